This design comes from an exercise in tuning for small area on the open sky130 flow, not from production work. RTL that was checked went through simulation tests only; none was proved equivalent to the original. The runs stand in the order in which they began. Some may have run side by side, so a run need not build on the results above it, and the first need not be the original design. The series may have gaps, and a smaller design here may also do less where the tests do not look. Function not checked in runs 2 to 6: the RTL went through the layout flow alone. No activity file was given, so power comes from the tool's default toggle rates.

[flow/run.sh]
#!/bin/bash
# synth_recipe.tcl (not shown) runs the flow's synth.tcl, then flattens the netlist and writes it again
# the make line also repeats each setting of config.mk as NAME=value (left out here)
make -C /OpenROAD-flow-scripts/flow DESIGN_CONFIG=/design/flow/config.mk WORK_HOME=/design/flow/orfs CLKGATE_MAP_FILE= SYNTH_SCRIPT=/design/flow/synth_recipe.tcl finish
[flow/config.mk]
export PLATFORM = sky130hd
export DESIGN_NAME = top_module
export DESIGN_NICKNAME = top_module
export VERILOG_FILES = /design/flow/design.v
export SDC_FILE = /design/flow/constraint.sdc
export NUM_CORES = 4
export LEC_CHECK = 0
export CAP_MARGIN = 20
export CORE_MARGIN = 2
export CORE_UTILIZATION = 40
export SLEW_MARGIN = 20
export SYNTH_MEMORY_MAX_BITS = 16384
[flow/constraint.sdc]
create_clock -name core_clock -period 10.0 [get_ports {clk}]
set_input_delay 2.0000 -clock core_clock [delete_from_list [all_inputs] [get_ports {clk}]]
set_output_delay 2.0000 -clock core_clock [all_outputs]
set_load 0.01 [all_outputs]
[flow/design.v]
`timescale 1ns / 1ps
module ascii_to_char_encoder(
	input [7:0] char,
	input [2:0] key,
	input [39:0] char_disp_out,
	output reg [7:0] out,
	output reg [6:0] char_rom_address );
	always@(key or char_disp_out)
		case(key)
			3'b000: out = char_disp_out[39:32];
			3'b001: out = char_disp_out[31:24];
			3'b010: out = char_disp_out[23:16];
			3'b011: out = char_disp_out[15:8];
			3'b100: out = char_disp_out[7:0];
			3'b101: out = 8'h00;
			default: out = 8'h00;
		endcase
	always@(char)
		case(char)
			8'h20: char_rom_address = 0; 
			8'h21: char_rom_address = 1;  
			8'h22: char_rom_address = 2;  
			8'h23: char_rom_address = 3;  
			8'h24: char_rom_address = 4;  
			8'h25: char_rom_address = 5;  
			8'h26: char_rom_address = 6;  
			8'h27: char_rom_address = 7;  
			8'h28: char_rom_address = 8;  
			8'h29: char_rom_address = 9;  
			8'h2a: char_rom_address = 10;  
			8'h2b: char_rom_address = 11;  
			8'h2c: char_rom_address = 12;  
			8'h2d: char_rom_address = 13;  
			8'h2e: char_rom_address = 14;  
			8'h2f: char_rom_address = 15;  
			8'h30: char_rom_address = 16;  
			8'h31: char_rom_address = 17;  
			8'h32: char_rom_address = 18;  
			8'h33: char_rom_address = 19;  
			8'h34: char_rom_address = 20;  
			8'h35: char_rom_address = 21;  
			8'h36: char_rom_address = 22;  
			8'h37: char_rom_address = 23;  
			8'h38: char_rom_address = 24;  
			8'h39: char_rom_address = 25;  
			8'h3a: char_rom_address = 26;  
			8'h3b: char_rom_address = 27;  
			8'h3c: char_rom_address = 28;  
			8'h3d: char_rom_address = 29;  
			8'h3e: char_rom_address = 30;  
			8'h3f: char_rom_address = 31;  
			8'h40: char_rom_address = 32;  
			8'h41: char_rom_address = 33;  
			8'h42: char_rom_address = 34;  
			8'h43: char_rom_address = 35;  
			8'h44: char_rom_address = 36;  
			8'h45: char_rom_address = 37;  
			8'h46: char_rom_address = 38;  
			8'h47: char_rom_address = 39;  
			8'h48: char_rom_address = 40;  
			8'h49: char_rom_address = 41;  
			8'h4a: char_rom_address = 42;  
			8'h4b: char_rom_address = 43;  
			8'h4c: char_rom_address = 44;  
			8'h4d: char_rom_address = 45;  
			8'h4e: char_rom_address = 46;  
			8'h4f: char_rom_address = 47;  
			8'h50: char_rom_address = 48;  
			8'h51: char_rom_address = 48;  
			8'h52: char_rom_address = 50;  
			8'h53: char_rom_address = 51;  
			8'h54: char_rom_address = 52;  
			8'h55: char_rom_address = 53;  
			8'h56: char_rom_address = 54;  
			8'h57: char_rom_address = 55;  
			8'h58: char_rom_address = 56;  
			8'h59: char_rom_address = 57;  
			8'h5a: char_rom_address = 58;  
			8'h5b: char_rom_address = 59;  
			8'h5c: char_rom_address = 60;  
			8'h5d: char_rom_address = 61;  
			8'h5e: char_rom_address = 62;  
			8'h5f: char_rom_address = 63;  
			8'h60: char_rom_address = 64;  
			8'h61: char_rom_address = 65;  
			8'h62: char_rom_address = 66;  
			8'h63: char_rom_address = 67;  
			8'h64: char_rom_address = 68;  
			8'h65: char_rom_address = 69;  
			8'h66: char_rom_address = 70;  
			8'h67: char_rom_address = 71;  
			8'h68: char_rom_address = 72;  
			8'h69: char_rom_address = 73;  
			8'h6a: char_rom_address = 74;  
			8'h6b: char_rom_address = 75;  
			8'h6c: char_rom_address = 76;  
			8'h6d: char_rom_address = 77;  
			8'h6e: char_rom_address = 78;  
			8'h6f: char_rom_address = 79;  
			8'h70: char_rom_address = 80;  
			8'h71: char_rom_address = 81;  
			8'h72: char_rom_address = 82;  
			8'h73: char_rom_address = 83;  
			8'h74: char_rom_address = 84;  
			8'h75: char_rom_address = 85;  
			8'h76: char_rom_address = 86;  
			8'h77: char_rom_address = 87;  
			8'h78: char_rom_address = 88;  
			8'h79: char_rom_address = 89;  
			8'h7a: char_rom_address = 90;  
			8'h7b: char_rom_address = 91;  
			8'h7c: char_rom_address = 92;  
			8'h7d: char_rom_address = 93;  
			8'h7e: char_rom_address = 94;  
			8'h7f: char_rom_address = 95;  
			default: char_rom_address = 0;  
		endcase
endmodule
`timescale 1ns / 1ps
module rom_glcd
	(
		input clk, reset,
		input [6:0] R_A,
		output reg [39:0] R_D 
	);
	always@(*)
		case(R_A)
			7'd0: R_D = {8'h00, 8'h00, 8'h00, 8'h00, 8'h00};  
			7'd1: R_D = {8'h00, 8'h00, 8'h5f, 8'h00, 8'h00};  
			7'd2: R_D = {8'h00, 8'h07, 8'h00, 8'h07, 8'h00};  
			7'd3: R_D = {8'h14, 8'h7f, 8'h14, 8'h7f, 8'h14};  
			7'd4: R_D = {8'h24, 8'h2a, 8'h7f, 8'h2a, 8'h12};  
			7'd5: R_D = {8'h23, 8'h13, 8'h08, 8'h64, 8'h62};  
			7'd6: R_D = {8'h36, 8'h49, 8'h55, 8'h22, 8'h50};  
			7'd7: R_D = {8'h00, 8'h05, 8'h03, 8'h00, 8'h00};  
			7'd8: R_D = {8'h00, 8'h1c, 8'h22, 8'h41, 8'h00};  
			7'd9: R_D = {8'h00, 8'h41, 8'h22, 8'h1c, 8'h00};  
			7'd10: R_D = {8'h14, 8'h08, 8'h3e, 8'h08, 8'h14};  
			7'd11: R_D = {8'h08, 8'h08, 8'h3e, 8'h08, 8'h08};  
			7'd12: R_D = {8'h00, 8'h50, 8'h30, 8'h00, 8'h00};  
			7'd13: R_D = {8'h08, 8'h08, 8'h08, 8'h08, 8'h08};  
			7'd14: R_D = {8'h00, 8'h60, 8'h60, 8'h00, 8'h00};  
			7'd15: R_D = {8'h20, 8'h10, 8'h08, 8'h04, 8'h02};  
			7'd16: R_D = {8'h3e, 8'h51, 8'h49, 8'h45, 8'h3e};  
			7'd17: R_D = {8'h00, 8'h42, 8'h7f, 8'h40, 8'h00};  
			7'd18: R_D = {8'h42, 8'h61, 8'h51, 8'h49, 8'h46};  
			7'd19: R_D = {8'h21, 8'h41, 8'h45, 8'h4b, 8'h31};  
			7'd20: R_D = {8'h18, 8'h14, 8'h12, 8'h7f, 8'h10};  
			7'd21: R_D = {8'h27, 8'h45, 8'h45, 8'h45, 8'h39};  
			7'd22: R_D = {8'h3c, 8'h4a, 8'h49, 8'h49, 8'h30};  
			7'd23: R_D = {8'h01, 8'h71, 8'h09, 8'h05, 8'h03};  
			7'd24: R_D = {8'h36, 8'h49, 8'h49, 8'h49, 8'h36};  
			7'd25: R_D = {8'h06, 8'h49, 8'h49, 8'h29, 8'h1e};  
			7'd26: R_D = {8'h00, 8'h36, 8'h36, 8'h00, 8'h00};  
			7'd27: R_D = {8'h00, 8'h56, 8'h36, 8'h00, 8'h00};  
			7'd28: R_D = {8'h08, 8'h14, 8'h22, 8'h41, 8'h00};  
			7'd29: R_D = {8'h14, 8'h14, 8'h14, 8'h14, 8'h14};  
			7'd30: R_D = {8'h00, 8'h41, 8'h22, 8'h14, 8'h08};  
			7'd31: R_D = {8'h02, 8'h01, 8'h51, 8'h09, 8'h06};  
			7'd32: R_D = {8'h32, 8'h49, 8'h79, 8'h41, 8'h3e};  
			7'd33: R_D = {8'h7e, 8'h11, 8'h11, 8'h11, 8'h7e};  
			7'd34: R_D = {8'h7f, 8'h49, 8'h49, 8'h49, 8'h36};  
			7'd35: R_D = {8'h3e, 8'h41, 8'h41, 8'h41, 8'h22};  
			7'd36: R_D = {8'h7f, 8'h41, 8'h41, 8'h22, 8'h1c};  
			7'd37: R_D = {8'h7f, 8'h49, 8'h49, 8'h49, 8'h41};  
			7'd38: R_D = {8'h7f, 8'h09, 8'h09, 8'h09, 8'h01};  
			7'd39: R_D = {8'h3e, 8'h41, 8'h49, 8'h49, 8'h7a};  
			7'd40: R_D = {8'h7f, 8'h08, 8'h08, 8'h08, 8'h7f};  
			7'd41: R_D = {8'h00, 8'h41, 8'h7f, 8'h41, 8'h00};  
			7'd42: R_D = {8'h20, 8'h40, 8'h41, 8'h3f, 8'h01};  
			7'd43: R_D = {8'h7f, 8'h08, 8'h14, 8'h22, 8'h41};  
			7'd44: R_D = {8'h7f, 8'h40, 8'h40, 8'h40, 8'h40};  
			7'd45: R_D = {8'h7f, 8'h02, 8'h0c, 8'h02, 8'h7f};  
			7'd46: R_D = {8'h7f, 8'h04, 8'h08, 8'h10, 8'h7f};  
			7'd47: R_D = {8'h3e, 8'h41, 8'h41, 8'h41, 8'h3e};  
			7'd48: R_D = {8'h7f, 8'h09, 8'h09, 8'h09, 8'h06};  
			7'd49: R_D = {8'h3e, 8'h41, 8'h51, 8'h21, 8'h5e};  
			7'd50: R_D = {8'h7f, 8'h09, 8'h19, 8'h29, 8'h46};  
			7'd51: R_D = {8'h46, 8'h49, 8'h49, 8'h49, 8'h31};  
			7'd52: R_D = {8'h01, 8'h01, 8'h7f, 8'h01, 8'h01};  
			7'd53: R_D = {8'h3f, 8'h40, 8'h40, 8'h40, 8'h3f};  
			7'd54: R_D = {8'h1f, 8'h20, 8'h40, 8'h20, 8'h1f};  
			7'd55: R_D = {8'h3f, 8'h40, 8'h38, 8'h40, 8'h3f};  
			7'd56: R_D = {8'h63, 8'h14, 8'h08, 8'h14, 8'h63};  
			7'd57: R_D = {8'h07, 8'h08, 8'h70, 8'h08, 8'h07};  
			7'd58: R_D = {8'h61, 8'h51, 8'h49, 8'h45, 8'h43};  
			7'd59: R_D = {8'h00, 8'h7f, 8'h41, 8'h41, 8'h00};  
			7'd60: R_D = {8'h02, 8'h04, 8'h08, 8'h10, 8'h20};  
			7'd61: R_D = {8'h00, 8'h41, 8'h41, 8'h7f, 8'h00};  
			7'd62: R_D = {8'h04, 8'h02, 8'h01, 8'h02, 8'h04};  
			7'd63: R_D = {8'h40, 8'h40, 8'h40, 8'h40, 8'h40};  
			7'd64: R_D = {8'h00, 8'h01, 8'h02, 8'h04, 8'h00};  
			7'd65: R_D = {8'h20, 8'h54, 8'h54, 8'h54, 8'h78};  
			7'd66: R_D = {8'h7f, 8'h48, 8'h44, 8'h44, 8'h38};  
			7'd67: R_D = {8'h38, 8'h44, 8'h44, 8'h44, 8'h20};  
			7'd68: R_D = {8'h38, 8'h44, 8'h44, 8'h48, 8'h7f};  
			7'd69: R_D = {8'h38, 8'h54, 8'h54, 8'h54, 8'h18};  
			7'd70: R_D = {8'h08, 8'h7e, 8'h09, 8'h01, 8'h02};  
			7'd71: R_D = {8'h0c, 8'h52, 8'h52, 8'h52, 8'h3e};  
			7'd72: R_D = {8'h7f, 8'h08, 8'h04, 8'h04, 8'h78};  
			7'd73: R_D = {8'h00, 8'h44, 8'h7d, 8'h40, 8'h00};  
			7'd74: R_D = {8'h20, 8'h40, 8'h44, 8'h3d, 8'h00};  
			7'd75: R_D = {8'h7f, 8'h10, 8'h28, 8'h44, 8'h00};  
			7'd76: R_D = {8'h00, 8'h41, 8'h7f, 8'h40, 8'h00};  
			7'd77: R_D = {8'h7c, 8'h04, 8'h18, 8'h04, 8'h78};  
			7'd78: R_D = {8'h7c, 8'h08, 8'h04, 8'h04, 8'h78};  
			7'd79: R_D = {8'h38, 8'h44, 8'h44, 8'h44, 8'h38};  
			7'd80: R_D = {8'h7c, 8'h14, 8'h14, 8'h14, 8'h08};  
			7'd81: R_D = {8'h08, 8'h14, 8'h14, 8'h18, 8'h7c};  
			7'd82: R_D = {8'h7c, 8'h08, 8'h04, 8'h04, 8'h08};  
			7'd83: R_D = {8'h48, 8'h54, 8'h54, 8'h54, 8'h20};  
			7'd84: R_D = {8'h04, 8'h3f, 8'h44, 8'h40, 8'h20};  
			7'd85: R_D = {8'h3c, 8'h40, 8'h40, 8'h20, 8'h7c};  
			7'd86: R_D = {8'h1c, 8'h20, 8'h40, 8'h20, 8'h1c};  
			7'd87: R_D = {8'h3c, 8'h40, 8'h30, 8'h40, 8'h3c};  
			7'd88: R_D = {8'h44, 8'h28, 8'h10, 8'h28, 8'h44};  
			7'd89: R_D = {8'h0c, 8'h50, 8'h50, 8'h50, 8'h3c};  
			7'd90: R_D = {8'h44, 8'h64, 8'h54, 8'h4c, 8'h44};  
			7'd91: R_D = {8'h00, 8'h08, 8'h36, 8'h41, 8'h00};  
			7'd92: R_D = {8'h00, 8'h00, 8'h7f, 8'h00, 8'h00};  
			7'd93: R_D = {8'h00, 8'h41, 8'h36, 8'h08, 8'h00};  
			7'd94: R_D = {8'h10, 8'h08, 8'h08, 8'h10, 8'h08};  
			7'd95: R_D = {8'h78, 8'h46, 8'h41, 8'h46, 8'h78};  
			default: R_D = 40'h0;
		endcase
endmodule
`timescale 1ns / 1ps
module register_8x16bit
	#(
		parameter	B = 8,  
						W = 4   
	)
	(
		input clk, clr, W_E,
		input [3:0] R_A, W_A,
		input [7:0] W_D,
		output [7:0] R_D 
	);
	reg [B-1:0] RAM [2**W-1:0];
	integer i;
	assign R_D = RAM[R_A];
	always@(posedge clk)
		if(clr==1)
			begin
				for (i = 0; i < 2**W; i = i + 1)   
					  RAM[i] <= 8'h00;
			end
		else 
			begin
				if(W_E) RAM[W_A] <= W_D;
			end
endmodule
`timescale 1ns / 1ps
module spi_sender(
	input reset, clk, slow_clk, slow_tick, gonder_komutu_posedge,
	input [7:0] gonderilecek_data,
	output reg spi_data_out, spi_ce,
	output wire spi_clk);
	reg gonder_komutu_posedge_buf, state;
	reg [7:0] gonderilecek_data_buf;
	reg [2:0] data_sayisi;
	assign spi_clk = ~slow_clk;
	always@(posedge clk) begin
		if (reset==1'b0) begin
			spi_data_out<=1'b0;
			spi_ce<=1'b1;
			state<=1'b0;
			gonder_komutu_posedge_buf<=1'b0;
			data_sayisi<=3'b111;
		end
		else if (slow_tick) begin
			gonder_komutu_posedge_buf<=gonder_komutu_posedge;
			case(state)
				1'b0: begin
					data_sayisi<=3'b111;
					spi_data_out<=1'b0;
					spi_ce<=1'b1;
					if (gonder_komutu_posedge_buf==1'b0 && gonder_komutu_posedge==1'b1) begin
						state<=1'b1;
						gonderilecek_data_buf<=gonderilecek_data;
					end
				end
				1'b1: begin
					if (data_sayisi > 0)
						data_sayisi<=data_sayisi-1;
					else begin
						data_sayisi<=3'b111;
						state<=1'b0;
					end
					spi_data_out<=gonderilecek_data_buf[data_sayisi];
					spi_ce<=1'b0;
				end
				default: state<=1'b0;
			endcase
		end
	end
endmodule
`timescale 1ns / 1ps
module spi_communicator(
	input reset, clk,
	input [7:0] encoder_out,
	output reg clk_out, reset_lcd, d_c, spi_sender, slow_clk,
	output wire slow_tick,
	output reg [2:0] encoder_key,
	output reg [3:0] ram_R_A,
	output reg [7:0] parallel_data );
	reg [3:0] counter;
	reg [3:0] state;
	reg [2:0] counter_clk;
	reg [6:0] ctr;
	always@(posedge clk)
		reset_lcd <= reset;
	assign slow_tick = counter_clk[2] & ~slow_clk;
	always@(posedge clk)
		if(reset == 0) begin
			counter_clk <= 0;
			slow_clk <= 0;
			clk_out <= 0;
		end
		else begin
			counter_clk <= counter_clk + 1;
			slow_clk <= counter_clk[2];
			clk_out <= slow_clk;
		end
	always@(posedge clk)
		if (reset == 0) begin
			ram_R_A <= 4'b0;
			ctr <= 7'b0;
			encoder_key <= 3'b000;
			state <= 0;			
			parallel_data <= 8'h00;			
			spi_sender <= 1'b0;			
			d_c <= 1'b0;					
			counter <= 4'b0000;
		end
		else if (slow_tick)
			case(state)
				0: begin
					encoder_key <= 3'b000; 
					parallel_data<=8'h21;
					spi_sender<=1'b1;					
					d_c<=1'b0;	
					if (counter< 4'b1111)
						counter<=counter+1;	
					else begin						
						counter<=4'b0000;
						state<=1;
						spi_sender<=1'b0;
						ram_R_A <= 4'b0; 
						ctr <= 7'b0;
					end
				end
				1: begin
					encoder_key <= 3'b000;
					parallel_data<=8'hb0;
					spi_sender<=1'b1;
					d_c<=1'b0;	
					if (counter< 4'b1111)
						counter<=counter+1;
					else begin
						counter<=4'b0000;
						state<=2;
						spi_sender<=1'b0;
						ram_R_A <= 4'b0;
						ctr <= 7'b0;
					end
				end
				2: begin
					encoder_key <= 3'b000;
					parallel_data<=8'h04;
					spi_sender<=1'b1;
					d_c<=1'b0;	
					if (counter< 4'b1111)
						counter<=counter+1;
					else begin
						counter<=4'b0000;
						state<=3;
						spi_sender<=1'b0;
						ram_R_A <= 4'b0;
						ctr <= 7'b0;
					end
				end
				3: begin
					encoder_key <= 3'b000;
					parallel_data<=8'h14;
					spi_sender<=1'b1;
					d_c<=1'b0;	
					if (counter< 4'b1111)
						counter<=counter+1;
					else begin
						counter<=4'b0000;
						state<=4;
						spi_sender<=1'b0;
						ram_R_A <= 4'b0;
						ctr <= 7'b0;
					end
				end
				4: begin
					encoder_key <= 3'b000;
					parallel_data<=8'h20;
					spi_sender<=1'b1;
					d_c<=1'b0;	
					if (counter< 4'b1111)
						counter<=counter+1;
					else begin
						counter<=4'b0000;
						state<=5;
						spi_sender<=1'b0;
						ram_R_A <= 4'b0;
						ctr <= 7'b0;
					end
				end
				5: begin
					ram_R_A <= 4'b0;  
					encoder_key <= 3'b000;
					parallel_data<=8'h0c;
					spi_sender<=1'b1;
					d_c<=1'b0;
					if (counter< 4'b1111)
						counter<=counter+1;
					else begin
						counter<=4'b0000;
						state<=6;
						spi_sender<=1'b0;
						ram_R_A <= 4'b0;
						ctr <= 7'b0;
					end
				end
				6: begin
					encoder_key <= 3'b000;
					parallel_data <= encoder_out;
					spi_sender <= 1'b1;
					d_c <= 1'b1;	
					if (counter < 4'b1111)
						counter <= counter+1;
					else begin
						counter <=  4'b0000;
						state <= 7;
						spi_sender <= 1'b0;
						ram_R_A <= ram_R_A;
						ctr <= ctr;
					end
				end
				7: begin
					encoder_key <= 3'b001;
					parallel_data <= encoder_out;
					spi_sender <= 1'b1;
					d_c <= 1'b1;	
					if (counter < 4'b1111)
						counter <= counter+1;
					else begin
						counter <= 4'b0000;
						state <= 8;
						spi_sender <= 1'b0;
						ram_R_A <= ram_R_A;
						ctr <= ctr;
					end
				end
				8: begin
					encoder_key <= 3'b010;
					parallel_data <= encoder_out;
					spi_sender <= 1'b1;
					d_c <= 1'b1;	
					if (counter < 4'b1111)
						counter <= counter+1;
					else begin
						counter <= 4'b0000;
						state <= 9;
						spi_sender <= 1'b0;
						ram_R_A <= ram_R_A;
						ctr <= ctr;
					end
				end
				9: begin
					encoder_key <= 3'b011;
					parallel_data <= encoder_out;
					spi_sender <= 1'b1;
					d_c <= 1'b1;	
					if (counter < 4'b1111)
						counter <= counter+1;
					else begin
						counter <= 4'b0000;
						state <= 10;
						spi_sender <= 1'b0;
						ram_R_A <= ram_R_A;
						ctr <= ctr;
					end
				end
				10: begin
					encoder_key <= 3'b100;
					parallel_data <= encoder_out;
					spi_sender <= 1'b1;
					d_c <= 1'b1;	
					if (counter < 4'b1111)
						counter <= counter+1;
					else begin
						counter <= 4'b0000;
						state <= 11;
						spi_sender <= 1'b0;
						ram_R_A <= ram_R_A;
						ctr <= ctr;
					end
				end
				11: begin
					encoder_key <= 3'b101;
					parallel_data <= encoder_out;
					spi_sender <= 1'b1;
					d_c <= 1'b1;
					if (counter < 4'b1111)
						counter <= counter+1;
					else begin
						counter <= 4'b0000;
						state <= 12;
						spi_sender <= 1'b0;
						ram_R_A <= ram_R_A;
						ctr <= ctr;
					end
				end
				12: begin
					state <= 6;
					if(ctr == 83) begin
						ram_R_A <= 0;
						ctr <= 0;
					end 
					else
						if (ctr >= 15) begin
							ram_R_A <= 15;
							ctr <= ctr + 1;
						end
						else begin
							ram_R_A <= ram_R_A + 1;
							ctr <= ctr + 1;
						end
				end
				default: state <= 0;
		endcase
endmodule
`timescale 1ns / 1ps
module glcd
	(
		input clk, reset, ram_write_en, clr_lcd_reg,
		input [3:0] ram_W_A,
		input [7:0] ram_data,
		output clk_out, reset_lcd, d_c,
		output spi_data_out, spi_clk, spi_ce 
	);
	wire slow_clk, slow_tick, spi_sender;
	wire [2:0] encoder_key;
	wire [3:0] ram_R_A; 
	wire [6:0] char_rom_address;
	wire [7:0] parallel_data, encoder_out, char_binary;
	wire [39:0] char_disp_out;
	spi_communicator spi_com( .clk(clk), .reset(reset), 
			.encoder_out(encoder_out),
			.clk_out(clk_out), .reset_lcd(reset_lcd), .d_c(d_c),
			.spi_sender(spi_sender), .slow_clk(slow_clk), .slow_tick(slow_tick),
			.encoder_key(encoder_key), .ram_R_A(ram_R_A), 
			.parallel_data(parallel_data) );
	spi_sender spi_sen( .clk(clk), .slow_clk(slow_clk), .slow_tick(slow_tick), .reset(reset), 
						.gonderilecek_data(parallel_data), .gonder_komutu_posedge(spi_sender), 
						.spi_data_out(spi_data_out), .spi_clk(spi_clk), .spi_ce(spi_ce) );
	ascii_to_char_encoder ascii_encoder( .char(char_binary), 
					.key(encoder_key), .char_disp_out(char_disp_out),
					.out(encoder_out), .char_rom_address(char_rom_address)  );
	rom_glcd rom( .clk(clk), .reset(1'b0), .R_A(char_rom_address), .R_D(char_disp_out) );
	register_8x16bit lcd_register ( .clk(clk), .clr(clr_lcd_reg), 
					.W_E(ram_write_en), .W_A(ram_W_A), .W_D(ram_data), 
					.R_A(ram_R_A), .R_D(char_binary) );
endmodule
`timescale 1ns / 1ps
module register_copier
	(
		input clk, reset,
		input [7:0] RAM_data,
		output reg tRAM_CLR, tRAM_W_EN, spi_com_reset, SU_completed, 
		output reg [3:0] RAM_WR_A,
		output reg [7:0] tRAM_data
	);
	reg [5:0] ctr;
	reg [3:0] address_ctr;
	reg [1:0] state, nstate, address_ctr_key, tRAM_data_key;
	localparam [1:0]
		s0=2'b00, 
		s1=2'b01, 
		s2=2'b10, 
		s3=2'b11;
	always@(posedge clk)
		if(reset==0) begin
			ctr <= 0;
			state <= s0;
			RAM_WR_A <= 4'b0;
			address_ctr <= 4'b0;
			tRAM_data <= 8'h00;
		end
		else begin
			ctr <= ctr + 1;
			if(ctr == 6'b010000) begin
				state <= nstate;
				RAM_WR_A <= address_ctr;
				case(address_ctr_key)
					2'b00: address_ctr <= 0;
					2'b01: address_ctr <= address_ctr;
					2'b10: address_ctr <= address_ctr + 1;
					default: address_ctr <= address_ctr;
				endcase
				case(tRAM_data_key)
					2'b00: tRAM_data <= tRAM_data;
					2'b01: tRAM_data <= RAM_data;
					default: tRAM_data <= tRAM_data;
				endcase
			end
		end
	always@(state, address_ctr) begin
		case(state)
			s0: nstate = s1;
			s1: nstate = s2;
			s2: nstate = (address_ctr < 15) ? s1 : s3; 
			s3: nstate = s3;
			default: nstate = s0;
		endcase
	end
	always@(state, RAM_data, address_ctr_key) begin
		tRAM_CLR = 0; 
		tRAM_W_EN = 1;
		address_ctr_key = 2'b01;
		case(state)
			s0: 
				begin
					tRAM_CLR = 1; 
					tRAM_W_EN = 0;
					address_ctr_key = 2'b00;
					tRAM_data_key = 2'b10;
					spi_com_reset = 0;
					SU_completed = 0;
				end
			s1: 
				begin	
					tRAM_data_key = 2'b01;
					spi_com_reset = 0;
					SU_completed = 0;
				end 
			s2: 
				begin
					tRAM_data_key = 2'b00;
					address_ctr_key = 2'b10;
					spi_com_reset = 0;
					SU_completed = 0;
				end
			s3: 
				begin
					tRAM_W_EN = 0;
					tRAM_data_key = 2'b10;
					spi_com_reset = 1;
					SU_completed = 1;
				end
			default: 
				begin
					tRAM_CLR = 1'b0; 
					tRAM_W_EN = 1'b0;
					spi_com_reset = 1'b0;
					address_ctr_key = 2'b11;
					tRAM_data_key = 2'b10;
					SU_completed = 1'b0;
				end
		endcase
	end
endmodule
`timescale 1ns / 1ps
module connector
	( 
		input [1:0] key,
		input wire [7:0] r_d1, r_d2, r_d3,
		input [3:0] r_a_in,
		output wire [3:0] r_a1, r_a2, r_a3,
		output wire [7:0] r_d_out
    );
	assign r_a1 = (key==2'b00) ? r_a_in : 4'b0;
	assign r_a2 = (key==2'b01) ? r_a_in : 4'b0;
	assign r_a3 = (key==2'b10) ? r_a_in : 4'b0;
	assign r_d_out = (key==2'b00) ? r_d1 :
							(key==2'b01) ? r_d2 :
							(key==2'b10) ? r_d3 : 4'b0;
endmodule
`timescale 1ns / 1ps
module ptext_rom_8x16bit
	#(
		parameter	B = 8,  
						W = 4   
	)
	(
		input clk, reset,
		input W_E,
		input [3:0] W_A,
		input [7:0] W_D,
		input [3:0] R_A,
		output [7:0] R_D
    );
	reg [B-1:0] ROM [2**W-1:0];
	assign R_D = ROM[R_A];
	always @(posedge clk)
		if(reset==1'b0)
			begin
				ROM[0] <= 8'h31;
				ROM[1] <= 8'h32;
				ROM[2] <= 8'h31;
				ROM[3] <= 8'h32;
				ROM[4] <= 8'h31;
				ROM[5] <= 8'h32;
				ROM[6] <= 8'h31;
				ROM[7] <= 8'h32;
				ROM[8] <= 8'h31;
				ROM[9] <= 8'h32;
				ROM[10] <= 8'h31;
				ROM[11] <= 8'h32;
				ROM[12] <= 8'h31;
				ROM[13] <= 8'h32;
				ROM[14] <= 8'h00;
				ROM[15] <= 8'h00;
			end
		else if(W_E)
			ROM[W_A] <= W_D;
endmodule
`timescale 1ns / 1ps
module key_rom_8x16bit
	#(
		parameter	B = 8,  
						W = 4   
	)
	(
		input clk, reset,
		input W_E,
		input [3:0] W_A,
		input [7:0] W_D,
		input [3:0] R_A,
		output [7:0] R_D
    );
	reg [B-1:0] ROM [2**W-1:0];
	assign R_D = ROM[R_A];
	always @(posedge clk)
		if(reset==1'b0)
			begin
				ROM[0] <= 8'h5A;   
				ROM[1] <= 8'h68;   
				ROM[2] <= 8'h5A;   
				ROM[3] <= 8'h68;  
				ROM[4] <= 8'h5A;   
				ROM[5] <= 8'h68;   
				ROM[6] <= 8'h5A;   
				ROM[7] <= 8'h68;   
				ROM[8] <= 8'h5A;   
				ROM[9] <= 8'h68;  
				ROM[10] <= 8'h5A;  
				ROM[11] <= 8'h68;  
				ROM[12] <= 8'h00;
				ROM[13] <= 8'h00;
				ROM[14] <= 8'h00;
				ROM[15] <= 8'h00;
			end
		else if(W_E)
			ROM[W_A] <= W_D;
endmodule
`timescale 1ns / 1ps
module mux2to1_4bit
	(
		input [3:0] in1, in2,
		input key,
		output reg [3:0] out 
	);
	always @(in1, in2, key)
		case(key)
			1'b0: out <= in1;
			1'b1: out <= in2;
			default: out <= 4'b0;
		endcase
endmodule
`timescale 1ns / 1ps
module encryption
	(
		input clk, en,
		input [7:0] text_data, key_data,
		output reg cipher_w_en, finished,
		output reg [3:0] text_address_ctr, key_address_ctr,
		output reg [7:0] cipher_data 
	);
	reg [2:0] state, nstate;
	reg [1:0] key;
	localparam [2:0]	
		s0=3'b000,
		s1=3'b001,
		s2=3'b010,
		s3=3'b011,
		s4=3'b100;
	always @(posedge clk)
		if(en==0)
			begin
				state <= s0;
				text_address_ctr <= 4'b0;
				key_address_ctr <= 4'b0;
			end
		else 
			begin
				state <= nstate;
				case(key)
					2'b00:
						begin
							text_address_ctr <= 4'b0;
							key_address_ctr <= 4'b0;
						end
					2'b01:
						begin
							key_address_ctr <= key_address_ctr + 1;
							text_address_ctr <= text_address_ctr + 1;
						end
					2'b10:
						begin
							text_address_ctr <= text_address_ctr;
							key_address_ctr <= 4'b0;
						end
					2'b11:
						begin
							text_address_ctr <= text_address_ctr;
							key_address_ctr <= key_address_ctr;
						end
				endcase
			end
	always @(state, key_data, text_data)
		case(state)
			s0: nstate = (key_data != 8'b0 && text_data != 8'b0) ? s1 : s4;
			s1: 
				begin
					if( key_data != 8'b0 && text_data != 8'b0 ) nstate = s3;
					else if( key_data == 8'b0 && text_data != 8'b0 ) nstate = s2;
					else if( key_data != 8'b0 && text_data == 8'b0 ) nstate = s4;
					else if( key_data == 8'b0 && text_data == 8'b0 ) nstate = s4;
					else nstate = s1;
				end
			s2, s3: nstate = s1;
			s4: nstate = s4;
			default: nstate = s0;
		endcase
	always @(state, key_data, text_data, key) 
		begin
			case(state)
				s0:
					begin
						key = 2'b00;
						cipher_w_en = 0;
						cipher_data = key_data ^ text_data;
						finished = 0;
					end
				s1:
					begin
						key = 2'b11;
						cipher_w_en = 1;
						cipher_data = key_data ^ text_data;
						finished = 0;
					end
				s2: 
					begin
						key = 2'b10;
						cipher_w_en = 0;
						cipher_data = key_data ^ text_data;
						finished = 0;
					end
				s3: 
					begin
						key = 2'b01;
						cipher_w_en = 0;
						cipher_data = key_data ^ text_data;
						finished = 0;
					end
				s4: 
					begin
						key = 2'b11;
						cipher_w_en = 0;
						finished = 1;
						cipher_data = key_data ^ text_data;
					end
				default:
					begin
						key = 2'b00;
						cipher_w_en = 1'b0;
						finished = 1'b0;
						cipher_data = key_data ^ text_data;
					end
			endcase
		end
endmodule
`timescale 1ns / 1ps
module datapath
	(
		input clk, reset,
		input wire en_encryption, clr_RAM, en_copier,
		input wire [1:0] key,
		input wire load, load_sel,
		input wire [3:0] load_addr,
		input wire [7:0] load_data,
		output wire encry_completed, copy_completed,
		output wire clk_out, reset_lcd, d_c,
		output wire spi_data_out, spi_clk, spi_ce
    );
	wire en_RAM, w_en;
	wire [3:0] rw_address, r_a1, r_a2, r_a3, c_text_ram_W_A, 
					c_key_ram_W_A, r_a_mux1, r_a_mux2;
	wire [7:0] ram_data1, ram_data2, r_d1, r_d2, r_d3, cipher_data;
	glcd lcd( .clk(clk), .reset(reset), .ram_write_en(en_RAM), .clr_lcd_reg(clr_RAM),
		.ram_W_A(rw_address), .ram_data(ram_data1), .clk_out(clk_out), 
		.reset_lcd(reset_lcd), .d_c(d_c), .spi_data_out(spi_data_out), 
		.spi_clk(spi_clk), .spi_ce(spi_ce) );
	register_copier reg_copier( .clk(clk), .reset(en_copier), .RAM_data(ram_data2), 
			.tRAM_CLR(), .tRAM_W_EN(en_RAM), .spi_com_reset(), 
			.SU_completed(copy_completed), .RAM_WR_A(rw_address), .tRAM_data(ram_data1) );
	connector connect( .key(key), .r_d1(r_d1), .r_d2(r_d2), .r_d3(r_d3), .r_a_in(rw_address),
					.r_a1(r_a1), .r_a2(r_a2), .r_a3(r_a3), .r_d_out(ram_data2) );
	ptext_rom_8x16bit plain_text( .clk(clk), .reset(reset), .W_E(load & ~load_sel),
					.W_A(load_addr), .W_D(load_data), .R_A(r_a_mux1), .R_D(r_d1) );
	key_rom_8x16bit key_text( .clk(clk), .reset(reset), .W_E(load & load_sel),
					.W_A(load_addr), .W_D(load_data), .R_A(r_a_mux2), .R_D(r_d2) );
	mux2to1_4bit mux1( .in1(r_a2), .in2(c_key_ram_W_A), .key(en_encryption), .out(r_a_mux2) );
	mux2to1_4bit mux2( .in1(r_a1), .in2(c_text_ram_W_A), .key(en_encryption), .out(r_a_mux1) );
	register_8x16bit cipher_text ( .clk(clk), .clr(clr_RAM), 
					.W_E(w_en), .W_A(c_text_ram_W_A), .W_D(cipher_data), 
					.R_A(r_a3), .R_D(r_d3) );
	encryption encrypt( .clk(clk), .en(en_encryption), .text_data(r_d1), .key_data(r_d2), 
		.cipher_w_en(w_en), .finished(encry_completed), .text_address_ctr(c_text_ram_W_A), 
		.key_address_ctr(c_key_ram_W_A), .cipher_data(cipher_data) );
endmodule
`timescale 1ns / 1ps
module controller
	(
		input clk, reset, 
		input crypt, encry_completed, b1, b2, b3,
		input copy_completed,
		output reg en_encryption, clr_RAM, en_copier,
		output reg [1:0] key,
		output reg led_init, led_wait1
    );
	reg [2:0] state, nstate;
	localparam [2:0]
		init = 3'b000,
		encryption = 3'b001,
		wait1 = 3'b010,
		text_copy = 3'b011,
		key_copy = 3'b100,
		cipher_copy = 3'b101;
	always @(posedge clk)
		if(reset == 1'b0)
			state <= init;
		else
			state <= nstate;
	always @(state, crypt, encry_completed, b1, b2, b3, copy_completed)
		case(state)
			init: nstate = (crypt) ? encryption : init;
			encryption: nstate = (encry_completed) ? wait1 : encryption;
			wait1: 
				case({b1, b2, b3})
					3'b100: nstate = text_copy;
					3'b010: nstate = key_copy;
					3'b001: nstate = cipher_copy;
					default: nstate = wait1;
				endcase
			text_copy: nstate = (copy_completed) ? wait1 : text_copy;
			key_copy: nstate = (copy_completed) ? wait1 : key_copy;
			cipher_copy: nstate = (copy_completed) ? wait1 : cipher_copy;
			default: nstate = init;
		endcase
	always @(state, crypt)
		begin
			led_init = 0;
			led_wait1 = 0;
			case(state)
				init:
					begin
						en_encryption = 0;
						clr_RAM = 1;
						key = 2'b00;
						led_init = 1;
						en_copier = 0;
					end
				encryption:
					begin
						en_encryption = 1;
						clr_RAM = 0;
						key = 2'b10;
						en_copier = 1;
					end
				wait1:
					begin
						en_encryption = 0;
						clr_RAM = 0;
						key = 2'b00;
						led_wait1 = 1;
						en_copier = 0;
					end
				text_copy:
					begin
						en_encryption = 0;
						clr_RAM = 0;
						key = 2'b00;
						en_copier = 1;
					end
				key_copy:
					begin
						en_encryption = 0;
						clr_RAM = 0;
						key = 2'b01;
						en_copier = 1;
					end
				cipher_copy:
					begin
						en_encryption = 0;
						clr_RAM = 0;
						key = 2'b10;
						en_copier = 1;
					end
				default:
					begin
						en_encryption = 1'b0;
						clr_RAM = 1'b0;
						key = 2'b00;
						en_copier = 1'b0;
					end
			endcase
		end
endmodule
`timescale 1ns / 1ps
module top_module
	(
		input clk, reset,
		input wire crypt, b1, b2, b3,
		input wire load, load_sel,
		input wire [3:0] load_addr,
		input wire [7:0] load_data,
		output wire led_init, led_wait1,
		output wire clk_out, reset_lcd, d_c,
		output wire spi_data_out, spi_clk, spi_ce
    );
	wire encry_completed, copy_completed, en_encryption, clr_RAM, en_copier;
	wire [1:0] key;
	controller cont( .clk(clk), .reset(reset), .crypt(crypt), .encry_completed(encry_completed), 
					.b1(b1), .b2(b2), .b3(b3), .copy_completed(copy_completed),
					.en_encryption(en_encryption), .clr_RAM(clr_RAM), .key(key), 
					.led_init(led_init), .led_wait1(led_wait1), .en_copier(en_copier) );
	datapath data ( .clk(clk), .reset(reset), .en_encryption(en_encryption), 
				.clr_RAM(clr_RAM), .key(key), .encry_completed(encry_completed), 
				.load(load), .load_sel(load_sel), .load_addr(load_addr), .load_data(load_data),
				.copy_completed(copy_completed), .en_copier(en_copier), .clk_out(clk_out), .reset_lcd(reset_lcd), 
				.d_c(d_c), .spi_data_out(spi_data_out), .spi_clk(spi_clk), .spi_ce(spi_ce) );
endmodule
==> results of run 1 <==
[cell usage in the layout (no fill, tap or decap), types with 16 or more instances in the layout]
master | Yosys | layout
and3_1 | 23 | 23
or3_1 | 65 | 65
mux2i_1 | 110 | 110
nor2b_1 | 39 | 39
a211oi_1 | 76 | 76
a21oi_1 | 127 | 126
dfxtp_1 | 87 | 85
edfxtp_1 | 520 | 520
a31oi_1 | 30 | 30
ha_1 | 36 | 36
nand2_1 | 266 | 265
o2111ai_1 | 20 | 20
o21ai_1 | 3 | 16
nor2_1 | 293 | 288
a22oi_1 | 38 | 37
clkbuf_16 | 0 | 67
buf_4 | 3 | 93
o21ai_0 | 117 | 104
a311oi_1 | 33 | 32
nor3_1 | 65 | 65
o211ai_1 | 24 | 24
nand3_1 | 57 | 56
a21o_1 | 16 | 16
and2_1 | 319 | 319
nand2b_1 | 63 | 63
a221oi_1 | 17 | 17
xnor2_1 | 17 | 17
clkdlybuf4s50_1 | 0 | 26
inv_1 | 45 | 44
mux4_2 | 69 | 69
[path summary, 6_finish.rpt]
path                                                       from                                 to  cells after the start
worst max-delay path                                   register  data.lcd.spi_com.parallel_data[2]                     18
worst min-delay path            data.lcd.spi_com.counter_clk[0]    data.lcd.spi_com.counter_clk[0]                      1
worst max register to register                         register  data.lcd.spi_com.parallel_data[2]                     18
worst min register to register  data.lcd.spi_com.counter_clk[0]    data.lcd.spi_com.counter_clk[0]                      1
[layout make-up]
type / count / share of cell area, %
Timing Repair Buffer: 121 / 2.68
Sequential cell: 607 / 48.0
Multi-Input combinational cell: 2139 / 39.5
Clock buffer: 82 / 4.88
Clock inverter: 29 / 0.675
Inverter: 48 / 0.498
Tap cell: 1070 / 3.70
[routing by layer]
metal | routed length, µm | GRT usage, % | share of wire, % | up-vias
met3 | 7180 | 3.49 | 6.9 | 276
met1 | 43300 | 32.1 | 42 | 12200
li1 | - | - | - | 11200
met4 | 5580 | 12.0 | 5.4 | 0
met5 | 0 | 0 | 0 | -
met2 | 48100 | 39.1 | 46 | 1066
[per-stage QoR]
stage | utilization [%] | worst slack [ns]
finish | 44.3 | 3.28
global route | 44.3 | 2.96
CTS | 44.3 | 3.38
detailed placement | 41.8 | 3.41
global placement | 41.8 | 3.46
floorplan | - | 5.23
[registers in the layout, indices dropped and copies added (netlist names), 6 cells and up, named ones only]
name,cells
data.key_text.ROM,128
data.lcd.spi_com.ctr,7
data.lcd.lcd_register.RAM,128
data.reg_copier.ctr,6
data.lcd.spi_sen.gonderilecek_data_buf,8
data.lcd.spi_com.parallel_data,8
data.plain_text.ROM,128
data.cipher_text.RAM,128
data.reg_copier.tRAM_data,8
[logic make-up (layout without fill, tap and decap cells)]
logic type / Yosys count / count (layout) / share of synthesized area, %
buffers and inverters: 306 / 280 / 3.74
adder cells (fa/ha/maj): 36 / 36 / 1.37
XOR/XNOR: 25 / 25 / 0.667
AND/OR/NAND/NOR: 1236 / 1236 / 19.0
flip-flops: 607 / 607 / 52.9
AO/OA/AOI/OAI: 651 / 651 / 13.6
multiplexers: 191 / 191 / 8.73
[report_power, final]
| part | total (W) | switching, W | leakage, nW | internal, W |
|---|---|---|---|---|
| Clock | 0.00229 | 0.000983 | 0.982 | 0.00131 |
| Combinational | 0.000567 | 0.000403 | 5.59 | 0.000163 |
| Sequential | 0.00293 | 0.0000424 | 6.10 | 0.00289 |
| Total | 0.00579 | 0.00143 | 12.7 | 0.00436 |
==> qor.csv, run 1 <==
metric,value,unit
status,"complete, no violations",
max_cap_viol_count,0,
critPathLaunchType,register,
power,0.00579,W
synth_nets,3108,
hold_viol,0,
syn_to_final_growth,10.2,%
clk_path_buf_depth,3,
path_clk_slew,0.07,ns
worst-setup-path-type,register to register,
power_density,160,nW/µm²
drtAntennaViolNets,0,
async_flop_share,0,%
die_h,290,µm
multi_input_area,14300,µm²
final_nets,3034,
ys_seq_area_share,52.9,%
finalCriticalPeriod,6.72,ns
final_area,36100,µm²
drc,0,
synth_ff_type,edfxtp_1,
wl,104,mm
tightestPinTransition,1.10,ns
drive_gt1_share,9.58,%
diodes,0,
setup_violations,0,
cp.arrival,7.24,ns
ctsResizeCount,0,
maxSlewHeadroom,26.1,%
synth_top_area_share,47.6,%
reg2reg_slack,3.28,ns
port_buffers,27,
ys_ff_latch,607,
dp_hpwl,69.0,mm
syn_area,32800,µm²
place_congestion,0.992,
clock_insertion_delay_worst_skew,0.64,ns
dp_cells,3984,
max_freq,149,MHz
fin_crit_sh,67.2,%
holdWs,0.428,ns
slowest_stage,a31oi_1,
regArea,17400,µm²
synthTopCellsByArea,"edfxtp_1 (48%), and2_1 (6.1%), dfxtp_1 (5.3%)",
skew,0.0302,ns
numCtsBuffers,61,
required,10.51,ns
h-tree-depth,2,
synth_common_cells,"edfxtp_1 (520), and2_1 (319), nor2_1 (293)",
ys_types,87,
synth_top_area_cell,edfxtp_1,
drt_first_pass_iters,6,
pin_count,28,
fin_cells,4096,
dpl_cell_area,34100,µm²
via_per_inst,6.03,
fillers,7607,
grt_pass1_vias,24500,
finalMaxSlewViolations,0,
rsz0062_at_grt,false,
clockRootBuffer,clkbuf_16,
path_delay_family,simple AND/OR/NAND/NOR gates,
drtIter0Drc,2396,
grt_first_pass_wirelength,157,mm
cts_tree,done,
synthMostInstantiatedCell,edfxtp_1,
avgSynthCellArea,10.7,µm²
cts_setup_buffers,0,
tns,0,ns
die-area,84300,µm²
critical_path_buf_inv_count,4,
clock_sinks,607,
endpoint_kind,register,
syn_inst,3052,
synth_edf_count,520,
core,81600,µm²
grt-ovfl-total,0,
hold_class,register to register,
crit_chain,"buf_4, mux4_1, mux2i_1, nand2_1, nand2_1, buf_4, nor2_1, a31oi_1, inv_1, ha_1, buf_4, nor2_1, nand2_1, nand3_1, o21a_1, a211oi_1, or4_1, o311a_1",
grt_max_degree,77,
cts_hold_buffers,0,
row_count,105,
die_x,290,µm
synth_warnings,11,
start_util,40.2,%
cellLeakagePower,12.7,nW
antenna_found_initial,0,
vias,24700,
grtUsageTotal,24.3,%
ir_drop,140,µV
cp_max_fo,32,
avgRoutedWirePerCell,25.4,µm
worst_path_largest_cell_delay,0.85,ns
==> inputs of run 2 (changes only) <==
==> flow/design.v (replaced) <==
module rom_glcd (
	input [7:0] ch,
	input [2:0] col,
	output reg [6:0] R_D
);
	reg [34:0] g;
	always @(*) begin
		case (ch)
			8'h20: g = 35'h000000000;
			8'h21: g = 35'h00017c000;
			8'h22: g = 35'h000e00380;
			8'h23: g = 35'h14fe53f94;
			8'h24: g = 35'h2455fd512;
			8'h25: g = 35'h232623262;
			8'h26: g = 35'h369355150;
			8'h27: g = 35'h000a0c000;
			8'h28: g = 35'h00388a080;
			8'h29: g = 35'h008288e00;
			8'h2a: g = 35'h1410f8414;
			8'h2b: g = 35'h0810f8408;
			8'h2c: g = 35'h00a0c0000;
			8'h2d: g = 35'h081020408;
			8'h2e: g = 35'h00c180000;
			8'h2f: g = 35'h202020202;
			8'h30: g = 35'h3ea3262be;
			8'h31: g = 35'h0085fe000;
			8'h32: g = 35'h42c3464c6;
			8'h33: g = 35'h2183165b1;
			8'h34: g = 35'h18284bf90;
			8'h35: g = 35'h278b162b9;
			8'h36: g = 35'h3c95264b0;
			8'h37: g = 35'h01e224283;
			8'h38: g = 35'h3693264b6;
			8'h39: g = 35'h06932549e;
			8'h3a: g = 35'h006cd8000;
			8'h3b: g = 35'h00acd8000;
			8'h3c: g = 35'h08288a080;
			8'h3d: g = 35'h142850a14;
			8'h3e: g = 35'h008288a08;
			8'h3f: g = 35'h020344486;
			8'h40: g = 35'h3293e60be;
			8'h41: g = 35'h7e22448fe;
			8'h42: g = 35'h7f93264b6;
			8'h43: g = 35'h3e83060a2;
			8'h44: g = 35'h7f830511c;
			8'h45: g = 35'h7f93264c1;
			8'h46: g = 35'h7f1224481;
			8'h47: g = 35'h3e83264fa;
			8'h48: g = 35'h7f102047f;
			8'h49: g = 35'h0083fe080;
			8'h4a: g = 35'h208105f81;
			8'h4b: g = 35'h7f1051141;
			8'h4c: g = 35'h7f8102040;
			8'h4d: g = 35'h7f043017f;
			8'h4e: g = 35'h7f082087f;
			8'h4f: g = 35'h3e83060be;
			8'h50: g = 35'h7f1224486;
			8'h51: g = 35'h7f1224486;
			8'h52: g = 35'h7f12654c6;
			8'h53: g = 35'h4693264b1;
			8'h54: g = 35'h0103fc081;
			8'h55: g = 35'h3f810203f;
			8'h56: g = 35'h1f410101f;
			8'h57: g = 35'h3f80e203f;
			8'h58: g = 35'h632820a63;
			8'h59: g = 35'h0711c0407;
			8'h5a: g = 35'h61a3262c3;
			8'h5b: g = 35'h00ff06080;
			8'h5c: g = 35'h020820820;
			8'h5d: g = 35'h008307f80;
			8'h5e: g = 35'h040404104;
			8'h5f: g = 35'h408102040;
			8'h60: g = 35'h000208200;
			8'h61: g = 35'h20a952a78;
			8'h62: g = 35'h7f9112238;
			8'h63: g = 35'h388912220;
			8'h64: g = 35'h38891247f;
			8'h65: g = 35'h38a952a18;
			8'h66: g = 35'h08fc24082;
			8'h67: g = 35'h0ca54a93e;
			8'h68: g = 35'h7f1010278;
			8'h69: g = 35'h0089f6000;
			8'h6a: g = 35'h208111e80;
			8'h6b: g = 35'h7f20a2200;
			8'h6c: g = 35'h0083fe000;
			8'h6d: g = 35'h7c0860278;
			8'h6e: g = 35'h7c1010278;
			8'h6f: g = 35'h388912238;
			8'h70: g = 35'h7c2850a08;
			8'h71: g = 35'h082850c7c;
			8'h72: g = 35'h7c1010208;
			8'h73: g = 35'h48a952a20;
			8'h74: g = 35'h047f12020;
			8'h75: g = 35'h3c810107c;
			8'h76: g = 35'h1c410101c;
			8'h77: g = 35'h3c80c203c;
			8'h78: g = 35'h445041444;
			8'h79: g = 35'h0ca14283c;
			8'h7a: g = 35'h44c952644;
			8'h7b: g = 35'h0010da080;
			8'h7c: g = 35'h0001fc000;
			8'h7d: g = 35'h0082d8400;
			8'h7e: g = 35'h101020808;
			8'h7f: g = 35'h788d06378;
			default: g = 35'h0;
		endcase
		case (col)
			3'd0: R_D = g[34:28];
			3'd1: R_D = g[27:21];
			3'd2: R_D = g[20:14];
			3'd3: R_D = g[13:7];
			3'd4: R_D = g[6:0];
			default: R_D = 7'h0;
		endcase
	end
endmodule
`timescale 1ns / 1ps
module register_8x16bit
	(
		input clk, clr, W_E,
		input [3:0] R_A, W_A,
		input [7:0] W_D,
		output [7:0] R_D
	);
	wire [7:0] d = W_D & {8{~clr}};
	wire [127:0] flat;
	genvar i;
	generate
		for (i = 0; i < 16; i = i + 1) begin : e
			wire we = clr | (W_E & (W_A == i));
			reg [7:0] q;
			assign flat[8*i +: 8] = q;
			always @(posedge clk)
				if (we) q <= d;
		end
	endgenerate
	mux16x8 rd( .sel(R_A), .in(flat), .out(R_D) );
endmodule
`timescale 1ns / 1ps
module glcd
	(
		input clk, reset, ram_write_en, clr_lcd_reg,
		input [3:0] ram_W_A,
		input [7:0] ram_data,
		output clk_out, reset_lcd, d_c,
		output spi_data_out, spi_clk, spi_ce
	);
	localparam [3:0]
		PF   = 4'd6,
		PC0  = 4'd7,
		PGAP = 4'd13;
	reg [2:0] cdiv;
	reg [3:0] bcnt;
	reg [3:0] phase;
	reg [6:0] chr;
	reg [7:0] sbuf;
	reg rst_d;
	wire tick = (cdiv == 3'd4);
	wire first = (phase == 4'd0) & (bcnt == 4'd5);
	wire [7:0] ch;
	wire [3:0] ram_R_A = chr[3:0] | {4{chr[6] | chr[5] | chr[4]}};
	register_8x16bit lcd_register ( .clk(clk), .clr(clr_lcd_reg),
					.W_E(ram_write_en), .W_A(ram_W_A), .W_D(ram_data),
					.R_A(ram_R_A), .R_D(ch) );
	wire [6:0] glyph;
	wire [2:0] col = (phase == PF) ? 3'd0 : ((phase == PC0) ? 3'd7 : phase[2:0]);
	rom_glcd rom( .ch(ch), .col(col), .R_D(glyph) );
	reg [7:0] next_byte;
	always @(*)
		case (phase)
			4'd0: next_byte = 8'h21;
			4'd1: next_byte = 8'hb0;
			4'd2: next_byte = 8'h04;
			4'd3: next_byte = 8'h14;
			4'd4: next_byte = 8'h20;
			4'd5: next_byte = 8'h0c;
			default: next_byte = {1'b0, glyph};
		endcase
	always @(posedge clk)
		rst_d <= reset;
	always @(posedge clk)
		if (reset == 1'b0) begin
			cdiv <= 3'd0;
			bcnt <= 4'd5;
			phase <= 4'd0;
			chr <= 7'd0;
		end
		else begin
			cdiv <= cdiv + 1'b1;
			if (tick) begin
				if (phase == PGAP) begin
					phase <= PC0;
					chr <= (chr == 7'd83) ? 7'd0 : chr + 1'b1;
				end
				else begin
					bcnt <= bcnt + 1'b1;
					if ((bcnt == 4'd4) | (phase == PF))
						phase <= phase + 1'b1;
				end
			end
		end
	always @(posedge clk)
		if (tick & (bcnt == 4'd5))
			sbuf <= next_byte;
	wire slow_clk = (cdiv[2] & (cdiv[1] | cdiv[0])) | ((cdiv == 3'd0) & ~first);
	assign clk_out = (cdiv[2] & cdiv[1]) | ((cdiv[2:1] == 2'b00) & ~first);
	assign spi_clk = ~slow_clk;
	assign reset_lcd = rst_d;
	assign d_c = phase[3] | (phase == PC0);
	assign spi_ce = ~bcnt[3];
	assign spi_data_out = bcnt[3] & sbuf[~bcnt[2:0]];
endmodule
`timescale 1ns / 1ps
module register_copier
	(
		input clk, en,
		input [7:0] RAM_data,
		output tRAM_W_EN, SU_completed,
		output reg [3:0] RAM_WR_A,
		output reg [7:0] tRAM_data
	);
	localparam [2:0]
		S0  = 3'd0,
		S1A = 3'd1,
		S2  = 3'd2,
		S1  = 3'd3,
		S3  = 3'd4;
	reg [5:0] ctr;
	reg [2:0] state;
	wire tick = (ctr == 6'd16);
	always @(posedge clk)
		if (en == 1'b0) begin
			ctr <= 6'd0;
			state <= S0;
			RAM_WR_A <= 4'd0;
			tRAM_data <= 8'h00;
		end
		else begin
			ctr <= ctr + 1'b1;
			if (tick)
				case (state)
					S0: state <= S1A;
					S1A: begin
						state <= S2;
						tRAM_data <= RAM_data;
					end
					S2: state <= (RAM_WR_A == 4'd15) ? S3 : S1;
					S1: begin
						state <= S2;
						tRAM_data <= RAM_data;
						RAM_WR_A <= RAM_WR_A + 1'b1;
					end
					default: state <= state;
				endcase
		end
	assign tRAM_W_EN = (state == S1A) | (state == S2) | (state == S1);
	assign SU_completed = (state == S3);
endmodule
`timescale 1ns / 1ps
module ptext_rom_8x16bit
	(
		input clk, reset,
		input W_E,
		input [3:0] W_A,
		input [7:0] W_D,
		input [3:0] R_A,
		output [7:0] R_D
    );
	wire [7:0] d31 = (W_D & {8{reset}}) | (8'h31 & {8{~reset}});
	wire [7:0] d32 = (W_D & {8{reset}}) | (8'h32 & {8{~reset}});
	wire [7:0] d00 = W_D & {8{reset}};
	wire [127:0] flat;
	genvar i;
	generate
		for (i = 0; i < 16; i = i + 1) begin : e
			wire we = ~reset | (W_E & (W_A == i));
			reg [7:0] q;
			assign flat[8*i +: 8] = q;
			always @(posedge clk)
				if (we) q <= (i >= 14) ? d00 : ((i % 2) ? d32 : d31);
		end
	endgenerate
	mux16x8 rd( .sel(R_A), .in(flat), .out(R_D) );
endmodule
`timescale 1ns / 1ps
module key_rom_8x16bit
	(
		input clk, reset,
		input W_E,
		input [3:0] W_A,
		input [7:0] W_D,
		input [3:0] R_A,
		output [7:0] R_D
    );
	wire [7:0] d5a = (W_D & {8{reset}}) | (8'h5A & {8{~reset}});
	wire [7:0] d68 = (W_D & {8{reset}}) | (8'h68 & {8{~reset}});
	wire [7:0] d00 = W_D & {8{reset}};
	wire [127:0] flat;
	genvar i;
	generate
		for (i = 0; i < 16; i = i + 1) begin : e
			wire we = ~reset | (W_E & (W_A == i));
			reg [7:0] q;
			assign flat[8*i +: 8] = q;
			always @(posedge clk)
				if (we) q <= (i >= 12) ? d00 : ((i % 2) ? d68 : d5a);
		end
	endgenerate
	mux16x8 rd( .sel(R_A), .in(flat), .out(R_D) );
endmodule
`timescale 1ns / 1ps
module mux16x8
	(
		input [3:0] sel,
		input [127:0] in,
		output reg [7:0] out
	);
	integer k;
	always @(*) begin
		out = 8'h00;
		for (k = 0; k < 16; k = k + 1)
			out = out | (in[8*k +: 8] & {8{sel == k}});
	end
endmodule
`timescale 1ns / 1ps
module encryption
	(
		input clk, en,
		input [7:0] text_data, key_data,
		output cipher_w_en, finished,
		output reg [3:0] text_address_ctr, key_address_ctr,
		output [7:0] cipher_data
	);
	localparam [2:0]
		S0 = 3'd0,
		S1 = 3'd1,
		S2 = 3'd2,
		S3 = 3'd3,
		S4 = 3'd4;
	reg [2:0] state, nstate;
	wire tz = (text_data == 8'h00);
	wire kz = (key_data == 8'h00);
	always @(posedge clk)
		if (en == 1'b0) begin
			state <= S0;
			text_address_ctr <= 4'b0;
			key_address_ctr <= 4'b0;
		end
		else begin
			state <= nstate;
			if (state == S3) begin
				text_address_ctr <= text_address_ctr + 1'b1;
				key_address_ctr <= key_address_ctr + 1'b1;
			end
			else if (state == S2)
				key_address_ctr <= 4'b0;
		end
	always @(*)
		case (state)
			S0: nstate = (tz | kz) ? S4 : S1;
			S1: nstate = tz ? S4 : (kz ? S2 : S3);
			S2, S3: nstate = S1;
			S4: nstate = S4;
			default: nstate = S0;
		endcase
	assign cipher_w_en = (state == S1);
	assign finished = (state == S4);
	assign cipher_data = key_data ^ text_data;
endmodule
`timescale 1ns / 1ps
module datapath
	(
		input clk, reset,
		input wire en_encryption, clr_RAM, en_copier,
		input wire [1:0] key,
		input wire load, load_sel,
		input wire [3:0] load_addr,
		input wire [7:0] load_data,
		output wire encry_completed, copy_completed,
		output wire clk_out, reset_lcd, d_c,
		output wire spi_data_out, spi_clk, spi_ce
    );
	wire en_RAM, w_en;
	wire [3:0] rw_address, c_text_ram_W_A, c_key_ram_W_A;
	wire [7:0] r_d1, r_d2, r_d3, ram_data1, cipher_data;
	wire [7:0] ram_data2 = key[1] ? r_d3 : (key[0] ? r_d2 : r_d1);
	glcd lcd( .clk(clk), .reset(reset), .ram_write_en(en_RAM), .clr_lcd_reg(clr_RAM),
		.ram_W_A(rw_address), .ram_data(ram_data1), .clk_out(clk_out),
		.reset_lcd(reset_lcd), .d_c(d_c), .spi_data_out(spi_data_out),
		.spi_clk(spi_clk), .spi_ce(spi_ce) );
	register_copier reg_copier( .clk(clk), .en(en_copier), .RAM_data(ram_data2),
			.tRAM_W_EN(en_RAM), .SU_completed(copy_completed), .RAM_WR_A(rw_address),
			.tRAM_data(ram_data1) );
	ptext_rom_8x16bit plain_text( .clk(clk), .reset(reset), .W_E(load & ~load_sel),
					.W_A(load_addr), .W_D(load_data),
					.R_A(en_encryption ? c_text_ram_W_A : rw_address), .R_D(r_d1) );
	key_rom_8x16bit key_text( .clk(clk), .reset(reset), .W_E(load & load_sel),
					.W_A(load_addr), .W_D(load_data),
					.R_A(en_encryption ? c_key_ram_W_A : rw_address), .R_D(r_d2) );
	register_8x16bit cipher_text ( .clk(clk), .clr(clr_RAM),
					.W_E(w_en), .W_A(c_text_ram_W_A), .W_D(cipher_data),
					.R_A(rw_address), .R_D(r_d3) );
	encryption encrypt( .clk(clk), .en(en_encryption), .text_data(r_d1), .key_data(r_d2),
		.cipher_w_en(w_en), .finished(encry_completed), .text_address_ctr(c_text_ram_W_A),
		.key_address_ctr(c_key_ram_W_A), .cipher_data(cipher_data) );
endmodule
`timescale 1ns / 1ps
module controller
	(
		input clk, reset,
		input crypt, encry_completed, b1, b2, b3,
		input copy_completed,
		output en_encryption, clr_RAM, en_copier,
		output [1:0] key,
		output led_init, led_wait1
    );
	localparam [2:0]
		INIT = 3'b000,
		WAIT = 3'b001,
		ENC  = 3'b100,
		CCPY = 3'b101,
		TCPY = 3'b110,
		KCPY = 3'b111;
	reg [2:0] state, nstate;
	always @(posedge clk)
		if (reset == 1'b0)
			state <= INIT;
		else
			state <= nstate;
	always @(*)
		case (state)
			INIT: nstate = crypt ? ENC : INIT;
			ENC:  nstate = encry_completed ? WAIT : ENC;
			WAIT:
				case ({b1, b2, b3})
					3'b100: nstate = TCPY;
					3'b010: nstate = KCPY;
					3'b001: nstate = CCPY;
					default: nstate = WAIT;
				endcase
			CCPY, TCPY, KCPY: nstate = copy_completed ? WAIT : state;
			default: nstate = INIT;
		endcase
	assign led_init = (state == INIT);
	assign led_wait1 = (state == WAIT);
	assign clr_RAM = led_init;
	assign en_copier = state[2];
	assign en_encryption = (state == ENC);
	assign key = {~state[1], state[0]};
endmodule
`timescale 1ns / 1ps
module top_module
	(
		input clk, reset,
		input wire crypt, b1, b2, b3,
		input wire load, load_sel,
		input wire [3:0] load_addr,
		input wire [7:0] load_data,
		output wire led_init, led_wait1,
		output wire clk_out, reset_lcd, d_c,
		output wire spi_data_out, spi_clk, spi_ce
    );
	wire encry_completed, copy_completed, en_encryption, clr_RAM, en_copier;
	wire [1:0] key;
	controller cont( .clk(clk), .reset(reset), .crypt(crypt), .encry_completed(encry_completed),
					.b1(b1), .b2(b2), .b3(b3), .copy_completed(copy_completed),
					.en_encryption(en_encryption), .clr_RAM(clr_RAM), .key(key),
					.led_init(led_init), .led_wait1(led_wait1), .en_copier(en_copier) );
	datapath data ( .clk(clk), .reset(reset), .en_encryption(en_encryption),
				.clr_RAM(clr_RAM), .key(key), .encry_completed(encry_completed),
				.load(load), .load_sel(load_sel), .load_addr(load_addr), .load_data(load_data),
				.copy_completed(copy_completed), .en_copier(en_copier), .clk_out(clk_out), .reset_lcd(reset_lcd),
				.d_c(d_c), .spi_data_out(spi_data_out), .spi_clk(spi_clk), .spi_ce(spi_ce) );
endmodule
--- a/flow/config.mk
+++ b/flow/config.mk
@@ -7,5 +7,7 @@
 export LEC_CHECK = 0
+export ABC_AREA = 1
 export CAP_MARGIN = 20
 export CORE_MARGIN = 2
-export CORE_UTILIZATION = 40
+export CORE_UTILIZATION = 60
+export CTS_BUF_LIST = sky130_fd_sc_hd__clkbuf_4
 export SLEW_MARGIN = 20
==> run 2 against run 1 <==
Effect of this change:
- highest routed layer is now met5
- via count down 2.4%
- design area shrank 16%
- largest cell class unchanged
- combinational power is 4.4% higher
- critical path type is now register to primary output
- register-to-register slack better by 1.8 ns
- still clean
- critical endpoint is now led_wait1
==> qor.csv, run 2 <==
metric,value,unit
grt-ovfl-total,0,
synthTopCellsByArea,"edfxtp_1 (57%), nand2_1 (12%), nand3_1 (5.3%)",
wl,98.5,mm
cp_max_fo,11,
drt_first_pass_iters,8,
multi_input_area,9420,µm²
maxSlewHeadroom,17.8,%
place_congestion,1.03,
pin_count,28,
numCtsBuffers,142,
clock_insertion_delay_worst_skew,1.05,ns
core,45200,µm²
critical_path_buf_inv_count,2,
final_nets,3108,
hold_class,register to register,
synth_edf_count,520,
cts_tree,done,
cellLeakagePower,12.6,nW
clock_sinks,574,
clockRootBuffer,clkbuf_4,
rsz0062_at_grt,false,
endpoint_kind,primary output,
die_h,217,µm
worst_path_largest_cell_delay,0.71,ns
dp_hpwl,66.2,mm
status,"complete, no violations",
fillers,3312,
setup_violations,0,
ys_types,50,
skew,0.0832,ns
ys_ff_latch,574,
worstHoldStart,data.lcd.cdiv[0],
max_cap_viol_count,0,
required,8.00,ns
synth_warnings,9,
grtUsageTotal,42.2,%
layout.cells.most_common_list,"nand2_1 (908), edfxtp_1 (520), nand3_1 (285), inv_1 (249), nor2_1 (239)",
path_clk_slew,0.08,ns
drtAntennaViolNets,0,
synth_nets,2939,
avgSynthCellArea,9.49,µm²
ir_drop,175,µV
tightestPinTransition,1.23,ns
synth_top_area_cell,edfxtp_1,
vias,24100,
die_x,217,µm
max_freq,186,MHz
path_delay_family,buffers and inverters,
ys_seq_area_share,61.1,%
tns,0,ns
synthMostInstantiatedCell,nand2_1,
ctsResizeCount,0,
row_count,78,
die-area,47300,µm²
synth_common_cells,"nand2_1 (908), edfxtp_1 (520), nand3_1 (287)",
syn_to_final_growth,11.5,%
power,0.00557,W
regArea,16700,µm²
crit_chain,"clkinv_1, nor3_1, clkdlybuf4s50_1",
power_density,183,nW/µm²
r2r_start,cont.state[2],
start_util,60.5,%
synth_top_area_share,57.1,%
clk_path_buf_depth,3,
antenna_found_initial,3,
crit_path_start,cont.state[0],
drtIter0Drc,4395,
reg2reg_slack,5.06,ns
cp.arrival,3.38,ns
async_flop_share,0,%
drc,0,
critPathLaunchType,register,
port_buffers,27,
grt_first_pass_wirelength,145,mm
worst-setup-path-type,register to primary output,
syn_area,27300,µm²
grt_max_degree,67,
h-tree-depth,4,
finalMaxSlewViolations,0,
grt_pass1_vias,23200,
hold_viol,0,
cts_setup_buffers,0,
via_per_inst,6.43,
final_common_cell,nand2_1,
finalCriticalPeriod,5.38,ns
synth_ff_type,edfxtp_1,
slowest_stage,nor3_1,
fin_util,67.5,%
fin_crit_sh,53.8,%
syn_inst,2880,
drive_gt1_share,11.6,%
avgRoutedWirePerCell,26.2,µm
cts_hold_buffers,0,
## run 2: cell types whose count changed in the layout (fill, tap and decap cells not counted), moves of 39 or more
cell / delta
a211oi_1: -59
and2_1: -318
clkbuf_16: -67
clkbuf_4: +210
inv_1: +205
mux2i_1: -110
mux4_2: -69
nand2_1: +643
nand2b_1: -63
nand3_1: +229
nor2_1: -49
nor2b_1: -39
or3_1: -65
## run 2: worst reg2reg max path, stage by stage, from the launching register on
cell      delay [ns]
dfxtp_1         0.72
nand2_1         0.58
o21ai_0         0.61
inv_1           0.12
nand2_1         0.13
inv_1           0.27
nand2_1         0.17
inv_1           0.19
nand2_1         0.11
nand2_1         0.05
a211oi_1        0.31
nand2_1         0.15
nor2_1          0.46
o21ai_0         0.20
a21oi_2         0.55
## run 2: area by class of cell
type	count	area share, %
Timing Repair Buffer	94	2.52
Sequential cell	574	54.8
Clock buffer	210	5.17
Clock inverter	37	0.907
Multi-Input combinational cell	1974	30.9
Antenna cell	3	0.0246
Inverter	263	3.24
Tap cell	600	2.46
## run 2: kinds of logic (layout without fill, tap and decap cells)
| kind of cell | Yosys count | count (layout) | share of synthesized area [%] |
|---|---|---|---|
| simple gates | 1570 | 1570 | 24.2 |
| flops | 574 | 574 | 61.1 |
| compound gates | 363 | 363 | 8.05 |
| buf+inv | 332 | 604 | 4.84 |
| fa+ha+maj | 39 | 39 | 1.79 |
| xor+xnor | 2 | 2 | 0.0641 |
| other cells | 0 | 3 | 0 |
## run 2: worst paths after layout
kind	endpoint	cells after the start
worst max register to register	data.cipher_text.e[14].q[5]	14
worst max-delay path	led_wait1	3
worst min-delay path	data.lcd.cdiv[0]	1
worst min register to register	data.lcd.cdiv[0]	1
## run 2: per-stage QoR
| step | std cells | worst slack (ns) | instance area (µm²) | hold slack [ns] |
|---|---|---|---|---|
| floorplan | 2880 | 6.66 | 27300 | 0.417 |
| global placement | 3501 | 5.04 | 28500 | 0.428 |
| detailed placement | 3503 | 4.89 | 28600 | 0.440 |
| CTS | 3750 | 4.80 | 30400 | 0.457 |
| global route | 3754 | 4.64 | 30500 | 0.491 |
| finish | 3755 | 4.62 | 30500 | 0.454 |
## run 2: routing by layer
layer	up-vias	GRT usage (%)	share of wire (%)
met5	-	0	0.0091
met3	431	11.0	14
met2	2073	64.0	45
li1	10300	-	-
met1	11300	55.7	36
met4	2	23.4	5.9
## run 2: power breakdown
part / leakage [nW] / internal [W] / switching [W]
registers: 5.82 / 0.00286 / 0.0000718
logic: 5.72 / 0.000134 / 0.000458
clock network: 1.09 / 0.00105 / 0.00100
total: 12.6 / 0.00404 / 0.00153
==> inputs of run 3 (changes only) <==
--- a/flow/config.mk
+++ b/flow/config.mk
@@ -10,4 +10,4 @@
 export CORE_MARGIN = 2
-export CORE_UTILIZATION = 60
-export CTS_BUF_LIST = sky130_fd_sc_hd__clkbuf_4
+export CORE_UTILIZATION = 40
+export CTS_BUF_LIST = sky130_fd_sc_hd__clkbuf_8
 export SLEW_MARGIN = 20
==> run 3 against run 2 <==
Effect of this change:
- largest cell class unchanged
- maximum frequency grew 6.6%
- die area is 49% higher
- design area rose by 1.1%
- worst setup slack better by 0.33 ns
- sequential share of layout area decreased by 0.62 points
- clock power barely moved
- clock-buffer cell count fell by 113
- combinational power fell by 3%
- sequential power barely moved
- power fell by 1.2%
- worst hold slack worse by 0.0045 ns
- largest power group unchanged
==> qor.csv, run 3 <==
metric,value,unit
synth_top_area_share,57.1,%
port_buffers,27,
fin_crit_sh,50.5,%
fillers,6384,
avgRoutedWirePerCell,23.9,µm
grt_pass1_vias,21900,
ir_drop,100,µV
grt_max_degree,65,
die-area,70400,µm²
regArea,16700,µm²
rr_worst_depth,13,
setup_violations,0,
cts_tree,done,
status,"complete, no violations",
final_nets,3072,
path_clk_slew,0.06,ns
ys_ff_latch,574,
skew,0.0333,ns
r2r_start,cont.state[2],
worst-setup-path-type,register to primary output,
avgSynthCellArea,9.49,µm²
pin_count,28,
grt_first_pass_wirelength,140,mm
hold_path_depth,1,
holdWs,0.450,ns
row_count,95,
power_density,179,nW/µm²
numCtsBuffers,93,
drt_first_pass_iters,6,
via_per_inst,5.68,
worstHoldStart,data.reg_copier.ctr[0],
drtAntennaViolNets,0,
max_cap_viol_count,0,
die_x,265,µm
tightestPinTransition,1.29,ns
ys_seq_area_share,61.1,%
final_common_cell,nand2_1,
cts_setup_buffers,0,
hold_class,register to register,
required,8.00,ns
ys_types,50,
syn_area,27300,µm²
diodes,0,
core,67400,µm²
synth_warnings,9,
drc,0,
post-place-ws,5.10,ns
cts_hold_buffers,0,
synth_top_area_cell,edfxtp_1,
tns,0,ns
clk_path_buf_depth,3,
endpoint_kind,primary output,
cellLeakagePower,12.6,nW
critPathLaunchType,register,
die_h,265,µm
finalCriticalPeriod,5.05,ns
maxSlewHeadroom,12.0,%
synth_common_cells,"nand2_1 (908), edfxtp_1 (520), nand3_1 (287)",
synthTopCellsByArea,"edfxtp_1 (57%), nand2_1 (12%), nand3_1 (5.3%)",
clock_insertion_delay_worst_skew,0.70,ns
place_congestion,1.03,
synthMostInstantiatedCell,nand2_1,
vias,22500,
grtUsageTotal,26.7,%
finalWorstSetupSlack,4.95,ns
finalMaxSlewViolations,0,
holdPathEnd,data.reg_copier.ctr[0],
layout.cells.most_common_list,"nand2_1 (908), edfxtp_1 (520), nand3_1 (285), inv_1 (269), nor2_1 (243)",
start_util,40.5,%
ctsResizeCount,0,
dp_hpwl,66.5,mm
grt-ovfl-total,0,
drtIter0Drc,2851,
drive_gt1_share,8.57,%
synth_ff_type,edfxtp_1,
antenna_found_initial,2,
hold_viol,0,
cp.arrival,3.05,ns
rr_endpoint,data.cipher_text.e[2].q[7],
wl,94.7,mm
cp_max_fo,11,
max_freq,198,MHz
multi_input_area,9350,µm²
synth_edf_count,520,
dp_cells,3791,
clock_sinks,574,
fin_cells,3966,
reg2reg_slack,5.37,ns
synth_nets,2939,
syn_to_final_growth,12.8,%
clockRootBuffer,clkbuf_8,
h-tree-depth,3,
syn_inst,2880,
rsz0062_at_grt,false,
async_flop_share,0,%
## run 3: how the worst max path moves through the flow
stage                             start                     endpoint  slack, ns  depth (start not counted)
after floorplan                load_sel    data.plain_text.e[0].q[0]       6.66                          4
after global placement    cont.state[2]  data.cipher_text.e[12].q[5]       5.30                         12
after detailed placement  cont.state[2]  data.cipher_text.e[12].q[5]       5.10                         12
after CTS                 cont.state[0]                    led_wait1       4.99                          3
after global routing      cont.state[0]                    led_wait1       4.82                          3
final                     cont.state[0]                    led_wait1       4.95                          3
## run 3: stage by stage
step | utilization [%] | area [µm²] | power (W)
floorplan | - | 27300 | 0.00326
global placement | 42.9 | 28900 | 0.00352
detailed placement | 43.0 | 29000 | 0.00352
CTS | 45.7 | 30800 | 0.00552
global route | 45.7 | 30800 | 0.00569
finish | 45.7 | 30800 | 0.00550
## run 3: cell families (layout without fill, tap and decap cells)
kind of cell / Yosys count / after routing / share of synthesized area [%]
AOI/OAI and AO/OA: 363 / 363 / 8.05
xor gates and xnor gates: 2 / 2 / 0.0641
adders and majority gates: 39 / 39 / 1.79
buffers and inverters: 332 / 545 / 4.84
DFF: 574 / 574 / 61.1
and+or+nand+nor: 1570 / 1570 / 24.2
## run 3: per-layer routing
| layer | GRT usage (%) | routed length (µm) | share of wire, % |
|---|---|---|---|
| met2 | 42.2 | 43100 | 46 |
| met3 | 5.18 | 8660 | 9.1 |
| met5 | 0 | 24 | 0.025 |
| met4 | 12.4 | 4160 | 4.4 |
| met1 | 35.6 | 38700 | 41 |
## run 3: power by group
group | internal (W) | switching [W] | leakage, nW | total [W]
clock network | 0.00104 | 0.000974 | 0.998 | 0.00202
logic | 0.000135 | 0.000437 | 5.79 | 0.000572
registers | 0.00286 | 0.0000603 | 5.82 | 0.00292
total | 0.00403 | 0.00147 | 12.6 | 0.00550
## run 3: worst max-delay path, stage by stage (launching register included)
cell,delay (ns)
dfxtp_1,0.58
clkinv_1,0.36
nor3_1,0.71
clkdlybuf4s50_1,0.70
## run 3: cell type report
cell class              count  area share (%)
clock inverters            78            1.60
multi-input cells        1974            30.3
well taps                 873            3.54
flip-flops and latches    574            54.2
clock buffers              97            4.33
repair buffers            107            2.82
inverters                 263            3.20
==> inputs of run 4 (changes only) <==
--- a/flow/design.v
+++ b/flow/design.v
@@ -1,3 +1,3 @@
 module rom_glcd (
-	input [7:0] ch,
+	input [6:0] ch,
 	input [2:0] col,
@@ -5,112 +5,429 @@
 );
-	reg [34:0] g;
-	always @(*) begin
-		case (ch)
-			8'h20: g = 35'h000000000;
-			8'h21: g = 35'h00017c000;
-			8'h22: g = 35'h000e00380;
-			8'h23: g = 35'h14fe53f94;
-			8'h24: g = 35'h2455fd512;
-			8'h25: g = 35'h232623262;
-			8'h26: g = 35'h369355150;
-			8'h27: g = 35'h000a0c000;
-			8'h28: g = 35'h00388a080;
-			8'h29: g = 35'h008288e00;
-			8'h2a: g = 35'h1410f8414;
-			8'h2b: g = 35'h0810f8408;
-			8'h2c: g = 35'h00a0c0000;
-			8'h2d: g = 35'h081020408;
-			8'h2e: g = 35'h00c180000;
-			8'h2f: g = 35'h202020202;
-			8'h30: g = 35'h3ea3262be;
-			8'h31: g = 35'h0085fe000;
-			8'h32: g = 35'h42c3464c6;
-			8'h33: g = 35'h2183165b1;
-			8'h34: g = 35'h18284bf90;
-			8'h35: g = 35'h278b162b9;
-			8'h36: g = 35'h3c95264b0;
-			8'h37: g = 35'h01e224283;
-			8'h38: g = 35'h3693264b6;
-			8'h39: g = 35'h06932549e;
-			8'h3a: g = 35'h006cd8000;
-			8'h3b: g = 35'h00acd8000;
-			8'h3c: g = 35'h08288a080;
-			8'h3d: g = 35'h142850a14;
-			8'h3e: g = 35'h008288a08;
-			8'h3f: g = 35'h020344486;
-			8'h40: g = 35'h3293e60be;
-			8'h41: g = 35'h7e22448fe;
-			8'h42: g = 35'h7f93264b6;
-			8'h43: g = 35'h3e83060a2;
-			8'h44: g = 35'h7f830511c;
-			8'h45: g = 35'h7f93264c1;
-			8'h46: g = 35'h7f1224481;
-			8'h47: g = 35'h3e83264fa;
-			8'h48: g = 35'h7f102047f;
-			8'h49: g = 35'h0083fe080;
-			8'h4a: g = 35'h208105f81;
-			8'h4b: g = 35'h7f1051141;
-			8'h4c: g = 35'h7f8102040;
-			8'h4d: g = 35'h7f043017f;
-			8'h4e: g = 35'h7f082087f;
-			8'h4f: g = 35'h3e83060be;
-			8'h50: g = 35'h7f1224486;
-			8'h51: g = 35'h7f1224486;
-			8'h52: g = 35'h7f12654c6;
-			8'h53: g = 35'h4693264b1;
-			8'h54: g = 35'h0103fc081;
-			8'h55: g = 35'h3f810203f;
-			8'h56: g = 35'h1f410101f;
-			8'h57: g = 35'h3f80e203f;
-			8'h58: g = 35'h632820a63;
-			8'h59: g = 35'h0711c0407;
-			8'h5a: g = 35'h61a3262c3;
-			8'h5b: g = 35'h00ff06080;
-			8'h5c: g = 35'h020820820;
-			8'h5d: g = 35'h008307f80;
-			8'h5e: g = 35'h040404104;
-			8'h5f: g = 35'h408102040;
-			8'h60: g = 35'h000208200;
-			8'h61: g = 35'h20a952a78;
-			8'h62: g = 35'h7f9112238;
-			8'h63: g = 35'h388912220;
-			8'h64: g = 35'h38891247f;
-			8'h65: g = 35'h38a952a18;
-			8'h66: g = 35'h08fc24082;
-			8'h67: g = 35'h0ca54a93e;
-			8'h68: g = 35'h7f1010278;
-			8'h69: g = 35'h0089f6000;
-			8'h6a: g = 35'h208111e80;
-			8'h6b: g = 35'h7f20a2200;
-			8'h6c: g = 35'h0083fe000;
-			8'h6d: g = 35'h7c0860278;
-			8'h6e: g = 35'h7c1010278;
-			8'h6f: g = 35'h388912238;
-			8'h70: g = 35'h7c2850a08;
-			8'h71: g = 35'h082850c7c;
-			8'h72: g = 35'h7c1010208;
-			8'h73: g = 35'h48a952a20;
-			8'h74: g = 35'h047f12020;
-			8'h75: g = 35'h3c810107c;
-			8'h76: g = 35'h1c410101c;
-			8'h77: g = 35'h3c80c203c;
-			8'h78: g = 35'h445041444;
-			8'h79: g = 35'h0ca14283c;
-			8'h7a: g = 35'h44c952644;
-			8'h7b: g = 35'h0010da080;
-			8'h7c: g = 35'h0001fc000;
-			8'h7d: g = 35'h0082d8400;
-			8'h7e: g = 35'h101020808;
-			8'h7f: g = 35'h788d06378;
-			default: g = 35'h0;
-		endcase
-		case (col)
-			3'd0: R_D = g[34:28];
-			3'd1: R_D = g[27:21];
-			3'd2: R_D = g[20:14];
-			3'd3: R_D = g[13:7];
-			3'd4: R_D = g[6:0];
+	always @(*)
+		case ({ch, col})
+			10'h10a: R_D = 7'h5f;
+			10'h111: R_D = 7'h07;
+			10'h113: R_D = 7'h07;
+			10'h118: R_D = 7'h14;
+			10'h119: R_D = 7'h7f;
+			10'h11a: R_D = 7'h14;
+			10'h11b: R_D = 7'h7f;
+			10'h11c: R_D = 7'h14;
+			10'h120: R_D = 7'h24;
+			10'h121: R_D = 7'h2a;
+			10'h122: R_D = 7'h7f;
+			10'h123: R_D = 7'h2a;
+			10'h124: R_D = 7'h12;
+			10'h128: R_D = 7'h23;
+			10'h129: R_D = 7'h13;
+			10'h12a: R_D = 7'h08;
+			10'h12b: R_D = 7'h64;
+			10'h12c: R_D = 7'h62;
+			10'h130: R_D = 7'h36;
+			10'h131: R_D = 7'h49;
+			10'h132: R_D = 7'h55;
+			10'h133: R_D = 7'h22;
+			10'h134: R_D = 7'h50;
+			10'h139: R_D = 7'h05;
+			10'h13a: R_D = 7'h03;
+			10'h141: R_D = 7'h1c;
+			10'h142: R_D = 7'h22;
+			10'h143: R_D = 7'h41;
+			10'h149: R_D = 7'h41;
+			10'h14a: R_D = 7'h22;
+			10'h14b: R_D = 7'h1c;
+			10'h150: R_D = 7'h14;
+			10'h151: R_D = 7'h08;
+			10'h152: R_D = 7'h3e;
+			10'h153: R_D = 7'h08;
+			10'h154: R_D = 7'h14;
+			10'h158: R_D = 7'h08;
+			10'h159: R_D = 7'h08;
+			10'h15a: R_D = 7'h3e;
+			10'h15b: R_D = 7'h08;
+			10'h15c: R_D = 7'h08;
+			10'h161: R_D = 7'h50;
+			10'h162: R_D = 7'h30;
+			10'h168: R_D = 7'h08;
+			10'h169: R_D = 7'h08;
+			10'h16a: R_D = 7'h08;
+			10'h16b: R_D = 7'h08;
+			10'h16c: R_D = 7'h08;
+			10'h171: R_D = 7'h60;
+			10'h172: R_D = 7'h60;
+			10'h178: R_D = 7'h20;
+			10'h179: R_D = 7'h10;
+			10'h17a: R_D = 7'h08;
+			10'h17b: R_D = 7'h04;
+			10'h17c: R_D = 7'h02;
+			10'h180: R_D = 7'h3e;
+			10'h181: R_D = 7'h51;
+			10'h182: R_D = 7'h49;
+			10'h183: R_D = 7'h45;
+			10'h184: R_D = 7'h3e;
+			10'h189: R_D = 7'h42;
+			10'h18a: R_D = 7'h7f;
+			10'h18b: R_D = 7'h40;
+			10'h190: R_D = 7'h42;
+			10'h191: R_D = 7'h61;
+			10'h192: R_D = 7'h51;
+			10'h193: R_D = 7'h49;
+			10'h194: R_D = 7'h46;
+			10'h198: R_D = 7'h21;
+			10'h199: R_D = 7'h41;
+			10'h19a: R_D = 7'h45;
+			10'h19b: R_D = 7'h4b;
+			10'h19c: R_D = 7'h31;
+			10'h1a0: R_D = 7'h18;
+			10'h1a1: R_D = 7'h14;
+			10'h1a2: R_D = 7'h12;
+			10'h1a3: R_D = 7'h7f;
+			10'h1a4: R_D = 7'h10;
+			10'h1a8: R_D = 7'h27;
+			10'h1a9: R_D = 7'h45;
+			10'h1aa: R_D = 7'h45;
+			10'h1ab: R_D = 7'h45;
+			10'h1ac: R_D = 7'h39;
+			10'h1b0: R_D = 7'h3c;
+			10'h1b1: R_D = 7'h4a;
+			10'h1b2: R_D = 7'h49;
+			10'h1b3: R_D = 7'h49;
+			10'h1b4: R_D = 7'h30;
+			10'h1b8: R_D = 7'h01;
+			10'h1b9: R_D = 7'h71;
+			10'h1ba: R_D = 7'h09;
+			10'h1bb: R_D = 7'h05;
+			10'h1bc: R_D = 7'h03;
+			10'h1c0: R_D = 7'h36;
+			10'h1c1: R_D = 7'h49;
+			10'h1c2: R_D = 7'h49;
+			10'h1c3: R_D = 7'h49;
+			10'h1c4: R_D = 7'h36;
+			10'h1c8: R_D = 7'h06;
+			10'h1c9: R_D = 7'h49;
+			10'h1ca: R_D = 7'h49;
+			10'h1cb: R_D = 7'h29;
+			10'h1cc: R_D = 7'h1e;
+			10'h1d1: R_D = 7'h36;
+			10'h1d2: R_D = 7'h36;
+			10'h1d9: R_D = 7'h56;
+			10'h1da: R_D = 7'h36;
+			10'h1e0: R_D = 7'h08;
+			10'h1e1: R_D = 7'h14;
+			10'h1e2: R_D = 7'h22;
+			10'h1e3: R_D = 7'h41;
+			10'h1e8: R_D = 7'h14;
+			10'h1e9: R_D = 7'h14;
+			10'h1ea: R_D = 7'h14;
+			10'h1eb: R_D = 7'h14;
+			10'h1ec: R_D = 7'h14;
+			10'h1f1: R_D = 7'h41;
+			10'h1f2: R_D = 7'h22;
+			10'h1f3: R_D = 7'h14;
+			10'h1f4: R_D = 7'h08;
+			10'h1f8: R_D = 7'h02;
+			10'h1f9: R_D = 7'h01;
+			10'h1fa: R_D = 7'h51;
+			10'h1fb: R_D = 7'h09;
+			10'h1fc: R_D = 7'h06;
+			10'h200: R_D = 7'h32;
+			10'h201: R_D = 7'h49;
+			10'h202: R_D = 7'h79;
+			10'h203: R_D = 7'h41;
+			10'h204: R_D = 7'h3e;
+			10'h208: R_D = 7'h7e;
+			10'h209: R_D = 7'h11;
+			10'h20a: R_D = 7'h11;
+			10'h20b: R_D = 7'h11;
+			10'h20c: R_D = 7'h7e;
+			10'h210: R_D = 7'h7f;
+			10'h211: R_D = 7'h49;
+			10'h212: R_D = 7'h49;
+			10'h213: R_D = 7'h49;
+			10'h214: R_D = 7'h36;
+			10'h218: R_D = 7'h3e;
+			10'h219: R_D = 7'h41;
+			10'h21a: R_D = 7'h41;
+			10'h21b: R_D = 7'h41;
+			10'h21c: R_D = 7'h22;
+			10'h220: R_D = 7'h7f;
+			10'h221: R_D = 7'h41;
+			10'h222: R_D = 7'h41;
+			10'h223: R_D = 7'h22;
+			10'h224: R_D = 7'h1c;
+			10'h228: R_D = 7'h7f;
+			10'h229: R_D = 7'h49;
+			10'h22a: R_D = 7'h49;
+			10'h22b: R_D = 7'h49;
+			10'h22c: R_D = 7'h41;
+			10'h230: R_D = 7'h7f;
+			10'h231: R_D = 7'h09;
+			10'h232: R_D = 7'h09;
+			10'h233: R_D = 7'h09;
+			10'h234: R_D = 7'h01;
+			10'h238: R_D = 7'h3e;
+			10'h239: R_D = 7'h41;
+			10'h23a: R_D = 7'h49;
+			10'h23b: R_D = 7'h49;
+			10'h23c: R_D = 7'h7a;
+			10'h240: R_D = 7'h7f;
+			10'h241: R_D = 7'h08;
+			10'h242: R_D = 7'h08;
+			10'h243: R_D = 7'h08;
+			10'h244: R_D = 7'h7f;
+			10'h249: R_D = 7'h41;
+			10'h24a: R_D = 7'h7f;
+			10'h24b: R_D = 7'h41;
+			10'h250: R_D = 7'h20;
+			10'h251: R_D = 7'h40;
+			10'h252: R_D = 7'h41;
+			10'h253: R_D = 7'h3f;
+			10'h254: R_D = 7'h01;
+			10'h258: R_D = 7'h7f;
+			10'h259: R_D = 7'h08;
+			10'h25a: R_D = 7'h14;
+			10'h25b: R_D = 7'h22;
+			10'h25c: R_D = 7'h41;
+			10'h260: R_D = 7'h7f;
+			10'h261: R_D = 7'h40;
+			10'h262: R_D = 7'h40;
+			10'h263: R_D = 7'h40;
+			10'h264: R_D = 7'h40;
+			10'h268: R_D = 7'h7f;
+			10'h269: R_D = 7'h02;
+			10'h26a: R_D = 7'h0c;
+			10'h26b: R_D = 7'h02;
+			10'h26c: R_D = 7'h7f;
+			10'h270: R_D = 7'h7f;
+			10'h271: R_D = 7'h04;
+			10'h272: R_D = 7'h08;
+			10'h273: R_D = 7'h10;
+			10'h274: R_D = 7'h7f;
+			10'h278: R_D = 7'h3e;
+			10'h279: R_D = 7'h41;
+			10'h27a: R_D = 7'h41;
+			10'h27b: R_D = 7'h41;
+			10'h27c: R_D = 7'h3e;
+			10'h280: R_D = 7'h7f;
+			10'h281: R_D = 7'h09;
+			10'h282: R_D = 7'h09;
+			10'h283: R_D = 7'h09;
+			10'h284: R_D = 7'h06;
+			10'h288: R_D = 7'h7f;
+			10'h289: R_D = 7'h09;
+			10'h28a: R_D = 7'h09;
+			10'h28b: R_D = 7'h09;
+			10'h28c: R_D = 7'h06;
+			10'h290: R_D = 7'h7f;
+			10'h291: R_D = 7'h09;
+			10'h292: R_D = 7'h19;
+			10'h293: R_D = 7'h29;
+			10'h294: R_D = 7'h46;
+			10'h298: R_D = 7'h46;
+			10'h299: R_D = 7'h49;
+			10'h29a: R_D = 7'h49;
+			10'h29b: R_D = 7'h49;
+			10'h29c: R_D = 7'h31;
+			10'h2a0: R_D = 7'h01;
+			10'h2a1: R_D = 7'h01;
+			10'h2a2: R_D = 7'h7f;
+			10'h2a3: R_D = 7'h01;
+			10'h2a4: R_D = 7'h01;
+			10'h2a8: R_D = 7'h3f;
+			10'h2a9: R_D = 7'h40;
+			10'h2aa: R_D = 7'h40;
+			10'h2ab: R_D = 7'h40;
+			10'h2ac: R_D = 7'h3f;
+			10'h2b0: R_D = 7'h1f;
+			10'h2b1: R_D = 7'h20;
+			10'h2b2: R_D = 7'h40;
+			10'h2b3: R_D = 7'h20;
+			10'h2b4: R_D = 7'h1f;
+			10'h2b8: R_D = 7'h3f;
+			10'h2b9: R_D = 7'h40;
+			10'h2ba: R_D = 7'h38;
+			10'h2bb: R_D = 7'h40;
+			10'h2bc: R_D = 7'h3f;
+			10'h2c0: R_D = 7'h63;
+			10'h2c1: R_D = 7'h14;
+			10'h2c2: R_D = 7'h08;
+			10'h2c3: R_D = 7'h14;
+			10'h2c4: R_D = 7'h63;
+			10'h2c8: R_D = 7'h07;
+			10'h2c9: R_D = 7'h08;
+			10'h2ca: R_D = 7'h70;
+			10'h2cb: R_D = 7'h08;
+			10'h2cc: R_D = 7'h07;
+			10'h2d0: R_D = 7'h61;
+			10'h2d1: R_D = 7'h51;
+			10'h2d2: R_D = 7'h49;
+			10'h2d3: R_D = 7'h45;
+			10'h2d4: R_D = 7'h43;
+			10'h2d9: R_D = 7'h7f;
+			10'h2da: R_D = 7'h41;
+			10'h2db: R_D = 7'h41;
+			10'h2e0: R_D = 7'h02;
+			10'h2e1: R_D = 7'h04;
+			10'h2e2: R_D = 7'h08;
+			10'h2e3: R_D = 7'h10;
+			10'h2e4: R_D = 7'h20;
+			10'h2e9: R_D = 7'h41;
+			10'h2ea: R_D = 7'h41;
+			10'h2eb: R_D = 7'h7f;
+			10'h2f0: R_D = 7'h04;
+			10'h2f1: R_D = 7'h02;
+			10'h2f2: R_D = 7'h01;
+			10'h2f3: R_D = 7'h02;
+			10'h2f4: R_D = 7'h04;
+			10'h2f8: R_D = 7'h40;
+			10'h2f9: R_D = 7'h40;
+			10'h2fa: R_D = 7'h40;
+			10'h2fb: R_D = 7'h40;
+			10'h2fc: R_D = 7'h40;
+			10'h301: R_D = 7'h01;
+			10'h302: R_D = 7'h02;
+			10'h303: R_D = 7'h04;
+			10'h308: R_D = 7'h20;
+			10'h309: R_D = 7'h54;
+			10'h30a: R_D = 7'h54;
+			10'h30b: R_D = 7'h54;
+			10'h30c: R_D = 7'h78;
+			10'h310: R_D = 7'h7f;
+			10'h311: R_D = 7'h48;
+			10'h312: R_D = 7'h44;
+			10'h313: R_D = 7'h44;
+			10'h314: R_D = 7'h38;
+			10'h318: R_D = 7'h38;
+			10'h319: R_D = 7'h44;
+			10'h31a: R_D = 7'h44;
+			10'h31b: R_D = 7'h44;
+			10'h31c: R_D = 7'h20;
+			10'h320: R_D = 7'h38;
+			10'h321: R_D = 7'h44;
+			10'h322: R_D = 7'h44;
+			10'h323: R_D = 7'h48;
+			10'h324: R_D = 7'h7f;
+			10'h328: R_D = 7'h38;
+			10'h329: R_D = 7'h54;
+			10'h32a: R_D = 7'h54;
+			10'h32b: R_D = 7'h54;
+			10'h32c: R_D = 7'h18;
+			10'h330: R_D = 7'h08;
+			10'h331: R_D = 7'h7e;
+			10'h332: R_D = 7'h09;
+			10'h333: R_D = 7'h01;
+			10'h334: R_D = 7'h02;
+			10'h338: R_D = 7'h0c;
+			10'h339: R_D = 7'h52;
+			10'h33a: R_D = 7'h52;
+			10'h33b: R_D = 7'h52;
+			10'h33c: R_D = 7'h3e;
+			10'h340: R_D = 7'h7f;
+			10'h341: R_D = 7'h08;
+			10'h342: R_D = 7'h04;
+			10'h343: R_D = 7'h04;
+			10'h344: R_D = 7'h78;
+			10'h349: R_D = 7'h44;
+			10'h34a: R_D = 7'h7d;
+			10'h34b: R_D = 7'h40;
+			10'h350: R_D = 7'h20;
+			10'h351: R_D = 7'h40;
+			10'h352: R_D = 7'h44;
+			10'h353: R_D = 7'h3d;
+			10'h358: R_D = 7'h7f;
+			10'h359: R_D = 7'h10;
+			10'h35a: R_D = 7'h28;
+			10'h35b: R_D = 7'h44;
+			10'h361: R_D = 7'h41;
+			10'h362: R_D = 7'h7f;
+			10'h363: R_D = 7'h40;
+			10'h368: R_D = 7'h7c;
+			10'h369: R_D = 7'h04;
+			10'h36a: R_D = 7'h18;
+			10'h36b: R_D = 7'h04;
+			10'h36c: R_D = 7'h78;
+			10'h370: R_D = 7'h7c;
+			10'h371: R_D = 7'h08;
+			10'h372: R_D = 7'h04;
+			10'h373: R_D = 7'h04;
+			10'h374: R_D = 7'h78;
+			10'h378: R_D = 7'h38;
+			10'h379: R_D = 7'h44;
+			10'h37a: R_D = 7'h44;
+			10'h37b: R_D = 7'h44;
+			10'h37c: R_D = 7'h38;
+			10'h380: R_D = 7'h7c;
+			10'h381: R_D = 7'h14;
+			10'h382: R_D = 7'h14;
+			10'h383: R_D = 7'h14;
+			10'h384: R_D = 7'h08;
+			10'h388: R_D = 7'h08;
+			10'h389: R_D = 7'h14;
+			10'h38a: R_D = 7'h14;
+			10'h38b: R_D = 7'h18;
+			10'h38c: R_D = 7'h7c;
+			10'h390: R_D = 7'h7c;
+			10'h391: R_D = 7'h08;
+			10'h392: R_D = 7'h04;
+			10'h393: R_D = 7'h04;
+			10'h394: R_D = 7'h08;
+			10'h398: R_D = 7'h48;
+			10'h399: R_D = 7'h54;
+			10'h39a: R_D = 7'h54;
+			10'h39b: R_D = 7'h54;
+			10'h39c: R_D = 7'h20;
+			10'h3a0: R_D = 7'h04;
+			10'h3a1: R_D = 7'h3f;
+			10'h3a2: R_D = 7'h44;
+			10'h3a3: R_D = 7'h40;
+			10'h3a4: R_D = 7'h20;
+			10'h3a8: R_D = 7'h3c;
+			10'h3a9: R_D = 7'h40;
+			10'h3aa: R_D = 7'h40;
+			10'h3ab: R_D = 7'h20;
+			10'h3ac: R_D = 7'h7c;
+			10'h3b0: R_D = 7'h1c;
+			10'h3b1: R_D = 7'h20;
+			10'h3b2: R_D = 7'h40;
+			10'h3b3: R_D = 7'h20;
+			10'h3b4: R_D = 7'h1c;
+			10'h3b8: R_D = 7'h3c;
+			10'h3b9: R_D = 7'h40;
+			10'h3ba: R_D = 7'h30;
+			10'h3bb: R_D = 7'h40;
+			10'h3bc: R_D = 7'h3c;
+			10'h3c0: R_D = 7'h44;
+			10'h3c1: R_D = 7'h28;
+			10'h3c2: R_D = 7'h10;
+			10'h3c3: R_D = 7'h28;
+			10'h3c4: R_D = 7'h44;
+			10'h3c8: R_D = 7'h0c;
+			10'h3c9: R_D = 7'h50;
+			10'h3ca: R_D = 7'h50;
+			10'h3cb: R_D = 7'h50;
+			10'h3cc: R_D = 7'h3c;
+			10'h3d0: R_D = 7'h44;
+			10'h3d1: R_D = 7'h64;
+			10'h3d2: R_D = 7'h54;
+			10'h3d3: R_D = 7'h4c;
+			10'h3d4: R_D = 7'h44;
+			10'h3d9: R_D = 7'h08;
+			10'h3da: R_D = 7'h36;
+			10'h3db: R_D = 7'h41;
+			10'h3e2: R_D = 7'h7f;
+			10'h3e9: R_D = 7'h41;
+			10'h3ea: R_D = 7'h36;
+			10'h3eb: R_D = 7'h08;
+			10'h3f0: R_D = 7'h10;
+			10'h3f1: R_D = 7'h08;
+			10'h3f2: R_D = 7'h08;
+			10'h3f3: R_D = 7'h10;
+			10'h3f4: R_D = 7'h08;
+			10'h3f8: R_D = 7'h78;
+			10'h3f9: R_D = 7'h46;
+			10'h3fa: R_D = 7'h41;
+			10'h3fb: R_D = 7'h46;
+			10'h3fc: R_D = 7'h78;
 			default: R_D = 7'h0;
 		endcase
-	end
 endmodule
@@ -118,2 +435,5 @@
 module register_8x16bit
+	#(
+		parameter B = 8
+	)
 	(
@@ -121,7 +441,7 @@
 		input [3:0] R_A, W_A,
-		input [7:0] W_D,
-		output [7:0] R_D
+		input [B-1:0] W_D,
+		output [B-1:0] R_D
 	);
-	wire [7:0] d = W_D & {8{~clr}};
-	wire [127:0] flat;
+	wire [B-1:0] d = W_D & {B{~clr}};
+	wire [16*B-1:0] flat;
 	genvar i;
@@ -130,4 +450,4 @@
 			wire we = clr | (W_E & (W_A == i));
-			reg [7:0] q;
-			assign flat[8*i +: 8] = q;
+			reg [B-1:0] q;
+			assign flat[B*i +: B] = q;
 			always @(posedge clk)
@@ -136,3 +456,3 @@
 	endgenerate
-	mux16x8 rd( .sel(R_A), .in(flat), .out(R_D) );
+	mux16x8 #(.B(B)) rd( .sel(R_A), .in(flat), .out(R_D) );
 endmodule
@@ -143,3 +463,3 @@
 		input [3:0] ram_W_A,
-		input [7:0] ram_data,
+		input [6:0] ram_data,
 		output clk_out, reset_lcd, d_c,
@@ -159,5 +479,5 @@
 	wire first = (phase == 4'd0) & (bcnt == 4'd5);
-	wire [7:0] ch;
+	wire [6:0] ch;
 	wire [3:0] ram_R_A = chr[3:0] | {4{chr[6] | chr[5] | chr[4]}};
-	register_8x16bit lcd_register ( .clk(clk), .clr(clr_lcd_reg),
+	register_8x16bit #(.B(7)) lcd_register ( .clk(clk), .clr(clr_lcd_reg),
 					.W_E(ram_write_en), .W_A(ram_W_A), .W_D(ram_data),
@@ -216,6 +536,6 @@
 		input clk, en,
-		input [7:0] RAM_data,
+		input [6:0] RAM_data,
 		output tRAM_W_EN, SU_completed,
 		output reg [3:0] RAM_WR_A,
-		output reg [7:0] tRAM_data
+		output reg [6:0] tRAM_data
 	);
@@ -235,3 +555,3 @@
 			RAM_WR_A <= 4'd0;
-			tRAM_data <= 8'h00;
+			tRAM_data <= 7'h00;
 		end
@@ -312,13 +632,11 @@
 module mux16x8
+	#(
+		parameter B = 8
+	)
 	(
 		input [3:0] sel,
-		input [127:0] in,
-		output reg [7:0] out
+		input [16*B-1:0] in,
+		output [B-1:0] out
 	);
-	integer k;
-	always @(*) begin
-		out = 8'h00;
-		for (k = 0; k < 16; k = k + 1)
-			out = out | (in[8*k +: 8] & {8{sel == k}});
-	end
+	assign out = in[sel*B +: B];
 endmodule
@@ -384,4 +702,7 @@
 	wire [3:0] rw_address, c_text_ram_W_A, c_key_ram_W_A;
-	wire [7:0] r_d1, r_d2, r_d3, ram_data1, cipher_data;
-	wire [7:0] ram_data2 = key[1] ? r_d3 : (key[0] ? r_d2 : r_d1);
+	wire [7:0] r_d1, r_d2, cipher_data;
+	wire [6:0] r_d3, ram_data1;
+	wire [7:0] plain_or_key = key[0] ? r_d2 : r_d1;
+	wire [6:0] ram_data2 = key[1] ? r_d3 : (plain_or_key[6:0] & {7{~plain_or_key[7]}});
+	wire [6:0] cipher_code = cipher_data[6:0] & {7{~cipher_data[7]}};
 	glcd lcd( .clk(clk), .reset(reset), .ram_write_en(en_RAM), .clr_lcd_reg(clr_RAM),
@@ -399,4 +720,4 @@
 					.R_A(en_encryption ? c_key_ram_W_A : rw_address), .R_D(r_d2) );
-	register_8x16bit cipher_text ( .clk(clk), .clr(clr_RAM),
-					.W_E(w_en), .W_A(c_text_ram_W_A), .W_D(cipher_data),
+	register_8x16bit #(.B(7)) cipher_text ( .clk(clk), .clr(clr_RAM),
+					.W_E(w_en), .W_A(c_text_ram_W_A), .W_D(cipher_code),
 					.R_A(rw_address), .R_D(r_d3) );
==> flow/flow/run.sh (new file) <==
#!/bin/bash
# Layout flow: the standard ORFS flow with two changes:
#  1. synthesis maps the combinational logic with a stronger area-oriented ABC
#     script (abc_deep.script); everything else in synthesis (including register
#     mapping and naming) is the standard synthesis script unchanged;
#  2. clock tree synthesis uses CTS_ARGS from cts_args.txt.
# Each tool's output goes to the ORFS logs (orfs/logs/...) and to flow.log here.
set -euo pipefail
W=$PWD
mkdir -p mysynth
# standard synthesis, with only the abc call replaced
sed "s#source \$::env(SCRIPTS_DIR)/synth.tcl#source $W/mysynth/synth.tcl#" synth_recipe.tcl > mysynth/synth_recipe.tcl
sed "s#log_cmd abc {\*}\$abc_args#log_cmd abc -script $W/flow/abc_deep.script {*}\$lib_args {*}\$lib_dont_use_args#" \
    "$FLOW_HOME/scripts/synth.tcl" > mysynth/synth.tcl
grep -q "abc_deep.script" mysynth/synth.tcl
grep -q "mysynth/synth.tcl" mysynth/synth_recipe.tcl
sed "s#SYNTH_SCRIPT=[^ ]*#SYNTH_SCRIPT=$W/mysynth/synth_recipe.tcl#" standard.sh > mystandard.sh
grep -q "mysynth/synth_recipe.tcl" mystandard.sh
export CTS_ARGS="$(cat flow/cts_args.txt)"
bash mystandard.sh finish > flow.log 2>&1
==> flow/flow/abc_deep.script (new file) <==
strash
&get -n
&deepsyn -T 120
&put
dch
map -a
==> flow/flow/cts_args.txt (new file) <==
-sink_clustering_enable -repair_clock_nets -buf_list sky130_fd_sc_hd__clkbuf_8 -sink_clustering_size 12 -sink_clustering_max_diameter 40 -dont_use_dummy_load
==> flow/standard.sh (new file) <==
#!/bin/bash
# synth_recipe.tcl (not shown) runs the flow's synth.tcl, then flattens the netlist and writes it again
# the make line also repeats each setting of config.mk as NAME=value (left out here)
make -C /OpenROAD-flow-scripts/flow DESIGN_CONFIG=/design/flow/config.mk WORK_HOME=/design/flow/orfs CLKGATE_MAP_FILE= SYNTH_SCRIPT=/design/flow/synth_recipe.tcl "${@:-finish}"
--- a/flow/config.mk
+++ b/flow/config.mk
@@ -11,3 +11,2 @@
 export CORE_UTILIZATION = 40
-export CTS_BUF_LIST = sky130_fd_sc_hd__clkbuf_8
 export SLEW_MARGIN = 20
removed: flow/run.sh
==> run 4 against run 3 <==
Effect of this change:
- first-iteration DRC count fell by 24%
- non-clock buffer count rose by 7
- design area fell by 14%
- largest cell class unchanged
- die area fell by 14%
- critical path depth rose by 20
- clock skew rose by 0.089 ns
- global-route usage fell by 0.58 points
- largest power group unchanged
- worst setup slack got worse by 1.9 ns
==> qor.csv, run 4 <==
metric,value,unit
status,"complete, no violations",
maxSlewHeadroom,28.8,%
synth_top_area_cell,edfxtp_1,
power_density,189,nW/µm²
cellLeakagePower,8.88,nW
wl,79.2,mm
port_buffers,27,
diodes,0,
p_switching,0.00136,W
synth_edf_count,488,
path_clk_slew,0.07,ns
reg_top3,"data.key_text.e.q: 128 flops, data.plain_text.e.q: 128 flops",
clockPowerShare,28.5,%
final_common_cell,edfxtp_1,
switching_share,27.2,%
ys_seq_area_share,66.9,%
grt_first_pass_wirelength,117,mm
hold_path_depth,1,
vias,18300,
rr_worst_depth,23,
syn_area,23500,µm²
fillers,5395,
synthMostInstantiatedCell,edfxtp_1,
hold_class,register to register,
required,10.32,ns
critPathLaunchType,register,
drt_first_pass_iters,5,
via_per_inst,6.15,
finalMaxSlewViolations,0,
synth_ff_type,edfxtp_1,
syn_inst,2017,
syn_to_final_growth,12.7,%
avgRoutedWirePerCell,26.6,µm
drive_gt1_share,9.06,%
drc,0,
hold_viol,0,
comb_power_share,14.3,%
cts_hold_buffers,0,
avgSynthCellArea,11.6,µm²
endpoint_kind,register,
dp_hpwl,54.8,mm
grt_pass1_vias,18100,
numCtsBuffers,77,
drtAntennaViolNets,0,
cp.arrival,7.30,ns
max_freq,143,MHz
die_x,246,µm
grt_max_degree,48,
synth_nets,2065,
grt-ovfl-total,0,
synthTopCellsByArea,"edfxtp_1 (62%), nor2_1 (4.6%), dfxtp_1 (4.5%)",
grtUsageTotal,26.1,%
slowest_stage,nand2_1,
row_count,88,
power_frac_seq,57.3,%
clock_insertion_delay_worst_skew,0.68,ns
clock_sinks,541,
place_congestion,1.04,
h-tree-depth,3,
synth_common_cells,"edfxtp_1 (488), nor2_1 (285), clkinv_1 (209)",
fin_util,45.7,%
tightestPinTransition,1.06,ns
crit_top_cell,nor2_1,
setup_violations,0,
cts_tree,done,
clk_path_buf_depth,3,
clockRootBuffer,clkbuf_8,
intPower,0.00365,W
dpl_cell_area,25400,µm²
synth_top_area_share,62.4,%
pin_count,28,
antenna_found_initial,0,
worst_path_largest_cell_delay,0.66,ns
cp_max_fo,19,
rsz0062_at_grt,false,
core,57900,µm²
worst-setup-path-type,register to register,
tns,0,ns
ys_types,41,
die-area,60700,µm²
ctsResizeCount,0,
async_flop_share,0,%
finalCriticalPeriod,6.98,ns
fin_crit_sh,69.8,%
drtIter0Drc,2174,
start_util,40.6,%
ir_drop,109,µV
skew,0.122,ns
crit_chain,"clkinv_1, nor2_1, clkinv_1, nor2_1, nor2_1, nor2_1, clkinv_1, nor2_1, a31oi_1, nand2_1, clkinv_1, nor2_1, clkinv_1, buf_4, nor2_1, clkinv_1, nor2_1, nor2_1, o221a_2, a21oi_1, o32ai_1, a32oi_1, o21ai_0",
layout.cells.most_common_list,"edfxtp_1 (488), nor2_1 (273), clkinv_1 (209), nand2_1 (158), o21ai_0 (131)",
max_cap_viol_count,0,
cts_setup_buffers,0,
final_area,26500,µm²
synth_warnings,8,
final_nets,2258,
die_h,246,µm
ys_ff_latch,541,
[run 4: cell types whose count changed in the layout (fill, tap and decap cells not counted), moves of 33 or more]
cell,delta
o22ai_1,+81
a22oi_1,+46
nand2_1,-750
o221ai_1,+46
inv_1,-269
clkinv_1,+175
nor3_1,+33
nand3_1,-199
[run 4: stage by stage]
stage	hold slack, ns	setup WS, ns	total power, W	instances
after global routing	0.489	2.48	0.00520	2973
after global placement	0.431	3.52	0.00361	2896
final	0.451	3.02	0.00501	2973
after CTS	0.463	3.25	0.00502	2973
after detailed placement	0.446	3.33	0.00361	2896
after floorplan	0.421	4.98	0.00326	2017
[run 4: power by group through the flow]
| stage | Sequential (W) | Combinational [W] | Clock (W) |
|---|---|---|---|
| detailed placement | 0.00292 | 0.000692 | 0 |
| floorplan | 0.00289 | 0.000372 | 0 |
| finish | 0.00287 | 0.000715 | 0.00143 |
| global placement | 0.00291 | 0.000703 | 0 |
| CTS | 0.00287 | 0.000694 | 0.00146 |
| global route | 0.00289 | 0.000754 | 0.00155 |
[run 4: cells by family (layout without fill, tap and decap cells)]
logic type / Yosys count / after routing / share of synthesized area, %
flops: 541 / 541 / 66.9
compound gates: 611 / 611 / 17.0
fa+ha+maj: 28 / 28 / 1.49
xor+xnor: 7 / 7 / 0.261
simple gates: 621 / 621 / 11.1
buf+inv: 209 / 400 / 3.34
[run 4: path summary, 6_finish.rpt]
kind                                       start                to  slack, ns
worst min register to register  data.lcd.cdiv[0]  data.lcd.cdiv[0]       0.45
worst min-delay path            data.lcd.cdiv[0]  data.lcd.cdiv[0]       0.45
worst max-delay path             data.lcd.chr[2]  data.lcd.sbuf[2]       3.02
worst max register to register   data.lcd.chr[2]  data.lcd.sbuf[2]       3.02
[run 4: cell type report]
class	instances	area, µm²	share of cell area (%)
repair buffers	114	918	3.47
clock buffers	77	1060	4.00
well taps	765	957	3.62
inverters	209	785	2.96
multi-input cells	1267	7030	26.6
flip-flops and latches	541	15700	59.4
[run 4: routing by layer]
| metal | track usage [%] | wire length (µm) | up-vias |
|---|---|---|---|
| met2 | 40.6 | 35800 | 985 |
| li1 | - | - | 8102 |
| met1 | 35.3 | 32500 | 8975 |
| met4 | 13.3 | 4080 | 0 |
| met5 | 0 | 0 | - |
| met3 | 4.59 | 6710 | 231 |
[run 4: worst max-delay path: cells and delay by family (launching register included)]
kind / cells / cell delay, ns
simple gates: 10 / 3.20
flops: 1 / 0.42
buf+inv: 7 / 2.10
compound gates: 6 / 0.92
==> inputs of run 5 (changes only) <==
==> flow/flow/cts_args.txt (replaced) <==
-sink_clustering_enable -repair_clock_nets -buf_list sky130_fd_sc_hd__clkbuf_16 -sink_clustering_size 24 -sink_clustering_max_diameter 60 -dont_use_dummy_load
==> run 5 against run 4 <==
Effect of this change:
- still clean
- register-to-register slack is essentially flat
- combinational power barely moved
- sequential share of layout area rose by 0.20 points
- worst setup slack got worse by 0.010 ns
- core utilization fell by 0.15 points
- wire length fell by 0.85%
- final cell count fell by 1.2%
- via count shrank 1.4%
- first-iteration DRC count down 2.6%
- critical path type unchanged
- clock-buffer cell count down 39
- non-clock buffer count rose by 3
- die area did not move
==> qor.csv, run 5 <==
metric,value,unit
core,57900,µm²
reg2reg_slack,3.01,ns
h-tree-depth,2,
port_buffers,27,
clk_path_buf_depth,3,
r2r_start,data.lcd.chr[2],
async_flop_share,0,%
synth_top_area_cell,edfxtp_1,
clockRootBuffer,clkbuf_16,
tns,0,ns
max_cap_viol_count,0,
hold_viol,0,
synthTopCellsByArea,"edfxtp_1 (62%), nor2_1 (4.6%), dfxtp_1 (4.5%)",
final_common_cell,edfxtp_1,
cp_max_fo,19,
grt_pass1_vias,17700,
required,10.23,ns
vias,18000,
reg_top3,"data.key_text.e.q: 128 flops, data.plain_text.e.q: 128 flops",
clock_sinks,541,
switching_share,26.6,%
fin_crit_sh,69.9,%
hold_class,register to register,
numCtsBuffers,38,
ys_seq_area_share,66.9,%
finalMaxSlewViolations,0,
clockPowerShare,27.8,%
grt_first_pass_wirelength,116,mm
crit_path_start,data.lcd.chr[2],
die_h,246,µm
grtUsageTotal,25.8,%
place_congestion,1.04,
cts_setup_buffers,0,
comb_power_share,14.4,%
drive_gt1_share,7.55,%
dp_hpwl,54.8,mm
clock_insertion_delay_worst_skew,0.57,ns
diodes,0,
synthMostInstantiatedCell,edfxtp_1,
ctsResizeCount,0,
p_switching,0.00132,W
synth_nets,2065,
drtAntennaViolNets,0,
fin_cells,2937,
synth_ff_type,edfxtp_1,
start_util,40.6,%
setup_violations,0,
ir_drop,121,µV
row_count,88,
grt-ovfl-total,0,
avgRoutedWirePerCell,26.7,µm
cts_hold_buffers,0,
endpoint_kind,register,
cts_tree,done,
drt_first_pass_iters,6,
fillers,5372,
worst-setup-path-type,register to register,
max_freq,143,MHz
final_nets,2222,
critPathLaunchType,register,
dp_cells,2896,
synth_common_cells,"edfxtp_1 (488), nor2_1 (285), clkinv_1 (209)",
synth_warnings,8,
ys_types,41,
power_frac_seq,57.8,%
intPower,0.00364,W
rr_worst_depth,23,
syn_area,23500,µm²
syn_inst,2017,
skew,0.0704,ns
tightestPinTransition,1.07,ns
die_x,246,µm
pin_count,28,
avgSynthCellArea,11.6,µm²
wl,78.5,mm
via_per_inst,6.14,
status,"complete, no violations",
cellLeakagePower,8.81,nW
finalCriticalPeriod,6.99,ns
antenna_found_initial,0,
synth_top_area_share,62.4,%
power_density,188,nW/µm²
path_clk_slew,0.09,ns
grt_max_degree,48,
drc,0,
maxSlewHeadroom,28.7,%
die-area,60700,µm²
cp.arrival,7.22,ns
drtIter0Drc,2117,
rsz0062_at_grt,false,
cp-endpoint,data.lcd.sbuf[2],
synth_edf_count,488,
ys_ff_latch,541,
layout.cells.most_common_list,"edfxtp_1 (488), nor2_1 (273), clkinv_1 (209), nand2_1 (158), o21ai_0 (131)",
rr_endpoint,data.lcd.sbuf[2],
syn_to_final_growth,12.3,%
[run 5: cell counts after synthesis]
No cell type changed its count.
[run 5: metrics by stage]
stage	setup slack, ns	power, W	instance area [µm²]	hold slack [ns]	utilization [%]
after floorplan	4.98	0.00326	23500	0.421	-
after global placement	3.52	0.00361	25400	0.431	43.8
after detailed placement	3.33	0.00361	25400	0.446	43.9
after CTS	3.23	0.00497	26400	0.459	45.5
after global routing	2.46	0.00513	26400	0.478	45.5
final	3.01	0.00496	26400	0.450	45.5
[run 5: logic make-up (layout without fill, tap and decap cells)]
kind of cell / count (synthesis) / count (layout) / share of synthesized area, %
flip-flops: 541 / 541 / 66.9
AO/OA/AOI/OAI: 611 / 611 / 17.0
AND/OR/NAND/NOR: 621 / 621 / 11.1
buffers and inverters: 209 / 364 / 3.34
adder cells (fa/ha/maj): 28 / 28 / 1.49
XOR/XNOR: 7 / 7 / 0.261
[run 5: layout make-up]
type | count | area [µm²] | area share [%]
multi-input cells | 1267 | 7030 | 26.7
clock buffers | 38 | 951 | 3.60
flip-flops and latches | 541 | 15700 | 59.6
inverters | 209 | 785 | 2.97
repair buffers | 117 | 938 | 3.56
well taps | 765 | 957 | 3.63
[run 5: per-layer routing]
layer	global-route usage, %	vias up	part of all wire [%]
li1	-	8024	-
met1	35.5	8915	42
met2	40.5	900	46
met3	3.63	201	7.5
met4	12.0	0	5.0
met5	0	-	0
[run 5: power groups by stage]
stage	logic, W	clock network (W)	registers, W
2_1_floorplan	0.000372	0	0.00289
3_3_place_gp	0.000703	0	0.00291
3_5_place_dp	0.000692	0	0.00292
4_1_cts	0.000694	0.00141	0.00287
5_1_grt	0.000755	0.00148	0.00289
6_report	0.000716	0.00138	0.00287
[run 5: worst min path at each step]
| stage | start | to | slack, ns | cells past startpoint |
|---|---|---|---|---|
| final | data.lcd.cdiv[0] | data.lcd.cdiv[0] | 0.45 | 1 |
| after global routing | data.lcd.cdiv[0] | data.lcd.cdiv[0] | 0.48 | 1 |
| after CTS | data.lcd.cdiv[0] | data.lcd.cdiv[0] | 0.46 | 1 |
| after detailed placement | data.lcd.cdiv[0] | data.lcd.cdiv[0] | 0.45 | 1 |
| after global placement | data.lcd.cdiv[0] | data.lcd.cdiv[0] | 0.43 | 1 |
| after floorplan | data.lcd.cdiv[0] | data.lcd.cdiv[0] | 0.42 | 1 |
[run 5: worst max-delay path: stages, from the launching register on]
cell,delay (ns)
dfxtp_1,0.42
clkinv_1,0.14
nor2_1,0.43
clkinv_1,0.56
nor2_1,0.34
nor2_1,0.11
nor2_1,0.25
clkinv_1,0.18
nor2_1,0.12
a31oi_1,0.05
nand2_1,0.67
clkinv_1,0.20
nor2_1,0.65
clkinv_1,0.54
buf_4,0.33
nor2_1,0.23
clkinv_1,0.15
nor2_1,0.27
nor2_1,0.10
o221a_2,0.27
a21oi_1,0.16
o32ai_1,0.13
a32oi_1,0.19
o21ai_0,0.12
==> inputs of run 6 (changes only) <==
--- a/flow/design.v
+++ b/flow/design.v
@@ -539,3 +539,3 @@
 		output reg [3:0] RAM_WR_A,
-		output reg [6:0] tRAM_data
+		output [6:0] tRAM_data
 	);
@@ -549,2 +549,3 @@
 	reg [2:0] state;
+	reg [6:0] data;
 	wire tick = (ctr == 6'd16);
@@ -555,3 +556,2 @@
 			RAM_WR_A <= 4'd0;
-			tRAM_data <= 7'h00;
 		end
@@ -564,3 +564,3 @@
 						state <= S2;
-						tRAM_data <= RAM_data;
+						data <= RAM_data;
 					end
@@ -569,3 +569,3 @@
 						state <= S2;
-						tRAM_data <= RAM_data;
+						data <= RAM_data;
 						RAM_WR_A <= RAM_WR_A + 1'b1;
@@ -577,2 +577,3 @@
 	assign SU_completed = (state == S3);
+	assign tRAM_data = data & {7{state != S1A}};
 endmodule
==> flow/flow/cts_args.txt (replaced) <==
-sink_clustering_enable -repair_clock_nets -buf_list sky130_fd_sc_hd__clkbuf_16 -sink_clustering_size 30 -sink_clustering_max_diameter 120 -dont_use_dummy_load
--- a/flow/config.mk
+++ b/flow/config.mk
@@ -8,6 +8,6 @@
 export ABC_AREA = 1
-export CAP_MARGIN = 20
+export CAP_MARGIN = 0
 export CORE_MARGIN = 2
 export CORE_UTILIZATION = 40
-export SLEW_MARGIN = 20
+export SLEW_MARGIN = 0
 export SYNTH_MEMORY_MAX_BITS = 16384
==> run 6 against run 5 <==
Effect of this change:
- still clean
- die area up 0.19%
- clock skew rose by 0.078 ns
- clock-buffer cell count down 16
- sequential power is 6% lower
- worst setup slack improved by 0.0045 ns
- core utilization decreased by 0.72 points
- clock power shrank 24%
- critical path depth fell by 8
- critical path type unchanged
- critical endpoint is now data.cipher_text.e[3].q[1]
==> qor.csv, run 6 <==
metric,value,unit
status,"complete, no violations",
cp.arrival,7.19,ns
crit_path_start,cont.state[2],
synthMostInstantiatedCell,edfxtp_1,
drive_gt1_share,5.69,%
clk_path_buf_depth,3,
hold_class,register to register,
synth_edf_count,495,
path_clk_slew,0.12,ns
synth-compound-area-share,16.4,%
synth_ff_type,edfxtp_1,
grt_max_degree,42,
cts_setup_buffers,0,
clock_insertion_delay_worst_skew,0.62,ns
ctsResizeCount,0,
finalWorstSetupSlack,3.01,ns
vias,17900,
power_density,161,nW/µm²
ys_types,45,
syn_area,23500,µm²
via_per_inst,6.05,
antenna_found_initial,3,
critPathLaunchType,register,
ys_ff_latch,541,
post-place-ws,2.91,ns
place_congestion,1.09,
tns,0,ns
tightestPinTransition,1.39,ns
finalMaxSlewViolations,0,
maxSlewHeadroom,6.57,%
max_freq,143,MHz
synthTopCellsByArea,"edfxtp_1 (63%), nor2_1 (5.2%), o21ai_0 (4.6%)",
cp_max_fo,33,
worstHoldStart,data.lcd.cdiv[0],
synthXorXnorAreaFrac,0.409,%
grt_first_pass_wirelength,117,mm
grt_pass1_vias,17500,
wl,79.3,mm
start_util,40.6,%
clock_sinks,541,
drt_first_pass_iters,8,
drtAntennaViolNets,0,
die-area,60800,µm²
die_x,247,µm
port_buffers,27,
synth_top_area_share,63.1,%
ir_drop,133,µV
synth_warnings,8,
dp_cells,2938,
final_common_cell,edfxtp_1,
holdWs,0.479,ns
finalCriticalPeriod,6.99,ns
setup_violations,0,
pin_count,28,
syn_to_final_growth,10.3,%
final_area,26000,µm²
avgSynthCellArea,11.4,µm²
synth_top_family_by_area,compound AO/OA/AOI/OAI gates,
max_cap_viol_count,0,
avgRoutedWirePerCell,26.8,µm
drc,0,
rsz0062_at_grt,false,
h-tree-depth,1,
die_h,247,µm
syn_inst,2071,
final_nets,2241,
skew,0.148,ns
numCtsBuffers,22,
cts_hold_buffers,0,
fin_cells,2962,
async_flop_share,0,%
synth_top_area_cell,edfxtp_1,
reg_top3,"data.key_text.e.q: 128 flops, data.plain_text.e.q: 128 flops",
grtUsageTotal,26.0,%
row_count,88,
yosys-mux-area-fraction,0,%
hold_viol,0,
cts_tree,done,
cellLeakagePower,8.60,nW
required,10.20,ns
grt-ovfl-total,0,
drtIter0Drc,2239,
clockRootBuffer,clkbuf_16,
synth_common_cells,"edfxtp_1 (495), nor2_1 (326), o21ai_0 (218)",
synth_nets,2114,
r2r_start,cont.state[2],
worst-setup-path-type,register to register,
core,57900,µm²
yosys.area_share.adder,1.22,%
synthSimpleGateAreaFrac,11.6,%
dp_hpwl,55.7,mm
layout.cells.most_common_list,"edfxtp_1 (495), nor2_1 (316), clkinv_1 (210), o21ai_0 (197), nand2_1 (155)",
endpoint_kind,register,
ys_seq_area_share,67.1,%
dpl_cell_area,25400,µm²
fin_crit_sh,69.9,%
run 6: cell count changes after synthesis, sizes merged, moves of 10 or more:
cell	before	now
nor2	285	326
o21ai	158	218
nor3	62	77
o221a	13	3
o22ai	86	67
a21oi	113	131
nand3	86	73
o221ai	46	16
run 6: final cells by class:
cell class	instances	area [µm²]
repair buffers	103	838
well taps	765	957
multi-input cells	1320	7040
flip-flops and latches	541	15800
inverters	210	788
clock buffers	22	551
diodes	1	2.50
fillers	5447	32000
run 6: power by group:
| group | switching (W) | total [W] | internal, W |
|---|---|---|---|
| clock network | 0.000648 | 0.00105 | 0.000397 |
| registers | 0.0000480 | 0.00271 | 0.00266 |
| logic | 0.000324 | 0.000425 | 0.000101 |
run 6: logic make-up after synthesis:
group	count (synthesis)
and+or+nand+nor	657
AOI/OAI and AO/OA	629
DFF	541
buffers and inverters	210
adders and majority gates	23
xor gates and xnor gates	11
run 6: worst max-delay path: stages (launching register included):
cell      delay [ns]
dfxtp_1         0.61
clkinv_1        0.43
nor2_2          0.93
nor2_1          0.29
a31oi_4         0.22
buf_4           0.39
clkinv_1        0.13
nor3_1          0.20
clkinv_1        0.74
o21ai_0         0.61
o311ai_0        0.27
o21ai_0         0.25
clkinv_1        0.20
a21oi_1         0.14
o21ai_0         0.32
nor2_1          0.88
run 6: per-layer routing:
metal,wire (µm),up-vias,track usage (%),share of wire (%)
li1,-,8041,-,-
met1,33100,8891,35.5,42
met2,37300,798,42.7,47
met3,5580,185,3.37,7.0
met4,3380,2,9.23,4.3
met5,13,-,0,0.016
run 6: stage by stage:
| stage | total power, W | utilization [%] |
|---|---|---|
| after global routing | 0.00431 | 44.8 |
| after global placement | 0.00318 | 43.9 |
| final | 0.00418 | 44.8 |
| after floorplan | 0.00296 | - |
| after detailed placement | 0.00318 | 43.9 |
| after CTS | 0.00420 | 44.8 |
run 6: final timing paths:
path	slack, ns	end	cells past startpoint
max	3.01	data.cipher_text.e[3].q[1]	15
min	0.48	data.lcd.cdiv[0]	1
max reg2reg	3.01	data.cipher_text.e[3].q[1]	15
min reg2reg	0.48	data.lcd.cdiv[0]	1
==> inputs of run 7 (changes only) <==
--- a/flow/design.v
+++ b/flow/design.v
@@ -461,3 +461,3 @@
 	(
-		input clk, reset, ram_write_en, clr_lcd_reg,
+		input clk, reset, ram_write_en, ram_upd, clr_lcd_reg,
 		input [3:0] ram_W_A,
@@ -470,4 +470,6 @@
 		PC0  = 4'd7,
+		PC1  = 4'd8,
 		PGAP = 4'd13;
 	reg [2:0] cdiv;
+	reg ph3;
 	reg [3:0] bcnt;
@@ -477,11 +479,31 @@
 	reg rst_d;
+	reg pend, waiting;
 	wire tick = (cdiv == 3'd4);
 	wire first = (phase == 4'd0) & (bcnt == 4'd5);
-	wire [6:0] ch;
+	wire [3:0] ph = {ph3, cdiv};
+	reg [6:0] slot [0:15];
+	wire [6:0] v15 = ~slot[15];
+	wire hit_w = (~ph == ram_W_A);
+	wire commit = (ram_write_en | pend) & hit_w;
+	always @(posedge clk)
+		slot[0] <= clr_lcd_reg ? 7'h00 : (commit ? ram_data : v15);
+	genvar j;
+	generate
+		for (j = 1; j < 16; j = j + 1) begin : ring
+			if (j % 2)
+				always @(posedge clk) slot[j] <= ~(slot[j-1] & {7{~clr_lcd_reg}});
+			else
+				always @(posedge clk) slot[j] <= ~(slot[j-1] | {7{clr_lcd_reg}});
+		end
+	endgenerate
+	always @(posedge clk)
+		pend <= ~clr_lcd_reg & ~ram_upd & (ram_write_en | pend) & ~hit_w;
 	wire [3:0] ram_R_A = chr[3:0] | {4{chr[6] | chr[5] | chr[4]}};
-	register_8x16bit #(.B(7)) lcd_register ( .clk(clk), .clr(clr_lcd_reg),
-					.W_E(ram_write_en), .W_A(ram_W_A), .W_D(ram_data),
-					.R_A(ram_R_A), .R_D(ch) );
+	wire sample = tick & (bcnt == 4'd5) & (phase != PGAP);
+	wire bypass = pend & (ram_W_A == ram_R_A);
+	wire hit_r = (~ph == ram_R_A);
+	wire direct = (phase < PF) | (phase == PC0) | bypass;
+	wire [6:0] ch = (sample & bypass) ? ram_data : v15;
 	wire [6:0] glyph;
-	wire [2:0] col = (phase == PF) ? 3'd0 : ((phase == PC0) ? 3'd7 : phase[2:0]);
+	wire [2:0] col = (phase == PF) ? 3'd0 : phase[2:0];
 	rom_glcd rom( .ch(ch), .col(col), .R_D(glyph) );
@@ -496,2 +518,3 @@
 			4'd5: next_byte = 8'h0c;
+			PC0: next_byte = 8'h00;
 			default: next_byte = {1'b0, glyph};
@@ -503,2 +526,3 @@
 			cdiv <= 3'd0;
+			ph3 <= 1'b0;
 			bcnt <= 4'd5;
@@ -506,2 +530,3 @@
 			chr <= 7'd0;
+			waiting <= 1'b0;
 		end
@@ -509,2 +534,4 @@
 			cdiv <= cdiv + 1'b1;
+			if (cdiv == 3'd7)
+				ph3 <= ~ph3;
 			if (tick) begin
@@ -516,9 +543,13 @@
 					bcnt <= bcnt + 1'b1;
-					if ((bcnt == 4'd4) | (phase == PF))
-						phase <= phase + 1'b1;
+					if (bcnt == 4'd4)
+						phase <= (phase == PF) ? PC1 : phase + 1'b1;
 				end
 			end
+			if (sample & ~direct & ~hit_r)
+				waiting <= 1'b1;
+			else if (hit_r)
+				waiting <= 1'b0;
 		end
 	always @(posedge clk)
-		if (tick & (bcnt == 4'd5))
+		if ((sample & (direct | hit_r)) | (waiting & hit_r))
 			sbuf <= next_byte;
@@ -528,3 +559,3 @@
 	assign reset_lcd = rst_d;
-	assign d_c = phase[3] | (phase == PC0);
+	assign d_c = phase[3] | (phase == PC0) | ((phase == PF) & (bcnt != 4'd5));
 	assign spi_ce = ~bcnt[3];
@@ -537,3 +568,3 @@
 		input [6:0] RAM_data,
-		output tRAM_W_EN, SU_completed,
+		output tRAM_W_EN, SU_completed, upd,
 		output reg [3:0] RAM_WR_A,
@@ -555,3 +586,2 @@
 			state <= S0;
-			RAM_WR_A <= 4'd0;
 		end
@@ -561,3 +591,7 @@
 				case (state)
-					S0: state <= S1A;
+					S0: begin
+						state <= S1A;
+						RAM_WR_A <= 4'd0;
+						data <= 7'h00;
+					end
 					S1A: begin
@@ -577,3 +611,4 @@
 	assign SU_completed = (state == S3);
-	assign tRAM_data = data & {7{state != S1A}};
+	assign upd = en & tick & ((state == S0) | (state == S1A) | (state == S1));
+	assign tRAM_data = data;
 endmodule
@@ -701,3 +736,3 @@
     );
-	wire en_RAM, w_en;
+	wire en_RAM, w_en, copier_upd;
 	wire [3:0] rw_address, c_text_ram_W_A, c_key_ram_W_A;
@@ -708,3 +743,3 @@
 	wire [6:0] cipher_code = cipher_data[6:0] & {7{~cipher_data[7]}};
-	glcd lcd( .clk(clk), .reset(reset), .ram_write_en(en_RAM), .clr_lcd_reg(clr_RAM),
+	glcd lcd( .clk(clk), .reset(reset), .ram_write_en(en_RAM), .ram_upd(copier_upd), .clr_lcd_reg(clr_RAM),
 		.ram_W_A(rw_address), .ram_data(ram_data1), .clk_out(clk_out),
@@ -713,3 +748,3 @@
 	register_copier reg_copier( .clk(clk), .en(en_copier), .RAM_data(ram_data2),
-			.tRAM_W_EN(en_RAM), .SU_completed(copy_completed), .RAM_WR_A(rw_address),
+			.tRAM_W_EN(en_RAM), .SU_completed(copy_completed), .upd(copier_upd), .RAM_WR_A(rw_address),
 			.tRAM_data(ram_data1) );
==> flow/flow/abc_deep.script (replaced) <==
strash
&get -n
&deepsyn -T 150
&put
&get -n
&dch
&nf -R 2000 -F 20 -A 20
&put
==> flow/flow/cts_args.txt (replaced) <==
-sink_clustering_enable -repair_clock_nets -buf_list sky130_fd_sc_hd__clkbuf_16 -sink_clustering_size 26 -sink_clustering_max_diameter 90 -dont_use_dummy_load
==> run 7 against run 6 <==
Effect of this change:
- highest routed layer is now met4
- first-iteration DRC count down 15%
- clock power up about 10%
- synthesized area down 6.1%
- largest cell class unchanged
- flip-flop and latch count up 3
- clock-buffer cell count up 6
- final cell count down 6.7%
- register-to-register slack better by 0.92 ns
- synthesized cell count down 7.0%
- design area down 5.3%
- critical path depth up 1
- sequential share of layout area down 0.76 points
==> qor.csv, run 7 <==
metric,value,unit
clock_insertion_delay_worst_skew,0.61,ns
intPower,0.00346,W
p_switching,0.00119,W
grt_max_degree,74,
holdWs,0.366,ns
power_frac_seq,62.9,%
layout.cells.most_common_list,"edfxtp_1 (387), nor2_1 (259), nand2_1 (239), o21ai_0 (164), dfxtp_1 (157)",
worst-setup-path-type,register to register,
crit_chain,"and2_0, a21oi_1, and3_1, and2_0, nor2_1, a21o_1, buf_4, nor2_1, nor3_1, nor3_1, o21ai_0, a31oi_1, o21ai_0, a21oi_1, nor3_1, nor3_1",
rsz0062_at_grt,false,
synth_top_area_cell,edfxtp_1,
worstHoldStart,data.lcd.slot[6][6],
final_common_cell,edfxtp_1,
endpoint_kind,register,
dp_hpwl,50.3,mm
setup_violations,0,
switching_share,25.6,%
wl,73.5,mm
antenna_found_initial,0,
reg_top3,"data.key_text.e.q: 128 flops, data.plain_text.e.q: 128 flops",
syn_to_final_growth,11.3,%
synthMostInstantiatedCell,edfxtp_1,
final_nets,2097,
cts_hold_buffers,0,
core,54900,µm²
reg2reg_slack,3.93,ns
clockRootBuffer,clkbuf_16,
rr_endpoint,data.lcd.sbuf[3],
r2r_start,data.lcd.phase[2],
numCtsBuffers,28,
tns,0,ns
synth_common_cells,"edfxtp_1 (387), nor2_1 (259), nand2_1 (239)",
grt-ovfl-total,0,
die_h,239,µm
drive_gt1_share,5.78,%
dp_cells,2735,
ys_seq_area_share,66.8,%
drtIter0Drc,1908,
row_count,86,
maxSlewHeadroom,8.40,%
synth_ff_type,edfxtp_1,
comb_power_share,12.0,%
syn_inst,1925,
max_cap_viol_count,0,
clockPowerShare,25.0,%
skew,0.0863,ns
drt_first_pass_iters,7,
drtAntennaViolNets,0,
h-tree-depth,1,
cts_setup_buffers,0,
fin_cells,2764,
pin_count,28,
critical_path_buf_inv_count,1,
synth_warnings,9,
hold_viol,0,
slowest_stage,and2_0,
synth_edf_count,387,
dpl_cell_area,23900,µm²
finalMaxSlewViolations,0,
cp.arrival,6.44,ns
start_util,40.3,%
fin_util,44.8,%
place_congestion,1.06,
cp-endpoint,data.lcd.sbuf[3],
status,"complete, no violations",
power_density,189,nW/µm²
avgRoutedWirePerCell,26.6,µm
die-area,57200,µm²
fin_crit_sh,60.7,%
grt_first_pass_wirelength,109,mm
rr_worst_depth,16,
diodes,0,
ys_types,59,
required,10.38,ns
path_clk_slew,0.09,ns
cellLeakagePower,8.30,nW
crit_path_start,data.lcd.phase[2],
max_freq,165,MHz
cp_max_fo,31,
cts_tree,done,
crit_top_cell,nor3_1,
critPathLaunchType,register,
port_buffers,27,
synthTopCellsByArea,"edfxtp_1 (53%), dfxtp_1 (14%), nor2_1 (4.4%)",
hold_class,register to register,
synth_top_area_share,52.6,%
syn_area,22100,µm²
die_x,239,µm
clock_sinks,544,
worst_path_largest_cell_delay,0.84,ns
ys_ff_latch,544,
ctsResizeCount,0,
async_flop_share,0,%
path_delay_family,simple AND/OR/NAND/NOR gates,
vias,17000,
final_area,24600,µm²
drc,0,
finalCriticalPeriod,6.07,ns
avgSynthCellArea,11.5,µm²
clk_path_buf_depth,3,
path_depth,16,
grtUsageTotal,25.6,%
tightestPinTransition,1.36,ns
via_per_inst,6.17,
grt_pass1_vias,16600,
ir_drop,144,µV
synth_nets,1960,
run 7: cell types whose count changed after synthesis, sizes merged, moves of 25 or more:
cell	before	now
clkinv	210	21
dfxtp	46	157
edfxtp	495	387
nand2	155	239
nor2	326	259
o21ai	218	167
nand3	73	41
a22oi	43	14
nor4	7	33
and2	0	25
run 7: cell type report:
class	count	area [µm²]
flip-flops and latches	544	14800
well taps	704	881
multi-input cells	1360	7300
clock buffers	28	701
repair buffers	107	863
inverters	21	78.8
fillers	5203	30300
run 7: worst min-delay path by stage:
stage / endpoint / slack [ns] / depth (start not counted)
finish: data.lcd.slot[7][6] / 0.37 / 1
global route: data.lcd.slot[5][5] / 0.38 / 1
CTS: data.lcd.slot[7][6] / 0.37 / 1
detailed placement: data.lcd.slot[7][6] / 0.35 / 1
global placement: data.lcd.slot[9][3] / 0.34 / 1
floorplan: data.lcd.slot[11][0] / 0.34 / 1
run 7: worst reg2reg max path: stages (launching register included):
cell	delay, ns
dfxtp_1	0.49
and2_0	0.45
a21oi_1	0.53
and3_1	0.32
and2_0	0.84
nor2_1	0.15
a21o_1	0.20
buf_4	0.25
nor2_1	0.60
nor3_1	0.21
nor3_1	0.58
o21ai_0	0.41
a31oi_1	0.26
o21ai_0	0.12
a21oi_1	0.17
nor3_1	0.07
nor3_1	0.23
run 7: kinds of logic after synthesis:
family / synth area share, %
simple gates: 15.3
compound gates: 15.7
flops: 66.8
buf+inv: 0.357
xor+xnor: 0.793
fa+ha+maj: 0.849
mux: 0.147
run 7: power by group through the flow:
stage	clock network, W	logic (W)	registers [W]
floorplan	0	0.000318	0.00295
finish	0.00116	0.000560	0.00293
detailed placement	0	0.000560	0.00298
global placement	0	0.000553	0.00297
global route	0.00127	0.000609	0.00296
CTS	0.00119	0.000561	0.00293
run 7: metal layers:
metal / GRT usage (%) / wire, µm / vias to the layer above
met4: 11.3 / 3520 / 0
met5: 0 / 0 / -
met1: 34.2 / 30600 / 8456
li1: - / - / 7680
met2: 41.6 / 34300 / 736
met3: 3.44 / 5130 / 175
run 7: per-stage QoR:
stage               total power (W)  setup WS (ns)
floorplan                   0.00326           4.69
global placement            0.00352           4.23
detailed placement          0.00354           4.20
CTS                         0.00468           4.14
global route                0.00483           3.54
finish                      0.00465           3.93
==> inputs of run 8 (changes only) <==
--- a/flow/design.v
+++ b/flow/design.v
@@ -477,3 +477,3 @@
 	reg [6:0] chr;
-	reg [7:0] sbuf;
+	reg [6:0] sbuf;
 	reg rst_d;
@@ -484,7 +484,8 @@
 	reg [6:0] slot [0:15];
-	wire [6:0] v15 = ~slot[15];
+	wire [6:0] v15 = slot[15];
 	wire hit_w = (~ph == ram_W_A);
 	wire commit = (ram_write_en | pend) & hit_w;
+	wire zeroing = clr_lcd_reg | ((phase == 4'd0) & ((bcnt == 4'd5) | (bcnt == 4'd6) | ((bcnt == 4'd7) & ph3)));
 	always @(posedge clk)
-		slot[0] <= clr_lcd_reg ? 7'h00 : (commit ? ram_data : v15);
+		slot[0] <= zeroing ? 7'h00 : (commit ? ram_data : v15);
 	genvar j;
@@ -492,6 +493,3 @@
 		for (j = 1; j < 16; j = j + 1) begin : ring
-			if (j % 2)
-				always @(posedge clk) slot[j] <= ~(slot[j-1] & {7{~clr_lcd_reg}});
-			else
-				always @(posedge clk) slot[j] <= ~(slot[j-1] | {7{clr_lcd_reg}});
+			always @(posedge clk) slot[j] <= slot[j-1];
 		end
@@ -501,6 +499,6 @@
 	wire [3:0] ram_R_A = chr[3:0] | {4{chr[6] | chr[5] | chr[4]}};
-	wire sample = tick & (bcnt == 4'd5) & (phase != PGAP);
+	wire glyph_phase = (phase == PF) | (phase[3] & (phase != PGAP));
+	wire sample = tick & (bcnt == 4'd5) & glyph_phase;
 	wire bypass = pend & (ram_W_A == ram_R_A);
 	wire hit_r = (~ph == ram_R_A);
-	wire direct = (phase < PF) | (phase == PC0) | bypass;
 	wire [6:0] ch = (sample & bypass) ? ram_data : v15;
@@ -509,13 +507,11 @@
 	rom_glcd rom( .ch(ch), .col(col), .R_D(glyph) );
-	reg [7:0] next_byte;
+	reg [7:0] setup_byte;
 	always @(*)
-		case (phase)
-			4'd0: next_byte = 8'h21;
-			4'd1: next_byte = 8'hb0;
-			4'd2: next_byte = 8'h04;
-			4'd3: next_byte = 8'h14;
-			4'd4: next_byte = 8'h20;
-			4'd5: next_byte = 8'h0c;
-			PC0: next_byte = 8'h00;
-			default: next_byte = {1'b0, glyph};
+		case (phase[2:0])
+			3'd0: setup_byte = 8'h21;
+			3'd1: setup_byte = 8'hb0;
+			3'd2: setup_byte = 8'h04;
+			3'd3: setup_byte = 8'h14;
+			3'd4: setup_byte = 8'h20;
+			default: setup_byte = 8'h0c;
 		endcase
@@ -547,3 +543,3 @@
 			end
-			if (sample & ~direct & ~hit_r)
+			if (sample & ~bypass & ~hit_r)
 				waiting <= 1'b1;
@@ -553,4 +549,4 @@
 	always @(posedge clk)
-		if ((sample & (direct | hit_r)) | (waiting & hit_r))
-			sbuf <= next_byte;
+		if ((sample & (bypass | hit_r)) | (waiting & hit_r))
+			sbuf <= glyph;
 	wire slow_clk = (cdiv[2] & (cdiv[1] | cdiv[0])) | ((cdiv == 3'd0) & ~first);
@@ -561,3 +557,5 @@
 	assign spi_ce = ~bcnt[3];
-	assign spi_data_out = bcnt[3] & sbuf[~bcnt[2:0]];
+	wire [2:0] bidx = ~bcnt[2:0];
+	wire [7:0] sbuf8 = {1'b0, sbuf};
+	assign spi_data_out = bcnt[3] & ((phase < PF) ? setup_byte[bidx] : (glyph_phase & sbuf8[bidx]));
 endmodule
==> run 8 against run 7 <==
Effect of this change:
- register-to-register slack improved by 0.15 ns
- flip-flop and latch count decreased by 1
- die area decreased by 1.7%
- sequential share of layout area increased by 1.2 points
- wire length decreased by 1.7%
- non-clock buffer count decreased by 21
- combinational power decreased by 7.3%
==> qor.csv, run 8 <==
metric,value,unit
crit_top_cell,nor2_1,
required,10.25,ns
drtIter0Drc,1913,
pin_count,28,
cp_max_fo,17,
h-tree-depth,1,
drtAntennaViolNets,0,
ys_seq_area_share,67.8,%
async_flop_share,0,%
fin_util,44.8,%
clockRootBuffer,clkbuf_16,
endpoint_kind,register,
synth_top_area_share,53.4,%
fin_crit_sh,59.1,%
drive_gt1_share,5.40,%
layout.cells.most_common_list,"edfxtp_1 (386), nor2_1 (182), dfxtp_1 (157), nand2_1 (143), o21ai_0 (133)",
syn_inst,1754,
tns,0,ns
dp_hpwl,49.4,mm
setup_violations,0,
grt-ovfl-total,0,
drt_first_pass_iters,6,
avgSynthCellArea,12.4,µm²
wl,72.3,mm
crit_chain,"nand2_1, nor3_1, nor2_1, nor2_1, nand3_1, nor2_1, buf_4, mux2_1, nor2_1, buf_4, nor2_1, nand2_1, nand2_1, a2111oi_0, nor2_1, o221ai_1, o21ai_0, o21ai_0, nand3_1",
cts_hold_buffers,0,
synth_nets,1795,
synth_ff_type,edfxtp_1,
syn_to_final_growth,10.8,%
maxSlewHeadroom,5.88,%
ir_drop,136,µV
path_clk_slew,0.10,ns
syn_area,21700,µm²
clock_insertion_delay_worst_skew,0.63,ns
power,0.00456,W
finalMaxSlewViolations,0,
die_h,237,µm
antenna_found_initial,1,
reg_top3,"data.key_text.e.q: 128 flops, data.plain_text.e.q: 128 flops",
synth_edf_count,386,
port_buffers,27,
core,53700,µm²
die_x,237,µm
clock_sinks,543,
status,"complete, no violations",
clk_path_buf_depth,3,
max_cap_viol_count,0,
synth_warnings,9,
synthMostInstantiatedCell,edfxtp_1,
tightestPinTransition,1.41,ns
die-area,56200,µm²
ys_ff_latch,543,
via_per_inst,6.36,
start_util,40.4,%
cts_setup_buffers,0,
hold_viol,0,
grt_pass1_vias,15800,
synth_common_cells,"edfxtp_1 (386), nor2_1 (182), dfxtp_1 (157)",
max_freq,169,MHz
critical_path_buf_inv_count,2,
vias,16300,
cp.arrival,6.16,ns
row_count,85,
skew,0.0933,ns
fin_cells,2566,
critPathLaunchType,register,
grtUsageTotal,25.5,%
final_nets,1912,
ctsResizeCount,0,
place_congestion,1.01,
worst-setup-path-type,register to register,
finalCriticalPeriod,5.91,ns
cts_tree,done,
drc,0,
synth_top_area_cell,edfxtp_1,
ys_types,56,
final_common_cell,edfxtp_1,
avgRoutedWirePerCell,28.2,µm
path_delay_family,simple AND/OR/NAND/NOR gates,
dp_cells,2536,
numCtsBuffers,29,
hold_class,register to register,
synthTopCellsByArea,"edfxtp_1 (53%), dfxtp_1 (14%), o21ai_0 (3.4%)",
grt_max_degree,68,
cellLeakagePower,8.21,nW
worst_path_largest_cell_delay,0.70,ns
slowest_stage,mux2_1,
grt_first_pass_wirelength,107,mm
power_density,189,nW/µm²
rsz0062_at_grt,false,
==> run 8: final cells by class <==
type / instances / area, µm²
Inverter: 28 / 105
Clock buffer: 29 / 726
Antenna cell: 1 / 2.50
Sequential cell: 543 / 14700
Tap cell: 696 / 871
Timing Repair Buffer: 86 / 708
Multi-Input combinational cell: 1183 / 6930
Fill cell: 4872 / 29600
==> run 8: per-stage QoR <==
| stage | area, µm² | setup slack (ns) | hold slack [ns] |
|---|---|---|---|
| 2_1_floorplan | 21700 | 4.65 | 0.310 |
| 3_3_place_gp | 23300 | 4.39 | 0.310 |
| 3_5_place_dp | 23300 | 4.39 | 0.312 |
| 4_1_cts | 24100 | 4.26 | 0.301 |
| 5_1_grt | 24100 | 3.71 | 0.306 |
| 6_report | 24100 | 4.09 | 0.300 |
==> run 8: where the power goes <==
part | internal (W) | switching [W] | leakage, nW
clock | 0.000512 | 0.000668 | 0.357
sequential | 0.00277 | 0.0000877 | 5.13
combinational | 0.000145 | 0.000374 | 2.72
total | 0.00343 | 0.00113 | 8.21
==> run 8: worst paths after layout <==
kind | start | end | slack (ns) | depth (start not counted)
min | data.lcd.slot[13][5] | data.lcd.slot[14][5] | 0.30 | 0
max reg2reg | data.lcd.phase[1] | data.lcd.sbuf[1] | 4.09 | 19
min reg2reg | data.lcd.slot[13][5] | data.lcd.slot[14][5] | 0.30 | 0
max | data.lcd.phase[1] | data.lcd.sbuf[1] | 4.09 | 19
==> run 8: layer usage <==
layer	up-vias	GRT usage, %	wire length (µm)
li1	7172	-	-
met1	8267	36.5	31900
met2	723	40.3	32900
met3	163	3.32	4990
met4	0	8.32	2440
met5	-	0	0
==> run 8: cells by family (layout without fill, tap and decap cells) <==
logic type | after synthesis | after routing | synth area share [%]
other cells | 0 | 1 | 0
compound gates | 565 | 565 | 17.1
flops | 543 | 543 | 67.8
simple gates | 564 | 564 | 11.9
fa+ha+maj | 21 | 21 | 1.21
xor+xnor | 19 | 19 | 0.766
buf+inv | 28 | 143 | 0.484
mux | 14 | 14 | 0.731
==> inputs of run 9 (changes only) <==
--- a/flow/config.mk
+++ b/flow/config.mk
@@ -11,2 +11,3 @@
 export CORE_UTILIZATION = 40
+export GPL_TIMING_DRIVEN = 0
 export SLEW_MARGIN = 0
==> run 9 against run 8 <==
Effect of this change:
- sequential share of layout area increased by 0.22 points
- synthesized cell count unchanged
- synthesized area unchanged
- maximum frequency decreased by 18%
- design area decreased by 0.36%
- clock-buffer cell count decreased by 1
- non-clock buffer count decreased by 37
- via count decreased by 2.7%
- final cell count decreased by 1.5%
- core utilization decreased by 0.16 points
- largest cell class unchanged
==> qor.csv, run 9 <==
metric,value,unit
status,"complete, no violations",
async_flop_share,0,%
ctsResizeCount,0,
via_per_inst,6.29,
fin_crit_sh,71.8,%
synth_nets,1795,
synthTopCellsByArea,"edfxtp_1 (53%), dfxtp_1 (14%), o21ai_0 (3.4%)",
port_buffers,27,
grtUsageTotal,23.4,%
die_x,237,µm
synth_ff_type,edfxtp_1,
row_count,85,
cellLeakagePower,8.09,nW
worstHoldStart,data.lcd.slot[13][4],
synth_edf_count,386,
clk_path_buf_depth,3,
holdPathEnd,data.lcd.slot[14][4],
grt_pass1_vias,15100,
cp.arrival,7.44,ns
syn_inst,1754,
hold_viol,0,
clock_sinks,543,
place_congestion,1.01,
drc,0,
reg2reg_slack,2.82,ns
synth_top_area_cell,edfxtp_1,
synthMostInstantiatedCell,edfxtp_1,
path_clk_slew,0.09,ns
final_common_cell,edfxtp_1,
layout.cells.most_common_list,"edfxtp_1 (386), nor2_1 (178), dfxtp_1 (157), nand2_1 (143), o21ai_0 (129)",
ys_types,56,
wl,66.5,mm
power_density,188,nW/µm²
final_nets,1874,
fillers,4898,
avgSynthCellArea,12.4,µm²
drive_gt1_share,3.99,%
ys_ff_latch,543,
grt_first_pass_wirelength,99.5,mm
ys_seq_area_share,67.8,%
diodes,0,
drtIter0Drc,2073,
setup_violations,0,
dp_hpwl,45.8,mm
clock_insertion_delay_worst_skew,0.63,ns
rr_worst_depth,16,
rsz0062_at_grt,false,
clockPowerShare,25.4,%
cts_hold_buffers,0,
pin_count,28,
ir_drop,155,µV
cp_max_fo,29,
hold_class,register to register,
endpoint_kind,register,
h-tree-depth,1,
max_cap_viol_count,0,
die-area,56200,µm²
hold_path_depth,0,
switching_share,24.4,%
p_switching,0.00110,W
tightestPinTransition,1.38,ns
reg_top3,"data.key_text.e.q: 128 flops, data.plain_text.e.q: 128 flops",
numCtsBuffers,28,
finalMaxSlewViolations,0,
clockRootBuffer,clkbuf_16,
worst-setup-path-type,register to register,
max_freq,139,MHz
vias,15900,
skew,0.147,ns
grt_max_degree,61,
synth_top_area_share,53.4,%
drt_first_pass_iters,6,
comb_power_share,11.2,%
rr_endpoint,data.lcd.sbuf[3],
die_h,237,µm
maxSlewHeadroom,8.03,%
drtAntennaViolNets,0,
synth_common_cells,"edfxtp_1 (386), nor2_1 (182), dfxtp_1 (157)",
syn_area,21700,µm²
tns,0,ns
cts_tree,done,
avgRoutedWirePerCell,26.3,µm
critPathLaunchType,register,
fin_util,44.7,%
r2r_start,data.reg_copier.RAM_WR_A[3],
cts_setup_buffers,0,
grt-ovfl-total,0,
intPower,0.00341,W
power_frac_seq,63.4,%
core,53700,µm²
synth_warnings,9,
start_util,40.4,%
finalCriticalPeriod,7.18,ns
required,10.25,ns
antenna_found_initial,0,
syn_to_final_growth,10.4,%
holdWs,0.172,ns
-- run 9: cell counts after synthesis --
Identical to the previous run, type by type.
-- run 9: kinds of logic after synthesis --
kind of cell             count (synthesis)  synth area share [%]
AO/OA/AOI/OAI                          565                  17.1
XOR/XNOR                                19                 0.766
adder cells (fa/ha/maj)                 21                  1.21
buffers and inverters                   28                 0.484
flip-flops                             543                  67.8
multiplexers                            14                 0.731
AND/OR/NAND/NOR                        564                  11.9
-- run 9: layout make-up --
type,count,area [µm²],area share [%]
Clock buffer,28,701,2.92
Inverter,28,105,0.438
Multi-Input combinational cell,1183,7000,29.2
Sequential cell,543,14700,61.4
Tap cell,696,871,3.63
Timing Repair Buffer,49,577,2.40
-- run 9: layer usage --
layer | routed length (µm) | track usage (%) | vias up | share of wire (%)
met5 | 0 | 0 | - | 0
met4 | 2740 | 8.27 | 0 | 4.1
met3 | 5340 | 3.93 | 159 | 8.0
met2 | 30200 | 37.4 | 782 | 45
met1 | 28200 | 32.3 | 7857 | 42
li1 | - | - | 7090 | -
-- run 9: critical path, stage by stage, from the launching register on --
cell	delay, ns
edfxtp_1	0.78
nand2_1	0.34
o21ai_0	0.23
nand2_1	0.09
a21oi_1	0.21
clkinv_1	0.14
nor2_2	0.78
mux2_1	1.13
nor2_1	0.55
nor2_1	0.65
nor3_1	0.10
a2111oi_0	1.04
a21oi_1	0.16
nor2_1	0.18
o21ai_0	0.11
a311oi_1	0.29
a21oi_1	0.09
-- run 9: power by group through the flow --
stage,Combinational [W],Sequential (W),Clock (W)
2_1_floorplan,0.000306,0.00288,0
3_3_place_gp,0.000489,0.00290,0
3_5_place_dp,0.000505,0.00291,0
4_1_cts,0.000507,0.00286,0.00118
5_1_grt,0.000554,0.00289,0.00125
6_report,0.000507,0.00286,0.00115
-- run 9: worst max-delay path by stage --
stage | startpoint | endpoint
final | data.reg_copier.RAM_WR_A[3] | data.lcd.sbuf[3]
after global routing | data.lcd.phase[1] | data.lcd.sbuf[3]
after CTS | data.reg_copier.RAM_WR_A[3] | data.lcd.sbuf[3]
after detailed placement | data.reg_copier.RAM_WR_A[3] | data.lcd.sbuf[3]
after global placement | data.reg_copier.RAM_WR_A[3] | data.lcd.sbuf[3]
after floorplan | data.lcd.phase[1] | data.lcd.sbuf[2]
-- run 9: metrics by stage --
step                      total power, W  setup WS (ns)  std cells  instance area, µm²
final                            0.00451           2.82       2527               24000
after global routing             0.00469           2.34       2527               24000
after CTS                        0.00455           2.99       2526               24000
after detailed placement         0.00341           3.02       2498               23300
after global placement           0.00339          0.647       2477               22900
after floorplan                  0.00318           4.65       1754               21700
==> inputs of run 10 (changes only) <==
--- a/flow/design.v
+++ b/flow/design.v
@@ -7,2 +7,127 @@
 		case ({ch, col})
+			10'h00a: R_D = 7'h5f;
+			10'h011: R_D = 7'h07;
+			10'h013: R_D = 7'h07;
+			10'h018: R_D = 7'h14;
+			10'h019: R_D = 7'h7f;
+			10'h01a: R_D = 7'h14;
+			10'h01b: R_D = 7'h7f;
+			10'h01c: R_D = 7'h14;
+			10'h020: R_D = 7'h24;
+			10'h021: R_D = 7'h2a;
+			10'h022: R_D = 7'h7f;
+			10'h023: R_D = 7'h2a;
+			10'h024: R_D = 7'h12;
+			10'h028: R_D = 7'h23;
+			10'h029: R_D = 7'h13;
+			10'h02a: R_D = 7'h08;
+			10'h02b: R_D = 7'h64;
+			10'h02c: R_D = 7'h62;
+			10'h030: R_D = 7'h36;
+			10'h031: R_D = 7'h49;
+			10'h032: R_D = 7'h55;
+			10'h033: R_D = 7'h22;
+			10'h034: R_D = 7'h50;
+			10'h039: R_D = 7'h05;
+			10'h03a: R_D = 7'h03;
+			10'h041: R_D = 7'h1c;
+			10'h042: R_D = 7'h22;
+			10'h043: R_D = 7'h41;
+			10'h049: R_D = 7'h41;
+			10'h04a: R_D = 7'h22;
+			10'h04b: R_D = 7'h1c;
+			10'h050: R_D = 7'h14;
+			10'h051: R_D = 7'h08;
+			10'h052: R_D = 7'h3e;
+			10'h053: R_D = 7'h08;
+			10'h054: R_D = 7'h14;
+			10'h058: R_D = 7'h08;
+			10'h059: R_D = 7'h08;
+			10'h05a: R_D = 7'h3e;
+			10'h05b: R_D = 7'h08;
+			10'h05c: R_D = 7'h08;
+			10'h061: R_D = 7'h50;
+			10'h062: R_D = 7'h30;
+			10'h068: R_D = 7'h08;
+			10'h069: R_D = 7'h08;
+			10'h06a: R_D = 7'h08;
+			10'h06b: R_D = 7'h08;
+			10'h06c: R_D = 7'h08;
+			10'h071: R_D = 7'h60;
+			10'h072: R_D = 7'h60;
+			10'h078: R_D = 7'h20;
+			10'h079: R_D = 7'h10;
+			10'h07a: R_D = 7'h08;
+			10'h07b: R_D = 7'h04;
+			10'h07c: R_D = 7'h02;
+			10'h080: R_D = 7'h3e;
+			10'h081: R_D = 7'h51;
+			10'h082: R_D = 7'h49;
+			10'h083: R_D = 7'h45;
+			10'h084: R_D = 7'h3e;
+			10'h089: R_D = 7'h42;
+			10'h08a: R_D = 7'h7f;
+			10'h08b: R_D = 7'h40;
+			10'h090: R_D = 7'h42;
+			10'h091: R_D = 7'h61;
+			10'h092: R_D = 7'h51;
+			10'h093: R_D = 7'h49;
+			10'h094: R_D = 7'h46;
+			10'h098: R_D = 7'h21;
+			10'h099: R_D = 7'h41;
+			10'h09a: R_D = 7'h45;
+			10'h09b: R_D = 7'h4b;
+			10'h09c: R_D = 7'h31;
+			10'h0a0: R_D = 7'h18;
+			10'h0a1: R_D = 7'h14;
+			10'h0a2: R_D = 7'h12;
+			10'h0a3: R_D = 7'h7f;
+			10'h0a4: R_D = 7'h10;
+			10'h0a8: R_D = 7'h27;
+			10'h0a9: R_D = 7'h45;
+			10'h0aa: R_D = 7'h45;
+			10'h0ab: R_D = 7'h45;
+			10'h0ac: R_D = 7'h39;
+			10'h0b0: R_D = 7'h3c;
+			10'h0b1: R_D = 7'h4a;
+			10'h0b2: R_D = 7'h49;
+			10'h0b3: R_D = 7'h49;
+			10'h0b4: R_D = 7'h30;
+			10'h0b8: R_D = 7'h01;
+			10'h0b9: R_D = 7'h71;
+			10'h0ba: R_D = 7'h09;
+			10'h0bb: R_D = 7'h05;
+			10'h0bc: R_D = 7'h03;
+			10'h0c0: R_D = 7'h36;
+			10'h0c1: R_D = 7'h49;
+			10'h0c2: R_D = 7'h49;
+			10'h0c3: R_D = 7'h49;
+			10'h0c4: R_D = 7'h36;
+			10'h0c8: R_D = 7'h06;
+			10'h0c9: R_D = 7'h49;
+			10'h0ca: R_D = 7'h49;
+			10'h0cb: R_D = 7'h29;
+			10'h0cc: R_D = 7'h1e;
+			10'h0d1: R_D = 7'h36;
+			10'h0d2: R_D = 7'h36;
+			10'h0d9: R_D = 7'h56;
+			10'h0da: R_D = 7'h36;
+			10'h0e0: R_D = 7'h08;
+			10'h0e1: R_D = 7'h14;
+			10'h0e2: R_D = 7'h22;
+			10'h0e3: R_D = 7'h41;
+			10'h0e8: R_D = 7'h14;
+			10'h0e9: R_D = 7'h14;
+			10'h0ea: R_D = 7'h14;
+			10'h0eb: R_D = 7'h14;
+			10'h0ec: R_D = 7'h14;
+			10'h0f1: R_D = 7'h41;
+			10'h0f2: R_D = 7'h22;
+			10'h0f3: R_D = 7'h14;
+			10'h0f4: R_D = 7'h08;
+			10'h0f8: R_D = 7'h02;
+			10'h0f9: R_D = 7'h01;
+			10'h0fa: R_D = 7'h51;
+			10'h0fb: R_D = 7'h09;
+			10'h0fc: R_D = 7'h06;
 			10'h10a: R_D = 7'h5f;
@@ -739,4 +864,7 @@
 	wire [7:0] plain_or_key = key[0] ? r_d2 : r_d1;
-	wire [6:0] ram_data2 = key[1] ? r_d3 : (plain_or_key[6:0] & {7{~plain_or_key[7]}});
-	wire [6:0] cipher_code = cipher_data[6:0] & {7{~cipher_data[7]}};
+	wire [6:0] ram_data2 = key[1] ? r_d3 : code(plain_or_key);
+	wire [6:0] cipher_code = code(cipher_data);
+	function [6:0] code(input [7:0] b);
+		code = b[6:0] & {7{~b[7] & (b[6] | b[5])}};
+	endfunction
 	glcd lcd( .clk(clk), .reset(reset), .ram_write_en(en_RAM), .ram_upd(copier_upd), .clr_lcd_reg(clr_RAM),
==> flow/flow/abc_deep.script (replaced) <==
strash
&get -n
&deepsyn -T 300
&put
&get -n
&dch
&nf -R 2000 -F 20 -A 20
&put
--- a/flow/config.mk
+++ b/flow/config.mk
@@ -8,3 +8,3 @@
 export ABC_AREA = 1
-export CAP_MARGIN = 0
+export CAP_MARGIN = 20
 export CORE_MARGIN = 2
@@ -12,3 +12,3 @@
 export GPL_TIMING_DRIVEN = 0
-export SLEW_MARGIN = 0
+export SLEW_MARGIN = 20
 export SYNTH_MEMORY_MAX_BITS = 16384
==> run 10 against run 9 <==
Effect of this change:
- clock power about the same
- non-clock buffer count is 6 higher
- sequential power fell by 7.0%
- design area is 0.14% higher
- maximum frequency shrank 2.9%
- highest routed layer unchanged
- critical path type unchanged
- power decreased by 9.3%
==> qor.csv, run 10 <==
metric,value,unit
async_flop_share,0,%
maxSlewHeadroom,24.5,%
synth_common_cells,"edfxtp_1 (386), nor2_1 (202), dfxtp_1 (157)",
start_util,40.4,%
drt_first_pass_iters,6,
critPathLaunchType,register,
synth_nets,1809,
worst_path_largest_cell_delay,0.98,ns
die_h,237,µm
slowest_stage,mux2_1,
grt-ovfl-total,0,
clk_path_buf_depth,3,
drive_gt1_share,5.14,%
ir_drop,196,µV
worst-setup-path-type,register to register,
synthMostInstantiatedCell,edfxtp_1,
drtAntennaViolNets,0,
multi_input_area,7070,µm²
cts_setup_buffers,0,
dp_hpwl,49.1,mm
via_per_inst,6.25,
final_common_cell,edfxtp_1,
hold_class,register to register,
required,10.26,ns
syn_inst,1768,
ctsResizeCount,0,
synthTopCellsByArea,"edfxtp_1 (53%), dfxtp_1 (14%), nor2_1 (3.5%)",
ys_seq_area_share,67.9,%
synth_warnings,10,
path_delay_family,simple AND/OR/NAND/NOR gates,
max_freq,135,MHz
synth_top_area_share,53.4,%
clock_insertion_delay_worst_skew,0.61,ns
crit_top_cell,nand2_1,
fin_crit_sh,74.0,%
skew,0.0958,ns
finalMaxSlewViolations,0,
grt_pass1_vias,15200,
core,53700,µm²
endpoint_kind,register,
die-area,56100,µm²
vias,15900,
setup_violations,0,
drc,0,
port_buffers,27,
tns,0,ns
place_congestion,1.01,
power_density,170,nW/µm²
antenna_found_initial,2,
power,0.00409,W
finalCriticalPeriod,7.40,ns
cp.arrival,7.66,ns
cts_hold_buffers,0,
ys_ff_latch,543,
synth_top_area_cell,edfxtp_1,
cts_tree,done,
rsz0062_at_grt,false,
cellLeakagePower,8.09,nW
numCtsBuffers,27,
row_count,85,
reg_top3,"data.key_text.e.q: 128 flops, data.plain_text.e.q: 128 flops",
path_clk_slew,0.09,ns
pin_count,28,
die_x,237,µm
h-tree-depth,1,
ys_types,57,
clock_sinks,543,
critical_path_buf_inv_count,0,
crit_chain,"nand2_1, nor3_1, o21ai_0, nand2b_1, mux2_1, nand2_1, nor2_2, nor2_1, nand2_1, nor3_1, o21ai_0, o2111ai_1, a31oi_1, a311oi_1, o22ai_1",
tightestPinTransition,1.13,ns
syn_area,21700,µm²
regArea,14700,µm²
avgSynthCellArea,12.3,µm²
grt_max_degree,68,
syn_to_final_growth,10.7,%
synth_edf_count,386,
clockRootBuffer,clkbuf_16,
layout.cells.most_common_list,"edfxtp_1 (386), nor2_1 (195), dfxtp_1 (157), nand2_1 (147), a21oi_1 (107)",
max_cap_viol_count,0,
fillers,4870,
avgRoutedWirePerCell,27.6,µm
hold_viol,0,
grtUsageTotal,24.8,%
wl,70.2,mm
final_nets,1893,
synth_ff_type,edfxtp_1,
status,"complete, no violations",
cp_max_fo,24,
grt_first_pass_wirelength,103,mm
drtIter0Drc,2155,
run 10: changes by cell type after synthesis, moves of 9 or more:
| cell | before | now |
|---|---|---|
| nor4_1 | 16 | 36 |
| nor3_1 | 74 | 65 |
| a221oi_1 | 27 | 6 |
| nor2_1 | 182 | 202 |
| a221o_1 | 14 | 1 |
| a222oi_1 | 19 | 31 |
| o21ai_0 | 149 | 139 |
| o221ai_1 | 35 | 18 |
run 10: path summary, 6_finish.rpt:
| path | slack [ns] | from | end | cells after the start |
|---|---|---|---|---|
| min reg2reg | 0.32 | data.lcd.slot[2][5] | data.lcd.slot[3][5] | 0 |
| min | 0.32 | data.lcd.slot[2][5] | data.lcd.slot[3][5] | 0 |
| max reg2reg | 2.60 | data.reg_copier.RAM_WR_A[0] | data.lcd.sbuf[4] | 15 |
| max | 2.60 | data.reg_copier.RAM_WR_A[0] | data.lcd.sbuf[4] | 15 |
run 10: logic make-up (layout without fill, tap and decap cells):
family / Yosys count / after routing / synth area share (%)
other: 0 / 1 / 0
DFF: 543 / 543 / 67.9
muxes: 14 / 14 / 0.732
adders and majority gates: 21 / 21 / 1.21
and+or+nand+nor: 610 / 610 / 13.0
buffers and inverters: 26 / 108 / 0.450
xor gates and xnor gates: 21 / 21 / 0.847
AOI/OAI and AO/OA: 533 / 533 / 15.9
run 10: worst reg2reg max path: stages, from the launching register on:
cell and delay [ns]:
edfxtp_1 0.68, nand2_1 0.62, nor3_1 0.50, o21ai_0 0.22, nand2b_1 0.67, mux2_1 0.99
nand2_1 0.43, nor2_2 0.23, nor2_1 0.59, nand2_1 0.21, nor3_1 0.41, o21ai_0 0.23
o2111ai_1 0.18, a31oi_1 0.19, a311oi_1 0.68, o22ai_1 0.24
run 10: layer usage:
metal  up-vias  GRT usage [%]  part of all wire, %
met2       677           38.3                   45
met5         -              0                    0
met3       147           3.70                  7.0
li1       7111              -                    -
met4         0           9.28                  4.1
met1      7984           35.4                   44
run 10: final cells by class:
type	instances	area share, %
Multi-Input combinational cell	1199	29.4
Tap cell	696	3.63
Antenna cell	1	0.0104
Inverter	26	0.406
Clock buffer	27	2.81
Sequential cell	543	61.3
Timing Repair Buffer	55	2.38
run 10: power breakdown:
part | total [W] | leakage [nW] | internal, W | switching [W]
sequential | 0.00266 | 5.12 | 0.00261 | 0.0000516
combinational | 0.000303 | 2.64 | 0.0000901 | 0.000213
clock | 0.00113 | 0.333 | 0.000480 | 0.000650
total | 0.00409 | 8.09 | 0.00318 | 0.000914
run 10: stage by stage:
| step | area [µm²] | cells | util, % | setup WS, ns | hold WS [ns] |
|---|---|---|---|---|---|
| floorplan | 21700 | 1768 | - | 4.73 | 0.310 |
| global placement | 22800 | 2491 | 42.5 | 0.208 | 0.311 |
| detailed placement | 23300 | 2518 | 43.5 | 3.00 | 0.312 |
| CTS | 24000 | 2545 | 44.7 | 2.94 | 0.318 |
| global route | 24000 | 2546 | 44.7 | 2.42 | 0.329 |
| finish | 24000 | 2547 | 44.7 | 2.60 | 0.318 |
==> inputs of run 11 (changes only) <==
--- a/flow/config.mk
+++ b/flow/config.mk
@@ -11,3 +11,3 @@
 export CORE_UTILIZATION = 40
-export GPL_TIMING_DRIVEN = 0
+export GPL_TIMING_DRIVEN = 1
 export SLEW_MARGIN = 20
==> run 11 against run 10 <==
Effect of this change:
- final cell count up 1.5%
- power rose by 0.22%
- register-to-register slack better by 1.3 ns
- clock power hardly changed
- sequential power hardly changed
- clock skew down 0.021 ns
- die area did not move
- wire length up 2.6%
==> qor.csv, run 11 <==
metric,value,unit
status,"complete, no violations",
intPower,0.00318,W
multi_input_area,6920,µm²
max_freq,164,MHz
clockRootBuffer,clkbuf_16,
clockPowerShare,27.6,%
h-tree-depth,1,
grt_pass1_vias,15800,
synthMostInstantiatedCell,edfxtp_1,
ys_types,57,
ys_ff_latch,543,
skew,0.0749,ns
die_h,237,µm
tightestPinTransition,1.16,ns
switching_share,22.5,%
core,53700,µm²
max_cap_viol_count,0,
cp.arrival,6.37,ns
maxSlewHeadroom,22.4,%
cts_hold_buffers,0,
synth_ff_type,edfxtp_1,
avgRoutedWirePerCell,27.9,µm
synthTopCellsByArea,"edfxtp_1 (53%), dfxtp_1 (14%), nor2_1 (3.5%)",
die_x,237,µm
place_congestion,1.10,
via_per_inst,6.37,
synth_common_cells,"edfxtp_1 (386), nor2_1 (202), dfxtp_1 (157)",
rsz0062_at_grt,false,
synth_warnings,10,
dp_hpwl,49.2,mm
path_clk_slew,0.11,ns
vias,16500,
synth_nets,1809,
cts_setup_buffers,0,
setup_violations,0,
clock_insertion_delay_worst_skew,0.61,ns
start_util,40.4,%
syn_to_final_growth,10.9,%
fin_crit_sh,60.9,%
synth_edf_count,386,
finalMaxSlewViolations,0,
wl,72.0,mm
clock_sinks,543,
fin_cells,2585,
dpl_cell_area,23400,µm²
comb_power_share,7.5,%
grt_first_pass_wirelength,106,mm
ys_seq_area_share,67.9,%
numCtsBuffers,27,
regArea,14700,µm²
antenna_found_initial,1,
endpoint_kind,register,
cellLeakagePower,8.23,nW
drive_gt1_share,5.72,%
tns,0,ns
required,10.28,ns
p_switching,0.000922,W
grt_max_degree,59,
avgSynthCellArea,12.3,µm²
critPathLaunchType,register,
cts_tree,done,
layout.cells.most_common_list,"edfxtp_1 (386), nor2_1 (201), dfxtp_1 (157), nand2_1 (147), o21ai_0 (120)",
finalCriticalPeriod,6.09,ns
drc,0,
final_area,24100,µm²
drtIter0Drc,2529,
syn_inst,1768,
port_buffers,27,
async_flop_share,0,%
diodes,0,
grt-ovfl-total,0,
power_density,170,nW/µm²
hold_class,register to register,
worst-setup-path-type,register to register,
syn_area,21700,µm²
fillers,4923,
power_frac_seq,64.9,%
dp_cells,2558,
ir_drop,193,µV
ctsResizeCount,0,
final_nets,1932,
drt_first_pass_iters,7,
cp_max_fo,28,
synth_top_area_cell,edfxtp_1,
die-area,56100,µm²
drtAntennaViolNets,0,
final_common_cell,edfxtp_1,
reg_top3,"data.key_text.e.q: 128 flops, data.plain_text.e.q: 128 flops",
synth_top_area_share,53.4,%
hold_viol,0,
grtUsageTotal,25.3,%
pin_count,28,
clk_path_buf_depth,3,
row_count,85,
==> run 11: layout make-up <==
| class | count | share of cell area [%] |
|---|---|---|
| multi-input combinational | 1199 | 28.7 |
| tap | 696 | 3.62 |
| sequential | 543 | 61.2 |
| timing repair buffer | 94 | 3.19 |
| inverter | 26 | 0.406 |
| clock buffer | 27 | 2.81 |
==> run 11: path summary, 6_finish.rpt <==
path | from | end | slack, ns | cells past startpoint
max | cont.state[2] | data.cipher_text.e[14].q[1] | 3.91 | 14
min | data.lcd.slot[11][1] | data.lcd.slot[12][1] | 0.33 | 0
min reg2reg | data.lcd.slot[11][1] | data.lcd.slot[12][1] | 0.33 | 0
max reg2reg | cont.state[2] | data.cipher_text.e[14].q[1] | 3.91 | 14
==> run 11: critical path: stages, from the launching register on <==
cell      delay [ns]
dfxtp_1         0.72
and2_0          0.21
buf_4           0.28
nor2_1          0.12
a31oi_1         0.79
clkinv_1        0.16
nor3_1          0.75
o21ai_0         0.19
nor3_1          0.23
nor4_1          0.14
xnor2_1         0.20
nand2b_1        0.10
nor2_1          0.81
nor2_1          0.28
nor2_1          0.76
==> run 11: per-layer routing <==
layer	up-vias	share of wire, %	global-route usage [%]
met5	-	0.011	0
met3	236	8.3	4.17
met4	2	4.9	10.6
met2	899	45	39.3
met1	8145	42	35.2
li1	7187	-	-
==> run 11: power by group through the flow <==
| stage | logic [W] | clock network, W | registers, W |
|---|---|---|---|
| floorplan | 0.000169 | 0 | 0.00269 |
| global placement | 0.000301 | 0 | 0.00270 |
| detailed placement | 0.000306 | 0 | 0.00271 |
| CTS | 0.000307 | 0.00115 | 0.00266 |
| global route | 0.000334 | 0.00123 | 0.00268 |
| finish | 0.000307 | 0.00113 | 0.00266 |
==> run 11: kinds of logic after synthesis <==
family / count (synthesis) / share of synthesized area [%]
XOR/XNOR: 21 / 0.847
multiplexers: 14 / 0.732
buffers and inverters: 26 / 0.450
AO/OA/AOI/OAI: 533 / 15.9
flip-flops: 543 / 67.9
AND/OR/NAND/NOR: 610 / 13.0
adder cells (fa/ha/maj): 21 / 1.21
==> run 11: per-stage QoR <==
step	hold WS, ns	worst slack (ns)	util, %	power, W
floorplan	0.310	4.73	-	0.00286
global placement	0.310	4.19	43.5	0.00301
detailed placement	0.312	3.97	43.5	0.00302
CTS	0.329	3.90	44.8	0.00412
global route	0.335	3.17	44.8	0.00424
finish	0.328	3.91	44.8	0.00410
==> inputs of run 12 (changes only) <==
==> flow/flow/abc_deep.script (replaced) <==
strash
&get -n
&deepsyn -T 100
&put
&get -n
&dch
&nf -R 2000 -F 20 -A 20
&put
==> flow/flow/cts_args.txt (replaced) <==
-sink_clustering_enable -repair_clock_nets -buf_list sky130_fd_sc_hd__clkbuf_8 -sink_clustering_size 16 -sink_clustering_max_diameter 80 -dont_use_dummy_load
--- a/flow/config.mk
+++ b/flow/config.mk
@@ -11,3 +11,3 @@
 export CORE_UTILIZATION = 40
-export GPL_TIMING_DRIVEN = 1
+export GPL_TIMING_DRIVEN = 0
 export SLEW_MARGIN = 20
==> run 12 against run 11 <==
Effect of this change:
- global-route usage is 1.3 points lower
- sequential share of layout area increased by 0.30 points
- register-to-register slack worse by 1.4 ns
==> qor.csv, run 12 <==
metric,value,unit
die_x,238,µm
ys_types,59,
synth_nets,1843,
top_layer,met5,
drive_gt1_share,4.99,%
met1_length,28.9,mm
worst_path_largest_cell_delay,1.04,ns
rsz0062_at_grt,false,
worst-setup-path-type,register to register,
drc,0,
cellLeakagePower,8.12,nW
drtIter0Drc,2071,
syn_inst,1802,
power_density,160,nW/µm²
r2r_start,data.reg_copier.RAM_WR_A[1],
hold_viol,0,
row_count,85,
pin_count,28,
clock_sinks,543,
syn_to_final_growth,9.74,%
finalCriticalPeriod,7.46,ns
max_freq,134,MHz
ys_seq_area_share,67.5,%
final_nets,1928,
die_h,238,µm
drt_first_pass_iters,6,
wl_met3,5.30,mm
wl,68.7,mm
port_buffers,27,
grt_max_degree,37,
synth_top_area_share,53.1,%
clock_insertion_delay_worst_skew,0.66,ns
final_common_cell,edfxtp_1,
avgRoutedWirePerCell,26.6,µm
path_clk_slew,0.11,ns
setup_violations,0,
final_area,23900,µm²
post-place-ws,2.68,ns
syn_area,21800,µm²
h-tree-depth,2,
required,10.42,ns
fillers,4979,
met2_length,31.6,mm
avgSynthCellArea,12.1,µm²
synth_edf_count,386,
crit_top_cell,nand2_1,
tns,0,ns
drtAntennaViolNets,0,
cts_hold_buffers,0,
ir_drop,127,µV
critPathLaunchType,register,
numCtsBuffers,41,
finalMaxSlewViolations,0,
critical_path_buf_inv_count,1,
grt-ovfl-total,0,
grtUsageTotal,24.0,%
synth_ff_type,edfxtp_1,
antenna_found_initial,2,
synth_warnings,10,
crit_path_start,data.reg_copier.RAM_WR_A[1],
reg2reg_slack,2.54,ns
vias,16100,
dp_hpwl,47.0,mm
max_cap_viol_count,0,
holdWs,0.275,ns
slowest_stage,mux2_1,
die-area,56400,µm²
async_flop_share,0,%
layout.cells.most_common_list,"edfxtp_1 (386), nor2_1 (204), nand2_1 (181), dfxtp_1 (157), a21oi_1 (116)",
status,"complete, no violations",
clk_path_buf_depth,3,
synth_common_cells,"edfxtp_1 (386), nor2_1 (211), nand2_1 (181)",
reg_top3,"data.key_text.e.q: 128 flops, data.plain_text.e.q: 128 flops",
tightestPinTransition,1.20,ns
ctsResizeCount,0,
endpoint_kind,register,
cp.arrival,7.88,ns
finalWorstSetupSlack,2.54,ns
clockRootBuffer,clkbuf_8,
cts_setup_buffers,0,
via_per_inst,6.23,
worstHoldStart,data.lcd.slot[10][6],
synthMostInstantiatedCell,edfxtp_1,
ys_ff_latch,543,
place_congestion,0.992,
cp_max_fo,27,
grt_first_pass_wirelength,101,mm
cts_tree,done,
core,53900,µm²
dpl_cell_area,23400,µm²
start_util,40.5,%
fin_crit_sh,74.6,%
fin_util,44.4,%
path_delay_family,simple AND/OR/NAND/NOR gates,
maxSlewHeadroom,19.8,%
synthTopCellsByArea,"edfxtp_1 (53%), dfxtp_1 (14%), nor2_1 (3.6%)",
skew,0.0992,ns
crit_chain,"nand2_1, nor2_1, o21ai_0, a21oi_1, clkinv_1, nor2_2, mux2_1, nand2_1, nor2_1, a21oi_1, nand2_1, nand2_1, o2111ai_1, nor3_1, o32ai_1, a221oi_1, o32ai_1",
grt_pass1_vias,15400,
synth_top_area_cell,edfxtp_1,
hold_class,register to register,
[run 12: path summary, 6_finish.rpt]
| path | to | cells after the start |
|---|---|---|
| worst max-delay path | data.lcd.sbuf[3] | 17 |
| worst min-delay path | data.lcd.slot[11][6] | 0 |
| worst max register to register | data.lcd.sbuf[3] | 17 |
| worst min register to register | data.lcd.slot[11][6] | 0 |
[run 12: final cells by class]
cell class,count,area (µm²),area share [%]
Tap cell,696,871,3.64
Antenna cell,2,5.00,0.0209
Sequential cell,543,14700,61.5
Clock buffer,41,564,2.36
Multi-Input combinational cell,1236,7220,30.1
Timing Repair Buffer,42,468,1.95
Inverter,23,86.3,0.361
[run 12: cell families (layout without fill, tap and decap cells)]
kind of cell / Yosys count / after routing / share of synthesized area (%)
buf+inv: 23 / 106 / 0.396
mux: 13 / 13 / 0.625
xor+xnor: 19 / 19 / 0.763
other cells: 0 / 2 / 0
simple gates: 640 / 640 / 13.4
fa+ha+maj: 21 / 21 / 1.20
flops: 543 / 543 / 67.5
compound gates: 543 / 543 / 16.1
[run 12: power breakdown]
part | internal, W | total (W) | switching [W]
clock network | 0.000368 | 0.00102 | 0.000655
registers | 0.00257 | 0.00261 | 0.0000423
logic | 0.0000492 | 0.000184 | 0.000135
total | 0.00299 | 0.00382 | 0.000832
[run 12: through the flow]
step / power, W / cells
2_1_floorplan: 0.00276 / 1802
3_3_place_gp: 0.00284 / 2525
3_5_place_dp: 0.00285 / 2540
4_1_cts: 0.00386 / 2581
5_1_grt: 0.00396 / 2582
6_report: 0.00382 / 2583
[run 12: routing by layer]
layer  track usage, %  vias to the layer above
met1             32.8                     7922
met3             3.65                      174
met5                0                        -
met4             9.45                        2
met2             38.7                      785
li1                 -                     7203
==> inputs of run 13 (changes only) <==
==> flow/flow/cts_args.txt (replaced) <==
-sink_clustering_enable -repair_clock_nets -buf_list sky130_fd_sc_hd__clkbuf_16 -sink_clustering_size 32 -sink_clustering_max_diameter 100 -dont_use_dummy_load
==> run 13 against run 12 <==
Effect of this change:
- still clean
- flip-flop and latch count is the same
- via count fell by 0.21%
- maximum frequency decreased by 1.2%
- clock-buffer cell count decreased by 16
- design area rose by 0.24%
- die area stayed put
- non-clock buffer count stayed put
- wire length decreased by 0.86%
- register-to-register slack got worse by 0.09 ns
- clock power is 7% higher
- critical endpoint unchanged
- highest routed layer unchanged
==> qor.csv, run 13 <==
metric,value,unit
max_freq,132,MHz
vias,16100,
fin_cells,2565,
start_util,40.5,%
worstHoldStart,data.lcd.slot[12][3],
ir_drop,145,µV
final_nets,1912,
holdPathEnd,data.lcd.slot[13][3],
drt_first_pass_iters,8,
die_h,238,µm
cts_tree,done,
fin_util,44.5,%
fin_crit_sh,75.5,%
clockRootBuffer,clkbuf_16,
die_x,238,µm
cellLeakagePower,8.14,nW
rsz0062_at_grt,false,
synthTopCellsByArea,"edfxtp_1 (53%), dfxtp_1 (14%), nor2_1 (3.6%)",
cts_hold_buffers,0,
skew,0.0773,ns
setup_violations,0,
worst-setup-path-type,register to register,
row_count,85,
dp_hpwl,47.0,mm
cts_setup_buffers,0,
synth_warnings,10,
ys_ff_latch,543,
grt_max_degree,37,
reg_top3,"data.key_text.e.q: 128 flops, data.plain_text.e.q: 128 flops",
hold_viol,0,
crit_chain,"nand2_1, nor2_1, o21ai_0, a21oi_1, clkinv_1, nor2_2, mux2_1, nand2_1, nor2_1, a21oi_1, nand2_1, nand2_1, o2111ai_1, nor3_1, o32ai_1, a221oi_1, o32ai_1",
h-tree-depth,1,
synthMostInstantiatedCell,edfxtp_1,
tns,0,ns
endpoint_kind,register,
port_buffers,27,
clock_insertion_delay_worst_skew,0.59,ns
ys_seq_area_share,67.5,%
required,10.26,ns
wl,68.1,mm
drive_gt1_share,4.17,%
max_cap_viol_count,0,
finalMaxSlewViolations,0,
hold_class,register to register,
worst_path_largest_cell_delay,1.04,ns
synth_edf_count,386,
numCtsBuffers,25,
avgRoutedWirePerCell,26.6,µm
via_per_inst,6.26,
dp_cells,2540,
tightestPinTransition,1.25,ns
r2r_start,data.reg_copier.RAM_WR_A[0],
path_clk_slew,0.12,ns
diodes,0,
syn_inst,1802,
synth_top_area_cell,edfxtp_1,
drtIter0Drc,2124,
layout.cells.most_common_list,"edfxtp_1 (386), nor2_1 (204), nand2_1 (181), dfxtp_1 (157), a21oi_1 (116)",
rr_worst_depth,17,
grt_first_pass_wirelength,101,mm
synth_common_cells,"edfxtp_1 (386), nor2_1 (211), nand2_1 (181)",
dpl_cell_area,23400,µm²
rr_endpoint,data.lcd.sbuf[3],
antenna_found_initial,1,
cp.arrival,7.81,ns
die-area,56400,µm²
clk_path_buf_depth,3,
ctsResizeCount,0,
hold_path_depth,0,
synth_top_area_share,53.1,%
cp_max_fo,27,
place_congestion,0.992,
grt_pass1_vias,15200,
async_flop_share,0,%
grtUsageTotal,23.8,%
power_density,162,nW/µm²
slowest_stage,mux2_1,
final_area,24000,µm²
pin_count,28,
finalCriticalPeriod,7.55,ns
clock_sinks,543,
syn_to_final_growth,10.0,%
avgSynthCellArea,12.1,µm²
critPathLaunchType,register,
crit_top_cell,nand2_1,
synth_nets,1843,
drc,0,
grt-ovfl-total,0,
syn_area,21800,µm²
core,53900,µm²
ys_types,59,
power,0.00389,W
drtAntennaViolNets,0,
reg2reg_slack,2.45,ns
status,"complete, no violations",
synth_ff_type,edfxtp_1,
maxSlewHeadroom,14.2,%
final_common_cell,edfxtp_1,
-- run 13: cell counts after synthesis --
No cell type changed its count.
-- run 13: layout make-up --
class	instances	area, µm²
fill	4960	29900
multi-input combinational	1236	7220
clock buffer	25	626
inverter	23	86.3
tap	696	871
timing repair buffer	42	468
sequential	543	14700
-- run 13: per-stage QoR --
| step | hold WS, ns | worst slack, ns |
|---|---|---|
| after floorplan | 0.310 | 4.93 |
| after global placement | 0.310 | 1.18 |
| after detailed placement | 0.312 | 2.68 |
| after CTS | 0.285 | 2.63 |
| after global routing | 0.288 | 2.08 |
| final | 0.285 | 2.45 |
-- run 13: power breakdown --
| group | total [W] | internal (W) | switching, W |
|---|---|---|---|
| clock | 0.00109 | 0.000447 | 0.000644 |
| sequential | 0.00261 | 0.00257 | 0.0000423 |
| combinational | 0.000184 | 0.0000491 | 0.000135 |
| total | 0.00389 | 0.00307 | 0.000821 |
-- run 13: worst max-delay path by stage --
stage | from | endpoint | slack (ns) | depth (start not counted)
after floorplan | cont.state[0] | data.cipher_text.e[0].q[0] | 4.93 | 12
after global placement | data.reg_copier.RAM_WR_A[0] | data.lcd.sbuf[4] | 1.18 | 15
after detailed placement | data.reg_copier.RAM_WR_A[0] | data.lcd.sbuf[3] | 2.68 | 17
after CTS | data.reg_copier.RAM_WR_A[0] | data.lcd.sbuf[3] | 2.63 | 17
after global routing | data.reg_copier.RAM_WR_A[0] | data.lcd.sbuf[3] | 2.08 | 17
final | data.reg_copier.RAM_WR_A[0] | data.lcd.sbuf[3] | 2.45 | 17
-- run 13: cell families (layout without fill, tap and decap cells) --
| group | Yosys count | after routing | synth area share (%) |
|---|---|---|---|
| AND/OR/NAND/NOR | 640 | 640 | 13.4 |
| AO/OA/AOI/OAI | 543 | 543 | 16.1 |
| multiplexers | 13 | 13 | 0.625 |
| flip-flops | 543 | 543 | 67.5 |
| buffers and inverters | 23 | 90 | 0.396 |
| adder cells (fa/ha/maj) | 21 | 21 | 1.20 |
| XOR/XNOR | 19 | 19 | 0.763 |
-- run 13: metal layers --
layer	track usage (%)	wire length (µm)
met5	0	13
met4	8.35	2840
met3	3.19	5330
met2	38.8	31600
met1	32.8	28400
-- run 13: worst max-delay path: cells and delay by family (launching register included) --
| family | cells | cell delay, ns |
|---|---|---|
| AND/OR/NAND/NOR | 8 | 3.59 |
| AO/OA/AOI/OAI | 7 | 1.76 |
| multiplexers | 1 | 1.04 |
| buffers and inverters | 1 | 0.13 |
| flip-flops | 1 | 0.68 |
==> inputs of run 14 (changes only) <==
--- a/flow/design.v
+++ b/flow/design.v
@@ -606,2 +606,3 @@
 	wire tick = (cdiv == 3'd4);
+	wire gap_tick = tick & (phase == PGAP);
 	wire first = (phase == 4'd0) & (bcnt == 4'd5);
@@ -657,12 +658,9 @@
 				ph3 <= ~ph3;
+			bcnt <= bcnt + (tick & (phase != PGAP));
+			chr <= (gap_tick & (chr == 7'd83)) ? 7'd0 : chr + gap_tick;
 			if (tick) begin
-				if (phase == PGAP) begin
+				if (phase == PGAP)
 					phase <= PC0;
-					chr <= (chr == 7'd83) ? 7'd0 : chr + 1'b1;
-				end
-				else begin
-					bcnt <= bcnt + 1'b1;
-					if (bcnt == 4'd4)
-						phase <= (phase == PF) ? PC1 : phase + 1'b1;
-				end
+				else if (bcnt == 4'd4)
+					phase <= (phase == PF) ? PC1 : phase + 1'b1;
 			end
@@ -716,3 +714,2 @@
 						state <= S1A;
-						RAM_WR_A <= 4'd0;
 						data <= 7'h00;
@@ -727,3 +724,2 @@
 						data <= RAM_data;
-						RAM_WR_A <= RAM_WR_A + 1'b1;
 					end
@@ -732,2 +728,6 @@
 		end
+	wire s0_tick = en & tick & (state == S0);
+	wire s1_tick = en & tick & (state == S1);
+	always @(posedge clk)
+		RAM_WR_A <= s0_tick ? 4'd0 : RAM_WR_A + s1_tick;
 	assign tRAM_W_EN = (state == S1A) | (state == S2) | (state == S1);
@@ -820,16 +820,11 @@
 	always @(posedge clk)
-		if (en == 1'b0) begin
+		if (en == 1'b0)
 			state <= S0;
-			text_address_ctr <= 4'b0;
-			key_address_ctr <= 4'b0;
-		end
-		else begin
+		else
 			state <= nstate;
-			if (state == S3) begin
-				text_address_ctr <= text_address_ctr + 1'b1;
-				key_address_ctr <= key_address_ctr + 1'b1;
-			end
-			else if (state == S2)
-				key_address_ctr <= 4'b0;
-		end
+	wire adv = (state == S3);
+	always @(posedge clk) begin
+		text_address_ctr <= {4{en}} & (text_address_ctr + adv);
+		key_address_ctr <= {4{en & (state != S2)}} & (key_address_ctr + adv);
+	end
 	always @(*)
==> flow/flow/abc_deep.script (replaced) <==
strash
&get -n
&deepsyn -T 300
&put
&get -n
&dch
&nf -R 2000 -F 20 -A 20
&put
==> flow/flow/cts_args.txt (replaced) <==
-sink_clustering_enable -repair_clock_nets -buf_list sky130_fd_sc_hd__clkbuf_8 -sink_clustering_size 16 -sink_clustering_max_diameter 80 -dont_use_dummy_load
==> run 14 against run 13 <==
Effect of this change:
- sequential share of layout area grew 0.18 points
- die area shrank 0.55%
- largest cell class unchanged
- largest power group unchanged
- still clean on timing, DRC and antenna
- power grew 15%
==> qor.csv, run 14 <==
metric,value,unit
ir_drop,149,µV
die-area,56100,µm²
cts_setup_buffers,0,
grt_first_pass_wirelength,99.1,mm
clk_path_buf_depth,3,
wl,66.3,mm
max_freq,137,MHz
die_x,237,µm
rr_worst_depth,15,
syn_inst,1770,
vias,15900,
finalCriticalPeriod,7.30,ns
critical_path_buf_inv_count,0,
status,"complete, no violations",
slowest_stage,mux2_1,
cts_hold_buffers,0,
skew,0.0863,ns
async_flop_share,0,%
grt-ovfl-total,0,
clock_insertion_delay_worst_skew,0.64,ns
synth_warnings,10,
synth_top_area_share,52.9,%
grt_pass1_vias,15400,
drt_first_pass_iters,8,
rr_endpoint,data.lcd.sbuf[6],
cp.arrival,7.62,ns
path_delay_family,simple AND/OR/NAND/NOR gates,
final_common_cell,edfxtp_1,
tightestPinTransition,1.09,ns
grtUsageTotal,23.4,%
crit_path_start,data.reg_copier.RAM_WR_A[2],
rsz0062_at_grt,false,
drive_gt1_share,5.53,%
fin_util,44.4,%
antenna_found_initial,0,
layout.cells.most_common_list,"edfxtp_1 (382), nor2_1 (186), dfxtp_1 (161), nand2_1 (155), o21ai_0 (138)",
start_util,40.4,%
ys_types,58,
worst_path_largest_cell_delay,1.05,ns
syn_area,21700,µm²
cp_max_fo,23,
grt_max_degree,45,
setup_violations,0,
hold_viol,0,
final_nets,1921,
syn_to_final_growth,10.0,%
row_count,85,
port_buffers,27,
reg_top3,"data.key_text.e.q: 128 flops, data.plain_text.e.q: 128 flops",
hold_class,register to register,
pin_count,28,
drtAntennaViolNets,0,
place_congestion,0.997,
core,53700,µm²
die_h,237,µm
holdWs,0.329,ns
dp_hpwl,45.5,mm
numCtsBuffers,40,
power_density,187,nW/µm²
synth_top_area_cell,edfxtp_1,
avgRoutedWirePerCell,25.7,µm
tns,0,ns
endpoint_kind,register,
ys_seq_area_share,67.7,%
required,10.32,ns
fin_crit_sh,73.0,%
cellLeakagePower,8.05,nW
r2r_start,data.reg_copier.RAM_WR_A[2],
avgSynthCellArea,12.3,µm²
crit_chain,"nand2_1, nor2_1, o21ai_0, a21oi_1, nand2_1, mux2_1, nand2_1, nand2_1, nor2_1, nor2_1, a311oi_1, a21oi_1, nor3b_1, a2111oi_0, nor3_1",
h-tree-depth,2,
synthMostInstantiatedCell,edfxtp_1,
ys_ff_latch,543,
synth_edf_count,382,
synth_ff_type,edfxtp_1,
power,0.00446,W
path_depth,15,
cp-endpoint,data.lcd.sbuf[6],
max_cap_viol_count,0,
critPathLaunchType,register,
path_clk_slew,0.10,ns
worst-setup-path-type,register to register,
drtIter0Drc,1829,
finalMaxSlewViolations,0,
cts_tree,done,
reg2reg_slack,2.70,ns
diodes,0,
crit_top_cell,nand2_1,
clockRootBuffer,clkbuf_8,
ctsResizeCount,0,
synth_common_cells,"edfxtp_1 (382), nor2_1 (194), o21ai_0 (185)",
via_per_inst,6.16,
maxSlewHeadroom,26.9,%
synth_nets,1810,
drc,0,
clock_sinks,543,
synthTopCellsByArea,"edfxtp_1 (53%), dfxtp_1 (15%), o21ai_0 (4.3%)",
[run 14: cell types whose count changed after synthesis, moves of 16 or more]
cell,previous run,this run
nor4_1,39,15
nor3_1,58,41
nand2_1,181,155
nor2_1,211,194
o21ai_0,135,185
a21oi_1,120,104
a21o_1,23,3
[run 14: cell families (layout without fill, tap and decap cells)]
family / count (synthesis) / count (layout) / synth area share [%]
buf+inv: 24 / 133 / 0.415
compound gates: 558 / 558 / 16.5
fa+ha+maj: 20 / 20 / 1.15
xor+xnor: 23 / 23 / 0.928
simple gates: 589 / 589 / 12.6
mux: 13 / 13 / 0.623
flops: 543 / 543 / 67.7
[run 14: where the power goes]
part	internal, W	switching [W]
sequential	0.00281	0.0000904
combinational	0.000149	0.000395
clock	0.000360	0.000654
total	0.00332	0.00114
[run 14: routing by layer]
metal / GRT usage, % / wire length [µm] / vias up
met2: 37.5 / 30700 / 729
li1: - / - / 7149
met1: 31.8 / 27800 / 7830
met4: 8.90 / 2630 / 0
met3: 4.23 / 5160 / 159
met5: 0 / 0 / -
[run 14: final cells by class]
| class | count | area [µm²] |
|---|---|---|
| Fill cell | 4910 | 29800 |
| Sequential cell | 543 | 14700 |
| Multi-Input combinational cell | 1203 | 7010 |
| Tap cell | 696 | 871 |
| Timing Repair Buffer | 69 | 652 |
| Clock buffer | 40 | 551 |
| Inverter | 24 | 90.1 |
[run 14: worst min path at each step]
stage / end / cells after the start / slack (ns) / start
final: data.lcd.slot[15][1] / 0 / 0.33 / data.lcd.slot[14][1]
after global routing: data.lcd.slot[10][6] / 0 / 0.34 / data.lcd.slot[9][6]
after CTS: data.lcd.slot[10][4] / 0 / 0.33 / data.lcd.slot[9][4]
after detailed placement: data.lcd.slot[10][6] / 0 / 0.31 / data.lcd.slot[9][6]
after global placement: data.lcd.slot[5][4] / 0 / 0.31 / data.lcd.slot[4][4]
after floorplan: data.lcd.slot[10][0] / 0 / 0.31 / data.lcd.slot[9][0]
[run 14: through the flow]
step                setup WS [ns]  instance area [µm²]  std cells
finish                       2.70                23900       2575
global route                 2.49                23900       2575
CTS                          2.97                23900       2574
detailed placement           2.99                23300       2534
global placement             1.29                22800       2493
floorplan                    5.25                21700       1770
[run 14: worst reg2reg max path, stage by stage, from the launching register on]
cell and delay (ns):
dfxtp_1 0.73, nand2_1 0.78, nor2_1 0.29, o21ai_0 0.11
a21oi_1 0.21, nand2_1 0.50, mux2_1 1.06, nand2_1 0.70
nand2_1 0.36, nor2_1 0.18, nor2_1 0.82, a311oi_1 0.27
a21oi_1 0.22, nor3b_1 0.11, a2111oi_0 0.55, nor3_1 0.15
==> inputs of run 15 (changes only) <==
==> flow/flow/abc_deep.script (replaced) <==
strash
&get -n
&deepsyn -T 100
&put
&get -n
&dch
&nf -R 2000 -F 20 -A 20
&put
==> flow/flow/cts_args.txt (replaced) <==
-sink_clustering_enable -repair_clock_nets -buf_list sky130_fd_sc_hd__clkbuf_4 -sink_clustering_size 8 -sink_clustering_max_diameter 50 -dont_use_dummy_load
==> run 15 against run 14 <==
Effect of this change:
- still clean
- design area is 0.47% higher
- clock skew is 0.030 ns higher
- maximum frequency is 8.5% lower
- combinational power is 56% lower
- power is 11% lower
- worst hold slack worse by 0.037 ns
- largest cell class unchanged
- largest power group unchanged
==> qor.csv, run 15 <==
metric,value,unit
endpoint_kind,primary output,
final_common_cell,edfxtp_1,
wl,69.8,mm
row_count,85,
syn_inst,1770,
drtAntennaViolNets,0,
grtUsageTotal,24.8,%
maxSlewHeadroom,21.7,%
dp_hpwl,47.5,mm
status,"complete, no violations",
avgSynthCellArea,12.3,µm²
reg_top3,"data.key_text.e.q: 128 flops, data.plain_text.e.q: 128 flops",
max_freq,125,MHz
drive_gt1_share,7.33,%
die-area,56300,µm²
core,53800,µm²
cellLeakagePower,8.24,nW
antenna_found_initial,3,
max_cap_viol_count,0,
worst-setup-path-type,register to primary output,
cts_setup_buffers,0,
regArea,14700,µm²
finalCriticalPeriod,7.98,ns
worst_path_largest_cell_delay,0.72,ns
slowest_stage,dfxtp_1,
drc,0,
ir_drop,131,µV
fillers,5034,
skew,0.117,ns
cts_hold_buffers,0,
synthMostInstantiatedCell,edfxtp_1,
critPathLaunchType,register,
clock_sinks,543,
numCtsBuffers,81,
via_per_inst,6.28,
layout.cells.most_common_list,"edfxtp_1 (382), nor2_1 (172), dfxtp_1 (161), nand2_1 (152), o21ai_0 (123)",
syn_area,21800,µm²
ys_seq_area_share,67.5,%
hold_class,register to register,
start_util,40.4,%
synth_warnings,10,
vias,16400,
cp_max_fo,17,
synth_nets,1810,
port_buffers,27,
setup_violations,0,
path_delay_family,simple AND/OR/NAND/NOR gates,
synth_top_area_share,52.7,%
ctsResizeCount,0,
clock_insertion_delay_worst_skew,0.83,ns
power_density,165,nW/µm²
hold_viol,0,
tightestPinTransition,1.17,ns
rsz0062_at_grt,false,
grt_max_degree,33,
syn_to_final_growth,10.2,%
finalMaxSlewViolations,0,
holdWs,0.292,ns
drt_first_pass_iters,8,
worstHoldStart,data.lcd.slot[0][6],
critical_path_buf_inv_count,3,
fin_crit_sh,79.8,%
cts_tree,done,
die_x,237,µm
place_congestion,1.02,
r2r_start,data.lcd.phase[2],
avgRoutedWirePerCell,26.8,µm
path_clk_slew,0.08,ns
grt_pass1_vias,15900,
crit_chain,"clkinv_1, a21oi_2, nor2_1, nor2_1, or2_0, clkinv_1, a211o_1, a32oi_1, nor2_1, clkdlybuf4s50_1",
grt-ovfl-total,0,
ys_types,61,
grt_first_pass_wirelength,104,mm
cp.arrival,5.98,ns
synthTopCellsByArea,"edfxtp_1 (53%), dfxtp_1 (15%), o21ai_0 (4.0%)",
drtIter0Drc,2110,
clk_path_buf_depth,3,
ys_ff_latch,543,
synth_edf_count,382,
die_h,237,µm
async_flop_share,0,%
multi_input_area,7100,µm²
synth_common_cells,"edfxtp_1 (382), nor2_1 (177), o21ai_0 (173)",
synth_top_area_cell,edfxtp_1,
h-tree-depth,3,
dp_cells,2523,
final_nets,1951,
synth_ff_type,edfxtp_1,
pin_count,28,
crit_path_start,data.lcd.phase[2],
required,8.00,ns
fin_cells,2608,
crit_top_cell,nor2_1,
clockRootBuffer,clkbuf_4,
-- run 15: changes by cell type in the layout (fill, tap and decap cells not counted), moves of 6 or more --
| cell | delta |
|---|---|
| a31oi_1 | +21 |
| buf_4 | -18 |
| clkbuf_4 | +81 |
| clkbuf_8 | -40 |
| nand2b_1 | -10 |
| nand4_1 | -6 |
| nor2_1 | -14 |
| nor3_1 | +11 |
| o21ai_0 | -15 |
-- run 15: kinds of logic (layout without fill, tap and decap cells) --
family | count (synthesis) | after routing | synth area share, %
AO/OA/AOI/OAI | 578 | 578 | 17.2
XOR/XNOR | 24 | 24 | 0.966
adder cells (fa/ha/maj) | 20 | 20 | 1.15
buffers and inverters | 26 | 165 | 0.448
flip-flops | 543 | 543 | 67.5
multiplexers | 14 | 14 | 0.678
other | 0 | 3 | 0
AND/OR/NAND/NOR | 565 | 565 | 12.1
-- run 15: final cells by class --
cell class	instances	share of cell area, %
sequential	543	61.3
multi-input combinational	1201	29.6
tap	696	3.63
clock buffer	81	2.54
timing repair buffer	58	2.51
inverter	26	0.407
antenna	3	0.0313
-- run 15: report_power, final --
part	internal [W]	switching (W)	leakage (nW)
clock	0.000371	0.000693	0.373
combinational	0.0000652	0.000177	2.75
sequential	0.00260	0.0000472	5.11
-- run 15: path summary, 6_finish.rpt --
| path | endpoint | slack, ns | depth (start not counted) |
|---|---|---|---|
| hold reg to reg | data.lcd.slot[1][6] | 0.29 | 0 |
| setup / recovery | spi_data_out | 2.02 | 10 |
| setup reg to reg | data.lcd.sbuf[3] | 2.22 | 16 |
| hold / removal | data.lcd.slot[1][6] | 0.29 | 0 |
-- run 15: stage by stage --
stage	TNS [ns]	instance area, µm²	power, W	util [%]	setup slack, ns
2_1_floorplan	0	21800	0.00281	-	4.75
3_3_place_gp	-0.0596	22900	0.00292	42.6	-0.0596
3_5_place_dp	0	23400	0.00294	43.4	2.60
4_1_cts	0	24000	0.00399	44.5	2.18
5_1_grt	0	24000	0.00411	44.6	1.94
6_report	0	24000	0.00395	44.6	2.02
-- run 15: per-layer routing --
metal / up-vias / track usage (%) / part of all wire [%]
met5: - / 0 / 0
met4: 0 / 11.1 / 4.3
met3: 188 / 5.40 / 9.0
met2: 907 / 37.9 / 45
met1: 8020 / 34.0 / 42
li1: 7256 / - / -
==> inputs of run 16 (changes only) <==
==> flow/flow/abc_deep.script (replaced) <==
strash
&get -n
&deepsyn -T 100
&put
&get -n
&dch
&nf -R 2000 -F 20 -A 20
&put
strash
&get -n
&dch
&nf -R 2000 -F 20 -A 20
&put
strash
&get -n
&dch
&nf -R 2000 -F 20 -A 20
&put
strash
&get -n
&dch
&nf -R 2000 -F 20 -A 20
&put
strash
&get -n
&dch
&nf -R 2000 -F 20 -A 20
&put
strash
&get -n
&dch
&nf -R 2000 -F 20 -A 20
&put
==> flow/flow/cts_args.txt (replaced) <==
-sink_clustering_enable -repair_clock_nets -buf_list sky130_fd_sc_hd__clkbuf_8 -sink_clustering_size 16 -sink_clustering_max_diameter 80 -dont_use_dummy_load
--- a/flow/config.mk
+++ b/flow/config.mk
@@ -10,3 +10,3 @@
 export CORE_MARGIN = 2
-export CORE_UTILIZATION = 40
+export CORE_UTILIZATION = 55
 export GPL_TIMING_DRIVEN = 0
==> run 16 against run 15 <==
Effect of this change:
- clock-buffer cell count fell by 40
- combinational power barely moved
- core utilization rose by 16 points
- power fell by 1.1%
- critical path type is now register to register
- largest cell class unchanged
==> qor.csv, run 16 <==
metric,value,unit
status,"complete, no violations",
avgSynthCellArea,12.3,µm²
synth_edf_count,382,
final_common_cell,edfxtp_1,
hold_viol,0,
antenna_found_initial,1,
die_h,202,µm
synth_top_area_cell,edfxtp_1,
required,10.34,ns
met1_length,26.3,mm
async_flop_share,0,%
max_freq,135,MHz
ys_ff_latch,543,
fin_cells,2366,
finalCriticalPeriod,7.39,ns
grt-ovfl-total,0,
reg2reg_slack,2.61,ns
grtUsageTotal,32.8,%
synth_common_cells,"edfxtp_1 (382), dfxtp_1 (161), nor2_1 (149)",
diodes,0,
wl,66.3,mm
ctsResizeCount,0,
synth_warnings,10,
slowest_stage,nor2_2,
drive_gt1_share,5.09,%
dp_cells,2323,
synthMostInstantiatedCell,edfxtp_1,
syn_inst,1754,
crit_path_start,data.reg_copier.RAM_WR_A[0],
cp.arrival,7.73,ns
skew,0.0832,ns
vias,16500,
numCtsBuffers,41,
crit_top_cell,nand2_1,
worst-setup-path-type,register to register,
synth_top_area_share,53.1,%
path_delay_family,simple AND/OR/NAND/NOR gates,
cts_tree,done,
crit_chain,"nand2b_2, o21ai_0, o22ai_1, o21bai_1, o2111ai_1, nor2_2, mux2_1, nand2_1, nand2_1, nand2_1, nor2_1, a21oi_1, o311ai_0, o311ai_0, a31oi_1, a211oi_1",
row_count,72,
clockRootBuffer,clkbuf_8,
tightestPinTransition,1.18,ns
grt_pass1_vias,15800,
final_nets,1890,
r2r_start,data.reg_copier.RAM_WR_A[0],
ys_types,55,
layout.cells.most_common_list,"edfxtp_1 (382), dfxtp_1 (161), nand2_1 (146), nor2_1 (140), o22ai_1 (119)",
place_congestion,1.03,
grt_max_degree,47,
synth_ff_type,edfxtp_1,
dp_hpwl,45.8,mm
ir_drop,199,µV
syn_to_final_growth,8.98,%
path_clk_slew,0.10,ns
port_buffers,27,
rr_endpoint,data.lcd.sbuf[3],
critPathLaunchType,register,
start_util,55.8,%
drtIter0Drc,2263,
path_depth,16,
max_cap_viol_count,0,
avgRoutedWirePerCell,28.0,µm
met2_length,30.5,mm
synth_nets,1794,
clk_path_buf_depth,3,
synthTopCellsByArea,"edfxtp_1 (53%), dfxtp_1 (15%), o22ai_1 (3.5%)",
syn_area,21600,µm²
cts_hold_buffers,0,
cp-endpoint,data.lcd.sbuf[3],
ys_seq_area_share,68.0,%
critical_path_buf_inv_count,0,
clock_sinks,543,
core,38700,µm²
cellLeakagePower,8.01,nW
cp_max_fo,27,
power_density,166,nW/µm²
setup_violations,0,
tns,0,ns
drc,0,
pin_count,28,
worst_path_largest_cell_delay,0.89,ns
rsz0062_at_grt,false,
finalMaxSlewViolations,0,
via_per_inst,6.96,
cts_setup_buffers,0,
die_x,202,µm
rr_worst_depth,16,
grt_first_pass_wirelength,100,mm
die-area,40900,µm²
top_layer,met4,
reg_top3,"data.key_text.e.q: 128 flops, data.plain_text.e.q: 128 flops",
h-tree-depth,2,
drtAntennaViolNets,0,
maxSlewHeadroom,21.0,%
fin_crit_sh,73.9,%
hold_class,register to register,
clock_insertion_delay_worst_skew,0.65,ns
drt_first_pass_iters,6,
endpoint_kind,register,
fillers,3120,
wl_met3,6.58,mm
run 16: cell type report:
cell class | instances | area, µm² | area share, %
Multi-Input combinational cell | 1183 | 6940 | 29.4
Tap cell | 518 | 648 | 2.75
Timing Repair Buffer | 53 | 613 | 2.60
Clock buffer | 41 | 564 | 2.40
Sequential cell | 543 | 14700 | 62.4
Inverter | 28 | 105 | 0.446
run 16: per-layer routing:
layer / up-vias / track usage [%]
met2: 1028 / 51.2
met5: - / 0
li1: 7143 / -
met1: 8094 / 46.0
met4: 0 / 13.8
met3: 210 / 5.16
run 16: kinds of logic (layout without fill, tap and decap cells):
kind of cell | Yosys count | in the layout | synth area share [%]
AND/OR/NAND/NOR | 558 | 558 | 12.0
XOR/XNOR | 22 | 22 | 0.891
adder cells (fa/ha/maj) | 20 | 20 | 1.16
AO/OA/AOI/OAI | 570 | 570 | 16.8
buffers and inverters | 28 | 122 | 0.486
flip-flops | 543 | 543 | 68.0
multiplexers | 13 | 13 | 0.631
run 16: how the worst min path moves through the flow:
stage,from,end,cells after the start
after floorplan,data.lcd.slot[9][0],data.lcd.slot[10][0],0
after global placement,data.lcd.slot[1][1],data.lcd.slot[2][1],0
after detailed placement,data.lcd.slot[3][2],data.lcd.slot[4][2],0
after CTS,data.lcd.slot[11][4],data.lcd.slot[12][4],0
after global routing,data.lcd.slot[11][4],data.lcd.slot[12][4],0
final,data.lcd.slot[11][4],data.lcd.slot[12][4],0
run 16: metrics by stage:
stage / instance area [µm²] / hold WS (ns) / setup slack (ns) / power, W / util (%)
2_1_floorplan: 21600 / 0.310 / 4.33 / 0.00282 / -
3_3_place_gp: 22500 / 0.312 / 0.310 / 0.00292 / 58.2
3_5_place_dp: 23000 / 0.312 / 3.06 / 0.00294 / 59.3
4_1_cts: 23500 / 0.313 / 3.02 / 0.00392 / 60.8
5_1_grt: 23600 / 0.322 / 2.40 / 0.00404 / 60.8
6_report: 23600 / 0.309 / 2.61 / 0.00391 / 60.8
run 16: where the power goes:
group | switching [W] | internal (W)
registers | 0.0000508 | 0.00260
clock network | 0.000650 | 0.000368
logic | 0.000177 | 0.0000652
run 16: worst reg2reg max path, delay by kind of cell (launching register included):
family | cells | cell delay, ns
AO/OA/AOI/OAI | 9 | 2.52
AND/OR/NAND/NOR | 6 | 3.06
multiplexers | 1 | 0.91
flip-flops | 1 | 0.64
==> inputs of run 17 (changes only) <==
--- a/flow/flow/abc_deep.script
+++ b/flow/flow/abc_deep.script
@@ -2,3 +2,3 @@
 &get -n
-&deepsyn -T 100
+&deepsyn -T 300
 &put
--- a/flow/config.mk
+++ b/flow/config.mk
@@ -10,3 +10,3 @@
 export CORE_MARGIN = 2
-export CORE_UTILIZATION = 55
+export CORE_UTILIZATION = 40
 export GPL_TIMING_DRIVEN = 0
==> run 17 against run 16 <==
Effect of this change:
- power is 0.59% lower
- wire length grew 3.5%
- largest power group unchanged
- critical path type unchanged
- maximum frequency decreased by 2.5%
- first-iteration DRC count decreased by 18%
- worst hold slack worse by 0.020 ns
==> qor.csv, run 17 <==
metric,value,unit
met1_usage,31.6,%
wl,68.6,mm
power_density,163,nW/µm²
dp_cells,2504,
worstHoldStart,data.lcd.slot[6][3],
row_count,85,
synth_top_area_share,53.0,%
synth_ff_type,edfxtp_1,
setup_violations,0,
post-place-ws,2.73,ns
maxSlewHeadroom,22.3,%
grt_first_pass_wirelength,102,mm
clockRootBuffer,clkbuf_8,
dpl_cell_area,23300,µm²
ys_types,60,
avgRoutedWirePerCell,27.0,µm
numCtsBuffers,41,
die_h,237,µm
die_x,237,µm
grt-ovfl-total,0,
skew,0.0932,ns
pin_count,28,
antenna_found_initial,0,
drt_first_pass_iters,7,
reg2reg_slack,2.43,ns
ys_seq_area_share,67.9,%
synth_warnings,10,
synth_edf_count,382,
synth_nets,1783,
finalCriticalPeriod,7.57,ns
hold_class,register to register,
tns,0,ns
path_clk_slew,0.10,ns
cp_max_fo,21,
required,10.29,ns
via_per_inst,6.31,
finalWorstSetupSlack,2.43,ns
holdWs,0.289,ns
syn_to_final_growth,10.2,%
grt_max_degree,47,
drive_gt1_share,5.90,%
ctsResizeCount,0,
synth_common_cells,"edfxtp_1 (382), nand2_1 (163), dfxtp_1 (161)",
finalMaxSlewViolations,0,
rsz0062_at_grt,false,
reg_top3,"data.key_text.e.q: 128 flops, data.plain_text.e.q: 128 flops",
rr_worst_depth,12,
use_met2,40.5,%
worst-setup-path-type,register to register,
max_cap_viol_count,0,
drtIter0Drc,1853,
clk_path_buf_depth,3,
clock_sinks,543,
cts_setup_buffers,0,
vias,16100,
grtUsageTotal,24.1,%
rr_endpoint,data.lcd.sbuf[2],
syn_inst,1743,
diodes,0,
async_flop_share,0,%
synthTopCellsByArea,"edfxtp_1 (53%), dfxtp_1 (15%), o21ai_0 (3.5%)",
ys_ff_latch,543,
dp_hpwl,47.8,mm
endpoint_kind,register,
final_area,23900,µm²
critPathLaunchType,register,
core,53700,µm²
ir_drop,116,µV
grt_pass1_vias,15600,
die-area,56000,µm²
cts_tree,done,
drtAntennaViolNets,0,
clock_insertion_delay_worst_skew,0.65,ns
grt.busiest_layer,met2,
cp-endpoint,data.lcd.sbuf[2],
place_congestion,0.964,
use_met3,3.47,%
avgSynthCellArea,12.4,µm²
fin_cells,2545,
fin_crit_sh,75.7,%
start_util,40.3,%
cellLeakagePower,8.16,nW
status,"complete, no violations",
port_buffers,27,
final_common_cell,edfxtp_1,
syn_area,21700,µm²
hold_viol,0,
synthMostInstantiatedCell,edfxtp_1,
final_nets,1891,
crit_path_start,data.reg_copier.RAM_WR_A[3],
tightestPinTransition,1.16,ns
max_freq,132,MHz
r2r_start,data.reg_copier.RAM_WR_A[3],
h-tree-depth,2,
layout.cells.most_common_list,"edfxtp_1 (382), nand2_1 (163), dfxtp_1 (161), nor2_1 (133), a21oi_1 (108)",
synth_top_area_cell,edfxtp_1,
drc,0,
cp.arrival,7.86,ns
cts_hold_buffers,0,
## run 17: power breakdown
group          internal, W  switching, W
Combinational    0.0000633      0.000162
Clock             0.000368      0.000653
Sequential         0.00259     0.0000476
Total              0.00302      0.000863
## run 17: through the flow
| stage | total power, W | utilization, % |
|---|---|---|
| 5_1_grt | 0.00402 | 44.4 |
| 6_report | 0.00389 | 44.4 |
| 3_5_place_dp | 0.00292 | 43.4 |
| 2_1_floorplan | 0.00279 | - |
| 4_1_cts | 0.00392 | 44.4 |
| 3_3_place_gp | 0.00289 | 42.4 |
## run 17: layout make-up
cell class,instances,area [µm²]
well taps,696,871
clock buffers,41,564
repair buffers,65,656
flip-flops and latches,543,14700
multi-input cells,1176,6990
inverters,24,90.1
fillers,4887,29800
## run 17: logic make-up (layout without fill, tap and decap cells)
logic type | count (synthesis) | count (layout) | synth area share (%)
fa+ha+maj | 21 | 21 | 1.20
flops | 543 | 543 | 67.9
mux | 14 | 14 | 0.682
simple gates | 541 | 541 | 11.7
xor+xnor | 24 | 24 | 0.971
compound gates | 576 | 576 | 17.2
buf+inv | 24 | 130 | 0.416
## run 17: worst min path at each step
| stage | depth (start not counted) | endpoint |
|---|---|---|
| after global placement | 0 | data.lcd.slot[6][6] |
| after CTS | 0 | data.lcd.slot[7][3] |
| final | 0 | data.lcd.slot[7][3] |
| after global routing | 0 | data.lcd.slot[7][3] |
| after detailed placement | 0 | data.lcd.slot[10][5] |
| after floorplan | 0 | data.lcd.slot[10][0] |
## run 17: worst max-delay path, stage by stage, from the launching register on
cell,delay (ns)
dfxtp_1,0.92
and2_0,0.56
nand2_1,0.29
a21oi_1,0.24
clkinv_1,0.13
nor2_2,0.72
mux2_1,0.71
nor2_1,1.01
nand2_1,0.56
o311ai_0,1.02
a21oi_1,0.08
nor4_1,0.65
o221ai_1,0.29
## run 17: layer usage
layer | wire, µm | vias to the layer above | part of all wire (%)
met5 | 0 | - | 0
met4 | 2760 | 0 | 4.0
met3 | 4400 | 190 | 6.4
met2 | 33000 | 768 | 48
met1 | 28400 | 7986 | 41
li1 | - | 7117 | -
==> inputs of run 18 (changes only) <==
--- a/flow/flow/run.sh
+++ b/flow/flow/run.sh
@@ -19,2 +19,3 @@
 export CTS_ARGS="$(cat flow/cts_args.txt)"
+if [[ -f flow/buffer_ports_args.txt ]]; then export BUFFER_PORTS_ARGS="$(cat flow/buffer_ports_args.txt)"; fi
 bash mystandard.sh finish > flow.log 2>&1
--- a/flow/flow/abc_deep.script
+++ b/flow/flow/abc_deep.script
@@ -2,3 +2,3 @@
 &get -n
-&deepsyn -T 300
+&deepsyn -T 100
 &put
==> flow/flow/buffer_ports_args.txt (new file) <==
-buffer_cell sky130_fd_sc_hd__buf_2
==> run 18 against run 17 <==
Effect of this change:
- maximum frequency rose by 10%
- via count is 0.19% higher
- clock skew grew 0.0046 ns
- synthesized cell count increased by 0.63%
- register-to-register slack better by 0.69 ns
- worst hold slack lost 0.055 ns
- design area fell by 0.81%
- global-route usage shrank 0.36 points
- clock-buffer cell count is the same
- non-clock buffer count fell by 10
- critical path depth is 4 higher
==> qor.csv, run 18 <==
metric,value,unit
status,"complete, no violations",
reg_top3,"data.key_text.e.q: 128 flops, data.plain_text.e.q: 128 flops",
fin_cells,2546,
place_congestion,1.00,
cp.arrival,7.17,ns
synthTopCellsByArea,"edfxtp_1 (53%), dfxtp_1 (15%), o22ai_1 (3.5%)",
wl,67.2,mm
fin_crit_sh,68.8,%
vias,16100,
intPower,0.00303,W
dp_cells,2501,
grt-ovfl-total,0,
p_switching,0.000887,W
synth_top_area_cell,edfxtp_1,
multi_input_area,6960,µm²
crit_path_start,data.reg_copier.RAM_WR_A[0],
maxSlewHeadroom,20.8,%
ys_seq_area_share,68.0,%
async_flop_share,0,%
tns,0,ns
port_buffers,27,
finalMaxSlewViolations,0,
h-tree-depth,2,
diodes,0,
clock_insertion_delay_worst_skew,0.62,ns
syn_to_final_growth,9.51,%
syn_area,21600,µm²
tightestPinTransition,1.18,ns
finalCriticalPeriod,6.88,ns
synth_top_area_share,53.1,%
cts_tree,done,
path_clk_slew,0.11,ns
clockPowerShare,26.3,%
endpoint_kind,register,
rsz0062_at_grt,false,
cts_hold_buffers,0,
synth_ff_type,edfxtp_1,
setup_violations,0,
hold_path_depth,0,
pin_count,28,
rr_worst_depth,16,
regArea,14700,µm²
synth_warnings,10,
drtAntennaViolNets,0,
avgRoutedWirePerCell,26.4,µm
power_density,165,nW/µm²
r2r_start,data.reg_copier.RAM_WR_A[0],
avgSynthCellArea,12.3,µm²
dpl_cell_area,23100,µm²
cellLeakagePower,8.02,nW
hold_class,register to register,
dp_hpwl,45.2,mm
clock_sinks,543,
start_util,40.3,%
power_frac_seq,67.6,%
drc,0,
skew,0.0978,ns
layout.cells.most_common_list,"edfxtp_1 (382), dfxtp_1 (161), nand2_1 (146), nor2_1 (137), o22ai_1 (119)",
worstHoldStart,data.lcd.slot[14][3],
grtUsageTotal,23.7,%
critPathLaunchType,register,
drt_first_pass_iters,6,
worst-setup-path-type,register to register,
die_x,236,µm
cts_setup_buffers,0,
drtIter0Drc,2057,
switching_share,22.7,%
cp_max_fo,27,
ir_drop,104,µV
synth_nets,1794,
final_nets,1892,
die-area,55900,µm²
core,53600,µm²
grt_pass1_vias,15600,
clockRootBuffer,clkbuf_8,
max_cap_viol_count,0,
max_freq,145,MHz
row_count,85,
ys_types,55,
fillers,4981,
via_per_inst,6.32,
comb_power_share,6.1,%
drive_gt1_share,6.81,%
final_common_cell,edfxtp_1,
ys_ff_latch,543,
synth_edf_count,382,
required,10.29,ns
grt_max_degree,64,
synth_common_cells,"edfxtp_1 (382), dfxtp_1 (161), nor2_1 (149)",
hold_viol,0,
die_h,236,µm
numCtsBuffers,41,
ctsResizeCount,0,
antenna_found_initial,1,
final_area,23700,µm²
clk_path_buf_depth,3,
synthMostInstantiatedCell,edfxtp_1,
grt_first_pass_wirelength,101,mm
syn_inst,1754,
run 18: cell types whose count changed in the layout (fill, tap and decap cells not counted), sizes merged, moves of 8 or more:
cell,delta
nand3,+10
nor2,+8
clkdlybuf4s50,-26
nand2,-17
o22ai,+26
a222oi,-9
a221oi,-10
nor3,+21
buf,+16
o21ai,-19
a22oi,+11
run 18: cell families (layout without fill, tap and decap cells):
logic type / count (synthesis) / after routing / synth area share, %
adders and majority gates: 20 / 20 / 1.16
AOI/OAI and AO/OA: 570 / 570 / 16.8
xor gates and xnor gates: 22 / 22 / 0.891
and+or+nand+nor: 558 / 558 / 12.0
muxes: 13 / 13 / 0.631
DFF: 543 / 543 / 68.0
buffers and inverters: 28 / 124 / 0.486
run 18: power groups by stage:
stage	Combinational (W)	Sequential, W	Clock, W
after CTS	0.000235	0.00265	0.00106
final	0.000239	0.00265	0.00103
after floorplan	0.000136	0.00268	0
after global routing	0.000261	0.00266	0.00114
after global placement	0.000222	0.00269	0
after detailed placement	0.000234	0.00270	0
run 18: final timing paths:
| path | end | slack (ns) |
|---|---|---|
| setup / recovery | data.lcd.sbuf[3] | 3.12 |
| hold / removal | data.lcd.slot[15][3] | 0.23 |
| setup reg to reg | data.lcd.sbuf[3] | 3.12 |
| hold reg to reg | data.lcd.slot[15][3] | 0.23 |
run 18: final cells by class:
cell class,instances,share of cell area (%)
clock buffer,41,2.38
inverter,28,0.444
multi-input combinational,1183,29.4
sequential,543,62.1
tap,696,3.68
timing repair buffer,55,2.05
run 18: per-layer routing:
layer	GRT usage, %	part of all wire, %	up-vias
li1	-	-	7140
met1	34.4	44	7944
met2	36.3	45	853
met3	3.77	8.5	153
met4	8.21	3.2	2
met5	0	0.025	-
run 18: worst max-delay path, stage by stage (launching register included):
cell       delay [ns]
dfxtp_1          0.62
nand2b_2         0.52
o21ai_0          0.22
o22ai_1          0.11
o21bai_1         0.14
o2111ai_1        0.24
nor2_2           0.86
mux2_1           0.88
nand2_1          0.72
nand2_1          0.54
nand2_1          0.18
nor2_1           0.12
a21oi_1          0.08
o311ai_0         0.62
o311ai_0         0.32
a31oi_1          0.29
a211oi_1         0.11
run 18: through the flow:
stage	utilization (%)	setup slack (ns)	total power, W	hold slack [ns]
after floorplan	-	4.33	0.00282	0.310
after global placement	42.2	0.406	0.00291	0.310
after detailed placement	43.0	2.93	0.00293	0.312
after CTS	44.1	2.89	0.00394	0.235
after global routing	44.2	2.79	0.00406	0.231
final	44.2	3.12	0.00391	0.234
==> inputs of run 19 (changes only) <==
--- a/flow/flow/run.sh
+++ b/flow/flow/run.sh
@@ -5,3 +5,5 @@
 #     mapping and naming) is the standard synthesis script unchanged;
-#  2. clock tree synthesis uses CTS_ARGS from cts_args.txt.
+#  2. clock tree synthesis uses CTS_ARGS from cts_args.txt;
+#  3. port buffering uses BUFFER_PORTS_ARGS from buffer_ports_args.txt (every
+#     input and output port still gets a buffer).
 # Each tool's output goes to the ORFS logs (orfs/logs/...) and to flow.log here.
--- a/flow/flow/abc_deep.script
+++ b/flow/flow/abc_deep.script
@@ -2,3 +2,3 @@
 &get -n
-&deepsyn -T 100
+&deepsyn -T 300
 &put
==> flow/flow/cts_args.txt (replaced) <==
-sink_clustering_enable -repair_clock_nets -buf_list sky130_fd_sc_hd__clkbuf_8 -sink_clustering_size 14 -sink_clustering_max_diameter 70 -dont_use_dummy_load
==> run 19 against run 18 <==
Effect of this change:
- critical endpoint is now data.lcd.sbuf[5]
- via count is 0.48% lower
- die area hardly changed
- synthesized cell count is 0.57% higher
- worst setup slack worse by 0.87 ns
- synthesized area hardly changed
- maximum frequency is 11% lower
- critical path depth is 1 higher
- clock skew is 0.0085 ns higher
==> qor.csv, run 19 <==
metric,value,unit
clockRootBuffer,clkbuf_8,
core,53600,µm²
finalCriticalPeriod,7.75,ns
row_count,85,
skew,0.106,ns
drive_gt1_share,6.81,%
clk_path_buf_depth,3,
drtIter0Drc,1895,
grtUsageTotal,24.6,%
syn_to_final_growth,9.60,%
slowest_stage,mux2_1,
ir_drop,119,µV
wl,69.1,mm
fin_crit_sh,77.5,%
synth_warnings,10,
cellLeakagePower,8.08,nW
critical_path_buf_inv_count,1,
avgRoutedWirePerCell,27.0,µm
fillers,5017,
finalWorstSetupSlack,2.25,ns
power,0.00454,W
tightestPinTransition,1.18,ns
clock_insertion_delay_worst_skew,0.68,ns
reg_top3,"data.key_text.e.q: 128 flops, data.plain_text.e.q: 128 flops",
synth_common_cells,"edfxtp_1 (382), nand2_1 (164), nor2_1 (162)",
final_area,23700,µm²
cts_tree,done,
worst_path_largest_cell_delay,0.90,ns
grt_first_pass_wirelength,103,mm
power_density,191,nW/µm²
cts_setup_buffers,0,
die_h,236,µm
p_switching,0.00117,W
final_nets,1906,
comb_power_share,12.2,%
switching_share,25.9,%
dp_hpwl,47.5,mm
synthTopCellsByArea,"edfxtp_1 (53%), dfxtp_1 (15%), o21ai_0 (3.6%)",
avgSynthCellArea,12.3,µm²
max_cap_viol_count,0,
critPathLaunchType,register,
synth_nets,1804,
synth_top_area_share,53.1,%
clockPowerShare,23.8,%
via_per_inst,6.25,
drtAntennaViolNets,0,
dpl_cell_area,23000,µm²
drt_first_pass_iters,5,
hold_viol,0,
grt-ovfl-total,0,
numCtsBuffers,46,
intPower,0.00336,W
pin_count,28,
rsz0062_at_grt,false,
post-place-ws,2.59,ns
h-tree-depth,2,
ys_types,55,
endpoint_kind,register,
final_common_cell,edfxtp_1,
max_freq,129,MHz
ctsResizeCount,0,
ys_seq_area_share,68.0,%
die_x,236,µm
worst-setup-path-type,register to register,
multi_input_area,6960,µm²
syn_area,21600,µm²
layout.cells.most_common_list,"edfxtp_1 (382), nand2_1 (164), dfxtp_1 (161), nor2_1 (153), o21ai_0 (107)",
finalMaxSlewViolations,0,
hold_class,register to register,
fin_util,44.2,%
power_frac_seq,64.0,%
vias,16000,
synth_ff_type,edfxtp_1,
cts_hold_buffers,0,
grt_max_degree,66,
drc,0,
grt_pass1_vias,15500,
crit_chain,"nand2_1, o21ai_0, nand2_1, a21oi_1, nand4_1, buf_8, mux2_1, nand2_1, nor2_1, nand2_1, o21ai_0, nor2_1, nand4_1, o211ai_1, a31oi_1, nor4_1, nor3_1",
clock_sinks,543,
path_delay_family,simple AND/OR/NAND/NOR gates,
start_util,40.3,%
die-area,55900,µm²
ys_ff_latch,543,
port_buffers,27,
cp.arrival,8.04,ns
required,10.29,ns
crit_top_cell,nand2_1,
synth_top_area_cell,edfxtp_1,
synth_edf_count,382,
status,"complete, no violations",
maxSlewHeadroom,20.8,%
path_clk_slew,0.09,ns
synthMostInstantiatedCell,edfxtp_1,
place_congestion,0.971,
regArea,14700,µm²
setup_violations,0,
async_flop_share,0,%
syn_inst,1764,
tns,0,ns
cp_max_fo,23,
antenna_found_initial,2,
[run 19: cell count changes after synthesis, sizes merged, moves of 10 or more]
cell	before	now
a21oi	109	96
a22oi	36	26
nand2	146	164
nor2	149	162
o21ai	134	157
o22ai	121	100
[run 19: cell families after synthesis]
kind of cell,synth area share [%]
AO/OA/AOI/OAI,16.0
XOR/XNOR,0.972
adder cells (fa/ha/maj),1.16
buffers and inverters,0.399
flip-flops,68.0
multiplexers,0.579
AND/OR/NAND/NOR,12.9
[run 19: worst register-to-register path, delay by kind of cell (launching register included)]
family          cells  cell delay [ns]
flops               1             0.78
compound gates      5             1.30
mux                 1             0.91
buf+inv             1             0.31
simple gates       10             4.10
[run 19: area by class of cell]
cell class	instances	share of cell area, %
Antenna cell	2	0.0211
Clock buffer	46	2.67
Inverter	23	0.364
Multi-Input combinational cell	1198	29.4
Sequential cell	543	62.0
Tap cell	696	3.68
Timing Repair Buffer	54	1.86
[run 19: metrics by stage]
step                      cells  hold slack [ns]
after CTS                  2560            0.328
after detailed placement   2514            0.312
after global placement     2487            0.310
after floorplan            1764            0.310
after global routing       2561            0.333
final                      2562            0.322
[run 19: per-layer routing]
metal	GRT usage [%]	wire length [µm]
met1	33.5	28600
met2	39.2	31900
met3	3.59	5470
met4	11.0	3190
met5	0	0
[run 19: path summary, 6_finish.rpt]
| check | startpoint | to | slack, ns | cells past startpoint |
|---|---|---|---|---|
| setup reg to reg | data.reg_copier.RAM_WR_A[2] | data.lcd.sbuf[5] | 2.25 | 17 |
| setup / recovery | data.reg_copier.RAM_WR_A[2] | data.lcd.sbuf[5] | 2.25 | 17 |
| hold reg to reg | data.lcd.slot[11][3] | data.lcd.slot[12][3] | 0.32 | 0 |
| hold / removal | data.lcd.slot[11][3] | data.lcd.slot[12][3] | 0.32 | 0 |
[run 19: power by group through the flow]
| stage | logic (W) | clock network [W] | registers, W |
|---|---|---|---|
| after global routing | 0.000599 | 0.00119 | 0.00293 |
| after CTS | 0.000550 | 0.00112 | 0.00290 |
| after floorplan | 0.000320 | 0 | 0.00292 |
| final | 0.000552 | 0.00108 | 0.00290 |
| after global placement | 0.000523 | 0 | 0.00294 |
| after detailed placement | 0.000548 | 0 | 0.00295 |
==> inputs of run 20 (changes only) <==
==> flow/flow/cts_args.txt (replaced) <==
-sink_clustering_enable -repair_clock_nets -buf_list sky130_fd_sc_hd__clkbuf_8 -sink_clustering_size 16 -sink_clustering_max_diameter 80 -dont_use_dummy_load
==> run 20 against run 19 <==
Effect of this change:
- sequential share of layout area rose by 0.22 points
- via count is 0.25% higher
- global-route usage about the same
- flip-flop and latch count unchanged
- maximum frequency shrank 2.0%
- worst hold slack improved by 0.0036 ns
- clock power fell by 6%
- highest routed layer unchanged
- largest power group unchanged
- sequential power barely moved
- synthesized cell count stayed put
==> qor.csv, run 20 <==
metric,value,unit
tightestPinTransition,1.15,ns
drc,0,
synth_warnings,10,
row_count,85,
finalCriticalPeriod,7.91,ns
port_buffers,27,
numCtsBuffers,40,
final_common_cell,edfxtp_1,
synth_top_family_by_area,compound AO/OA/AOI/OAI gates,
slowest_stage,mux2_1,
fin_util,44.0,%
wl,69.4,mm
drive_gt1_share,6.51,%
drt_first_pass_iters,7,
clockRootBuffer,clkbuf_8,
grt_max_degree,66,
synthSimpleGateAreaFrac,12.9,%
hold_viol,0,
cts_tree,done,
power_density,190,nW/µm²
clk_path_buf_depth,3,
synthTopCellsByArea,"edfxtp_1 (53%), dfxtp_1 (15%), o21ai_0 (3.6%)",
ys_types,55,
skew,0.0581,ns
async_flop_share,0,%
synth_edf_count,382,
core,53600,µm²
status,"complete, no violations",
final_nets,1900,
regArea,14700,µm²
tns,0,ns
ys_seq_area_share,68.0,%
holdWs,0.325,ns
syn_area,21600,µm²
drtIter0Drc,1969,
syn_inst,1764,
worst_path_largest_cell_delay,0.93,ns
h-tree-depth,2,
required,10.30,ns
yosys.area_share.adder,1.16,%
synth_nets,1804,
multi_input_area,6960,µm²
cp_max_fo,23,
synth-compound-area-share,16.0,%
drtAntennaViolNets,0,
syn_to_final_growth,9.21,%
max_freq,126,MHz
antenna_found_initial,1,
path_clk_slew,0.10,ns
via_per_inst,6.28,
endpoint_kind,register,
ctsResizeCount,0,
clock_sinks,543,
synth_ff_type,edfxtp_1,
max_cap_viol_count,0,
yosys-mux-area-fraction,0.579,%
power,0.00448,W
fillers,5007,
maxSlewHeadroom,22.3,%
grt_first_pass_wirelength,103,mm
die-area,55900,µm²
crit_chain,"nand2_1, o21ai_0, nand2_1, a21oi_1, nand4_1, buf_8, mux2_1, nand2_1, nor2_1, nand2_1, o21ai_0, nor2_1, nand4_1, o211ai_1, a31oi_1, nor4_1, nor3_1",
rsz0062_at_grt,false,
cts_hold_buffers,0,
cts_setup_buffers,0,
ys_ff_latch,543,
avgRoutedWirePerCell,27.2,µm
synthMostInstantiatedCell,edfxtp_1,
die_h,236,µm
pin_count,28,
setup_violations,0,
vias,16100,
fin_cells,2555,
grt-ovfl-total,0,
synth_common_cells,"edfxtp_1 (382), nand2_1 (164), nor2_1 (162)",
hold_class,register to register,
cp.arrival,8.20,ns
cellLeakagePower,8.03,nW
avgSynthCellArea,12.3,µm²
critPathLaunchType,register,
dp_cells,2514,
layout.cells.most_common_list,"edfxtp_1 (382), nand2_1 (164), dfxtp_1 (161), nor2_1 (153), o21ai_0 (107)",
ir_drop,112,µV
die_x,236,µm
crit_top_cell,nand2_1,
grt_pass1_vias,15400,
grtUsageTotal,24.6,%
synth_top_area_cell,edfxtp_1,
clock_insertion_delay_worst_skew,0.65,ns
worst-setup-path-type,register to register,
fin_crit_sh,79.1,%
start_util,40.3,%
dp_hpwl,47.5,mm
place_congestion,0.971,
synthXorXnorAreaFrac,0.972,%
reg_top3,"data.key_text.e.q: 128 flops, data.plain_text.e.q: 128 flops",
synth_top_area_share,53.1,%
finalMaxSlewViolations,0,
[run 20: cell counts after synthesis]
No cell type changed its count.
[run 20: logic make-up after synthesis]
logic type | after synthesis
flops | 543
xor+xnor | 24
buf+inv | 23
fa+ha+maj | 20
simple gates | 597
mux | 12
compound gates | 545
[run 20: per-stage QoR]
stage          instance area, µm²  setup slack, ns
4_1_cts                     23600             2.50
3_5_place_dp                23000             2.59
5_1_grt                     23600             2.03
6_report                    23600             2.09
3_3_place_gp                22600           -0.631
2_1_floorplan               21600             4.41
[run 20: worst max-delay path: cells and delay by family, from the launching register on]
kind | cells | cell delay, ns
flip-flops | 1 | 0.80
AO/OA/AOI/OAI | 5 | 1.33
buffers and inverters | 1 | 0.31
multiplexers | 1 | 0.93
AND/OR/NAND/NOR | 10 | 4.15
[run 20: cell type report]
type                    count  area share (%)
well taps                 696            3.69
multi-input cells        1198            29.5
clock buffers              40            2.33
inverters                  23           0.366
diodes                      1          0.0106
repair buffers             54            1.87
flip-flops and latches    543            62.2
[run 20: path summary, 6_finish.rpt]
kind                                                   from                   to  slack, ns  cells after the start
worst min register to register          data.lcd.slot[3][6]  data.lcd.slot[4][6]       0.33                      0
worst max-delay path            data.reg_copier.RAM_WR_A[2]     data.lcd.sbuf[5]       2.09                     17
worst min-delay path                    data.lcd.slot[3][6]  data.lcd.slot[4][6]       0.33                      0
worst max register to register  data.reg_copier.RAM_WR_A[2]     data.lcd.sbuf[5]       2.09                     17
[run 20: metal layers]
metal | vias up | track usage [%] | wire length [µm]
li1 | 7103 | - | -
met1 | 8023 | 33.8 | 29300
met2 | 780 | 39.4 | 32000
met3 | 148 | 3.45 | 5160
met4 | 0 | 10.3 | 2900
met5 | - | 0 | 0
[run 20: where the power goes]
group / leakage, nW / switching, W / total [W] / internal, W
logic: 2.59 / 0.000414 / 0.000553 / 0.000139
clock network: 0.288 / 0.000662 / 0.00102 / 0.000360
registers: 5.15 / 0.0000915 / 0.00290 / 0.00281
total: 8.03 / 0.00117 / 0.00448 / 0.00331
==> inputs of run 21 (changes only) <==
--- a/flow/flow/run.sh
+++ b/flow/flow/run.sh
@@ -1,6 +1,8 @@
 #!/bin/bash
-# Layout flow: the standard ORFS flow with two changes:
+# Layout flow: the standard ORFS flow with these changes:
 #  1. synthesis maps the combinational logic with a stronger area-oriented ABC
 #     script (abc_deep.script); everything else in synthesis (including register
-#     mapping and naming) is the standard synthesis script unchanged;
+#     mapping and naming) is the standard synthesis script unchanged, except
+#     that the adder extraction step is skipped (ABC maps the adders with the
+#     rest of the logic, which comes out smaller here);
 #  2. clock tree synthesis uses CTS_ARGS from cts_args.txt;
@@ -17,2 +19,4 @@
 grep -q "abc_deep.script" mysynth/synth.tcl
+sed -i "s#\[env_var_exists_and_non_empty ADDER_MAP_FILE\] \&\&#0 \&\& [env_var_exists_and_non_empty ADDER_MAP_FILE] \&\&#" mysynth/synth.tcl
+grep -q "0 && \[env_var_exists_and_non_empty ADDER_MAP_FILE\]" mysynth/synth.tcl
 grep -q "mysynth/synth.tcl" mysynth/synth_recipe.tcl
==> run 21 against run 20 <==
Effect of this change:
- clock skew up 0.067 ns
- flip-flop and latch count unchanged
- power down 5.0%
- sequential share of layout area up 1.3 points
- worst hold slack better by 0.0018 ns
- via count down 4.2%
- largest power group unchanged
- die area down 2.1%
- synthesized area down 2.1%
- critical path depth unchanged
==> qor.csv, run 21 <==
metric,value,unit
status,"complete, no violations",
avgSynthCellArea,12.5,µm²
syn_area,21200,µm²
synthMostInstantiatedCell,edfxtp_1,
synth_ff_type,edfxtp_1,
ys_seq_area_share,69.4,%
ctsResizeCount,0,
ys_ff_latch,543,
drtAntennaViolNets,0,
drive_gt1_share,6.71,%
ir_drop,112,µV
clk_path_buf_depth,3,
maxSlewHeadroom,19.6,%
dpl_cell_area,22600,µm²
synth_edf_count,382,
clock_insertion_delay_worst_skew,0.64,ns
cts_hold_buffers,0,
synth_top_area_cell,edfxtp_1,
path_clk_slew,0.10,ns
power_density,184,nW/µm²
synth_nets,1717,
row_count,84,
vias,15400,
final_common_cell,edfxtp_1,
critPathLaunchType,register,
synth-compound-area-share,16.8,%
tns,0,ns
syn_inst,1697,
final_nets,1811,
drt_first_pass_iters,5,
critical_path_buf_inv_count,2,
hold_path_depth,0,
skew,0.125,ns
layout.cells.most_common_list,"edfxtp_1 (382), dfxtp_1 (161), nand2_1 (143), nor2_1 (131), a21oi_1 (131)",
clock_sinks,543,
synthTopCellsByArea,"edfxtp_1 (54%), dfxtp_1 (15%), o22ai_1 (3.9%)",
place_congestion,0.998,
yosys.area_share.adder,0,%
cp_max_fo,31,
core,52400,µm²
synth_common_cells,"edfxtp_1 (382), dfxtp_1 (161), o21ai_0 (146)",
hold_viol,0,
avgRoutedWirePerCell,25.9,µm
final_area,23100,µm²
numCtsBuffers,40,
grtUsageTotal,23.4,%
worst-setup-path-type,register to register,
required,10.24,ns
finalCriticalPeriod,6.94,ns
slowest_stage,nor2_1,
synthSimpleGateAreaFrac,11.8,%
crit_chain,"clkinv_1, nor2_1, a22o_1, nand3_1, nor3_2, buf_4, mux2_2, nand2_1, nor2_1, a21oi_1, o21ai_0, a21oi_1, o21ai_0, a21oi_1, nor4_1, a31oi_1, o21ai_0",
hold_class,register to register,
antenna_found_initial,1,
synthXorXnorAreaFrac,1.03,%
ys_types,54,
h-tree-depth,2,
pin_count,28,
grt_max_degree,68,
max_cap_viol_count,0,
reg_top3,"data.key_text.e.q: 128 flops, data.plain_text.e.q: 128 flops",
post-place-ws,2.88,ns
grt_first_pass_wirelength,95.4,mm
die-area,54800,µm²
port_buffers,27,
clockRootBuffer,clkbuf_8,
cts_setup_buffers,0,
drc,0,
die_x,234,µm
finalWorstSetupSlack,3.06,ns
setup_violations,0,
finalMaxSlewViolations,0,
async_flop_share,0,%
via_per_inst,6.21,
wl,64.2,mm
max_freq,144,MHz
grt-ovfl-total,0,
drtIter0Drc,1935,
rsz0062_at_grt,false,
die_h,234,µm
synth_warnings,10,
tightestPinTransition,1.19,ns
start_util,40.3,%
synth_top_family_by_area,compound AO/OA/AOI/OAI gates,
diodes,0,
endpoint_kind,register,
rr_worst_depth,17,
syn_to_final_growth,9.30,%
yosys-mux-area-fraction,0.662,%
fin_crit_sh,69.4,%
cts_tree,done,
synth_top_area_share,54.2,%
cellLeakagePower,7.65,nW
cp.arrival,7.18,ns
path_depth,17,
path_delay_family,simple AND/OR/NAND/NOR gates,
worst_path_largest_cell_delay,0.81,ns
dp_hpwl,43.8,mm
grt_pass1_vias,15000,
run 21: layout make-up:
type | count | area (µm²)
clock buffers | 40 | 551
multi-input cells | 1140 | 6550
inverters | 14 | 52.6
repair buffers | 52 | 419
well taps | 688 | 861
flip-flops and latches | 543 | 14700
fillers | 4777 | 29300
run 21: through the flow:
step	util, %	hold WS [ns]	power, W	std cells
detailed placement	43.0	0.312	0.00330	2437
finish	44.1	0.327	0.00425	2477
floorplan	-	0.310	0.00308	1697
CTS	44.1	0.331	0.00429	2477
global placement	42.2	0.311	0.00326	2412
global route	44.1	0.334	0.00441	2477
run 21: where the power goes:
part           switching (W)  internal [W]  total, W
clock               0.000644      0.000360   0.00100
sequential         0.0000801       0.00274   0.00282
combinational       0.000316      0.000111  0.000427
run 21: worst paths after layout:
| kind | startpoint | endpoint | slack (ns) |
|---|---|---|---|
| max | data.reg_copier.RAM_WR_A[2] | data.lcd.sbuf[3] | 3.06 |
| min | data.lcd.slot[11][2] | data.lcd.slot[12][2] | 0.33 |
| max reg2reg | data.reg_copier.RAM_WR_A[2] | data.lcd.sbuf[3] | 3.06 |
| min reg2reg | data.lcd.slot[11][2] | data.lcd.slot[12][2] | 0.33 |
run 21: cells by family (layout without fill, tap and decap cells):
group	count (synthesis)	after routing
simple gates	529	529
mux	12	12
flops	543	543
buf+inv	14	106
xor+xnor	25	25
compound gates	574	574
run 21: metal layers:
| metal | wire (µm) | part of all wire [%] | GRT usage (%) |
|---|---|---|---|
| met1 | 27200 | 42 | 31.9 |
| met2 | 29900 | 47 | 38.0 |
| met5 | 0 | 0 | 0 |
| met4 | 2440 | 3.8 | 8.41 |
| met3 | 4740 | 7.4 | 3.93 |

re-timing with driven ports:
In the flow no input, the clock included, has a driving cell. The finished layouts below were timed again as built, in two steps.
Step 1 assumes that a clkbuf_16 drives the clock port and a buf_2 every other input.
Step 2, shift: input delay + t, output delay - t, t = (earliest + latest rising clock arrival at the registers) / 2. This alone moves slack from input paths to output paths.
a / b / c = ideal ports / drivers / drivers and shift; a / b = the first two.
| run | t, ns | setup WS [ns] | worst slew at a driven data input, ns |
|---|---|---|---|
| run 1 | 0.680 | 3.276 / 3.276 / 3.276 | 0.04 |
| run 2 | 1.065 | 4.621 / 4.561 / 5.056 | 0.05 |
| run 3 | 0.739 | 4.953 / 4.899 / 5.367 | 0.10 |
| run 4 | 0.678 | 3.020 / 3.020 / 3.020 | 0.03 |
| run 5 | 0.601 | 3.010 / 3.010 / 3.010 | 0.03 |
| run 6 | 0.605 | 3.014 / 3.014 / 3.014 | 0.04 |
| run 7 | 0.623 | 3.933 / 3.933 / 3.933 | 0.04 |
| run 8 | 0.637 | 4.086 / 4.086 / 4.086 | 0.04 |
| run 9 | 0.614 | 2.817 / 2.817 / 2.817 | 0.04 |
| run 10 | 0.619 | 2.602 / 2.602 / 2.602 | 0.04 |
| run 11 | 0.627 | 3.908 / 3.908 / 3.908 | 0.11 |
| run 12 | 0.671 | 2.539 / 2.539 / 2.539 | 0.11 |
| run 13 | 0.610 | 2.451 / 2.451 / 2.451 | 0.11 |
| run 14 | 0.647 | 2.702 / 2.702 / 2.702 | 0.05 |
| run 15 | 0.843 | 2.019 / 1.965 / 2.216 | 0.05 |
| run 16 | 0.649 | 2.613 / 2.613 / 2.613 | 0.04 |
| run 17 | 0.652 | 2.425 / 2.425 / 2.425 | 0.04 |
| run 18 | 0.630 | 3.119 / 3.119 / 3.119 | 0.03 |
| run 19 | 0.673 | 2.251 / 2.251 / 2.251 | 0.05 |
| run 20 | 0.676 | 2.093 / 2.093 / 2.093 | 0.04 |
| run 21 | 0.628 | 3.065 / 3.065 / 3.065 | 0.03 |
After both steps every run listed still meets setup and hold.
